Source: an optimization exercise on an open RTL-to-GDS flow (aim: small area). Production flows keep margins and buffers that such runs may drop.
At most, simulation tests tie the RTL to the original design; equivalence was not proved.
The runs stand in the order in which they began. Some may have run side by side, so a run need not build on the results above it, and the first need not be the original design.
Not every run is shown, and edits may drop behaviour that the tests do not exercise.
For runs 3 to 5, 11 and 12, only the layout was checked, not whether the RTL still works.
In runs 12 to 21 the design's own scripts or RTL, not TritonCTS, make the clock network.
No driver is modelled on the clock port, so clock power and skew are understated where the tree is cut down; a real chip needs a root buffer or a tree.

==> design.v <==
`timescale 1ns / 1ps
module freqCounter(
	input clk100,
	input rst,
	input RPhotoT,
	input LPhotoT,
	input servoPhotoT,
	output reg [1:0] RFreq,
	output reg [1:0] LFreq,
	output reg [1:0] servoFreq
    );
	localparam MAX_COUNT = 10_000;  
	logic [26:0] counter;
	logic ROld;
	logic LOld;
	logic SOld;
	logic [15:0] RFreqCount;
	logic [15:0] LFreqCount;
	logic [15:0] servoFreqCount;
	logic [15:0] RFreqOut;
	logic [15:0] LFreqOut;
	logic [15:0] servoFreqOut;
	always @(posedge clk100) begin
		if (rst) begin
			counter <= 0;
			ROld <= 0;
			LOld <= 0;
			SOld <= 0;
			RFreqCount <= 0;
			LFreqCount <= 0;
			servoFreqCount <= 0;
			RFreqOut <= 0;
			LFreqOut <= 0;
			servoFreqOut <= 0;
		end
		else begin
		counter <= counter + 1;
		if (RPhotoT != ROld) begin
			RFreqCount <= RFreqCount + 1;
		end
		else if (LPhotoT != LOld) begin
			LFreqCount <= LFreqCount + 1;
		end
		else if (servoPhotoT != SOld) begin
			servoFreqCount <= servoFreqCount + 1;
		end
		if (counter == MAX_COUNT) begin
			counter <= 0;
			RFreqOut <= RFreqCount >> 1;
			LFreqOut <= LFreqCount >> 1;
			servoFreqOut <= servoFreqCount >> 1;
			RFreqCount <= 0;
			LFreqCount <= 0;
			servoFreqCount <= 0;
		end
		ROld <= RPhotoT;
		LOld <= LPhotoT;
		SOld <= servoPhotoT;
		end
	end
	always @(posedge clk100) begin
		if (rst) begin
			RFreq <= 2'b00;
			LFreq <= 2'b00;
			servoFreq <= 2'b00;
		end
		else begin
		if (RFreqOut > 10 && RFreqOut < 40)begin
			RFreq <= 2'b01;  
		end
		else if (RFreqOut > 40 && RFreqOut < 110) begin
			RFreq <= 2'b10;  
		end
		else begin
			RFreq <= 2'b00;  
		end
		if (LFreqOut > 10 && LFreqOut < 40)begin
			LFreq <= 2'b01;
		end
		else if (LFreqOut > 40 && LFreqOut < 110) begin
			LFreq <= 2'b10;
		end
		else begin
			LFreq <= 2'b00;
		end
		if (servoFreqOut > 10 && servoFreqOut < 40)begin
			servoFreq <= 2'b01;
		end
		else if (servoFreqOut > 40 && servoFreqOut < 110) begin
			servoFreq <= 2'b10;
		end
		else begin
			servoFreq <= 2'b00;
		end
		end
	end
endmodule
`timescale 1ns / 1ps
module servoController(
        input clk100,
        input rst,
        input [1:0] servoFreq,
        input [1:0] RFreq,
        input [1:0] LFreq,
        output reg fireSig,
        output servoOut
    );
    localparam MAX_PWM_SIGNAL = 250;  
    localparam MAX_POS = 240;  
    localparam NEUTRAL_POS = 150;  
    localparam MIN_POS = 60;  
    localparam STEP = 1;  
    localparam TIME_S = 500_000;  
    logic [19:0] pwmSize;
    logic [19:0] pulseCount;  
	logic [28:0] timer;  
    logic servoOutTemp;
	logic timerLStart;
	logic timerRStart;
	logic pauseMovement;
    always @(posedge clk100) begin
      if (rst) begin
        pwmSize <= NEUTRAL_POS;
        pulseCount <= 0;
        timer <= 0;
        servoOutTemp <= 0;
        timerLStart <= 0;
        timerRStart <= 0;
        pauseMovement <= 0;
        fireSig <= 0;
      end
      else begin
        pulseCount <= pulseCount + 1;
		if (timerLStart || timerRStart) begin
			timer <= timer + 1;
		end
        if ((pulseCount < pwmSize)) begin
            servoOutTemp <= 1'b1;
        end
        else begin
            servoOutTemp <= 1'b0;
        end
       if (pulseCount == MAX_PWM_SIGNAL) begin
        	pulseCount <= 20'd0;
			if (RFreq == 2 || timerRStart) begin
				timerRStart <= 1;
				if (servoFreq != 2 && !pauseMovement) begin
					pwmSize <= (pwmSize < MAX_POS) ? (pwmSize + STEP) : (pwmSize);
				end
			end
			else if (LFreq == 2 || timerLStart) begin
				timerLStart <= 1;
				if (servoFreq != 2 && !pauseMovement) begin
					pwmSize <= (pwmSize > MIN_POS) ? (pwmSize - STEP) : (pwmSize);
				end
				end
		end
		if (servoFreq == 2) begin
			pauseMovement <= 1;
			fireSig <= 1;
		end
		else if (pwmSize >= MAX_POS || pwmSize <= MIN_POS) begin
			pauseMovement <= 1;
			fireSig <= 1;
		end
		if (timer == TIME_S) begin
		   timerRStart <= 0;
		   timerLStart <= 0;
		   timer <= 0;
		   pwmSize <= NEUTRAL_POS;
		   pauseMovement <= 0;
		   fireSig <= 0;
	   end
      end
    end
    assign servoOut = servoOutTemp;
endmodule
`timescale 1ns/1ps
module driverController (
	input clk100,
	input rst,
	input [2:0] infraSensor,
	input motor,
	output [3:0] IN
);
localparam COAST_SPEED = 81_750;  
localparam SPIN_RIGHT = 4'b1010;
localparam SPIN_LEFT = 4'b0101;
localparam FORWARD = 4'b1001;
localparam REVERSE = 4'b0110;
localparam PAUSE = 4'b0000;
logic [16:0] widthCounter;
logic [16:0] pwmSize;
logic [3:0] inTemp;
always @(posedge clk100) begin
	if (rst) begin
		widthCounter <= 0;
		pwmSize <= COAST_SPEED;
		inTemp <= 0;
	end
	else begin
	widthCounter <= widthCounter + 1;
	if ((widthCounter < pwmSize) && !motor) begin
		case (infraSensor)
			3'b000: inTemp <= FORWARD;
			3'b001: inTemp <= SPIN_RIGHT;
			3'b010: inTemp <= FORWARD;
			3'b011: inTemp <= SPIN_RIGHT;
			3'b100: inTemp <= SPIN_LEFT;
			3'b101: inTemp <= FORWARD;
			3'b110: inTemp <= SPIN_LEFT;
			3'b111: inTemp <= FORWARD;
		endcase
	end
	else begin
		inTemp <= PAUSE;
	end
	end
end
assign IN = inTemp;
endmodule
`timescale 1ns / 1ps
module fireController(
	input clk100,
	input rst,
	input fireSig,
	output actuatorPush,
	output actuatorPull
	);
	localparam TIME_A = 400_000;  
	localparam SETUP = 0;
	localparam WAIT = 1;
	localparam PUSH_TRIG = 2;
	localparam PULL_TRIG = 3;
	logic [31:0] timer;
	logic [7:0] state;
	logic actuatorPullTemp;
	logic actuatorPushTemp;
	assign actuatorPull = actuatorPullTemp;
	assign actuatorPush = actuatorPushTemp;
	always @(posedge clk100) begin
	  if (rst) begin
		timer <= 0;
		state <= SETUP;
		actuatorPullTemp <= 0;
		actuatorPushTemp <= 0;
	  end
	  else
		case (state)
			SETUP: begin  
				if (timer < TIME_A) begin
					timer <= timer + 1;
					state <= SETUP;
				end
				actuatorPullTemp <= 1;
				if (timer == TIME_A) begin
					state <= WAIT;
					actuatorPullTemp <= 0;
					timer <= 0;
				end
			end
			WAIT: begin  
				if (fireSig) begin
					state <= PUSH_TRIG;
				end
				else begin
					timer <= 0;
					actuatorPushTemp <= 0;
					actuatorPullTemp <= 0;
					state <= WAIT;
				end
			end
			PUSH_TRIG: begin  
				if (timer < TIME_A) begin
					timer <= timer + 1;
					state <= PUSH_TRIG;
				end
				actuatorPushTemp <= 1;  
				if (timer == TIME_A) begin
					timer <= 0;
					actuatorPushTemp <= 0;
					state <= PULL_TRIG;
				end
			end
			PULL_TRIG: begin  
				if (timer < TIME_A) begin
					timer <= timer + 1;
					state <= PULL_TRIG;
				end
				actuatorPullTemp <= 1;  
				if (timer == TIME_A) begin
					timer <= 0;
					actuatorPullTemp <= 0;
					state <= WAIT;
				end
			end
		endcase
	end
endmodule
`timescale 1ns/1ps
module sevsegController(
    input clk100,
    input rst,
	input [1:0] RFreq,
    input [1:0] LFreq,
    output [6:0] seg,
    output [3:0] an
);
    typedef enum logic [1:0] {FOUR = 0, THREE = 1, TWO = 2, ONE = 3} ANODE_POS;
    ANODE_POS position;
    logic [19:0] counter;
    logic [6:0] seg_temp;
    logic [3:0] an_temp;
    always @(posedge clk100) begin
        if (rst)
            counter <= 0;
        else
            counter <= counter + 1;
    end
    assign position = ANODE_POS'(counter[19:18]);
    always @(posedge clk100) begin
        if (rst)
            an_temp <= 4'b0111;
        else
        case (position)
            FOUR:    an_temp <= 4'b0111;
            THREE:   an_temp <= 4'b1011;
            TWO:     an_temp <= 4'b1101;
            ONE:     an_temp <= 4'b1110;
            default: an_temp <= 4'b0111;
        endcase
    end
    assign an = an_temp;
    always @(posedge clk100) begin
        if (rst)
            seg_temp <= 7'b0111111;
        else
        if (RFreq == 2 || LFreq == 2) begin
            seg_temp <= 7'b1000110;  
        end
        else if (RFreq == 1 || LFreq == 1) begin
            seg_temp <= 7'b0001110;  
        end
        else begin
            seg_temp <= 7'b0111111;  
        end
    end
    assign seg = seg_temp;
endmodule
`timescale 1ns / 1ps
module final_top(
	input clk100,			 
	input rst,				 
	output servoOut,		 
	output actuatorPull,	 
	output actuatorPush,	 
	input [2:0] infraSensor,  
	input servoPhotoT,	 
	input RPhotoT,		 
	input LPhotoT,		 
	input motor,	  
	output [3:0] IN,  
	output [6:0] seg,	 
	output [3:0] an		 
	);
	wire fireSig;
	wire [1:0] RFreq;
	wire [1:0] LFreq;
	wire [1:0] servoFreq;
	sevsegController u0 (
		.*
	);
	servoController u1 (
		.*
	);
	driverController u2 (
		.*
	);
	freqCounter u3 (
		.*
	);
	fireController u4 (
		.*
	);
endmodule
==> run.sh <==
#!/bin/bash
# synth_recipe.tcl (not shown) runs the flow's synth.tcl, then flattens the netlist and writes it again
# the make line also repeats each setting of config.mk as NAME=value (left out here)
make -C /OpenROAD-flow-scripts/flow DESIGN_CONFIG=/design/flow/config.mk WORK_HOME=/design/flow/orfs CLKGATE_MAP_FILE= SYNTH_SCRIPT=/design/flow/synth_recipe.tcl finish
==> config.mk <==
export PLATFORM = sky130hd
export DESIGN_NAME = final_top
export DESIGN_NICKNAME = final_top
export VERILOG_FILES = /design/flow/design.v
export SDC_FILE = /design/flow/constraint.sdc
export NUM_CORES = 4
export LEC_CHECK = 0
export CAP_MARGIN = 20
export CORE_MARGIN = 2
export CORE_UTILIZATION = 40
export SLEW_MARGIN = 20
==> constraint.sdc <==
create_clock -name core_clock -period 10.0 [get_ports {clk100}]
set_input_delay 2.0000 -clock core_clock [delete_from_list [all_inputs] [get_ports {clk100}]]
set_output_delay 2.0000 -clock core_clock [all_outputs]
set_load 0.01 [all_outputs]
==> results.yml, run 1 <==
synth:
  synth_cells: 1597
  syn_area_per_cell_um2: 8.35
  ys_ff_latch: 286
  netlist_area_um2: 13300
  synthArstFlopShare: 0
  synth_warnings: 5
  yosysUniqueCellTypes: 66
  synth-edff-count: 0
  synth_seq_area_share: 0.429
  postSynth.topFlopCell: "dfxtp_1"
critical_path:
  critPathLaunchType: "register"
  timing.critical_path.mode_cell: "nand2_1"
  r2r-end: "u1.pwmSize[13]"
  regToRegSetupSlack_ns: 5.44
  critical_path_class: "register to register"
  r2r_cells: 11
  end_kind: "register"
  cp_max_fo: 27
  worstReg2RegStart: "u1.timerRStart"
  cp_cell_sequence: "inv_1 -> nand2_1 -> inv_1 -> ha_1 -> nand2_1 -> a2111oi_0 -> a31oi_1 -> a211oi_1 -> o211ai_1 -> a211o_1 -> nand2_1"
  crit_required_ns: 10.51
  critPathSlowestCell: "nand2_1"
  cpPeakStageDelay_ns: 0.73
  arrival_ns: 5.07
finish:
  seq_area_um2: 5730
  final_cell_area_um2: 14900
  drive_above_1_share: 0.0472
  fillers: 3271
  layout_common_cells: "dfxtp_1, nor2_1, nand2_1, xor2_1, a21oi_1"
  final_common_cell: "dfxtp_1"
  diodes: 0
  final_nets: 1638
  syn2layout_area_growth_pct: 11.4
  multi_input_area_um2: 7130
timing:
  slew_violations: 0
  min_period_ns: 4.56
  layout_setup_ws_ns: 5.44
  rsz0062_at_grt: "no"
  hold_viol: 0
  fmax_mhz: 219
  setup-tns-final_ns: 0
  finClkSkew_ns: 0.00928
  relSlewSlack: 0.375
  worstMarginPinSlew_ns: 0.936
  finalCritPeriodShare: 0.456
  setup_viol_count_final: 0
clock_tree:
  clk_path_buf_depth: 3
  clk_pin_slew_worst_paths_ns: 0.06
  post_cts_buffers: 0
  cts_buffers: 31
  cts_sinks: 286
  cts_resized: 0
  clk_latency_ns: 0.57
  cts_hold_buf: 0
  tritoncts: "built"
  cts_max_level: 1
  cts_root_buf: "clkbuf_16"
global_routing:
  antenna_found_initial: 0
  grt_pass1_vias: 10200
  grt_start_max_net_pins: 76
  grt_pass1_wl_um: 47300
  grt-ovfl-total: 0
  track_usage: 0.154
drt:
  initialDrtViolationCount: 561
  wl_per_cell_um: 13.1
  ant_nets: 0
  num_vias: 10600
  drc: 0
  viasPerCell: 5.17
  drt_pre_antenna_iters: 5
  wirelength_um: 26900
worst_hold_path:
  hold_start: "u0.counter[0]"
  hold_path_class: "register to register"
  min_to: "u0.counter[0]"
  hold_depth: 1
place:
  placed_area_um2: 13900
  dpl_worst_slack_ns: 5.49
  io_buffers: 23
  dpl.hpwl_um: 17700
  gp_congestion: 0.838
die:
  core-area_um2: 32700
  die_area_um2: 34800
  floorplan.die.height_um: 187
  ios: 27
  rows: 66
  die_x_um: 187
  start_util: 0.408
job:
  maxCapViolCount: 0
run_status:
  run_status: "complete, no violations"
[sequential cells by signal (all words and copies together), names as in the netlist, 2 cells and up]
name	count
u1.pwmSize	20
u3.RFreqCount	16
u3.counter	27
u0.seg_temp	3
u1.pulseCount	20
u1.timer	29
u3.LFreqCount	16
u0.counter	20
u3.LFreqOut	15
u2.widthCounter	17
u4.state	2
u3.RFreqOut	15
u3.servoFreq	2
u2.inTemp	4
u3.servoFreqOut	15
u3.servoFreqCount	16
u4.timer	32
u3.RFreq	2
u3.LFreq	2
u0.an_temp	4
[cells in the mapped netlist, types with 4 or more instances]
cell type,number,area share
buf_1,9,0.0025
nor2_1,225,0.063
xnor2_1,49,0.032
o211ai_1,10,0.0056
inv_1,53,0.015
and3_1,32,0.015
nor2b_1,15,0.0070
o21ai_0,48,0.018
o2111ai_1,10,0.0066
buf_4,6,0.0034
a31o_2,4,0.0026
or3_1,26,0.012
and2_1,18,0.0084
o31ai_1,6,0.0034
dfxtp_1,286,0.43
nand2b_1,10,0.0047
or2_2,4,0.0019
a211oi_1,4,0.0023
ha_1,41,0.038
a21boi_0,4,0.0023
nor4_1,30,0.014
a41oi_1,5,0.0033
a2111oi_0,5,0.0033
a31oi_1,12,0.0056
a211o_1,6,0.0039
nor4b_1,6,0.0039
mux2i_1,7,0.0053
and4_1,16,0.011
nor3_1,29,0.011
a22oi_1,6,0.0034
clkbuf_1,56,0.016
nand3_1,70,0.026
a21o_1,11,0.0062
xor2_1,113,0.074
nand4_1,40,0.019
o21a_1,4,0.0023
a21oi_1,96,0.036
nand2_1,183,0.051
[routing by layer]
metal,vias to the layer above,wire [um],share of wire,track usage
li1,5502,-,-,-
met1,4935,13600,0.50,0.213
met2,140,11900,0.44,0.252
met3,37,839,0.031,0.0201
met4,0,573,0.021,0.0433
met5,-,0,0,0
[how the worst max path moves through the flow]
stage	from	end	cells after the start
floorplan	RPhotoT	u3.servoFreqCount[13]	7
global placement	u1.timerRStart	u1.pwmSize[16]	11
detailed placement	u1.timerRStart	u1.pwmSize[16]	11
CTS	u1.timerRStart	u1.pwmSize[16]	11
global route	u1.timerRStart	u1.pwmSize[15]	11
finish	u1.timerRStart	u1.pwmSize[13]	11
[layout make-up]
type | instances | share of cell area
multi-input combinational | 1186 | 0.480
clock buffer | 44 | 0.0595
inverter | 54 | 0.0136
tap | 442 | 0.0372
sequential | 286 | 0.385
clock inverter | 11 | 0.00640
timing repair buffer | 29 | 0.0183
[worst max-delay path: cells and delay by family (launching register included)]
kind / cells / cell delay, ns
adders and majority gates: 1 / 0.69
buffers and inverters: 2 / 0.84
AOI/OAI and AO/OA: 5 / 1.44
DFF: 1 / 0.65
and+or+nand+nor: 3 / 0.86
[metrics by stage]
stage	hold WS, ns	cells	utilization
5_1_grt	0.466	2052	0.455
4_1_cts	0.451	2052	0.454
6_report	0.443	2052	0.455
2_1_floorplan	0.418	1598	-
3_3_place_gp	0.432	1997	0.424
3_5_place_dp	0.437	1997	0.424
[logic make-up after synthesis]
kind of cell | Yosys count | synth area share
AO/OA/AOI/OAI | 256 | 0.125
XOR/XNOR | 162 | 0.106
adder cells (fa/ha/maj) | 41 | 0.0385
buffers and inverters | 126 | 0.0372
flip-flops | 286 | 0.429
multiplexers | 7 | 0.00525
other | 1 | 0.000281
AND/OR/NAND/NOR | 718 | 0.258
Power of run 1 is not shown: the default activity estimate is doubtful for this run.
==> run 2: changes to the inputs <==
==> design.v (replaced) <==
`timescale 1ns / 1ps
module final_top(
	input clk100,
	input rst,
	output servoOut,
	output actuatorPull,
	output actuatorPush,
	input [2:0] infraSensor,
	input servoPhotoT,
	input RPhotoT,
	input LPhotoT,
	input motor,
	output [3:0] IN,
	output [6:0] seg,
	output [3:0] an
	);
	logic [19:0] c;
	logic [3:0] an_r;
	logic [3:0] in_r;
	always @(posedge clk100) begin
		if (rst) begin
			c <= 0;
			an_r <= 4'b0111;
			in_r <= 4'b0000;
		end else begin
			c <= c + 1;
			case (c[19:18])
				2'd0: an_r <= 4'b0111;
				2'd1: an_r <= 4'b1011;
				2'd2: an_r <= 4'b1101;
				default: an_r <= 4'b1110;
			endcase
			if (c[16:0] < 17'd81750 && !motor)
				case (infraSensor)
					3'b001, 3'b011: in_r <= 4'b1010;
					3'b100, 3'b110: in_r <= 4'b0101;
					default:        in_r <= 4'b1001;
				endcase
			else
				in_r <= 4'b0000;
		end
	end
	assign an = an_r;
	assign IN = in_r;
	logic [13:0] w;
	logic ro, lo, so;
	logic [7:0] cr, cl, cs;
	logic r2, l2, af, s2;
	wire er = RPhotoT ^ ro;
	wire el = LPhotoT ^ lo;
	wire es = servoPhotoT ^ so;
	wire ir = er;
	wire il = !er && el;
	wire is_ = !er && !el && es;
	wire wend = (w == 14'd10000);
	wire wz = (w == 14'd0);
	function automatic [7:0] sinc(input [7:0] x, input i);
		sinc = (i && x != 8'hff) ? x + 8'd1 : x;
	endfunction
	function automatic fr(input [7:0] x);
		fr = (x >= 8'd22) && (x <= 8'd79);
	endfunction
	function automatic en(input [7:0] x);
		en = (x >= 8'd82) && (x <= 8'd219);
	endfunction
	always @(posedge clk100) begin
		if (rst) begin
			w <= 0;
			ro <= 0; lo <= 0; so <= 0;
			cr <= 0; cl <= 0; cs <= 0;
			r2 <= 0; l2 <= 0; af <= 0; s2 <= 0;
		end else begin
			ro <= RPhotoT; lo <= LPhotoT; so <= servoPhotoT;
			w <= wend ? 14'd0 : w + 14'd1;
			if (wend) begin
			end else if (wz) begin
				cr <= {7'd0, ir}; cl <= {7'd0, il}; cs <= {7'd0, is_};
				r2 <= en(cr); l2 <= en(cl); s2 <= en(cs);
				af <= fr(cr) || fr(cl);
			end else begin
				cr <= sinc(cr, ir); cl <= sinc(cl, il); cs <= sinc(cs, is_);
			end
		end
	end
	logic isc, isd;
	always @(posedge clk100) begin
		if (rst) begin
			isc <= 0; isd <= 1;
		end else begin
			isc <= r2 || l2;
			isd <= !(r2 || l2 || af);
		end
	end
	assign seg = {isc, isd, isd, !isc, 1'b1, 1'b1, isd};
	logic [7:0] p, pos;
	logic sv, act, dirR, fire;
	logic [10:0] k;
	wire pend = (p == 8'd250);
	wire send = act && (k == 11'd1992) && (p == 8'd8);
	always @(posedge clk100) begin
		if (rst) begin
			p <= 0; pos <= 8'd150; sv <= 0; act <= 0; dirR <= 0; fire <= 0; k <= 0;
		end else begin
			p <= pend ? 8'd0 : p + 8'd1;
			sv <= p < pos;
			if (send) begin
				act <= 0; dirR <= 0; fire <= 0; k <= 0; pos <= 8'd150;
			end else begin
				if (s2 || pos == 8'd240 || pos == 8'd60) fire <= 1;
				if (pend) begin
					if (act) k <= k + 11'd1;
					if (r2 || dirR) begin
						dirR <= 1; act <= 1;
						if (!s2 && !fire) pos <= pos + 8'd1;
					end else if (l2 || act) begin
						act <= 1;
						if (!s2 && !fire) pos <= pos - 8'd1;
					end
				end
			end
		end
	end
	assign servoOut = sv;
	localparam WAIT = 2'd0, PUSH = 2'd1, PULL = 2'd2;
	logic [18:0] f;
	logic [1:0] st;
	logic push, pull;
	wire term = (f == 19'd400000);
	always @(posedge clk100) begin
		if (rst) begin
			f <= 0; st <= PULL; push <= 0; pull <= 0;
		end else begin
			case (st)
				PUSH: if (term) begin f <= 0; push <= 0; st <= PULL; end
				      else begin f <= f + 19'd1; push <= 1; end
				PULL: if (term) begin f <= 0; pull <= 0; st <= WAIT; end
				      else begin f <= f + 19'd1; pull <= 1; end
				default: begin
					f <= 0; push <= 0; pull <= 0;
					if (fire) st <= PUSH;
				end
			endcase
		end
	end
	assign actuatorPush = push;
	assign actuatorPull = pull;
endmodule
==> run 2 against run 1 <==
  * Critical endpoint is now cs[6]
  * Sequential share of layout area decreased by 2.2 points
  * Final area down 52%
  * Sequential cell count fell by 157
  * Still clean
  * Global-route usage increased by 0.57 points
  * Worst setup slack improved by 0.80 ns
==> results.yml, run 2 <==
synth:
  postSynth.topFlopCell: "dfxtp_1"
  syn_area_per_cell_um2: 8.49
  ys_ff_latch: 129
  synth_most_common_cell: "dfxtp_1"
  synth_seq_area_share: 0.416
  synth_cells: 732
  synth_area_leaders: "dfxtp_1, xnor2_1, nor2_1"
  synth_warnings: 1
  netlist_area_um2: 6210
  synthTopCellsByCount: "dfxtp_1, nor2_1, xnor2_1"
  netlist.area_leader.share: 0.416
  synth_area_leader_cell: "dfxtp_1"
  yosysUniqueCellTypes: 56
  synthArstFlopShare: 0
  synth-edff-count: 0
timing:
  finalCritPeriodShare: 0.376
  min_period_ns: 3.76
  relSlewSlack: 0.409
  setup-tns-final_ns: 0
  fmax_mhz: 266
  hold_viol: 0
  slew_violations: 0
  finClkSkew_ns: 0.00937
  rsz0062_at_grt: "no"
  setup_viol_count_final: 0
  worstMarginPinSlew_ns: 0.873
clock_tree:
  clk_pin_slew_worst_paths_ns: 0.06
  cts_resized: 0
  post_cts_buffers: 0
  cts_root_buf: "clkbuf_16"
  clk_path_buf_depth: 2
  tritoncts: "built"
  cts_sinks: 129
  cts_max_level: 4
  cts_buffers: 17
  cts_hold_buf: 0
  clk_latency_ns: 0.42
critical_path:
  critical_path_class: "primary input to register"
  end_kind: "register"
  crit_required_ns: 10.26
  critPathLaunchType: "primary input"
  arrival_ns: 4.02
  cp_max_fo: 6
die:
  die_x_um: 129
  die_area_um2: 16500
  rows: 45
  core-area_um2: 15200
  start_util: 0.409
  floorplan.die.height_um: 129
  ios: 27
drt:
  ant_nets: 0
  drc: 0
  wl_per_cell_um: 12.8
  wirelength_um: 12100
  initialDrtViolationCount: 196
  drt_pre_antenna_iters: 5
  viasPerCell: 5.20
  num_vias: 4913
place:
  io_buffers: 23
  gp_congestion: 0.838
  dpl.hpwl_um: 8340
finish:
  regMostFlops: "c"
  final_common_cell: "dfxtp_1"
  top_regs: "c x20, f x19, w x14"
  drive_above_1_share: 0.0648
  diodes: 0
  largest_reg_flops: 20
  syn2layout_area_growth_pct: 14.6
  final_nets: 780
  layout_common_cells: "dfxtp_1, nor2_1, xnor2_1, nand2_1, nand3_1"
global_routing:
  antenna_found_initial: 0
  grt_pass1_vias: 4845
  grt_start_max_net_pins: 45
  track_usage: 0.160
  grt-ovfl-total: 0
  grt_pass1_wl_um: 21400
worst_hold_path:
  hold_path_class: "register to register"
job:
  maxCapViolCount: 0
run_status:
  run_status: "complete, no violations"
run 2: worst paths after layout:
path	from	endpoint	slack, ns	depth (start not counted)
max	RPhotoT	cs[6]	6.24	6
min	c[0]	c[0]	0.44	1
max reg2reg	w[0]	cl[2]	7.23	6
min reg2reg	c[0]	c[0]	0.44	1
run 2: kinds of logic (layout without fill, tap and decap cells):
family,count (synthesis),after routing,synth area share
mux,4,4,0.00665
buf+inv,73,96,0.0504
other cells,1,2,0.000604
fa+ha+maj,27,27,0.0544
compound gates,87,87,0.0912
simple gates,325,325,0.260
flops,129,129,0.416
xor+xnor,86,86,0.121
run 2: through the flow:
step	utilization	instance area [um2]	hold slack, ns	cells	setup slack [ns]
global route	0.468	7120	0.468	944	6.08
global placement	0.431	6550	0.426	913	5.83
floorplan	-	6220	0.413	733	6.48
CTS	0.468	7120	0.443	944	6.25
finish	0.468	7120	0.439	944	6.24
detailed placement	0.431	6550	0.432	913	5.81
run 2: area by class of cell:
| cell class | instances | area [um2] |
|---|---|---|
| fillers | 1408 | 8090 |
| repair buffers | 27 | 260 |
| flip-flops and latches | 129 | 2580 |
| multi-input cells | 531 | 3330 |
| inverters | 38 | 143 |
| clock inverters | 11 | 108 |
| well taps | 188 | 235 |
| clock buffers | 20 | 457 |
run 2: critical path: stages:
cell	delay [ns]
clkdlybuf4s50_1	0.46
xor2_1	0.19
or3_1	0.50
nor4b_1	0.59
a31o_2	0.23
a21oi_1	0.05
run 2: layer usage:
metal  global-route usage  routed length [um]  up-vias
met3               0.0520                 324       13
met5                    0                   0        -
met1                0.185                5610     2313
met2                0.271                5970       55
li1                     -                   -     2532
met4               0.0691                 159        0
Power of run 2 is not shown: the default activity estimate is doubtful for this run.
==> run 3: changes to the inputs <==
==> design.v (replaced) <==
`timescale 1ns / 1ps
module final_top(
	input clk100,
	input rst,
	output servoOut,
	output actuatorPull,
	output actuatorPush,
	input [2:0] infraSensor,
	input servoPhotoT,
	input RPhotoT,
	input LPhotoT,
	input motor,
	output [3:0] IN,
	output [6:0] seg,
	output [3:0] an
	);
	localparam SETUP = 2'd0, WAIT = 2'd1, PUSH = 2'd2, PULL = 2'd3;
	logic [1:0] st;
	logic push, pull;
	wire first = (st == SETUP) && !pull;
	logic [19:0] cl;
	wire [19:0] cinc = cl + {19'd0, !first};    
	logic [3:0] in_r;
	always @(posedge clk100) begin
		if (rst) begin
			cl <= 0;
			in_r <= 4'b0000;
		end else begin
			cl <= cinc;
			if (cinc[16:0] < 17'd81750 && !motor)
				case (infraSensor)
					3'b001, 3'b011: in_r <= 4'b1010;
					3'b100, 3'b110: in_r <= 4'b0101;
					default:        in_r <= 4'b1001;
				endcase
			else
				in_r <= 4'b0000;
		end
	end
	assign an = {cl[19:18] == 2'd0 ? 1'b0 : 1'b1, cl[19:18] == 2'd1 ? 1'b0 : 1'b1,
	             cl[19:18] == 2'd2 ? 1'b0 : 1'b1, cl[19:18] == 2'd3 ? 1'b0 : 1'b1};
	assign IN = in_r;
	logic [13:0] w;
	logic ro, lo, so;
	logic [7:0] cr, cL, cs;
	logic r2, l2, af, s2;
	wire er = RPhotoT ^ ro;
	wire el = LPhotoT ^ lo;
	wire es = servoPhotoT ^ so;
	wire ir = er;
	wire il = !er && el;
	wire is_ = !er && !el && es;
	wire wend = ((w & 14'h3bdf) == (14'h2a9f & 14'h3bdf));
	wire wz = ((w & 14'h0fff) == 14'h0000);
	function automatic [7:0] sinc(input [7:0] x, input i);
		sinc = (i && x != 8'hff) ? x + 8'd1 : x;
	endfunction
	function automatic fr(input [7:0] x);
		fr = (x >= 8'd22) && (x <= 8'd79);
	endfunction
	function automatic en(input [7:0] x);
		en = (x >= 8'd82) && (x <= 8'd219);
	endfunction
	always @(posedge clk100) begin
		if (rst) begin
			w <= 0;
			ro <= 0; lo <= 0; so <= 0;
			cr <= 0; cL <= 0; cs <= 0;
			r2 <= 0; l2 <= 0; af <= 0; s2 <= 0;
		end else begin
			ro <= RPhotoT; lo <= LPhotoT; so <= servoPhotoT;
			w <= wend ? 14'd0 : {w[12:0], ~(w[0] ^ w[13])};
			if (wend) begin
			end else if (wz) begin
				cr <= {7'd0, ir}; cL <= {7'd0, il}; cs <= {7'd0, is_};
				r2 <= en(cr); l2 <= en(cL); s2 <= en(cs);
				af <= fr(cr) || fr(cL);
			end else begin
				cr <= sinc(cr, ir); cL <= sinc(cL, il); cs <= sinc(cs, is_);
			end
		end
	end
	logic isc, isd;
	always @(posedge clk100) begin
		if (rst) begin
			isc <= 0; isd <= 1;
		end else begin
			isc <= r2 || l2;
			isd <= !(r2 || l2 || af);
		end
	end
	assign seg = {isc, isd, isd, !isc, 1'b1, 1'b1, isd};
	logic [7:0] q, pos;
	logic act, dirR, fire;
	logic [10:0] k;
	wire pend = (&q[7:3]) && !q[2] && q[0];           
	wire qwrap = (&q[7:3]) && q[1] && !q[0];          
	wire send = act && (&k[10:6]) && k[3] && (q == 8'd7);   
	always @(posedge clk100) begin
		if (rst) begin
			q <= 8'd250; pos <= 8'd150; act <= 0; dirR <= 0; fire <= 0; k <= 0;
		end else begin
			q <= qwrap ? 8'd0 : q + 8'd1;
			if (send) begin
				act <= 0; dirR <= 0; fire <= 0; k <= 0; pos <= 8'd150;
			end else begin
				if (s2 || (&pos[7:4]) || (pos[7:6] == 2'b00 && pos[1:0] == 2'b00)) fire <= 1;
				if (pend) begin
					if (act) k <= k + 11'd1;
					if (r2 || dirR) begin
						dirR <= 1; act <= 1;
						if (!s2 && !fire) pos <= pos + 8'd1;
					end else if (l2 || act) begin
						act <= 1;
						if (!s2 && !fire) pos <= pos - 8'd1;
					end
				end
			end
		end
	end
	assign servoOut = q < pos;
	logic [18:0] f;
	wire term = (f == 19'h4adb0);
	always @(posedge clk100) begin
		if (rst) begin
			f <= 0; st <= SETUP; push <= 0; pull <= 0;
		end else begin
			f <= (term || st == WAIT) ? 19'd0 : {f[17:0], ~(f[0] ^ f[18])};
			push <= (st == PUSH) && !term;
			pull <= (st == PULL || st == SETUP) && !term;
			case (st)
				PUSH: if (term) st <= PULL;
				WAIT: if (fire) st <= PUSH;
				default: if (term) st <= WAIT;
			endcase
		end
	end
	assign actuatorPush = push;
	assign actuatorPull = pull;
endmodule
==> run 3 against run 2 <==
  * Worst hold slack better by 0.0068 ns
  * Critical path type is now register to primary output
  * Core utilization is 0.21 points higher
  * Fmax decreased by 19%
  * Final area is 5.1% lower
  * Highest routed layer unchanged
  * Clock-buffer cell count is 1 higher
  * Sequential cell count decreased by 5
  * Synthesized cell count decreased by 10%
==> results.yml, run 3 <==
synth:
  netlist_area_um2: 5840
  synthArstFlopShare: 0
  synth_warnings: 1
  synth_top_family_by_area: "simple AND/OR/NAND/NOR gates"
  yosys.area_share.simple: 0.245
  ys_ff_latch: 124
  postSynth.topFlopCell: "dfxtp_1"
  synth.mux.area_fraction: 0.00515
  synth_xor_xnor_area_share: 0.0931
  synth_cells: 656
  synth_area_leader_cell: "dfxtp_1"
  synth_seq_area_share: 0.425
  synth_compound_area_frac: 0.127
  synthAdderAreaFrac: 0.0613
  syn_area_per_cell_um2: 8.90
  yosysUniqueCellTypes: 65
  netlist.area_leader.share: 0.425
  synth_area_leaders: "dfxtp_1, nor2_1, ha_1"
  synthTopCellsByCount: "dfxtp_1, nor2_1, xor2_1"
  synth-edff-count: 0
  synth_most_common_cell: "dfxtp_1"
clock_tree:
  clk_pin_slew_worst_paths_ns: 0.05
  cts_sinks: 124
  clk_path_buf_depth: 2
  cts_buffers: 17
  cts_resized: 0
  clk_latency_ns: 0.42
  cts_max_level: 4
  cts_hold_buf: 0
  tritoncts: "built"
  cts_root_buf: "clkbuf_16"
  post_cts_buffers: 0
global_routing:
  antenna_found_initial: 0
  grt_start_max_net_pins: 46
  grt-ovfl-total: 0
  track_usage: 0.158
  grt_pass1_vias: 4448
  grt_pass1_wl_um: 20300
timing:
  layout_setup_ws_ns: 5.38
  worstMarginPinSlew_ns: 0.897
  finClkSkew_ns: 0.00807
  slew_violations: 0
  relSlewSlack: 0.402
  rsz0062_at_grt: "no"
  fmax_mhz: 217
  setup_viol_count_final: 0
  setup-tns-final_ns: 0
  hold_viol: 0
  finalCritPeriodShare: 0.462
  min_period_ns: 4.62
drt:
  ant_nets: 0
  wirelength_um: 11300
  initialDrtViolationCount: 199
  num_vias: 4454
  drt_pre_antenna_iters: 4
  wl_per_cell_um: 13.1
  viasPerCell: 5.14
  drc: 0
finish:
  final_common_cell: "dfxtp_1"
  layout_common_cells: "dfxtp_1, nor2_1, xor2_1, nand2_1, and2_1"
  final_nets: 708
  drive_above_1_share: 0.0645
  syn2layout_area_growth_pct: 15.8
  regMostFlops: "cl"
  diodes: 0
  top_regs: "cl x20, f x19, w x14"
  largest_reg_flops: 20
place:
  gp_congestion: 0.821
  dpl.hpwl_um: 7680
  io_buffers: 23
  dpl_worst_slack_ns: 5.68
critical_path:
  critPathLaunchType: "register"
  timing.critical_path.mode_cell: "a21o_1"
  cp_max_fo: 3
  critPathSlowestCell: "clkdlybuf4s50_1"
  arrival_ns: 2.62
  critical_path_class: "register to primary output"
  crit_required_ns: 8.00
  cp_cell_sequence: "inv_1 -> ha_1 -> a21o_1 -> a21o_1 -> a211oi_1 -> o21bai_1 -> a31oi_1 -> clkdlybuf4s50_1"
  end_kind: "primary output"
  regToRegSetupSlack_ns: 7.11
  cpPeakStageDelay_ns: 0.58
die:
  rows: 44
  die_x_um: 125
  ios: 27
  floorplan.die.height_um: 125
  start_util: 0.406
  die_area_um2: 15600
  core-area_um2: 14400
run_status:
  run_status: "complete, no violations"
job:
  maxCapViolCount: 0
worst_hold_path:
  hold_path_class: "register to register"
run 3: worst max-delay path, delay by kind of cell (launching register included):
family	cells	cell delay [ns]
flip-flops	1	0.35
buffers and inverters	2	0.68
AO/OA/AOI/OAI	5	0.90
adder cells (fa/ha/maj)	1	0.28
run 3: cell families after synthesis:
logic type               Yosys count
AO/OA/AOI/OAI                    107
XOR/XNOR                          62
adder cells (fa/ha/maj)           28
buffers and inverters             57
flip-flops                       124
multiplexers                       3
other                              1
AND/OR/NAND/NOR                  274
run 3: final timing paths:
path              startpoint  cells past startpoint       end
hold / removal            af                      1       isd
setup / recovery      pos[1]                      8  servoOut
setup reg to reg       st[0]                     11   in_r[0]
hold reg to reg           af                      1       isd
run 3: area by class of cell:
cell class                      instances  area [um2]
Fill cell                            1341        7610
Tap cell                              184         230
Sequential cell                       124        2480
Clock buffer                           21         450
Inverter                               27         101
Timing Repair Buffer                   25         240
Multi-Input combinational cell        476        3110
Clock inverter                          9         145
run 3: routing by layer:
metal | GRT usage | share of wire | routed length, um
met3 | 0.0442 | 0.029 | 331
met2 | 0.262 | 0.48 | 5480
met5 | 0 | 0 | 0
met4 | 0.0707 | 0.011 | 120
met1 | 0.189 | 0.48 | 5410
run 3: per-stage QoR:
step           area [um2]  std cells   util  hold slack [ns]
4_1_cts              6760        866  0.470            0.448
3_5_place_dp         6160        836  0.429            0.439
6_report             6760        866  0.470            0.446
3_3_place_gp         6160        836  0.429            0.426
2_1_floorplan        5840        657      -            0.409
5_1_grt              6760        866  0.470            0.475
Power of run 3 is not shown: the default activity estimate is doubtful for this run.
==> run 4: changes to the inputs <==
--- a/config.mk
+++ b/config.mk
@@ -10,2 +10,4 @@
 export CORE_UTILIZATION = 40
+export CTS_BUF_LIST = sky130_fd_sc_hd__clkbuf_4
+export CTS_CLUSTER_SIZE = 20
 export SLEW_MARGIN = 20
==> run 4 against run 3 <==
  * Still clean on timing, DRC and antenna
  * Critical path depth is the same
  * Sequential cell count unchanged
  * Die area stayed put
  * Wire length down 1.9%
  * Via count up 0.43%
  * Highest routed layer unchanged
==> results.yml, run 4 <==
timing:
  setup_viol_count_final: 0
  worstMarginPinSlew_ns: 0.899
  min_period_ns: 4.73
  finalCritPeriodShare: 0.473
  hold_viol: 0
  finClkSkew_ns: 0.0123
  fmax_mhz: 211
  relSlewSlack: 0.401
  setup-tns-final_ns: 0
  slew_violations: 0
  rsz0062_at_grt: "no"
finish:
  top_regs: "cl x20, f x19, w x14"
  syn2layout_area_growth_pct: 10.7
  fillers: 1383
  final_nets: 708
  layout_common_cells: "dfxtp_1, nor2_1, xor2_1, nand2_1, and2_1"
  multi_input_area_um2: 3110
  final_common_cell: "dfxtp_1"
  largest_reg_flops: 20
  seq_area_um2: 2480
  drive_above_1_share: 0.0674
  regMostFlops: "cl"
die:
  start_util: 0.406
  ios: 27
  die_x_um: 125
  floorplan.die.height_um: 125
  rows: 44
  core-area_um2: 14400
  die_area_um2: 15600
synth:
  synth_most_common_cell: "dfxtp_1"
  ys_ff_latch: 124
  synth-edff-count: 0
  synth_warnings: 1
  synth_seq_area_share: 0.425
  synth_area_leaders: "dfxtp_1, nor2_1, ha_1"
  netlist_area_um2: 5840
  yosysUniqueCellTypes: 65
  netlist.area_leader.share: 0.425
  postSynth.topFlopCell: "dfxtp_1"
  syn_area_per_cell_um2: 8.90
  synth_area_leader_cell: "dfxtp_1"
  synthArstFlopShare: 0
  synth_cells: 656
  synthTopCellsByCount: "dfxtp_1, nor2_1, xor2_1"
clock_tree:
  cts_max_level: 4
  tritoncts: "built"
  clk_path_buf_depth: 2
  cts_buffers: 17
  cts_root_buf: "clkbuf_4"
  post_cts_buffers: 0
  clk_pin_slew_worst_paths_ns: 0.10
  clk_latency_ns: 0.52
  cts_sinks: 124
  cts_hold_buf: 0
  cts_resized: 0
drt:
  wirelength_um: 11100
  viasPerCell: 5.16
  initialDrtViolationCount: 242
  drc: 0
  drt_pre_antenna_iters: 4
  num_vias: 4473
  ant_nets: 0
  wl_per_cell_um: 12.8
global_routing:
  grt_util_met1: 0.187
  antenna_found_initial: 1
  grt_start_max_net_pins: 46
  grt_pass1_wl_um: 20000
  grt_pass1_vias: 4411
  track_usage: 0.154
  grt-busiest-layer: "met2"
  use_met3: 0.0417
  met2_usage: 0.259
  grt-ovfl-total: 0
place:
  dpl.hpwl_um: 7680
  io_buffers: 23
  gp_congestion: 0.821
critical_path:
  cpPeakStageDelay_ns: 0.57
  arrival_ns: 2.73
  timing.critical_path.mode_cell: "a21o_1"
  critPathSlowestCell: "clkdlybuf4s50_1"
  cp_max_fo: 3
  end_kind: "primary output"
  critPathLaunchType: "register"
  crit_required_ns: 8.00
  critical_path_class: "register to primary output"
  cp_cell_sequence: "inv_1 -> ha_1 -> a21o_1 -> a21o_1 -> a211oi_1 -> o21bai_1 -> a31oi_1 -> clkdlybuf4s50_1"
worst_hold_path:
  hold_path_class: "register to register"
job:
  maxCapViolCount: 0
run_status:
  run_status: "complete, no violations"
run 4: changes by cell type in the layout (fill, tap and decap cells not counted), sizes merged:
cell and change:
clkinv +1, clkbuf -1, diode +1
run 4: path summary, 6_finish.rpt:
check | from | endpoint | slack (ns) | cells past startpoint
max | pos[1] | servoOut | 5.27 | 8
min | af | isd | 0.45 | 1
min reg2reg | af | isd | 0.45 | 1
max reg2reg | st[0] | in_r[1] | 7.11 | 11
run 4: cell families after synthesis:
group           count (synthesis)  share of synthesized area
buf+inv                        57                     0.0429
simple gates                  274                      0.245
other cells                     1                   0.000643
flops                         124                      0.425
mux                             3                    0.00515
fa+ha+maj                      28                     0.0613
xor+xnor                       62                     0.0931
compound gates                107                      0.127
run 4: routing by layer:
layer / vias to the layer above / part of all wire
li1: 2311 / -
met1: 2091 / 0.48
met2: 52 / 0.47
met3: 19 / 0.029
met4: 0 / 0.019
met5: - / 0
run 4: area by class of cell:
class                           count  area share
Sequential cell                   124       0.384
Timing Repair Buffer               25      0.0372
Multi-Input combinational cell    476       0.481
Antenna cell                        1    0.000387
Clock inverter                     10      0.0230
Clock buffer                       20      0.0232
Inverter                           27      0.0157
Tap cell                          184      0.0356
run 4: critical path: cells and delay by family (launching register included):
family / cells / cell delay, ns
compound gates: 5 / 0.90
buf+inv: 2 / 0.67
flops: 1 / 0.37
fa+ha+maj: 1 / 0.28
run 4: per-stage QoR:
step / utilization / hold slack (ns) / setup WS (ns) / instances / cell area (um2)
floorplan: - / 0.409 / 6.44 / 657 / 5840
global placement: 0.429 / 0.426 / 5.72 / 836 / 6160
detailed placement: 0.429 / 0.439 / 5.68 / 836 / 6160
CTS: 0.450 / 0.455 / 5.18 / 866 / 6460
global route: 0.450 / 0.489 / 4.99 / 867 / 6460
finish: 0.450 / 0.455 / 5.27 / 867 / 6460
Power of run 4 is not shown: the default activity estimate is doubtful for this run.
==> run 5: changes to the inputs <==
--- a/design.v
+++ b/design.v
@@ -29,3 +29,3 @@
 			cl <= cinc;
-			if (cinc[16:0] < 17'd81750 && !motor)
+			if ((cl[16:0] < 17'd81749 || (&cl[16:0])) && !motor)
 				case (infraSensor)
@@ -107,4 +107,5 @@
 				if (s2 || (&pos[7:4]) || (pos[7:6] == 2'b00 && pos[1:0] == 2'b00)) fire <= 1;
+				if (!act) k <= 0;
+				else if (pend) k <= k + 11'd1;
 				if (pend) begin
-					if (act) k <= k + 11'd1;
 					if (r2 || dirR) begin
--- a/config.mk
+++ b/config.mk
@@ -11,3 +11,4 @@
 export CTS_BUF_LIST = sky130_fd_sc_hd__clkbuf_4
-export CTS_CLUSTER_SIZE = 20
+export CTS_CLUSTER_DIAMETER = 200
+export CTS_CLUSTER_SIZE = 40
 export SLEW_MARGIN = 20
==> run 5 against run 4 <==
  * Still clean
  * Non-clock buffer count down 1
  * Final cell count down 3.8%
  * Worst setup slack better by 0.034 ns
  * Register-to-register slack better by 0.34 ns
  * Sequential share of layout area up 1.0 points
  * Area after synthesis down 4.2%
  * Synthesized cell count down 5.5%
  * Via count down 4.3%
  * Largest cell class unchanged
==> results.yml, run 5 <==
synth:
  synth_warnings: 1
  synthArstFlopShare: 0
  synth_area_leader_cell: "dfxtp_1"
  netlist_area_um2: 5590
  synth_area_leaders: "dfxtp_1, xor2_1, nor2_1"
  synthTopCellsByCount: "dfxtp_1, nor2_1, xor2_1"
  yosysUniqueCellTypes: 57
  syn_area_per_cell_um2: 9.01
  ys_ff_latch: 124
  synth-edff-count: 0
  synth_cells: 620
  netlist.area_leader.share: 0.444
  synth_seq_area_share: 0.444
  postSynth.topFlopCell: "dfxtp_1"
  synth_most_common_cell: "dfxtp_1"
timing:
  relSlewSlack: 0.472
  rsz0062_at_grt: "no"
  slew_violations: 0
  layout_setup_ws_ns: 5.30
  setup-tns-final_ns: 0
  finClkSkew_ns: 0.0153
  min_period_ns: 4.70
  setup_viol_count_final: 0
  worstMarginPinSlew_ns: 0.787
  fmax_mhz: 213
  finalCritPeriodShare: 0.470
  hold_viol: 0
worst_hold_path:
  hold_path_class: "register to register"
  hold_depth: 1
  hold_start: "af"
  min_to: "isd"
critical_path:
  end_kind: "primary output"
  arrival_ns: 2.70
  critical_path_class: "register to primary output"
  critPathLaunchType: "register"
  r2r_cells: 9
  cp_max_fo: 8
  crit_required_ns: 8.00
  worstReg2RegStart: "r2"
  r2r-end: "pos[7]"
  regToRegSetupSlack_ns: 7.45
  crit_path_start: "q[2]"
finish:
  largest_reg_flops: 20
  diodes: 0
  syn2layout_area_growth_pct: 12.6
  top_regs: "cl x20, f x19, w x14"
  seq_area_um2: 2480
  layout_common_cells: "dfxtp_1, nor2_1, xor2_1, nand2_1, and2_1"
  drive_above_1_share: 0.0627
  final_cells: 834
  multi_input_area_um2: 2900
  regMostFlops: "cl"
  final_nets: 677
  fillers: 1386
  final_common_cell: "dfxtp_1"
drt:
  wirelength_um: 10300
  viasPerCell: 5.13
  drt_pre_antenna_iters: 4
  drc: 0
  route.met3.wl_um: 377
  dr_wl_met2_um: 4820
  routed.top_layer: "met4"
  wl_per_cell_um: 12.3
  num_vias: 4280
  drt-met1-wl_um: 4910
  ant_nets: 0
  initialDrtViolationCount: 205
global_routing:
  grt_pass1_vias: 4063
  grt_start_max_net_pins: 43
  grt_pass1_wl_um: 18000
  track_usage: 0.150
  grt-ovfl-total: 0
  antenna_found_initial: 0
clock_tree:
  cts_max_level: 4
  cts_sinks: 124
  post_cts_buffers: 0
  tritoncts: "built"
  clk_pin_slew_worst_paths_ns: 0.10
  cts_root_buf: "clkbuf_4"
  clk_path_buf_depth: 2
  cts_resized: 0
  cts_buffers: 17
  cts_hold_buf: 0
  clk_latency_ns: 0.52
place:
  gp_congestion: 0.814
  io_buffers: 23
  place_inst: 802
  dpl.hpwl_um: 7190
  dpl_worst_slack_ns: 5.81
die:
  core-area_um2: 13800
  floorplan.die.height_um: 122
  start_util: 0.406
  die_x_um: 122
  die_area_um2: 14900
  rows: 43
  ios: 27
job:
  maxCapViolCount: 0
run_status:
  run_status: "complete, no violations"
[run 5: changes by cell type in the layout (fill, tap and decap cells not counted), sizes merged, moves of 3 or more]
| cell | delta |
|---|---|
| xnor2 | -9 |
| nor2 | -6 |
| nor3 | +6 |
| a211oi | -5 |
| xor2 | +5 |
| a21o | -3 |
| a31oi | -3 |
| clkbuf | -3 |
| inv | -3 |
[run 5: how the worst max path moves through the flow]
stage	to	slack, ns	depth (start not counted)
2_1_floorplan	servoOut	6.55	7
3_3_place_gp	servoOut	5.86	6
3_5_place_dp	servoOut	5.81	6
4_1_cts	servoOut	5.21	6
5_1_grt	servoOut	5.10	6
6_report	servoOut	5.30	6
[run 5: worst max-delay path, cell delays in order, from the launching register on]
cell             delay [ns]
dfxtp_1                0.52
ha_1                   0.28
a21boi_0               0.12
o21ai_0                0.16
a21oi_1                0.09
o41ai_1                0.39
clkdlybuf4s50_1        0.63
[run 5: layout make-up]
cell class                 count  area share
clock inverter                15      0.0360
timing repair buffer          24      0.0378
inverter                      24      0.0143
clock buffer                  17      0.0203
sequential                   124       0.395
multi-input combinational    450       0.461
tap                          180      0.0358
[run 5: cells by family after synthesis]
kind of cell | Yosys count | synth area share
and+or+nand+nor | 268 | 0.248
DFF | 124 | 0.444
AOI/OAI and AO/OA | 92 | 0.111
xor gates and xnor gates | 58 | 0.0922
buffers and inverters | 47 | 0.0372
adders and majority gates | 27 | 0.0618
muxes | 3 | 0.00560
other | 1 | 0.000671
[run 5: routing by layer]
layer  track usage  up-vias
met2         0.250       54
met5             0        -
li1              -     2206
met3        0.0440       12
met1         0.184     2008
met4        0.0560        0
[run 5: metrics by stage]
step           cell area (um2)   util  hold WS (ns)
2_1_floorplan             5590      -         0.409
3_3_place_gp              5940  0.431         0.432
3_5_place_dp              5940  0.431         0.432
4_1_cts                   6290  0.457         0.453
5_1_grt                   6290  0.457         0.467
6_report                  6290  0.457         0.447
Power of run 5 is not shown: the default activity estimate is doubtful for this run.
==> run 6: changes to the inputs <==
--- a/design.v
+++ b/design.v
@@ -20,12 +20,22 @@
 	wire first = (st == SETUP) && !pull;
-	logic [19:0] cl;
-	wire [19:0] cinc = cl + {19'd0, !first};    
+	logic [16:0] dd;
+	logic [2:0] hi;
+	logic en_r;
 	logic [3:0] in_r;
+	wire dz16 = (dd[15:0] == 16'd0);
+	wire dd_zero = dz16 && !dd[16];
+	wire dd_last = dz16 && dd[16];                       
+	wire dd_clr = ((dd & 17'h1ff6f) == 17'h11346);       
 	always @(posedge clk100) begin
 		if (rst) begin
-			cl <= 0;
+			dd <= 0;
+			hi <= 0;
+			en_r <= 1;
 			in_r <= 4'b0000;
 		end else begin
-			cl <= cinc;
-			if ((cl[16:0] < 17'd81749 || (&cl[16:0])) && !motor)
+			dd <= {dd[15:0], dd[16] ^ dd[13] ^ dz16};
+			if (dd_zero && !first) hi <= hi + 3'd1;
+			if (dd_clr) en_r <= 0;
+			else if (dd_last) en_r <= 1;
+			if (en_r && !motor)
 				case (infraSensor)
@@ -39,4 +49,3 @@
 	end
-	assign an = {cl[19:18] == 2'd0 ? 1'b0 : 1'b1, cl[19:18] == 2'd1 ? 1'b0 : 1'b1,
-	             cl[19:18] == 2'd2 ? 1'b0 : 1'b1, cl[19:18] == 2'd3 ? 1'b0 : 1'b1};
+	assign an = {hi[2:1] != 2'd0, hi[2:1] != 2'd1, hi[2:1] != 2'd2, hi[2:1] != 2'd3};
 	assign IN = in_r;
@@ -54,4 +63,11 @@
 	wire wz = ((w & 14'h0fff) == 14'h0000);
-	function automatic [7:0] sinc(input [7:0] x, input i);
-		sinc = (i && x != 8'hff) ? x + 8'd1 : x;
+	function automatic [7:0] cnext(input [7:0] c, input i);
+		logic e;
+		integer b;
+		begin
+			e = i && !wend && !(&c);
+			cnext[0] = wz ? i : (c[0] ^ e);
+			for (b = 1; b < 8; b = b + 1)
+				cnext[b] = !wz && (c[b] ^ (e && (&(c | ~((8'd1 << b) - 8'd1)))));
+		end
 	endfunction
@@ -72,9 +88,6 @@
 			w <= wend ? 14'd0 : {w[12:0], ~(w[0] ^ w[13])};
-			if (wend) begin
-			end else if (wz) begin
-				cr <= {7'd0, ir}; cL <= {7'd0, il}; cs <= {7'd0, is_};
+			cr <= cnext(cr, ir); cL <= cnext(cL, il); cs <= cnext(cs, is_);
+			if (wz) begin
 				r2 <= en(cr); l2 <= en(cL); s2 <= en(cs);
 				af <= fr(cr) || fr(cL);
-			end else begin
-				cr <= sinc(cr, ir); cL <= sinc(cL, il); cs <= sinc(cs, is_);
 			end
@@ -92,19 +105,26 @@
 	assign seg = {isc, isd, isd, !isc, 1'b1, 1'b1, isd};
-	logic [7:0] q, pos;
-	logic act, dirR, fire;
+	logic [7:0] q, P;
+	logic sv, act, dirR, fire;
 	logic [10:0] k;
-	wire pend = (&q[7:3]) && !q[2] && q[0];           
-	wire qwrap = (&q[7:3]) && q[1] && !q[0];          
-	wire send = act && (&k[10:6]) && k[3] && (q == 8'd7);   
+	wire pend  = ((q & 8'hf7) == 8'hf0);    
+	wire q8    = ((q & 8'hfe) == 8'hfe);    
+	wire q0    = ((q & 8'h7f) == 8'h00);    
+	wire pos240 = ((P & 8'h3f) == 8'h00);   
+	wire pos60  = ((P & 8'hde) == 8'h00);   
+	wire send = act && (k == 11'h5f9) && q8;  
+	wire [7:0] Pfwd = {P[6:0], P[7] ^ ~(P[2] & P[6])};
+	wire [7:0] Pbwd = {P[0] ^ ~(P[3] & P[7]), P[7:1]};
 	always @(posedge clk100) begin
 		if (rst) begin
-			q <= 8'd250; pos <= 8'd150; act <= 0; dirR <= 0; fire <= 0; k <= 0;
+			q <= 8'h00; P <= 8'h33; sv <= 0; act <= 0; dirR <= 0; fire <= 0; k <= 0;
 		end else begin
-			q <= qwrap ? 8'd0 : q + 8'd1;
+			q <= pend ? 8'h00 : {q[6:0], q[7] ^ ~(q[2] & q[6])};
+			if (q0) sv <= 1;
+			else if (q == P) sv <= 0;
 			if (send) begin
-				act <= 0; dirR <= 0; fire <= 0; k <= 0; pos <= 8'd150;
+				act <= 0; dirR <= 0; fire <= 0; k <= 0; P <= 8'h33;
 			end else begin
-				if (s2 || (&pos[7:4]) || (pos[7:6] == 2'b00 && pos[1:0] == 2'b00)) fire <= 1;
+				if (s2 || pos240 || pos60) fire <= 1;
 				if (!act) k <= 0;
-				else if (pend) k <= k + 11'd1;
+				else if (pend) k <= {k[9:0], ~(k[1] ^ k[10])};
 				if (pend) begin
@@ -112,6 +132,6 @@
 						dirR <= 1; act <= 1;
-						if (!s2 && !fire) pos <= pos + 8'd1;
+						if (!s2 && !fire) P <= Pfwd;
 					end else if (l2 || act) begin
 						act <= 1;
-						if (!s2 && !fire) pos <= pos - 8'd1;
+						if (!s2 && !fire) P <= Pbwd;
 					end
@@ -121,5 +141,5 @@
 	end
-	assign servoOut = q < pos;
+	assign servoOut = sv;
 	logic [18:0] f;
-	wire term = (f == 19'h4adb0);
+	wire term = ((f & 19'h5ffff) == 19'h4adb0);
 	always @(posedge clk100) begin
--- a/config.mk
+++ b/config.mk
@@ -10,5 +10,2 @@
 export CORE_UTILIZATION = 40
-export CTS_BUF_LIST = sky130_fd_sc_hd__clkbuf_4
-export CTS_CLUSTER_DIAMETER = 200
-export CTS_CLUSTER_SIZE = 40
 export SLEW_MARGIN = 20
==> run 6 against run 5 <==
  * Final cell count decreased by 11%
  * Fmax rose by 32%
  * Global-route usage grew 0.54 points
  * Clock skew shrank 0.0078 ns
  * Critical path depth is the same
  * Area after synthesis fell by 11%
  * Sequential cell count up 2
  * Register-to-register slack worse by 0.10 ns
  * Worst setup slack improved by 1.1 ns
  * Final area is 6.0% lower
  * Critical path type is now primary input to register
  * Largest cell class is now registers
  * Highest routed layer unchanged
==> results.yml, run 6 <==
synth:
  synth_area_leaders: "dfxtp_1, xnor2_1, nor2_1"
  ys_ff_latch: 126
  synth_area_leader_cell: "dfxtp_1"
  netlist.area_leader.share: 0.505
  postSynth.topFlopCell: "dfxtp_1"
  synthArstFlopShare: 0
  synth_seq_area_share: 0.505
  netlist_area_um2: 4990
  synth_warnings: 1
  syn_area_per_cell_um2: 9.21
  yosysUniqueCellTypes: 52
  synth_most_common_cell: "dfxtp_1"
  synthTopCellsByCount: "dfxtp_1, nor2_1, nand2_1"
  synth_cells: 542
  synth-edff-count: 0
global_routing:
  grt_pass1_wl_um: 16300
  grt-ovfl-total: 0
  antenna_found_initial: 0
  track_usage: 0.156
  grt_pass1_vias: 3517
  grt_start_max_net_pins: 51
place:
  gp_congestion: 0.847
  io_buffers: 23
  dpl.hpwl_um: 6340
drt:
  initialDrtViolationCount: 215
  ant_nets: 0
  wl_per_cell_um: 13.0
  wirelength_um: 9590
  drt_pre_antenna_iters: 4
  drc: 0
  viasPerCell: 4.95
  num_vias: 3660
critical_path:
  worstReg2RegStart: "w[4]"
  r2r_cells: 5
  arrival_ns: 3.85
  regToRegSetupSlack_ns: 7.35
  crit_end: "cr[3]"
  critPathLaunchType: "primary input"
  end_kind: "register"
  critical_path_class: "primary input to register"
  crit_required_ns: 10.30
  r2r-end: "cr[3]"
  cp_max_fo: 50
  crit_path_start: "rst"
timing:
  relSlewSlack: 0.482
  min_period_ns: 3.55
  rsz0062_at_grt: "no"
  worstMarginPinSlew_ns: 0.776
  setup-tns-final_ns: 0
  fmax_mhz: 282
  finalCritPeriodShare: 0.355
  finClkSkew_ns: 0.00744
  slew_violations: 0
  setup_viol_count_final: 0
  hold_viol: 0
  holdWs_ns: 0.421
finish:
  regMostFlops: "f"
  top_regs: "f x19, dd x17, w x14"
  drive_above_1_share: 0.0771
  layout_common_cells: "dfxtp_1, nor2_1, nand2_1, a21oi_1, and2_1"
  final_common_cell: "dfxtp_1"
  diodes: 0
  final_nets: 575
  syn2layout_area_growth_pct: 18.4
  largest_reg_flops: 19
  fin_util: 0.488
die:
  ios: 27
  floorplan.die.height_um: 116
  die_area_um2: 13400
  die_x_um: 116
  start_util: 0.412
  core-area_um2: 12100
  rows: 40
clock_tree:
  cts_sinks: 126
  clk_latency_ns: 0.41
  post_cts_buffers: 0
  tritoncts: "built"
  cts_max_level: 4
  cts_root_buf: "clkbuf_16"
  cts_buffers: 17
  cts_hold_buf: 0
  clk_path_buf_depth: 2
  clk_pin_slew_worst_paths_ns: 0.05
  cts_resized: 0
run_status:
  run_status: "complete, no violations"
job:
  maxCapViolCount: 0
worst_hold_path:
  hold_path_class: "register to register"
[run 6: changes by cell type in the layout (fill, tap and decap cells not counted), sizes merged, moves of 13 or more]
cell | before | now
ha | 26 | 7
inv | 24 | 10
nand2 | 31 | 56
nand3 | 25 | 12
nand4 | 19 | 6
nor2 | 87 | 58
nor2b | 12 | 25
nor4 | 5 | 20
o21ai | 29 | 12
xor2 | 41 | 7
[run 6: final cells by class]
| type | instances | area (um2) |
|---|---|---|
| clock buffer | 25 | 505 |
| tap | 168 | 210 |
| multi-input combinational | 380 | 2300 |
| timing repair buffer | 24 | 233 |
| inverter | 10 | 37.5 |
| sequential | 126 | 2520 |
| fill | 1154 | 6200 |
| clock inverter | 6 | 105 |
[run 6: cell families (layout without fill, tap and decap cells)]
family          after synthesis  after routing  synth area share
simple gates                255            255             0.274
flops                       126            126             0.505
compound gates               78             78            0.0972
buf+inv                      37             65            0.0366
xor+xnor                     34             34            0.0611
fa+ha+maj                     7              7            0.0175
mux                           4              4           0.00802
other cells                   1              2          0.000751
[run 6: worst min-delay path by stage]
stage | from | slack [ns] | end | depth (start not counted)
floorplan | f[17] | 0.41 | f[18] | 1
global placement | f[17] | 0.41 | f[18] | 1
detailed placement | f[17] | 0.41 | f[18] | 1
CTS | f[17] | 0.42 | f[18] | 1
global route | f[17] | 0.45 | f[18] | 1
finish | f[17] | 0.42 | f[18] | 1
[run 6: metrics by stage]
step	setup WS [ns]	cell area, um2	cells
after global routing	6.24	5910	739
after CTS	6.45	5910	739
final	6.45	5910	739
after detailed placement	6.01	5300	708
after floorplan	6.74	5000	543
after global placement	6.03	5300	708
[run 6: per-layer routing]
metal | GRT usage | part of all wire
met1 | 0.194 | 0.49
met2 | 0.249 | 0.46
met3 | 0.0523 | 0.037
met4 | 0.0651 | 0.0096
met5 | 0 | 0
[run 6: worst max-delay path: stages]
cell and delay (ns):
buf_2 0.08, buf_4 0.44, inv_1 0.30, nand2_1 0.65
nor2_1 0.08, a31o_2 0.27
Power of run 6 is not shown: the default activity estimate is doubtful for this run.
==> run 7: changes to the inputs <==
==> flow/run.sh (new file) <==
#!/bin/bash
# Layout flow: the standard synthesis, then an area-oriented re-mapping of the
# combinational logic between the registers (registers, their names and cells are
# untouched; the result is proven equivalent to the standard netlist before use),
# then the standard floorplan..finish with single-drive port buffers and a clock
# tree without dummy loads. Each tool's output goes to its own log here.
set -euo pipefail
W=$(pwd)
RES=$W/orfs/results/$FLOW_PLATFORM/final_top/base
LIB=$FLOW_HOME/platforms/$FLOW_PLATFORM/lib/sky130_fd_sc_hd__tt_025C_1v80.lib
YOSYS=${YOSYS_EXE:-/OpenROAD-flow-scripts/tools/install/yosys/bin/yosys}
[[ -x $YOSYS ]] || YOSYS=$(command -v yosys)

# 1. standard synthesis
bash standard.sh synth > $W/log_1_standard_synth.log 2>&1

# 2. re-map the combinational logic for area
mkdir -p $W/remap
cp $RES/1_2_yosys.v $W/remap/in.v
DU=""
for c in $(sed -n '/^export DONT_USE_CELLS/,/^#/p' $FLOW_HOME/platforms/$FLOW_PLATFORM/config.mk | grep -o 'sky130_fd_sc_hd__[a-z0-9_]*'); do
  DU="$DU -dont_use $c"
done
cat > $W/remap/flat.ys <<EOS
read_liberty -overwrite -ignore_miss_func $LIB
read_verilog $W/remap/in.v
hierarchy -top $FLOW_TOP
blackbox sky130_fd_sc_hd__dfxtp_1
flatten
rename -hide w:*.*
opt_clean -purge
select -module $FLOW_TOP
write_verilog -noattr -selected $W/remap/flat.v
EOS
cat > $W/remap/map.ys <<EOS
read_liberty -lib $LIB
read_verilog $W/remap/flat.v
hierarchy -top $FLOW_TOP
techmap
opt -fast
abc -liberty $LIB $DU -script +strash;&get,-n;&deepsyn,-T,${DEEPSYN_T:-20};&dch;&nf,-a,-R,1000;&put
opt_clean -purge
splitnets
hilomap -singleton -hicell sky130_fd_sc_hd__conb_1 HI -locell sky130_fd_sc_hd__conb_1 LO
insbuf -buf sky130_fd_sc_hd__buf_1 A X
opt_clean -purge
stat -liberty $LIB
write_verilog -noattr -noexpr -nohex -nodec $W/remap/out.v
EOS
cat > $W/remap/equiv.ys <<EOS
read_liberty -overwrite -ignore_miss_func $LIB
blackbox sky130_fd_sc_hd__dfxtp_1
read_verilog $W/remap/in.v
rename $FLOW_TOP gold
read_verilog $W/remap/out.v
rename $FLOW_TOP gate
flatten gold gate
opt_clean
equiv_make gold gate eq
hierarchy -top eq
equiv_simple
equiv_status -assert
EOS
remapped=0
if $YOSYS -l $W/log_2_remap_flat.log -q $W/remap/flat.ys > /dev/null 2>&1 &&
   $YOSYS -l $W/log_2_remap_map.log -q $W/remap/map.ys > /dev/null 2>&1 &&
   $YOSYS -l $W/log_2_remap_equiv.log -q $W/remap/equiv.ys > /dev/null 2>&1 &&
   [[ $(grep -c 'sky130_fd_sc_hd__dfxtp' $W/remap/in.v) == $(grep -c 'sky130_fd_sc_hd__dfxtp' $W/remap/out.v) ]]; then
  cp $W/remap/out.v $RES/1_2_yosys.v
  rm -f $RES/1_synth.odb $RES/1_synth.sdc
  bash standard.sh synth > $W/log_2_remap_odb.log 2>&1
  remapped=1
fi
echo "remapped=$remapped"

# 3. floorplan .. finish
export BUFFER_PORTS_ARGS="-buffer_cell sky130_fd_sc_hd__buf_1"
export CTS_ARGS="-sink_clustering_enable -repair_clock_nets -dont_use_dummy_load -buf_list ${CTS_BUFS:-sky130_fd_sc_hd__clkbuf_4}"
bash standard.sh finish > $W/log_3_standard_finish.log 2>&1
==> standard.sh (new file) <==
#!/bin/bash
# synth_recipe.tcl (not shown) runs the flow's synth.tcl, then flattens the netlist and writes it again
# the make line also repeats each setting of config.mk as NAME=value (left out here)
make -C /OpenROAD-flow-scripts/flow DESIGN_CONFIG=/design/flow/config.mk WORK_HOME=/design/flow/orfs CLKGATE_MAP_FILE= SYNTH_SCRIPT=/design/flow/synth_recipe.tcl "${@:-finish}"
removed: run.sh
==> run 7 against run 6 <==
  * Non-clock buffer count is 1 higher
  * Register-to-register slack better by 0.17 ns
  * Sequential share of layout area rose by 9.3 points
  * Worst setup slack worse by 0.24 ns
==> results.yml, run 7 <==
synth:
  synth_cells: 467
  syn_area_per_cell_um2: 9.56
  synth_warnings: 1
  netlist_area_um2: 4460
job:
  maxCapViolCount: 0
die:
  floorplan.die.height_um: 110
  rows: 38
  start_util: 0.412
  ios: 27
  die_x_um: 110
  die_area_um2: 12000
  core-area_um2: 10800
critical_path:
  worstReg2RegStart: "q[6]"
  path_buf_inv: 2
  cp_cell_sequence: "clkbuf_2 -> buf_4 -> a21oi_1 -> nand3_1 -> or3_1 -> nor3_1 -> a222oi_1"
  crit_path_start: "rst"
  cp_top_family: "simple AND/OR/NAND/NOR gates"
  critical_path_class: "primary input to register"
  cp_max_fo: 40
  crit_required_ns: 10.35
  critPathSlowestCell: "nor3_1"
  end_kind: "register"
  arrival_ns: 4.15
  cpPeakStageDelay_ns: 0.67
  critPathLaunchType: "primary input"
place:
  dpl.hpwl_um: 5570
  place_inst: 627
  placed_area_um2: 4720
  io_buffers: 23
  gp_congestion: 0.779
timing:
  slew_violations: 0
  worstMarginPinSlew_ns: 0.875
  hold_viol: 0
  relSlewSlack: 0.415
  finClkSkew_ns: 0.0316
  finalCritPeriodShare: 0.380
  min_period_ns: 3.80
  setup-tns-final_ns: 0
  setup_viol_count_final: 0
  fmax_mhz: 263
  rsz0062_at_grt: "no"
drt:
  initialDrtViolationCount: 170
  viasPerCell: 5.24
  wirelength_um: 8340
  ant_nets: 0
  num_vias: 3373
  wl_per_cell_um: 13.0
  drc: 0
  drt_pre_antenna_iters: 5
finish:
  multi_input_area_um2: 1850
  largest_reg_flops: 19
  drive_above_1_share: 0.0417
  top_regs: "f x19, dd x17, w x14"
  final_cell_area_um2: 4860
  final_common_cell: "dfxtp_1"
  layout_common_cells: "dfxtp_1, nor2_1, nor2b_1, and2_0, a21oi_1"
  syn2layout_area_growth_pct: 8.80
  regMostFlops: "f"
  diodes: 0
  final_nets: 515
  fillers: 1093
  fin_util: 0.448
  final_cells: 644
  seq_area_um2: 2520
worst_hold_path:
  hold_path_class: "register to register"
  hold_start: "f[17]"
clock_tree:
  clk_pin_slew_worst_paths_ns: 0.11
  tritoncts: "built"
  cts_root_buf: "clkbuf_4"
  post_cts_buffers: 0
  clk_path_buf_depth: 2
  cts_hold_buf: 0
  cts_sinks: 126
  cts_resized: 0
  cts_buffers: 17
  cts_max_level: 4
  clk_latency_ns: 0.50
global_routing:
  track_usage: 0.152
  antenna_found_initial: 0
  grt_pass1_vias: 3153
  grt_start_max_net_pins: 41
  grt_pass1_wl_um: 14200
  grt-ovfl-total: 0
run_status:
  run_status: "complete, no violations"
-- run 7: path summary, 6_finish.rpt --
path                              end  slack (ns)  cells after the start
worst min-delay path            f[18]        0.45                      1
worst min register to register  f[18]        0.45                      1
worst max-delay path             P[0]        6.20                      7
worst max register to register   P[0]        7.52                      6
-- run 7: through the flow --
stage	hold slack, ns	worst slack (ns)
floorplan	0.407	6.47
global placement	0.413	5.73
detailed placement	0.428	5.71
CTS	0.454	6.27
global route	0.476	6.12
finish	0.446	6.20
-- run 7: worst reg2reg max path, stage by stage, from the launching register on --
cell and delay [ns]:
dfxtp_1 0.42, nand4_1 0.15, nor4_1 0.33, nand3_1 0.16
or3_1 0.36, nor3_1 0.67, a222oi_1 0.26
-- run 7: area by class of cell --
type                    instances  area share
clock buffers                  17      0.0263
inverters                      22      0.0170
multi-input cells             314       0.380
flip-flops and latches        126       0.519
well taps                     140      0.0361
repair buffers                 25      0.0211
-- run 7: layer usage --
metal	GRT usage	part of all wire	vias to the layer above	routed length (um)
li1	-	-	1747	-
met1	0.197	0.50	1566	4130
met2	0.224	0.46	54	3800
met3	0.0587	0.038	6	314
met4	0.0678	0.011	0	94
met5	0	0	-	0
Power of run 7 is not shown: the default activity estimate is doubtful for this run.
==> run 8: changes to the inputs <==
--- a/design.v
+++ b/design.v
@@ -23,3 +23,3 @@
 	logic en_r;
-	logic [3:0] in_r;
+	logic ina, inb;       
 	wire dz16 = (dd[15:0] == 16'd0);
@@ -33,3 +33,3 @@
 			en_r <= 1;
-			in_r <= 4'b0000;
+			ina <= 0; inb <= 0;
 		end else begin
@@ -39,10 +39,4 @@
 			else if (dd_last) en_r <= 1;
-			if (en_r && !motor)
-				case (infraSensor)
-					3'b001, 3'b011: in_r <= 4'b1010;
-					3'b100, 3'b110: in_r <= 4'b0101;
-					default:        in_r <= 4'b1001;
-				endcase
-			else
-				in_r <= 4'b0000;
+			ina <= en_r && !motor && !(infraSensor == 3'b001 || infraSensor == 3'b011);
+			inb <= en_r && !motor && !(infraSensor == 3'b100 || infraSensor == 3'b110);
 		end
@@ -50,3 +44,3 @@
 	assign an = {hi[2:1] != 2'd0, hi[2:1] != 2'd1, hi[2:1] != 2'd2, hi[2:1] != 2'd3};
-	assign IN = in_r;
+	assign IN = {inb, ina && !inb, !ina && inb, ina};
 	logic [13:0] w;
@@ -105,26 +99,29 @@
 	assign seg = {isc, isd, isd, !isc, 1'b1, 1'b1, isd};
-	logic [7:0] q, P;
+	logic [7:0] q, u;
 	logic sv, act, dirR, fire;
 	logic [10:0] k;
-	wire pend  = ((q & 8'hf7) == 8'hf0);    
-	wire q8    = ((q & 8'hfe) == 8'hfe);    
-	wire q0    = ((q & 8'h7f) == 8'h00);    
-	wire pos240 = ((P & 8'h3f) == 8'h00);   
-	wire pos60  = ((P & 8'hde) == 8'h00);   
-	wire send = act && (k == 11'h5f9) && q8;  
-	wire [7:0] Pfwd = {P[6:0], P[7] ^ ~(P[2] & P[6])};
-	wire [7:0] Pbwd = {P[0] ^ ~(P[3] & P[7]), P[7:1]};
+	function automatic [7:0] st1(input [7:0] x);
+		st1 = {x[6:0], x[7] ^ (x[0] & ~(x[1] & x[2]))};
+	endfunction
+	wire pend  = (q == 8'h81);                 
+	wire q8    = (q == 8'h03);                 
+	wire q0    = ((q & 8'hfd) == 8'h00);       
+	wire u0    = ((u & 8'hfd) == 8'h00);       
+	wire u11   = ((u & 8'he3) == 8'h00);       
+	wire u191  = ((u & 8'hdc) == 8'h00);       
+	wire send = act && (k == 11'h5f9) && q8;   
 	always @(posedge clk100) begin
 		if (rst) begin
-			q <= 8'h00; P <= 8'h33; sv <= 0; act <= 0; dirR <= 0; fire <= 0; k <= 0;
+			q <= 8'h02; u <= 8'hd7; sv <= 0; act <= 0; dirR <= 0; fire <= 0; k <= 0;
 		end else begin
-			q <= pend ? 8'h00 : {q[6:0], q[7] ^ ~(q[2] & q[6])};
+			q <= st1(q);
 			if (q0) sv <= 1;
-			else if (q == P) sv <= 0;
+			else if (u0) sv <= 0;
 			if (send) begin
-				act <= 0; dirR <= 0; fire <= 0; k <= 0; P <= 8'h33;
+				act <= 0; dirR <= 0; fire <= 0; k <= 0; u <= 8'hb5;
 			end else begin
-				if (s2 || pos240 || pos60) fire <= 1;
+				if (s2 || (q0 && (u11 || u191))) fire <= 1;
 				if (!act) k <= 0;
 				else if (pend) k <= {k[9:0], ~(k[1] ^ k[10])};
+				u <= st1(u);
 				if (pend) begin
@@ -132,6 +129,6 @@
 						dirR <= 1; act <= 1;
-						if (!s2 && !fire) P <= Pfwd;
+						if (!s2 && !fire) u <= u;
 					end else if (l2 || act) begin
 						act <= 1;
-						if (!s2 && !fire) P <= Pbwd;
+						if (!s2 && !fire) u <= st1(st1(u));
 					end
==> run 8 against run 7 <==
  * Critical path depth increased by 3
  * First-iteration DRC count decreased by 33%
  * Final cell count decreased by 1.6%
  * Non-clock buffer count decreased by 1
  * Die area decreased by 1.5%
  * Worst setup slack improved by 0.19 ns
  * Fmax increased by 5.4%
  * Core utilization decreased by 0.57 points
  * Worst hold slack got worse by 0.0070 ns
  * Clock skew increased by 0.0064 ns
  * Wire length decreased by 5.7%
  * Sequential cell count decreased by 2
==> results.yml, run 8 <==
critical_path:
  cp_max_fo: 6
  r2r_cells: 11
  end_kind: "register"
  crit_required_ns: 10.39
  worstReg2RegStart: "w[6]"
  critPathLaunchType: "primary input"
  arrival_ns: 4.00
  regToRegSetupSlack_ns: 7.67
  critical_path_class: "primary input to register"
  r2r-end: "cL[7]"
  crit_path_start: "LPhotoT"
  crit_end: "cL[7]"
finish:
  largest_reg_flops: 19
  drive_above_1_share: 0.0405
  top_regs: "f x19, dd x17, w x14"
  final_nets: 505
  layout_common_cells: "dfxtp_1, nor2_1, nor2b_1, and2_0, a21oi_1"
  syn2layout_area_growth_pct: 8.60
  regMostFlops: "f"
  fin_util: 0.442
  final_common_cell: "dfxtp_1"
  diodes: 0
die:
  die_area_um2: 11800
  floorplan.die.height_um: 109
  ios: 27
  die_x_um: 109
  core-area_um2: 10800
  start_util: 0.407
  rows: 38
drt:
  wirelength_um: 7870
  drc: 0
  num_vias: 3240
  viasPerCell: 5.11
  drt_pre_antenna_iters: 4
  initialDrtViolationCount: 114
  ant_nets: 0
  wl_per_cell_um: 12.4
timing:
  setup_viol_count_final: 0
  setup-tns-final_ns: 0
  finClkSkew_ns: 0.0380
  slew_violations: 0
  holdWs_ns: 0.439
  worstMarginPinSlew_ns: 0.854
  hold_viol: 0
  rsz0062_at_grt: "no"
  fmax_mhz: 278
  min_period_ns: 3.60
  relSlewSlack: 0.429
  finalCritPeriodShare: 0.360
global_routing:
  grt_start_max_net_pins: 47
  grt_pass1_vias: 3023
  antenna_found_initial: 0
  grt_pass1_wl_um: 13600
  grt-ovfl-total: 0
  track_usage: 0.145
run_status:
  run_status: "complete, no violations"
clock_tree:
  cts_sinks: 124
  cts_max_level: 4
  clk_latency_ns: 0.49
  cts_buffers: 17
  cts_hold_buf: 0
  clk_path_buf_depth: 2
  clk_pin_slew_worst_paths_ns: 0.10
  tritoncts: "built"
  post_cts_buffers: 0
  cts_root_buf: "clkbuf_4"
  cts_resized: 0
place:
  dpl.hpwl_um: 5320
  gp_congestion: 0.789
  io_buffers: 23
worst_hold_path:
  hold_start: "f[16]"
  hold_path_class: "register to register"
synth:
  synth_warnings: 1
  netlist_area_um2: 4400
  syn_area_per_cell_um2: 9.56
  synth_cells: 460
job:
  maxCapViolCount: 0
run 8: changes by cell type in the layout (fill, tap and decap cells not counted), sizes merged, moves of 5 or more:
cell | previous run | this run
a222oi | 9 | 0
and3 | 17 | 8
clkinv | 22 | 11
nor2 | 34 | 39
nor2b | 32 | 37
o21a | 4 | 9
run 8: final cells by class:
class	instances	area, um2
fill	1067	6020
sequential	124	2480
timing repair buffer	24	95.1
inverter	11	41.3
multi-input combinational	318	1850
tap	140	175
clock buffer	17	128
run 8: worst min-delay path by stage:
| stage | to | slack, ns | cells past startpoint |
|---|---|---|---|
| after floorplan | f[18] | 0.41 | 1 |
| after global placement | f[18] | 0.42 | 1 |
| after detailed placement | f[18] | 0.43 | 1 |
| after CTS | f[17] | 0.44 | 1 |
| after global routing | f[15] | 0.44 | 1 |
| final | f[17] | 0.44 | 1 |
run 8: critical path, cell delays in order:
cell and delay [ns]:
buf_1 0.11, xor2_1 0.20, nor3b_1 0.41, nand2_1 0.10
a31oi_1 0.18, and2_0 0.32, nor2b_1 0.33, and3_1 0.22
nor2_1 0.04, nor2_1 0.08
run 8: metal layers:
metal	part of all wire	GRT usage	vias to the layer above
met5	0	0	-
met4	0.011	0.0522	0
met3	0.033	0.0484	9
met2	0.45	0.229	40
met1	0.51	0.186	1501
li1	-	-	1690
run 8: per-stage QoR:
| step | std cells | instance area (um2) | setup WS (ns) |
|---|---|---|---|
| after global placement | 617 | 4640 | 5.98 |
| after floorplan | 461 | 4400 | 6.42 |
| after CTS | 634 | 4770 | 6.43 |
| final | 634 | 4770 | 6.40 |
| after detailed placement | 617 | 4640 | 5.93 |
| after global routing | 634 | 4770 | 6.19 |
Power of run 8 is not shown: the default activity estimate is doubtful for this run.
==> run 9: changes to the inputs <==
--- a/config.mk
+++ b/config.mk
@@ -9,3 +9,4 @@
 export CORE_MARGIN = 2
-export CORE_UTILIZATION = 40
+export CORE_UTILIZATION = 70
+export PLACE_DENSITY = 0.85
 export SLEW_MARGIN = 20
==> run 9 against run 8 <==
  * Fmax down 4.2%
  * Die area down 41%
  * Critical endpoint is now cL[5]
  * Worst setup slack worse by 0.16 ns
  * Area after synthesis unchanged
==> results.yml, run 9 <==
clock_tree:
  tritoncts: "built"
  cts_hold_buf: 0
  cts_buffers: 17
  post_cts_buffers: 0
  clk_pin_slew_worst_paths_ns: 0.07
  cts_max_level: 4
  cts_resized: 0
  clk_latency_ns: 0.51
  clk_path_buf_depth: 2
  cts_root_buf: "clkbuf_4"
  cts_sinks: 124
timing:
  finalCritPeriodShare: 0.376
  relSlewSlack: 0.281
  holdWs_ns: 0.439
  hold_viol: 0
  min_period_ns: 3.76
  setup-tns-final_ns: 0
  worstMarginPinSlew_ns: 1.07
  slew_violations: 0
  rsz0062_at_grt: "no"
  finClkSkew_ns: 0.0383
  fmax_mhz: 266
  setup_viol_count_final: 0
finish:
  final_cells: 568
  final_nets: 504
  regMostFlops: "f"
  top_regs: "f x19, dd x17, w x14"
  final_cell_area_um2: 4680
  layout_common_cells: "dfxtp_1, nor2_1, nor2b_1, and2_0, a21oi_1"
  drive_above_1_share: 0.0365
  diodes: 0
  final_common_cell: "dfxtp_1"
  largest_reg_flops: 19
  syn2layout_area_growth_pct: 6.43
worst_hold_path:
  hold_path_class: "register to register"
  hold_depth: 1
  min_to: "isd"
  hold_start: "af"
job:
  maxCapViolCount: 0
run_status:
  run_status: "complete, no violations"
place:
  gp_congestion: 0.895
  placed_area_um2: 4550
  place_inst: 551
  io_buffers: 23
  dpl.hpwl_um: 5450
global_routing:
  grt-ovfl-total: 0
  track_usage: 0.244
  grt_start_max_net_pins: 47
  grt_pass1_wl_um: 13800
  antenna_found_initial: 0
  grt_pass1_vias: 3172
die:
  ios: 27
  floorplan.die.height_um: 83.2
  rows: 28
  core-area_um2: 5990
  die_x_um: 83.2
  start_util: 0.734
  die_area_um2: 6930
critical_path:
  critical_path_class: "primary input to register"
  r2r_cells: 8
  crit_required_ns: 10.39
  cp_max_fo: 46
  r2r-end: "u[4]"
  regToRegSetupSlack_ns: 7.61
  worstReg2RegStart: "q[3]"
  end_kind: "register"
  critPathLaunchType: "primary input"
  arrival_ns: 4.15
drt:
  wl_per_cell_um: 14.1
  drc: 0
  ant_nets: 0
  drt_pre_antenna_iters: 5
  wirelength_um: 8000
  viasPerCell: 5.85
  initialDrtViolationCount: 168
  num_vias: 3325
synth:
  synth_cells: 460
  netlist_area_um2: 4400
  syn_area_per_cell_um2: 9.56
  synth_warnings: 1
## run 9: final cells by class
cell class	count	area, um2
Tap cell	75	93.8
Multi-Input combinational cell	318	1850
Sequential cell	124	2480
Fill cell	444	1310
Inverter	11	41.3
Clock buffer	17	128
Timing Repair Buffer	23	87.6
## run 9: per-layer routing
metal	wire, um	global-route usage	part of all wire	up-vias
met5	0	0	0	-
met4	93	0.0820	0.012	0
met3	398	0.0835	0.050	13
met2	3840	0.410	0.48	82
met1	3660	0.293	0.46	1549
li1	-	-	-	1681
## run 9: worst max-delay path: stages
cell	delay [ns]
clkbuf_2	0.69
clkinv_1	0.58
nand2_1	0.63
a21oi_1	0.09
o21a_1	0.13
## run 9: worst max-delay path by stage
| stage | end | startpoint | slack [ns] | cells past startpoint |
|---|---|---|---|---|
| final | cL[5] | rst | 6.24 | 5 |
| after global routing | cL[5] | rst | 6.04 | 5 |
| after CTS | cL[5] | rst | 6.26 | 5 |
| after detailed placement | cL[5] | rst | 5.76 | 5 |
| after global placement | cs[3] | rst | 5.79 | 5 |
| after floorplan | cs[6] | RPhotoT | 6.42 | 8 |
## run 9: through the flow
step                utilization  setup slack [ns]
global placement          0.760              5.79
finish                    0.781              6.24
global route              0.781              6.04
detailed placement        0.760              5.76
CTS                       0.781              6.26
floorplan                     -              6.42
Power of run 9 is not shown: the default activity estimate is doubtful for this run.
==> run 10: changes to the inputs <==
--- a/design.v
+++ b/design.v
@@ -20,3 +20,4 @@
 	wire first = (st == SETUP) && !pull;
-	logic [16:0] dd;
+	logic [16:0] ddp;
+	wire [16:0] dd = ddp ^ 17'h15555;
 	logic [2:0] hi;
@@ -30,3 +31,3 @@
 		if (rst) begin
-			dd <= 0;
+			ddp <= 17'h15555;
 			hi <= 0;
@@ -35,3 +36,3 @@
 		end else begin
-			dd <= {dd[15:0], dd[16] ^ dd[13] ^ dz16};
+			ddp <= {dd[15:0], dd[16] ^ dd[13] ^ dz16} ^ 17'h15555;
 			if (dd_zero && !first) hi <= hi + 3'd1;
@@ -45,4 +46,6 @@
 	assign IN = {inb, ina && !inb, !ina && inb, ina};
-	logic [13:0] w;
-	logic ro, lo, so;
+	logic [13:0] wp;
+	wire [13:0] w = wp ^ 14'h1555;
+	logic ron, lon, son;    
+	wire ro = !ron, lo = !lon, so = !son;
 	logic [7:0] cr, cL, cs;
@@ -75,4 +78,4 @@
 		if (rst) begin
-			w <= 0;
-			ro <= 0; lo <= 0; so <= 0;
+			wp <= 14'h1555;
+			ron <= 1; lon <= 1; son <= 1;
 			cr <= 0; cL <= 0; cs <= 0;
@@ -80,4 +83,4 @@
 		end else begin
-			ro <= RPhotoT; lo <= LPhotoT; so <= servoPhotoT;
-			w <= wend ? 14'd0 : {w[12:0], ~(w[0] ^ w[13])};
+			ron <= !RPhotoT; lon <= !LPhotoT; son <= !servoPhotoT;
+			wp <= (wend ? 14'd0 : {w[12:0], ~(w[0] ^ w[13])}) ^ 14'h1555;
 			cr <= cnext(cr, ir); cL <= cnext(cL, il); cs <= cnext(cs, is_);
@@ -99,5 +102,8 @@
 	assign seg = {isc, isd, isd, !isc, 1'b1, 1'b1, isd};
-	logic [7:0] q, u;
+	logic [7:0] qp, up;
+	wire [7:0] u = up ^ 8'h55;
+	wire [7:0] q = qp ^ 8'h55;
 	logic sv, act, dirR, fire;
-	logic [10:0] k;
+	logic [10:0] kp;
+	wire [10:0] k = kp ^ 11'h555;
 	function automatic [7:0] st1(input [7:0] x);
@@ -114,5 +120,5 @@
 		if (rst) begin
-			q <= 8'h02; u <= 8'hd7; sv <= 0; act <= 0; dirR <= 0; fire <= 0; k <= 0;
+			qp <= 8'h02 ^ 8'h55; up <= 8'hd7 ^ 8'h55; sv <= 0; act <= 0; dirR <= 0; fire <= 0; kp <= 11'h555;
 		end else begin
-			q <= st1(q);
+			qp <= st1(q) ^ 8'h55;
 			if (q0) sv <= 1;
@@ -120,8 +126,8 @@
 			if (send) begin
-				act <= 0; dirR <= 0; fire <= 0; k <= 0; u <= 8'hb5;
+				act <= 0; dirR <= 0; fire <= 0; kp <= 11'h555; up <= 8'hb5 ^ 8'h55;
 			end else begin
 				if (s2 || (q0 && (u11 || u191))) fire <= 1;
-				if (!act) k <= 0;
-				else if (pend) k <= {k[9:0], ~(k[1] ^ k[10])};
-				u <= st1(u);
+				if (!act) kp <= 11'h555;
+				else if (pend) kp <= {k[9:0], ~(k[1] ^ k[10])} ^ 11'h555;
+				up <= st1(u) ^ 8'h55;
 				if (pend) begin
@@ -129,6 +135,6 @@
 						dirR <= 1; act <= 1;
-						if (!s2 && !fire) u <= u;
+						if (!s2 && !fire) up <= up;
 					end else if (l2 || act) begin
 						act <= 1;
-						if (!s2 && !fire) u <= st1(st1(u));
+						if (!s2 && !fire) up <= st1(st1(u)) ^ 8'h55;
 					end
@@ -139,3 +145,4 @@
 	assign servoOut = sv;
-	logic [18:0] f;
+	logic [18:0] fp;
+	wire [18:0] f = fp ^ 19'h55555;
 	wire term = ((f & 19'h5ffff) == 19'h4adb0);
@@ -143,5 +150,5 @@
 		if (rst) begin
-			f <= 0; st <= SETUP; push <= 0; pull <= 0;
+			fp <= 19'h55555; st <= SETUP; push <= 0; pull <= 0;
 		end else begin
-			f <= (term || st == WAIT) ? 19'd0 : {f[17:0], ~(f[0] ^ f[18])};
+			fp <= ((term || st == WAIT) ? 19'd0 : {f[17:0], ~(f[0] ^ f[18])}) ^ 19'h55555;
 			push <= (st == PUSH) && !term;
--- a/config.mk
+++ b/config.mk
@@ -9,4 +9,3 @@
 export CORE_MARGIN = 2
-export CORE_UTILIZATION = 70
-export PLACE_DENSITY = 0.85
+export CORE_UTILIZATION = 40
 export SLEW_MARGIN = 20
==> run 10 against run 9 <==
  * Die area increased by 68%
  * Synthesized cell count grew 5.2%
  * Via count rose by 1.2%
  * Wire length rose by 0.31%
  * Still clean
  * Sequential cell count stayed put
  * Non-clock buffer count up 1
  * Clock-buffer cell count stayed put
  * Worst hold slack got worse by 0.082 ns
==> results.yml, run 10 <==
die:
  die_area_um2: 11600
  die_x_um: 108
  ios: 27
  rows: 37
  core-area_um2: 10400
  start_util: 0.415
  floorplan.die.height_um: 108
clock_tree:
  cts_resized: 0
  clk_latency_ns: 0.50
  clk_path_buf_depth: 2
  cts_buffers: 17
  cts_hold_buf: 0
  cts_root_buf: "clkbuf_4"
  clk_pin_slew_worst_paths_ns: 0.10
  tritoncts: "built"
  cts_max_level: 4
  cts_sinks: 124
  post_cts_buffers: 0
drt:
  drt_pre_antenna_iters: 4
  drc: 0
  viasPerCell: 5.15
  ant_nets: 0
  wirelength_um: 8020
  num_vias: 3366
  wl_per_cell_um: 12.3
  initialDrtViolationCount: 119
finish:
  drive_above_1_share: 0.0367
  final_common_cell: "dfxtp_1"
  fillers: 1040
  syn2layout_area_growth_pct: 8.51
  final_nets: 529
  seq_area_um2: 2480
  regMostFlops: "fp"
  layout_common_cells: "dfxtp_1, nor2_1, nand2_1, a21oi_1, o21ai_0"
  top_regs: "fp x19, ddp x17, wp x14"
  multi_input_area_um2: 1760
  diodes: 0
  largest_reg_flops: 19
global_routing:
  grt_pass1_vias: 3172
  track_usage: 0.151
  grt_start_max_net_pins: 40
  grt-ovfl-total: 0
  grt_pass1_wl_um: 14000
  antenna_found_initial: 0
critical_path:
  end_kind: "register"
  cp_cell_sequence: "clkbuf_2 -> buf_4 -> clkinv_1 -> nand2_1 -> nor2_1 -> a21oi_1 -> nor2_1"
  critPathSlowestCell: "nand2_1"
  critical_path_class: "primary input to register"
  cp_max_fo: 39
  critPathLaunchType: "primary input"
  crit_required_ns: 10.38
  regToRegSetupSlack_ns: 7.48
  r2r_cells: 8
  r2r-end: "up[3]"
  worstReg2RegStart: "qp[4]"
  timing.critical_path.mode_cell: "nor2_1"
  cpPeakStageDelay_ns: 0.71
  arrival_ns: 4.13
worst_hold_path:
  hold_path_class: "register to register"
  hold_start: "fp[17]"
  min_to: "fp[18]"
  hold_depth: 1
timing:
  rsz0062_at_grt: "no"
  slew_violations: 0
  setup_viol_count_final: 0
  fmax_mhz: 267
  hold_viol: 0
  relSlewSlack: 0.355
  finalCritPeriodShare: 0.375
  finClkSkew_ns: 0.0302
  min_period_ns: 3.75
  worstMarginPinSlew_ns: 0.959
  setup-tns-final_ns: 0
place:
  dpl.hpwl_um: 5480
  gp_congestion: 0.802
  io_buffers: 23
run_status:
  run_status: "complete, no violations"
synth:
  synth_warnings: 1
  synth_cells: 484
  netlist_area_um2: 4310
  syn_area_per_cell_um2: 8.90
job:
  maxCapViolCount: 0
-- run 10: cell types whose count changed in the layout (fill, tap and decap cells not counted), sizes merged, moves of 9 or more --
cell   delta
nand2    +39
a22o     -11
a21oi    +11
o21ai     +9
nor2     +44
and2     -25
nor2b    -29
-- run 10: layout make-up --
type	instances	area share
clock buffer	17	0.0273
multi-input combinational	342	0.376
tap	136	0.0364
inverter	11	0.00884
sequential	124	0.531
timing repair buffer	24	0.0203
-- run 10: routing by layer --
layer | global-route usage | vias up | routed length, um
met2 | 0.241 | 42 | 3650
met5 | 0 | - | 0
met1 | 0.188 | 1571 | 3990
met4 | 0.0467 | 0 | 83
li1 | - | 1745 | -
met3 | 0.0587 | 8 | 296
-- run 10: worst max-delay path: cells and delay by family --
kind / cells / cell delay (ns)
AOI/OAI and AO/OA: 1 / 0.14
and+or+nand+nor: 3 / 0.87
buffers and inverters: 3 / 1.10
-- run 10: worst max path at each step --
stage / startpoint / to / slack [ns] / depth (start not counted)
floorplan: LPhotoT / cs[6] / 6.45 / 9
global placement: rst / cr[0] / 5.74 / 7
detailed placement: rst / cL[0] / 5.70 / 7
CTS: rst / cL[0] / 6.22 / 7
global route: rst / cr[0] / 6.03 / 7
finish: rst / cL[0] / 6.25 / 7
-- run 10: through the flow --
stage	cell area (um2)	setup slack, ns	util	std cells	hold slack [ns]
floorplan	4310	6.45	-	485	0.343
global placement	4550	5.74	0.438	637	0.354
detailed placement	4550	5.70	0.438	637	0.353
CTS	4670	6.22	0.451	654	0.362
global route	4670	6.03	0.451	654	0.363
finish	4670	6.25	0.451	654	0.357
Power of run 10 is not shown: the default activity estimate is doubtful for this run.
==> run 11: changes to the inputs <==
--- a/design.v
+++ b/design.v
@@ -64,3 +64,3 @@
 		begin
-			e = i && !wend && !(&c);
+			e = i && !wend && !(c[7] && c[6] && c[5]);    
 			cnext[0] = wz ? i : (c[0] ^ e);
==> flow/run.sh (replaced) <==
#!/bin/bash
# Layout flow: the standard synthesis, then an area-oriented re-mapping of the
# combinational logic between the registers (registers, their names and cells are
# untouched; several ABC scripts are tried and the smallest result that is proven
# equivalent to the standard netlist is used), then the standard
# floorplan..finish with single-drive port buffers and a clock tree without dummy
# loads. Each tool's output goes to its own log here.
set -euo pipefail
W=$(pwd)
RES=$W/orfs/results/$FLOW_PLATFORM/final_top/base
LIB=$FLOW_HOME/platforms/$FLOW_PLATFORM/lib/sky130_fd_sc_hd__tt_025C_1v80.lib
YOSYS=${YOSYS_EXE:-/OpenROAD-flow-scripts/tools/install/yosys/bin/yosys}
[[ -x $YOSYS ]] || YOSYS=$(command -v yosys)

# 1. standard synthesis
bash standard.sh synth > $W/log_1_standard_synth.log 2>&1

# 2. re-map the combinational logic for area
R=$W/remap
mkdir -p $R
cp $RES/1_2_yosys.v $R/in.v
DU=""
for c in $(sed -n '/^export DONT_USE_CELLS/,/^#/p' $FLOW_HOME/platforms/$FLOW_PLATFORM/config.mk | grep -o 'sky130_fd_sc_hd__[a-z0-9_]*'); do
  DU="$DU -dont_use $c"
done
cat > $R/flat.ys <<EOS
read_liberty -overwrite -ignore_miss_func $LIB
read_verilog $R/in.v
hierarchy -top $FLOW_TOP
blackbox sky130_fd_sc_hd__dfxtp_1
flatten
rename -hide w:*.*
opt_clean -purge
select -module $FLOW_TOP
write_verilog -noattr -selected $R/flat.v
EOS
$YOSYS -l $W/log_2_remap_flat.log -q $R/flat.ys > /dev/null 2>&1 || true

SCRIPTS=(
  "+strash;&get,-n;&deepsyn,-T,25;&dch;&nf,-a,-R,1000;&put"
  "+strash;&get,-n;&st;&syn2;&dch;&nf,-a,-R,1000;&st;&syn2;&dch;&nf,-a,-R,1000;&put"
  "+strash;dch;amap;&get,-n;&st;&syn3;&dch,-f;&nf,-a,-R,1000;&put"
  "+strash;&get,-n;&st;&syn2;&deepsyn,-T,25;&st;&dch;&nf,-a,-R,1000;&put"
)
if [[ -s $R/flat.v ]]; then
  for i in "${!SCRIPTS[@]}"; do
    cat > $R/map$i.ys <<EOS
read_liberty -lib $LIB
read_verilog $R/flat.v
hierarchy -top $FLOW_TOP
techmap
opt -fast
abc -liberty $LIB $DU -script ${SCRIPTS[$i]}
opt_clean -purge
splitnets
hilomap -singleton -hicell sky130_fd_sc_hd__conb_1 HI -locell sky130_fd_sc_hd__conb_1 LO
insbuf -buf sky130_fd_sc_hd__buf_1 A X
opt_clean -purge
tee -o $R/area$i.txt stat -liberty $LIB
write_verilog -noattr -noexpr -nohex -nodec $R/out$i.v
EOS
    ( $YOSYS -l $W/log_2_remap_map$i.log -q $R/map$i.ys > /dev/null 2>&1 || true ) &
  done
  wait
fi
# candidates, smallest first
CANDS=$(for i in "${!SCRIPTS[@]}"; do
  a=$(grep -h 'Chip area' $R/area$i.txt 2>/dev/null | awk '{print $NF}')
  [[ -n "$a" && -s $R/out$i.v ]] && echo "$a $i"
done | sort -g | awk '{print $2}')
echo "remap candidates (smallest first): $CANDS"
remapped=none
for i in $CANDS; do
  cat > $R/equiv$i.ys <<EOS
read_liberty -overwrite -ignore_miss_func $LIB
blackbox sky130_fd_sc_hd__dfxtp_1
read_verilog $R/in.v
rename $FLOW_TOP gold
read_verilog $R/out$i.v
rename $FLOW_TOP gate
flatten gold gate
opt_clean
equiv_make gold gate eq
hierarchy -top eq
equiv_simple
equiv_status -assert
EOS
  if $YOSYS -l $W/log_2_remap_equiv$i.log -q $R/equiv$i.ys > /dev/null 2>&1 &&
     [[ $(grep -c 'sky130_fd_sc_hd__dfxtp' $R/in.v) == $(grep -c 'sky130_fd_sc_hd__dfxtp' $R/out$i.v) ]]; then
    cp $R/out$i.v $RES/1_2_yosys.v
    rm -f $RES/1_synth.odb $RES/1_synth.sdc
    bash standard.sh synth > $W/log_2_remap_odb.log 2>&1
    remapped=$i
    break
  fi
done
echo "remapped with script: $remapped"

# 3. floorplan .. finish
export BUFFER_PORTS_ARGS="-buffer_cell sky130_fd_sc_hd__buf_1"
export CTS_ARGS="-sink_clustering_enable -repair_clock_nets -dont_use_dummy_load -buf_list ${CTS_BUFS:-sky130_fd_sc_hd__clkbuf_4}"
bash standard.sh finish > $W/log_3_standard_finish.log 2>&1
==> run 11 against run 10 <==
  * Worst setup slack better by 0.25 ns
  * Worst hold slack better by 0.018 ns
  * Largest cell class unchanged
  * Via count down 1.8%
  * Register-to-register slack lost 0.50 ns
==> results.yml, run 11 <==
timing:
  setup-tns-final_ns: 0
  relSlewSlack: 0.330
  setup_viol_count_final: 0
  layout_setup_ws_ns: 6.50
  worstMarginPinSlew_ns: 0.991
  min_period_ns: 3.50
  fmax_mhz: 286
  rsz0062_at_grt: "no"
  finClkSkew_ns: 0.0344
  hold_viol: 0
  slew_violations: 0
  finalCritPeriodShare: 0.350
finish:
  syn2layout_area_growth_pct: 8.55
  final_common_cell: "dfxtp_1"
  layout_common_cells: "dfxtp_1, nor2_1, nand2_1, a21oi_1, o21ai_0"
  diodes: 0
  final_nets: 520
  drive_above_1_share: 0.0354
  top_regs: "fp x19, ddp x17, wp x14"
  fin_util: 0.448
  largest_reg_flops: 19
  regMostFlops: "fp"
die:
  rows: 37
  core-area_um2: 10400
  die_x_um: 107
  floorplan.die.height_um: 107
  start_util: 0.412
  ios: 27
  die_area_um2: 11500
critical_path:
  arrival_ns: 3.84
  worstReg2RegStart: "qp[3]"
  end_kind: "register"
  regToRegSetupSlack_ns: 6.98
  critPathLaunchType: "primary input"
  crit_path_start: "RPhotoT"
  r2r-end: "up[7]"
  crit_required_ns: 10.35
  crit_end: "cL[6]"
  cp_max_fo: 5
  critical_path_class: "primary input to register"
  r2r_cells: 9
drt:
  wl_per_cell_um: 11.9
  drt_pre_antenna_iters: 4
  num_vias: 3304
  wirelength_um: 7650
  initialDrtViolationCount: 94
  drc: 0
  ant_nets: 0
  viasPerCell: 5.12
clock_tree:
  cts_max_level: 4
  clk_path_buf_depth: 2
  clk_pin_slew_worst_paths_ns: 0.10
  cts_sinks: 124
  cts_root_buf: "clkbuf_4"
  cts_buffers: 17
  cts_resized: 0
  cts_hold_buf: 0
  post_cts_buffers: 0
  tritoncts: "built"
  clk_latency_ns: 0.51
synth:
  synth_warnings: 1
  synth_cells: 475
  syn_area_per_cell_um2: 9.00
  netlist_area_um2: 4280
global_routing:
  use_met3: 0.0436
  grt_pass1_vias: 3085
  grt_pass1_wl_um: 13300
  grt_start_max_net_pins: 35
  track_usage: 0.145
  grt-ovfl-total: 0
  grt_util_met1: 0.178
  met2_usage: 0.230
  grt-busiest-layer: "met2"
  antenna_found_initial: 0
place:
  io_buffers: 23
  dpl.hpwl_um: 5290
  gp_congestion: 0.821
  dpl_worst_slack_ns: 6.00
worst_hold_path:
  hold_start: "fp[17]"
  hold_path_class: "register to register"
run_status:
  run_status: "complete, no violations"
job:
  maxCapViolCount: 0
==> run 11: cell count changes in the layout (fill, tap and decap cells not counted), sizes merged, moves of 3 or more <==
cell    before  now
nor2        83   78
a21oi       42   39
xnor2        6    2
or2          3    7
a221oi       3    0
a22oi        1    4
a311oi       0    3
nor2b        8    2
nand4        8    3
nor3        21   15
o21ai       24   36
nand2       64   61
xor2         3    6
==> run 11: worst min-delay path by stage <==
stage	endpoint	slack [ns]	cells after the start
finish	fp[18]	0.37	1
CTS	fp[8]	0.37	1
floorplan	fp[18]	0.34	1
global placement	fp[18]	0.35	1
detailed placement	fp[18]	0.36	1
global route	fp[8]	0.39	1
==> run 11: cell type report <==
| cell class | count | area [um2] |
|---|---|---|
| Fill cell | 1046 | 5730 |
| Tap cell | 136 | 170 |
| Timing Repair Buffer | 24 | 93.8 |
| Sequential cell | 124 | 2480 |
| Clock buffer | 17 | 128 |
| Multi-Input combinational cell | 334 | 1730 |
| Inverter | 10 | 37.5 |
==> run 11: routing by layer <==
metal | routed length [um] | part of all wire
met3 | 229 | 0.030
met4 | 148 | 0.019
met1 | 3850 | 0.50
met5 | 0 | 0
met2 | 3430 | 0.45
==> run 11: per-stage QoR <==
stage          hold slack (ns)  instance area [um2]  instances
2_1_floorplan            0.343                 4280        476
3_5_place_dp             0.358                 4510        628
6_report                 0.375                 4640        645
5_1_grt                  0.386                 4640        645
3_3_place_gp             0.345                 4510        628
4_1_cts                  0.374                 4640        645
==> run 11: critical path, cell delays in order <==
cell	delay [ns]
buf_1	0.11
xor2_1	0.29
nand2b_1	0.13
a311oi_1	0.34
and3_1	0.27
and3_1	0.20
and2_0	0.23
and3_1	0.21
nor3_1	0.05
Power of run 11 is not shown: the default activity estimate is doubtful for this run.
==> run 12: changes to the inputs <==
--- a/flow/run.sh
+++ b/flow/run.sh
@@ -5,4 +5,4 @@
 # equivalent to the standard netlist is used), then the standard
-# floorplan..finish with single-drive port buffers and a clock tree without dummy
-# loads. Each tool's output goes to its own log here.
+# floorplan and placement with single-drive port buffers, a two-level clock tree
+# built here (flow/cts.tcl), and the standard routing and finish. Each tool's output goes to its own log here.
 set -euo pipefail
@@ -39,6 +39,6 @@
 SCRIPTS=(
-  "+strash;&get,-n;&deepsyn,-T,25;&dch;&nf,-a,-R,1000;&put"
-  "+strash;&get,-n;&st;&syn2;&dch;&nf,-a,-R,1000;&st;&syn2;&dch;&nf,-a,-R,1000;&put"
-  "+strash;dch;amap;&get,-n;&st;&syn3;&dch,-f;&nf,-a,-R,1000;&put"
-  "+strash;&get,-n;&st;&syn2;&deepsyn,-T,25;&st;&dch;&nf,-a,-R,1000;&put"
+  "+strash;&get,-n;&deepsyn,-T,30,-S,1;&dch;&nf,-a,-R,1000;&put"
+  "+strash;&get,-n;&deepsyn,-T,30,-S,2;&dch;&nf,-a,-R,1000;&put"
+  "+strash;&get,-n;&st;&syn2;&deepsyn,-T,30,-S,3;&st;&dch;&nf,-a,-R,1000;&put"
+  "+strash;&get,-n;&st;&syn2;&deepsyn,-T,30,-S,4;&st;&dch;&nf,-a,-R,1000;&put"
 )
@@ -98,5 +98,13 @@
 
-# 3. floorplan .. finish
+# 3. floorplan .. placement
 export BUFFER_PORTS_ARGS="-buffer_cell sky130_fd_sc_hd__buf_1"
-export CTS_ARGS="-sink_clustering_enable -repair_clock_nets -dont_use_dummy_load -buf_list ${CTS_BUFS:-sky130_fd_sc_hd__clkbuf_4}"
-bash standard.sh finish > $W/log_3_standard_finish.log 2>&1
+bash standard.sh place > $W/log_3_standard_place.log 2>&1
+
+# 4. clock tree (flow/cts.tcl): root buffer and NLEAF leaf buffers over equal groups
+export RES
+export FLOW_CLOCK=$(grep -o 'get_ports {[^}]*}' constraint.sdc | head -1 | sed 's/get_ports {\(.*\)}/\1/')
+export NLEAF=${NLEAF:-7} LEAFBUF=${LEAFBUF:-sky130_fd_sc_hd__clkbuf_8} ROOTBUF=${ROOTBUF:-sky130_fd_sc_hd__clkbuf_4}
+openroad -exit -no_init $W/flow/cts.tcl > $W/log_4_cts.log 2>&1
+
+# 5. routing .. finish (the standard steps from the clock-tree database on)
+bash standard.sh finish > $W/log_5_standard_finish.log 2>&1
==> flow/cts.tcl (new file) <==
# Clock tree built by hand after placement: the clock port drives one root buffer,
# which drives NLEAF leaf buffers; the flip-flops are split into NLEAF compact groups
# of equal size by recursive bisection, each driven by one leaf buffer placed at the
# group's centre. All flip-flops see the same two buffer levels.
set P $::env(FLOW_HOME)/platforms/$::env(FLOW_PLATFORM)
set RES $::env(RES)
read_liberty $P/lib/sky130_fd_sc_hd__tt_025C_1v80.lib
read_db $RES/3_place.odb
read_sdc $RES/3_place.sdc
source $P/setRC.tcl
set NLEAF $::env(NLEAF)
set LEAFBUF $::env(LEAFBUF)
set ROOTBUF $::env(ROOTBUF)
set block [ord::get_db_block]
set db [ord::get_db]
set clkport [lindex [all_clocks] 0]
set clknet [$block findNet $::env(FLOW_CLOCK)]
set sinks [$clknet getITerms]
puts "clock sinks: [llength $sinks]"
set pts {}
foreach it $sinks {
  set b [[$it getInst] getBBox]
  lappend pts [list [expr ([$b xMin]+[$b xMax])/2.0] [expr ([$b yMin]+[$b yMax])/2.0]]
}
proc cmpdim {pts dim a b} {
  set va [lindex $pts $a $dim]; set vb [lindex $pts $b $dim]
  if {$va < $vb} {return -1} elseif {$va > $vb} {return 1} else {return 0}
}
proc bisect {idxs pts k} {
  if {$k <= 1} { return [list $idxs] }
  set xs {}; set ys {}
  foreach i $idxs { lappend xs [lindex $pts $i 0]; lappend ys [lindex $pts $i 1] }
  set xs [lsort -real $xs]; set ys [lsort -real $ys]
  set dim [expr {([lindex $xs end]-[lindex $xs 0]) >= ([lindex $ys end]-[lindex $ys 0]) ? 0 : 1}]
  set srt [lsort -command [list cmpdim $pts $dim] $idxs]
  set k1 [expr $k/2]; set k2 [expr $k-$k1]
  set h [expr int(round(double([llength $srt])*$k1/$k))]
  return [concat [bisect [lrange $srt 0 [expr $h-1]] $pts $k1] [bisect [lrange $srt $h end] $pts $k2]]
}
set n [llength $pts]
set all {}
for {set i 0} {$i < $n} {incr i} { lappend all $i }
set groups [bisect $all $pts $NLEAF]
set rootm [$db findMaster $ROOTBUF]
set leafm [$db findMaster $LEAFBUF]
set root [odb::dbInst_create $block $rootm clkbuf_root]
set rootnet [odb::dbNet_create $block clknet_root]
$rootnet setSigType CLOCK
foreach it $sinks { $it disconnect }
[$root findITerm A] connect $clknet
[$root findITerm X] connect $rootnet
set rx 0; set ry 0
set k 0
foreach g $groups {
  set sx 0; set sy 0
  foreach i $g { set sx [expr $sx+[lindex $pts $i 0]]; set sy [expr $sy+[lindex $pts $i 1]] }
  set cx [expr $sx/[llength $g]]; set cy [expr $sy/[llength $g]]
  set rx [expr $rx+$cx]; set ry [expr $ry+$cy]
  set b [odb::dbInst_create $block $leafm clkbuf_leaf_$k]
  set net [odb::dbNet_create $block clknet_leaf_$k]
  $net setSigType CLOCK
  [$b findITerm A] connect $rootnet
  [$b findITerm X] connect $net
  $b setLocation [expr int($cx)] [expr int($cy)]
  $b setPlacementStatus PLACED
  foreach i $g { [lindex $sinks $i] connect $net }
  puts "leaf $k: [llength $g] flip-flops"
  incr k
}
$root setLocation [expr int($rx/$NLEAF)] [expr int($ry/$NLEAF)]
$root setPlacementStatus PLACED
detailed_placement
check_placement -verbose
set_propagated_clock [all_clocks]
estimate_parasitics -placement
set worst 0
foreach pin [get_pins -hierarchical */CLK] {
  foreach p {slew_max_rise slew_max_fall} {
    set s [get_property $pin $p]
    if {$s > $worst} {set worst $s}
  }
}
puts "worst flip-flop clock slew (placement estimate): $worst"
report_clock_skew
report_worst_slack -max
report_worst_slack -min
repair_timing -hold
report_worst_slack -min
write_db $RES/4_1_cts.odb
write_sdc -no_timestamp $RES/4_cts.sdc
==> run 12 against run 11 <==
  * Critical endpoint is now cs[6]
  * Sequential cell count did not move
  * Still clean
  * Worst setup slack got worse by 0.0091 ns
  * Clock skew fell by 0.022 ns
  * Fmax fell by 0.26%
  * Final area fell by 0.32%
  * Worst hold slack barely moved
  * Sequential share of layout area rose by 0.17 points
  * Via count fell by 0.58%
  * Critical path depth did not move
  * First-iteration DRC count rose by 41%
==> results.yml, run 12 <==
clock_tree:
  clk_pin_slew_worst_paths_ns: 0.11
  clk_latency_ns: 0.46
critical_path:
  r2r-end: "up[0]"
  crit_required_ns: 10.40
  critical_path_class: "primary input to register"
  cpPeakStageDelay_ns: 0.35
  critPathLaunchType: "primary input"
  arrival_ns: 3.90
  critPathSlowestCell: "a311oi_1"
  cp_max_fo: 4
  r2r_cells: 10
  worstReg2RegStart: "qp[4]"
  end_kind: "register"
  regToRegSetupSlack_ns: 7.11
  cp_cell_sequence: "buf_1 -> xor2_1 -> nand3b_1 -> a311oi_1 -> and3_1 -> and4_1 -> and2_0 -> o21ai_0 -> a21oi_1"
  path_buf_inv: 1
  cp_top_family: "simple AND/OR/NAND/NOR gates"
finish:
  final_cell_area_um2: 4630
  regMostFlops: "fp"
  final_common_cell: "dfxtp_1"
  largest_reg_flops: 19
  drive_above_1_share: 0.0178
  layout_common_cells: "dfxtp_1, nor2_1, nand2_1, a21oi_1, o21ai_0"
  final_nets: 516
  top_regs: "fp x19, ddp x17, wp x14"
  fin_util: 0.446
  final_cells: 641
  fillers: 1073
  syn2layout_area_growth_pct: 7.97
  diodes: 0
place:
  placed_area_um2: 4520
  dpl.hpwl_um: 5360
  place_inst: 633
  io_buffers: 23
  gp_congestion: 0.790
timing:
  rsz0062_at_grt: "no"
  worstMarginPinSlew_ns: 1.02
  min_period_ns: 3.51
  slew_violations: 0
  hold_viol: 0
  relSlewSlack: 0.316
  setup-tns-final_ns: 0
  finalCritPeriodShare: 0.351
  fmax_mhz: 285
  setup_viol_count_final: 0
  finClkSkew_ns: 0.0123
die:
  die_area_um2: 11600
  floorplan.die.height_um: 107
  rows: 37
  core-area_um2: 10400
  ios: 27
  start_util: 0.413
  die_x_um: 107
worst_hold_path:
  hold_start: "fp[17]"
  hold_path_class: "register to register"
  hold_depth: 1
  min_to: "fp[18]"
run_status:
  run_status: "complete, no violations"
drt:
  wl_per_cell_um: 12.2
  num_vias: 3285
  initialDrtViolationCount: 133
  viasPerCell: 5.12
  wirelength_um: 7790
  ant_nets: 0
  drc: 0
  drt_pre_antenna_iters: 4
synth:
  synth_cells: 480
  syn_area_per_cell_um2: 8.93
  netlist_area_um2: 4280
  synth_warnings: 1
global_routing:
  use_met3: 0.0133
  grt-busiest-layer: "met2"
  grt_util_met1: 0.183
  grt_pass1_wl_um: 13300
  met2_usage: 0.233
  track_usage: 0.134
  grt_start_max_net_pins: 37
  antenna_found_initial: 0
  grt-ovfl-total: 0
  grt_pass1_vias: 3068
job:
  maxCapViolCount: 0
run 12: cell type report:
| type | count | area, um2 | share of cell area |
|---|---|---|---|
| sequential | 124 | 2480 | 0.537 |
| inverter | 8 | 30.0 | 0.00649 |
| tap | 136 | 170 | 0.0368 |
| multi-input combinational | 341 | 1750 | 0.377 |
| buffer | 8 | 104 | 0.0225 |
| timing repair buffer | 24 | 93.8 | 0.0203 |
run 12: routing by layer:
metal	wire (um)	part of all wire
met5	0	0
met4	123	0.016
met3	245	0.031
met2	3530	0.45
met1	3900	0.50
run 12: worst max-delay path by stage:
stage	cells past startpoint	to	startpoint
final	9	cs[6]	RPhotoT
after global routing	10	cL[7]	RPhotoT
after detailed placement	9	cL[6]	RPhotoT
after global placement	9	cL[6]	RPhotoT
after floorplan	8	cL[6]	RPhotoT
run 12: worst reg2reg max path: cells and delay by family, from the launching register on:
family / cells / cell delay [ns]
DFF: 1 / 0.34
AOI/OAI and AO/OA: 3 / 0.53
and+or+nand+nor: 7 / 1.90
run 12: through the flow:
step           setup slack [ns]  hold slack [ns]
2_1_floorplan              6.46            0.343
3_3_place_gp               6.07            0.346
5_1_grt                    6.29            0.398
6_report                   6.49            0.374
3_5_place_dp               6.03            0.355
Power of run 12 is not shown: the default activity estimate is doubtful for this run.
==> run 13: changes to the inputs <==
--- a/design.v
+++ b/design.v
@@ -80,3 +80,2 @@
 			ron <= 1; lon <= 1; son <= 1;
-			cr <= 0; cL <= 0; cs <= 0;
 			r2 <= 0; l2 <= 0; af <= 0; s2 <= 0;
@@ -85,8 +84,10 @@
 			wp <= (wend ? 14'd0 : {w[12:0], ~(w[0] ^ w[13])}) ^ 14'h1555;
-			cr <= cnext(cr, ir); cL <= cnext(cL, il); cs <= cnext(cs, is_);
 			if (wz) begin
-				r2 <= en(cr); l2 <= en(cL); s2 <= en(cs);
-				af <= fr(cr) || fr(cL);
+				r2 <= en(cr) && !first; l2 <= en(cL) && !first; s2 <= en(cs) && !first;
+				af <= (fr(cr) || fr(cL)) && !first;
 			end
 		end
+	end
+	always @(posedge clk100) begin
+		cr <= cnext(cr, ir); cL <= cnext(cL, il); cs <= cnext(cs, is_);
 	end
==> run 13 against run 12 <==
  * Area after synthesis fell by 0.23%
  * Wire length fell by 0.78%
  * Critical path type unchanged
  * Register-to-register slack improved by 0.10 ns
  * First-iteration DRC count rose by 50%
==> results.yml, run 13 <==
finish:
  fillers: 1046
  multi_input_area_um2: 1710
  syn2layout_area_growth_pct: 7.99
  diodes: 0
  drive_above_1_share: 0.0179
  regMostFlops: "fp"
  layout_common_cells: "dfxtp_1, nor2_1, nand2_1, a21oi_1, nor3_1"
  final_common_cell: "dfxtp_1"
  top_regs: "fp x19, ddp x17, wp x14"
  largest_reg_flops: 19
  seq_area_um2: 2480
  final_nets: 514
timing:
  holdWs_ns: 0.374
  finalCritPeriodShare: 0.363
  hold_viol: 0
  worstMarginPinSlew_ns: 0.956
  fmax_mhz: 276
  setup_viol_count_final: 0
  finClkSkew_ns: 0.0118
  slew_violations: 0
  setup-tns-final_ns: 0
  rsz0062_at_grt: "no"
  min_period_ns: 3.63
  relSlewSlack: 0.358
critical_path:
  end_kind: "register"
  critical_path_class: "primary input to register"
  crit_path_start: "RPhotoT"
  regToRegSetupSlack_ns: 7.21
  worstReg2RegStart: "wp[11]"
  r2r-end: "r2"
  r2r_cells: 7
  crit_required_ns: 10.39
  arrival_ns: 4.01
  cp_max_fo: 4
  critPathLaunchType: "primary input"
  crit_end: "cs[6]"
job:
  maxCapViolCount: 0
place:
  io_buffers: 23
  dpl.hpwl_um: 5460
  gp_congestion: 0.798
synth:
  syn_area_per_cell_um2: 8.94
  synth_cells: 478
  synth_warnings: 1
  netlist_area_um2: 4270
die:
  rows: 37
  floorplan.die.height_um: 107
  die_x_um: 107
  start_util: 0.412
  core-area_um2: 10400
  ios: 27
  die_area_um2: 11500
global_routing:
  grt_start_max_net_pins: 35
  track_usage: 0.138
  grt_pass1_vias: 3086
  grt-ovfl-total: 0
  antenna_found_initial: 0
  grt_pass1_wl_um: 13800
drt:
  wl_per_cell_um: 12.1
  num_vias: 3227
  wirelength_um: 7730
  viasPerCell: 5.05
  drt_pre_antenna_iters: 4
  ant_nets: 0
  initialDrtViolationCount: 200
  drc: 0
worst_hold_path:
  hold_start: "fp[17]"
  hold_path_class: "register to register"
clock_tree:
  clk_pin_slew_worst_paths_ns: 0.10
  clk_latency_ns: 0.48
run_status:
  run_status: "complete, no violations"
## run 13: layout make-up
cell class	instances	area share
plain buffers	8	0.0225
inverters	15	0.0122
multi-input cells	332	0.370
flip-flops and latches	124	0.538
well taps	136	0.0369
repair buffers	24	0.0203
## run 13: worst max-delay path, cell delays in order
cell and delay (ns):
buf_1 0.11, xor2_1 0.27, nand3_1 0.17, nor3_1 0.27, and2_0 0.22, and3_1 0.22
and2_0 0.22, and3_1 0.26, nor2_1 0.06, a211oi_1 0.21
## run 13: through the flow
stage          cell area (um2)  worst slack, ns  cells   util
6_report                  4620             6.37    639  0.445
5_1_grt                   4620             6.12    639  0.445
3_5_place_dp              4510             5.85    631  0.435
3_3_place_gp              4510             6.01    631  0.435
2_1_floorplan             4280             6.35    479      -
## run 13: how the worst min path moves through the flow
stage / to / slack [ns] / cells past startpoint
after detailed placement: fp[18] / 0.35 / 1
after global placement: fp[18] / 0.35 / 1
final: fp[18] / 0.37 / 1
after floorplan: fp[18] / 0.34 / 1
after global routing: fp[18] / 0.41 / 1
## run 13: metal layers
layer	vias up	wire (um)	GRT usage
li1	1697	-	-
met4	0	175	0.0293
met5	-	0	0
met2	45	3520	0.234
met3	12	267	0.0121
met1	1473	3770	0.194
Power of run 13 is not shown: the default activity estimate is doubtful for this run.
==> run 14: changes to the inputs <==
--- a/design.v
+++ b/design.v
@@ -16,6 +16,5 @@
 	);
-	localparam SETUP = 2'd0, WAIT = 2'd1, PUSH = 2'd2, PULL = 2'd3;
-	logic [1:0] st;
-	logic push, pull;
-	wire first = (st == SETUP) && !pull;
+	logic fsx, fsy, fsz;
+	wire fs_wait = !fsx && !fsy && !fsz;
+	wire first = !fsx && fsy && !fsz;
 	logic [16:0] ddp;
@@ -151,16 +150,12 @@
 		if (rst) begin
-			fp <= 19'h55555; st <= SETUP; push <= 0; pull <= 0;
+			fp <= 19'h55555; fsx <= 0; fsy <= 1; fsz <= 0;
 		end else begin
-			fp <= ((term || st == WAIT) ? 19'd0 : {f[17:0], ~(f[0] ^ f[18])}) ^ 19'h55555;
-			push <= (st == PUSH) && !term;
-			pull <= (st == PULL || st == SETUP) && !term;
-			case (st)
-				PUSH: if (term) st <= PULL;
-				WAIT: if (fire) st <= PUSH;
-				default: if (term) st <= WAIT;
-			endcase
+			fp <= ((term || fs_wait) ? 19'd0 : {f[17:0], ~(f[0] ^ f[18])}) ^ 19'h55555;
+			fsx <= (fsy && fsz && term) || (fsx && !fsy) || (fsx && fsy && !term) || first;
+			fsy <= (!fsx && !fsy && fsz) || (fsy && fsz && !term) || (fsx && !fsy) || (fsx && fsy && !term) || first;
+			fsz <= (fs_wait && fire) || (!fsx && !fsy && fsz) || (fsy && fsz && !term);
 		end
 	end
-	assign actuatorPush = push;
-	assign actuatorPull = pull;
+	assign actuatorPush = fsy && fsz;
+	assign actuatorPull = fsx && fsy;
 endmodule
==> run 14 against run 13 <==
  * Die area up 0.20%
  * Core utilization up 0.30 points
  * Critical path depth down 1
  * Sequential share of layout area down 0.79 points
  * Clock skew down 0.0040 ns
  * Synthesized cell count up 1.0%
  * Final area up 0.68%
  * Critical endpoint unchanged
  * Largest cell class unchanged
==> results.yml, run 14 <==
timing:
  min_period_ns: 3.43
  worstMarginPinSlew_ns: 0.745
  relSlewSlack: 0.501
  rsz0062_at_grt: "no"
  hold_viol: 0
  setup-tns-final_ns: 0
  setup_viol_count_final: 0
  fmax_mhz: 292
  finClkSkew_ns: 0.00771
  finalCritPeriodShare: 0.343
  slew_violations: 0
clock_tree:
  clk_latency_ns: 0.46
  clk_pin_slew_worst_paths_ns: 0.10
critical_path:
  critPathLaunchType: "primary input"
  cp_max_fo: 4
  critical_path_class: "primary input to register"
  crit_required_ns: 10.36
  arrival_ns: 3.79
  end_kind: "register"
job:
  maxCapViolCount: 0
global_routing:
  grt-ovfl-total: 0
  grt_start_max_net_pins: 30
  grt_pass1_wl_um: 13500
  grt_pass1_vias: 3027
  track_usage: 0.135
  antenna_found_initial: 0
finish:
  largest_reg_flops: 19
  regMostFlops: "fp"
  top_regs: "fp x19, ddp x17, wp x14"
  syn2layout_area_growth_pct: 8.50
  final_nets: 521
  final_common_cell: "dfxtp_1"
  layout_common_cells: "dfxtp_1, nor2_1, nand2_1, a21oi_1, o21ai_0"
  drive_above_1_share: 0.0235
drt:
  wl_per_cell_um: 11.9
  drc: 0
  wirelength_um: 7680
  initialDrtViolationCount: 158
  drt_pre_antenna_iters: 5
  viasPerCell: 5.02
  ant_nets: 0
  num_vias: 3250
synth:
  syn_area_per_cell_um2: 8.87
  synth_cells: 483
  netlist_area_um2: 4280
  synth_warnings: 1
die:
  core-area_um2: 10400
  floorplan.die.height_um: 107
  ios: 27
  die_x_um: 107
  rows: 37
  die_area_um2: 11600
  start_util: 0.413
worst_hold_path:
  hold_path_class: "register to register"
place:
  io_buffers: 23
  gp_congestion: 0.820
  dpl.hpwl_um: 5300
run_status:
  run_status: "complete, no violations"
## run 14: worst max-delay path, cell delays in order
cell     delay [ns]
buf_1          0.11
xor2_1         0.31
and3_1         0.25
and4_1         0.26
and2_0         0.19
nor2b_1        0.21
and2_0         0.25
a21oi_1        0.09
o21a_1         0.11
## run 14: cell type report
cell class | instances | area [um2]
fillers | 1043 | 5720
inverters | 13 | 48.8
plain buffers | 8 | 104
multi-input cells | 340 | 1750
flip-flops and latches | 123 | 2460
repair buffers | 26 | 109
diodes | 1 | 2.50
well taps | 136 | 170
## run 14: final timing paths
kind                            depth (start not counted)     end  slack (ns)    start
worst min register to register                          1  fp[18]        0.37   fp[17]
worst min-delay path                                    1  fp[18]        0.37   fp[17]
worst max-delay path                                    9   cs[6]        6.57  RPhotoT
worst max register to register                          8   cr[6]        7.48    wp[0]
## run 14: layer usage
layer  track usage  part of all wire  up-vias
li1              -                 -     1717
met1         0.191              0.51     1479
met2         0.228              0.44       44
met3        0.0127             0.034       10
met4        0.0229             0.020        0
met5             0                 0        -
## run 14: through the flow
step	std cells	util	setup WS [ns]	hold WS [ns]	instance area [um2]
after floorplan	484	-	6.41	0.343	4290
after global placement	638	0.438	6.14	0.348	4540
after detailed placement	638	0.438	6.10	0.356	4540
after global routing	646	0.448	6.34	0.389	4640
final	647	0.448	6.57	0.370	4650
Power of run 14 is not shown: the default activity estimate is doubtful for this run.
==> run 15: changes to the inputs <==
--- a/flow/run.sh
+++ b/flow/run.sh
@@ -43,2 +43,6 @@
   "+strash;&get,-n;&st;&syn2;&deepsyn,-T,30,-S,4;&st;&dch;&nf,-a,-R,1000;&put"
+  "+strash;&get,-n;&deepsyn,-T,30,-S,5;&dch;&nf,-a,-R,1000;&put"
+  "+strash;&get,-n;&deepsyn,-T,30,-S,6;&dch;&nf,-a,-R,1000;&put"
+  "+strash;&get,-n;&st;&syn2;&deepsyn,-T,30,-S,7;&st;&dch;&nf,-a,-R,1000;&put"
+  "+strash;&get,-n;&st;&syn2;&deepsyn,-T,30,-S,8;&st;&dch;&nf,-a,-R,1000;&put"
 )
@@ -62,2 +66,3 @@
     ( $YOSYS -l $W/log_2_remap_map$i.log -q $R/map$i.ys > /dev/null 2>&1 || true ) &
+    (( (i + 1) % 4 == 0 )) && wait
   done
@@ -102,7 +107,21 @@
 
-# 4. clock tree (flow/cts.tcl): root buffer and NLEAF leaf buffers over equal groups
+# 4. clock tree (flow/cts.tcl): a root buffer and NLEAF leaf buffers over equal
+# groups of flip-flops. Configurations are tried smallest area first; the first
+# whose flip-flop clock slew (placement estimate) is at most 118 ps is built.
 export RES
 export FLOW_CLOCK=$(grep -o 'get_ports {[^}]*}' constraint.sdc | head -1 | sed 's/get_ports {\(.*\)}/\1/')
-export NLEAF=${NLEAF:-7} LEAFBUF=${LEAFBUF:-sky130_fd_sc_hd__clkbuf_8} ROOTBUF=${ROOTBUF:-sky130_fd_sc_hd__clkbuf_4}
-openroad -exit -no_init $W/flow/cts.tcl > $W/log_4_cts.log 2>&1
+export ROOTBUF=sky130_fd_sc_hd__clkbuf_4
+CHOSEN="7 sky130_fd_sc_hd__clkbuf_8"
+for cfg in "5 clkbuf_8" "10 clkbuf_4" "3 clkbuf_16" "11 clkbuf_4" "6 clkbuf_8" "12 clkbuf_4" "7 clkbuf_8" "13 clkbuf_4" "4 clkbuf_16" "14 clkbuf_4" "8 clkbuf_8"; do
+  set -- $cfg
+  s=$(CTS_TRIAL=1 NLEAF=$1 LEAFBUF=sky130_fd_sc_hd__$2 openroad -exit -no_init $W/flow/cts.tcl 2>&1 | tee -a $W/log_4_cts_trials.log | grep TRIAL_SLEW | awk '{print $2}')
+  echo "clock tree trial $cfg: slew $s"
+  if [[ -n "$s" ]] && awk -v s="$s" 'BEGIN{exit !(s <= 0.118)}'; then
+    CHOSEN="$1 sky130_fd_sc_hd__$2"
+    break
+  fi
+done
+set -- $CHOSEN
+echo "clock tree: $CHOSEN"
+NLEAF=$1 LEAFBUF=$2 openroad -exit -no_init $W/flow/cts.tcl > $W/log_4_cts.log 2>&1
 
--- a/flow/cts.tcl
+++ b/flow/cts.tcl
@@ -86,2 +86,6 @@
 report_worst_slack -min
+if {[info exists ::env(CTS_TRIAL)]} {
+  puts "TRIAL_SLEW $worst"
+  exit
+}
 repair_timing -hold
--- a/config.mk
+++ b/config.mk
@@ -9,3 +9,3 @@
 export CORE_MARGIN = 2
-export CORE_UTILIZATION = 40
+export CORE_UTILIZATION = 60
 export SLEW_MARGIN = 20
==> run 15 against run 14 <==
  * Still clean on timing, DRC and antenna
  * Sequential cell count unchanged
  * First-iteration DRC count down 5.7%
  * Fmax down 4.9%
  * Core utilization up 22 points
  * Clock skew up 0.0065 ns
  * Worst setup slack worse by 0.18 ns
  * Register-to-register slack worse by 0.14 ns
  * Worst hold slack better by 0.0017 ns
  * Critical path depth up 1
  * Final cell count down 6.5%
  * Critical path type unchanged
  * Largest cell class unchanged
==> results.yml, run 15 <==
finish:
  fin_util: 0.669
  regMostFlops: "fp"
  top_regs: "fp x19, ddp x17, wp x14"
  largest_reg_flops: 19
  fillers: 599
  layout_common_cells: "dfxtp_1, nor2_1, nand2_1, a21oi_1, nor3_1"
  diodes: 0
  final_nets: 520
  final_common_cell: "dfxtp_1"
  syn2layout_area_growth_pct: 6.97
  drive_above_1_share: 0.0314
job:
  maxCapViolCount: 0
synth:
  syn_area_per_cell_um2: 8.94
  synth_warnings: 1
  netlist_area_um2: 4280
  synth_cells: 478
drt:
  ant_nets: 0
  num_vias: 3325
  wl_per_cell_um: 12.6
  viasPerCell: 5.50
  wirelength_um: 7640
  drc: 0
  initialDrtViolationCount: 149
  drt_pre_antenna_iters: 4
global_routing:
  grt-ovfl-total: 0
  grt_pass1_vias: 3104
  antenna_found_initial: 0
  track_usage: 0.200
  grt_pass1_wl_um: 13200
  grt_start_max_net_pins: 33
critical_path:
  crit_required_ns: 10.39
  cp_max_fo: 5
  arrival_ns: 3.99
  critical_path_class: "primary input to register"
  critPathLaunchType: "primary input"
  end_kind: "register"
timing:
  worstMarginPinSlew_ns: 0.624
  min_period_ns: 3.61
  setup-tns-final_ns: 0
  finalCritPeriodShare: 0.361
  setup_viol_count_final: 0
  finClkSkew_ns: 0.0142
  rsz0062_at_grt: "no"
  hold_viol: 0
  relSlewSlack: 0.581
  slew_violations: 0
  fmax_mhz: 277
die:
  die_area_um2: 7820
  floorplan.die.height_um: 88.4
  start_util: 0.626
  core-area_um2: 6830
  ios: 27
  die_x_um: 88.4
  rows: 30
clock_tree:
  clk_latency_ns: 0.48
  clk_pin_slew_worst_paths_ns: 0.10
place:
  io_buffers: 23
  gp_congestion: 0.818
  dpl.hpwl_um: 5400
run_status:
  run_status: "complete, no violations"
worst_hold_path:
  hold_path_class: "register to register"
[run 15: stage by stage]
stage          setup WS, ns  area, um2  instances  hold slack (ns)
5_1_grt                6.18       4570        605            0.384
2_1_floorplan          6.21       4280        479            0.343
6_report               6.39       4570        605            0.372
3_5_place_dp           5.87       4480        592            0.354
3_3_place_gp           5.93       4480        592            0.348
[run 15: final timing paths]
| check | endpoint | slack (ns) | cells after the start | from |
|---|---|---|---|---|
| hold reg to reg | fp[18] | 0.37 | 1 | fp[17] |
| setup reg to reg | cs[6] | 7.34 | 9 | wp[0] |
| setup / recovery | cs[6] | 6.39 | 10 | RPhotoT |
| hold / removal | fp[18] | 0.37 | 1 | fp[17] |
[run 15: layout make-up]
cell class | instances | area, um2 | area share
buffer | 13 | 97.6 | 0.0213
inverter | 11 | 41.3 | 0.00903
multi-input combinational | 337 | 1750 | 0.383
sequential | 123 | 2460 | 0.538
tap | 96 | 120 | 0.0263
timing repair buffer | 25 | 101 | 0.0222
[run 15: critical path: stages]
cell      delay (ns)
buf_1           0.11
xor2_1          0.26
nand3_1         0.15
a311oi_1        0.33
and2_0          0.23
and3_1          0.27
and3_1          0.23
and2_0          0.22
a21oi_1         0.09
o21a_1          0.11
[run 15: routing by layer]
layer / wire length [um] / global-route usage / share of wire
met1: 3630 / 0.265 / 0.48
met2: 3670 / 0.356 / 0.48
met3: 226 / 0.0205 / 0.030
met4: 109 / 0.0399 / 0.014
met5: 0 / 0 / 0
Power of run 15 is not shown: the default activity estimate is doubtful for this run.
==> run 16: changes to the inputs <==
--- a/flow/run.sh
+++ b/flow/run.sh
@@ -39,10 +39,10 @@
 SCRIPTS=(
-  "+strash;&get,-n;&deepsyn,-T,30,-S,1;&dch;&nf,-a,-R,1000;&put"
-  "+strash;&get,-n;&deepsyn,-T,30,-S,2;&dch;&nf,-a,-R,1000;&put"
-  "+strash;&get,-n;&st;&syn2;&deepsyn,-T,30,-S,3;&st;&dch;&nf,-a,-R,1000;&put"
-  "+strash;&get,-n;&st;&syn2;&deepsyn,-T,30,-S,4;&st;&dch;&nf,-a,-R,1000;&put"
-  "+strash;&get,-n;&deepsyn,-T,30,-S,5;&dch;&nf,-a,-R,1000;&put"
-  "+strash;&get,-n;&deepsyn,-T,30,-S,6;&dch;&nf,-a,-R,1000;&put"
-  "+strash;&get,-n;&st;&syn2;&deepsyn,-T,30,-S,7;&st;&dch;&nf,-a,-R,1000;&put"
-  "+strash;&get,-n;&st;&syn2;&deepsyn,-T,30,-S,8;&st;&dch;&nf,-a,-R,1000;&put"
+  "+strash;&get,-n;&deepsyn,-T,30,-S,1;&st;&if,-K,4;&mfs;&st;&deepsyn,-T,10;&dch;&nf,-a,-R,1000;&put"
+  "+strash;&get,-n;&deepsyn,-T,30,-S,2;&st;&if,-K,4;&mfs;&st;&deepsyn,-T,10;&dch;&nf,-a,-R,1000;&put"
+  "+strash;&get,-n;&deepsyn,-T,30,-S,3;&st;&if,-K,4;&mfs;&st;&deepsyn,-T,10;&dch;&nf,-a,-R,1000;&put"
+  "+strash;&get,-n;&deepsyn,-T,30,-S,4;&st;&if,-K,3;&mfs;&st;&deepsyn,-T,10;&dch;&nf,-a,-R,1000;&put"
+  "+strash;&get,-n;&deepsyn,-T,30,-S,5;&st;&if,-K,4;&mfs;&st;&deepsyn,-T,10;&dch;&nf,-a,-R,1000;&put"
+  "+strash;&get,-n;&deepsyn,-T,30,-S,6;&st;&if,-K,3;&mfs;&st;&deepsyn,-T,10;&dch;&nf,-a,-R,1000;&put"
+  "+strash;&get,-n;&deepsyn,-T,30,-S,7;&dch;&nf,-a,-R,1000;&put"
+  "+strash;&get,-n;&deepsyn,-T,30,-S,8;&dch,-f;&nf,-a,-R,1000;&st;&dch;&nf,-a,-R,1000;&put"
 )
@@ -116,3 +116,3 @@
   set -- $cfg
-  s=$(CTS_TRIAL=1 NLEAF=$1 LEAFBUF=sky130_fd_sc_hd__$2 openroad -exit -no_init $W/flow/cts.tcl 2>&1 | tee -a $W/log_4_cts_trials.log | grep TRIAL_SLEW | awk '{print $2}')
+  s=$(CTS_TRIAL=1 NLEAF=$1 LEAFBUF=sky130_fd_sc_hd__$2 openroad -exit -no_init $W/flow/cts.tcl 2>&1 | tee -a $W/log_4_cts_trials.log | grep TRIAL_SLEW | awk '{print $2}' || true)
   echo "clock tree trial $cfg: slew $s"
==> run 16 against run 15 <==
  * Still clean on timing, DRC and antenna
  * Area after synthesis decreased by 0.20%
  * Clock skew is 0.0017 ns lower
  * Sequential share of layout area barely moved
  * Wire length up 0.39%
  * Die area down 0.20%
  * First-iteration DRC count down 2.7%
  * Synthesized cell count is 0.21% lower
  * Sequential cell count is the same
  * Final area about the same
==> results.yml, run 16 <==
run_status:
  run_status: "complete, no violations"
die:
  start_util: 0.625
  die_x_um: 88.3
  floorplan.die.height_um: 88.3
  core-area_um2: 6830
  rows: 30
  ios: 27
  die_area_um2: 7800
finish:
  drive_above_1_share: 0.0334
  fin_util: 0.669
  regMostFlops: "fp"
  final_common_cell: "dfxtp_1"
  syn2layout_area_growth_pct: 7.16
  largest_reg_flops: 19
  seq_area_um2: 2460
  layout_common_cells: "dfxtp_1, nor2_1, nand2_1, a21oi_1, o21ai_0"
  diodes: 0
  final_nets: 520
  multi_input_area_um2: 1730
  top_regs: "fp x19, ddp x17, wp x14"
  fillers: 596
drt:
  ant_nets: 0
  num_vias: 3296
  wl_per_cell_um: 12.7
  drc: 0
  wirelength_um: 7670
  initialDrtViolationCount: 145
  viasPerCell: 5.45
  drt_pre_antenna_iters: 4
timing:
  setup_viol_count_final: 0
  fmax_mhz: 270
  rsz0062_at_grt: "no"
  holdWs_ns: 0.372
  min_period_ns: 3.70
  worstMarginPinSlew_ns: 0.738
  relSlewSlack: 0.505
  hold_viol: 0
  layout_setup_ws_ns: 6.30
  slew_violations: 0
  setup-tns-final_ns: 0
  finClkSkew_ns: 0.0125
  finalCritPeriodShare: 0.370
place:
  io_buffers: 23
  dpl.hpwl_um: 5410
  gp_congestion: 0.838
  dpl_worst_slack_ns: 5.80
clock_tree:
  clk_pin_slew_worst_paths_ns: 0.09
  clk_latency_ns: 0.48
synth:
  netlist_area_um2: 4270
  synth_cells: 477
  synth_warnings: 1
  syn_area_per_cell_um2: 8.94
critical_path:
  arrival_ns: 4.05
  worstReg2RegStart: "wp[0]"
  end_kind: "register"
  cp_max_fo: 29
  crit_required_ns: 10.35
  crit_path_start: "rst"
  critPathLaunchType: "primary input"
  critical_path_class: "primary input to register"
worst_hold_path:
  hold_path_class: "register to register"
  hold_start: "fp[17]"
global_routing:
  grt_pass1_wl_um: 13000
  grt-ovfl-total: 0
  antenna_found_initial: 0
  track_usage: 0.197
  grt_pass1_vias: 3074
  grt_start_max_net_pins: 30
job:
  maxCapViolCount: 0
-- run 16: cell types whose count changed in the layout (fill, tap and decap cells not counted), moves of 3 or more --
cell,previous run,this run
a22oi_1,1,5
nand3b_1,4,0
a22o_1,0,4
nand2_1,60,55
nor3_1,26,23
o21ai_0,21,24
clkinv_1,11,15
or3_1,1,4
nor2_1,79,76
nand4_1,4,7
a31oi_1,2,5
and3_1,14,11
-- run 16: final timing paths --
check | to | slack (ns) | cells after the start
max reg2reg | cL[7] | 7.33 | 9
min | fp[18] | 0.37 | 1
min reg2reg | fp[18] | 0.37 | 1
max | fp[9] | 6.30 | 6
-- run 16: area by class of cell --
class | count | share of cell area
inverter | 15 | 0.0123
sequential | 123 | 0.539
tap | 96 | 0.0263
multi-input combinational | 332 | 0.378
timing repair buffer | 26 | 0.0238
buffer | 13 | 0.0213
-- run 16: per-layer routing --
metal	wire, um	vias to the layer above	GRT usage	part of all wire
li1	-	1725	-	-
met1	3700	1514	0.268	0.48
met2	3560	39	0.338	0.46
met3	243	18	0.0233	0.032
met4	162	0	0.0496	0.021
met5	0	-	0	0
-- run 16: per-stage QoR --
| stage | cells | area [um2] |
|---|---|---|
| final | 605 | 4570 |
| after global routing | 605 | 4570 |
| after detailed placement | 592 | 4470 |
| after global placement | 592 | 4470 |
| after floorplan | 478 | 4270 |
-- run 16: critical path, stage by stage --
cell	delay (ns)
buf_1	0.07
buf_4	0.31
clkinv_1	0.68
o21ai_0	0.46
or2_0	0.43
nor2_1	0.08
Power of run 16 is not shown: the default activity estimate is doubtful for this run.
==> run 17: changes to the inputs <==
--- a/config.mk
+++ b/config.mk
@@ -10,2 +10,3 @@
 export CORE_UTILIZATION = 60
+export PLACE_DENSITY = 0.9
 export SLEW_MARGIN = 20
==> run 17 against run 16 <==
  * Die area stayed put
  * Critical path depth unchanged
  * Fmax up 1.6%
  * Final area is 0.19% lower
  * Register-to-register slack worse by 0.39 ns
  * Critical path type unchanged
==> results.yml, run 17 <==
timing:
  finClkSkew_ns: 0.0171
  setup-tns-final_ns: 0
  finalCritPeriodShare: 0.364
  min_period_ns: 3.64
  relSlewSlack: 0.511
  hold_viol: 0
  worstMarginPinSlew_ns: 0.731
  setup_viol_count_final: 0
  fmax_mhz: 275
  rsz0062_at_grt: "no"
  slew_violations: 0
finish:
  diodes: 0
  final_nets: 518
  syn2layout_area_growth_pct: 6.95
  largest_reg_flops: 19
  layout_common_cells: "dfxtp_1, nor2_1, nand2_1, a21oi_1, o21ai_0"
  regMostFlops: "fp"
  final_common_cell: "dfxtp_1"
  top_regs: "fp x19, ddp x17, wp x14"
  drive_above_1_share: 0.0316
worst_hold_path:
  hold_start: "wp[5]"
  hold_path_class: "register to register"
job:
  maxCapViolCount: 0
place:
  dpl.hpwl_um: 5600
  io_buffers: 23
  gp_congestion: 0.908
synth:
  netlist_area_um2: 4270
  synth_warnings: 1
  syn_area_per_cell_um2: 8.94
  synth_cells: 477
critical_path:
  cp_top_family: "buffers and inverters"
  critical_path_class: "primary input to register"
  cp_max_fo: 29
  crit_end: "fp[17]"
  r2r_cells: 9
  cp_cell_sequence: "buf_1 -> buf_4 -> clkinv_1 -> o21ai_0 -> or2_0 -> nor2_1"
  critPathSlowestCell: "clkinv_1"
  cpPeakStageDelay_ns: 0.64
  critPathLaunchType: "primary input"
  arrival_ns: 4.00
  path_buf_inv: 3
  cp_num_cells: 6
  crit_path_start: "rst"
  regToRegSetupSlack_ns: 6.94
  worstReg2RegStart: "qp[2]"
  end_kind: "register"
  crit_required_ns: 10.36
  r2r-end: "up[0]"
drt:
  ant_nets: 0
  initialDrtViolationCount: 242
  num_vias: 3368
  wirelength_um: 7900
  wl_per_cell_um: 13.1
  viasPerCell: 5.59
  drt_pre_antenna_iters: 5
  drc: 0
die:
  die_x_um: 88.3
  die_area_um2: 7800
  start_util: 0.625
  rows: 30
  ios: 27
  floorplan.die.height_um: 88.3
  core-area_um2: 6830
global_routing:
  grt_pass1_vias: 3103
  track_usage: 0.199
  grt_start_max_net_pins: 30
  antenna_found_initial: 0
  grt-ovfl-total: 0
  grt_pass1_wl_um: 13000
run_status:
  run_status: "complete, no violations"
clock_tree:
  clk_latency_ns: 0.49
  clk_pin_slew_worst_paths_ns: 0.12
[run 17: worst min-delay path by stage]
stage                   to  slack, ns  cells past startpoint
global placement    fp[18]       0.35                      1
finish               wp[6]       0.37                      1
floorplan           fp[18]       0.34                      1
detailed placement  fp[18]       0.36                      1
global route         wp[6]       0.39                      1
[run 17: final cells by class]
cell class | instances | area (um2)
flip-flops and latches | 123 | 2460
fillers | 555 | 2270
multi-input cells | 332 | 1730
well taps | 96 | 120
repair buffers | 25 | 101
plain buffers | 12 | 90.1
inverters | 15 | 56.3
[run 17: through the flow]
step	utilization	setup WS [ns]	area, um2	std cells	hold slack (ns)
2_1_floorplan	-	6.27	4270	478	0.343
3_3_place_gp	0.654	5.90	4470	591	0.346
3_5_place_dp	0.654	5.86	4470	591	0.357
5_1_grt	0.668	6.15	4560	603	0.386
6_report	0.668	6.36	4560	603	0.371
[run 17: layer usage]
layer  track usage  up-vias  wire length, um
met5             0        -                0
met4        0.0441        0              114
met3        0.0252       12              363
met2         0.373       72             3880
met1         0.243     1567             3530
li1              -     1717                -
Power of run 17 is not shown: the default activity estimate is doubtful for this run.
==> run 18: changes to the inputs <==
--- a/flow/run.sh
+++ b/flow/run.sh
@@ -39,10 +39,10 @@
 SCRIPTS=(
-  "+strash;&get,-n;&deepsyn,-T,30,-S,1;&st;&if,-K,4;&mfs;&st;&deepsyn,-T,10;&dch;&nf,-a,-R,1000;&put"
-  "+strash;&get,-n;&deepsyn,-T,30,-S,2;&st;&if,-K,4;&mfs;&st;&deepsyn,-T,10;&dch;&nf,-a,-R,1000;&put"
-  "+strash;&get,-n;&deepsyn,-T,30,-S,3;&st;&if,-K,4;&mfs;&st;&deepsyn,-T,10;&dch;&nf,-a,-R,1000;&put"
-  "+strash;&get,-n;&deepsyn,-T,30,-S,4;&st;&if,-K,3;&mfs;&st;&deepsyn,-T,10;&dch;&nf,-a,-R,1000;&put"
-  "+strash;&get,-n;&deepsyn,-T,30,-S,5;&st;&if,-K,4;&mfs;&st;&deepsyn,-T,10;&dch;&nf,-a,-R,1000;&put"
-  "+strash;&get,-n;&deepsyn,-T,30,-S,6;&st;&if,-K,3;&mfs;&st;&deepsyn,-T,10;&dch;&nf,-a,-R,1000;&put"
-  "+strash;&get,-n;&deepsyn,-T,30,-S,7;&dch;&nf,-a,-R,1000;&put"
-  "+strash;&get,-n;&deepsyn,-T,30,-S,8;&dch,-f;&nf,-a,-R,1000;&st;&dch;&nf,-a,-R,1000;&put"
+  "+strash;&get,-n;&deepsyn,-I,4,-J,50,-S,1;&st;&if,-K,4;&mfs;&st;&deepsyn,-I,2,-J,30;&dch;&nf,-a,-R,1000;&put"
+  "+strash;&get,-n;&deepsyn,-I,4,-J,50,-S,2;&st;&if,-K,4;&mfs;&st;&deepsyn,-I,2,-J,30;&dch;&nf,-a,-R,1000;&put"
+  "+strash;&get,-n;&deepsyn,-I,4,-J,50,-S,3;&st;&if,-K,4;&mfs;&st;&deepsyn,-I,2,-J,30;&dch;&nf,-a,-R,1000;&put"
+  "+strash;&get,-n;&deepsyn,-I,4,-J,50,-S,4;&st;&if,-K,3;&mfs;&st;&deepsyn,-I,2,-J,30;&dch;&nf,-a,-R,1000;&put"
+  "+strash;&get,-n;&deepsyn,-I,4,-J,50,-S,5;&st;&if,-K,4;&mfs;&st;&deepsyn,-I,2,-J,30;&dch;&nf,-a,-R,1000;&put"
+  "+strash;&get,-n;&deepsyn,-I,4,-J,50,-S,6;&st;&if,-K,3;&mfs;&st;&deepsyn,-I,2,-J,30;&dch;&nf,-a,-R,1000;&put"
+  "+strash;&get,-n;&deepsyn,-I,4,-J,50,-S,7;&dch;&nf,-a,-R,1000;&put"
+  "+strash;&get,-n;&deepsyn,-I,4,-J,50,-S,8;&st;&if,-K,4;&mfs;&st;&if,-K,4;&mfs;&st;&deepsyn,-I,2,-J,30;&dch;&nf,-a,-R,1000;&put"
 )
@@ -109,3 +109,3 @@
 # groups of flip-flops. Configurations are tried smallest area first; the first
-# whose flip-flop clock slew (placement estimate) is at most 118 ps is built.
+# whose flip-flop clock slew (placement estimate) is at most 112 ps is built.
 export RES
@@ -118,3 +118,3 @@
   echo "clock tree trial $cfg: slew $s"
-  if [[ -n "$s" ]] && awk -v s="$s" 'BEGIN{exit !(s <= 0.118)}'; then
+  if [[ -n "$s" ]] && awk -v s="$s" 'BEGIN{exit !(s <= 0.112)}'; then
     CHOSEN="$1 sky130_fd_sc_hd__$2"
==> run 18 against run 17 <==
  * Still clean on timing, DRC and antenna
  * Synthesized cell count is the same
  * Global-route usage shrank 0.16 points
  * Area after synthesis is the same
  * Final area grew 0.16%
  * Via count grew 0.39%
  * Worst setup slack lost 0.0074 ns
  * Clock skew shrank 0.0076 ns
  * Critical endpoint unchanged
  * Largest cell class unchanged
  * Highest routed layer unchanged
==> results.yml, run 18 <==
worst_hold_path:
  hold_path_class: "register to register"
timing:
  rsz0062_at_grt: "no"
  finClkSkew_ns: 0.00945
  hold_viol: 0
  holdWs_ns: 0.382
  finalCritPeriodShare: 0.365
  fmax_mhz: 274
  min_period_ns: 3.65
  worstMarginPinSlew_ns: 0.739
  slew_violations: 0
  relSlewSlack: 0.506
  setup-tns-final_ns: 0
  setup_viol_count_final: 0
drt:
  wl_per_cell_um: 13.0
  ant_nets: 0
  viasPerCell: 5.60
  wirelength_um: 7850
  drt_pre_antenna_iters: 4
  initialDrtViolationCount: 263
  num_vias: 3381
  drc: 0
critical_path:
  regToRegSetupSlack_ns: 6.92
  cpPeakStageDelay_ns: 0.64
  cp_max_fo: 29
  arrival_ns: 4.00
  path_buf_inv: 3
  cp_cell_sequence: "buf_1 -> buf_4 -> clkinv_1 -> o21ai_0 -> or2_0 -> nor2_1"
  end_kind: "register"
  cp_top_family: "buffers and inverters"
  critPathSlowestCell: "clkinv_1"
  critical_path_class: "primary input to register"
  crit_required_ns: 10.35
  critPathLaunchType: "primary input"
finish:
  final_common_cell: "dfxtp_1"
  drive_above_1_share: 0.0335
  final_cell_area_um2: 4570
  diodes: 0
  largest_reg_flops: 19
  regMostFlops: "fp"
  top_regs: "fp x19, ddp x17, wp x14"
  syn2layout_area_growth_pct: 7.13
  fin_util: 0.669
  final_nets: 519
  layout_common_cells: "dfxtp_1, nor2_1, nand2_1, a21oi_1, o21ai_0"
die:
  ios: 27
  floorplan.die.height_um: 88.3
  start_util: 0.625
  die_area_um2: 7800
  rows: 30
  die_x_um: 88.3
  core-area_um2: 6830
clock_tree:
  clk_pin_slew_worst_paths_ns: 0.10
  clk_latency_ns: 0.48
global_routing:
  grt_pass1_wl_um: 12900
  antenna_found_initial: 0
  grt_pass1_vias: 3113
  track_usage: 0.197
  grt-ovfl-total: 0
  grt_start_max_net_pins: 30
synth:
  netlist_area_um2: 4270
  syn_area_per_cell_um2: 8.94
  synth_warnings: 1
  synth_cells: 477
place:
  io_buffers: 23
  gp_congestion: 0.908
  placed_area_um2: 4470
  dpl.hpwl_um: 5600
job:
  maxCapViolCount: 0
run_status:
  run_status: "complete, no violations"
[run 18: cell types whose count changed in the layout (fill, tap and decap cells not counted), sizes merged]
cell    before  now
clkbuf      12   13
[run 18: stage by stage]
| stage | worst slack (ns) | instances |
|---|---|---|
| after floorplan | 6.27 | 478 |
| after global placement | 5.90 | 591 |
| after detailed placement | 5.86 | 591 |
| after global routing | 6.13 | 604 |
| final | 6.35 | 604 |
[run 18: routing by layer]
layer  wire length, um  track usage  share of wire  vias to the layer above
li1                  -            -              -                     1718
met1              3550        0.243           0.45                     1579
met2              3810        0.368           0.49                       77
met3               409       0.0271          0.052                        7
met4                80       0.0399          0.010                        0
met5                 0            0              0                        -
[run 18: cell type report]
class	instances	area, um2
well taps	96	120
fillers	555	2260
inverters	15	56.3
repair buffers	25	101
plain buffers	13	97.6
multi-input cells	332	1730
flip-flops and latches	123	2460
[run 18: worst paths after layout]
| kind | startpoint | end | cells after the start |
|---|---|---|---|
| max | rst | fp[17] | 6 |
| min reg2reg | wp[5] | wp[6] | 1 |
| min | wp[5] | wp[6] | 1 |
| max reg2reg | qp[2] | up[0] | 9 |
Power of run 18 is not shown: the default activity estimate is doubtful for this run.
==> run 19: changes to the inputs <==
--- a/design.v
+++ b/design.v
@@ -106,4 +106,3 @@
 	logic sv, act, dirR, fire;
-	logic [10:0] kp;
-	wire [10:0] k = kp ^ 11'h555;
+	logic [10:0] k;
 	function automatic [7:0] st1(input [7:0] x);
@@ -120,3 +119,3 @@
 		if (rst) begin
-			qp <= 8'h02 ^ 8'h55; up <= 8'hd7 ^ 8'h55; sv <= 0; act <= 0; dirR <= 0; fire <= 0; kp <= 11'h555;
+			qp <= 8'h02 ^ 8'h55; up <= 8'hd7 ^ 8'h55; sv <= 0; act <= 0; dirR <= 0; fire <= 0; k <= 0;
 		end else begin
@@ -126,7 +125,7 @@
 			if (send) begin
-				act <= 0; dirR <= 0; fire <= 0; kp <= 11'h555; up <= 8'hb5 ^ 8'h55;
+				act <= 0; dirR <= 0; fire <= 0; k <= 0; up <= 8'hb5 ^ 8'h55;
 			end else begin
 				if (s2 || (q0 && (u11 || u191))) fire <= 1;
-				if (!act) kp <= 11'h555;
-				else if (pend) kp <= {k[9:0], ~(k[1] ^ k[10])} ^ 11'h555;
+				if (!act) k <= 0;
+				else if (pend) k <= {k[9:0], ~(k[1] ^ k[10])};
 				up <= st1(u) ^ 8'h55;
==> run 19 against run 18 <==
  * Still clean
  * Die area fell by 0.11%
  * Final cell count down 2.0%
  * Via count decreased by 2.8%
  * Synthesized cell count fell by 1.5%
  * Worst hold slack improved by 0.0043 ns
  * Largest cell class unchanged
==> results.yml, run 19 <==
drt:
  wirelength_um: 7580
  drt_pre_antenna_iters: 4
  initialDrtViolationCount: 139
  drc: 0
  num_vias: 3286
  ant_nets: 0
  wl_per_cell_um: 12.8
  viasPerCell: 5.55
global_routing:
  antenna_found_initial: 0
  met2_usage: 0.366
  grt_start_max_net_pins: 30
  grt-ovfl-total: 0
  grt_pass1_vias: 3018
  grt_util_met1: 0.246
  grt-busiest-layer: "met2"
  track_usage: 0.195
  use_met3: 0.0187
  grt_pass1_wl_um: 12700
critical_path:
  r2r_cells: 9
  critical_path_class: "primary input to register"
  end_kind: "register"
  critPathLaunchType: "primary input"
  regToRegSetupSlack_ns: 6.96
  crit_required_ns: 10.30
  crit_end: "fp[14]"
  r2r-end: "up[0]"
  crit_path_start: "rst"
  worstReg2RegStart: "qp[2]"
  arrival_ns: 4.20
  cp_max_fo: 28
die:
  rows: 30
  start_util: 0.624
  core-area_um2: 6830
  floorplan.die.height_um: 88.3
  die_x_um: 88.3
  ios: 27
  die_area_um2: 7790
finish:
  multi_input_area_um2: 1730
  regMostFlops: "fp"
  syn2layout_area_growth_pct: 7.25
  final_common_cell: "dfxtp_1"
  final_nets: 507
  largest_reg_flops: 19
  top_regs: "fp x19, ddp x17, wp x14"
  fillers: 574
  diodes: 0
  final_cells: 592
  seq_area_um2: 2460
  layout_common_cells: "dfxtp_1, nor2_1, nand2_1, a21oi_1, buf_1"
  drive_above_1_share: 0.0242
run_status:
  run_status: "complete, no violations"
timing:
  relSlewSlack: 0.463
  slew_violations: 0
  setup_viol_count_final: 0
  rsz0062_at_grt: "no"
  finClkSkew_ns: 0.00869
  hold_viol: 0
  holdWs_ns: 0.386
  worstMarginPinSlew_ns: 0.794
  min_period_ns: 3.89
  finalCritPeriodShare: 0.389
  setup-tns-final_ns: 0
  fmax_mhz: 257
place:
  io_buffers: 23
  dpl.hpwl_um: 5330
  place_inst: 584
  gp_congestion: 0.869
worst_hold_path:
  hold_path_class: "register to register"
clock_tree:
  clk_pin_slew_worst_paths_ns: 0.10
  clk_latency_ns: 0.44
synth:
  netlist_area_um2: 4260
  syn_area_per_cell_um2: 9.07
  synth_warnings: 1
  synth_cells: 470
job:
  maxCapViolCount: 0
-- run 19: final cells by class --
| type | instances | area share |
|---|---|---|
| multi-input cells | 326 | 0.379 |
| flip-flops and latches | 123 | 0.539 |
| inverters | 14 | 0.0115 |
| plain buffers | 8 | 0.0227 |
| well taps | 96 | 0.0263 |
| repair buffers | 25 | 0.0222 |
-- run 19: how the worst min path moves through the flow --
| stage | endpoint | cells past startpoint | startpoint |
|---|---|---|---|
| 5_1_grt | fp[18] | 1 | fp[17] |
| 2_1_floorplan | fp[18] | 1 | fp[17] |
| 3_5_place_dp | fp[18] | 1 | fp[17] |
| 3_3_place_gp | fp[18] | 1 | fp[17] |
| 6_report | fp[18] | 1 | fp[17] |
-- run 19: worst max-delay path, cell delays in order --
cell      delay [ns]
buf_1           0.06
buf_4           0.29
clkinv_1        0.69
nand2_1         0.29
a21oi_1         0.09
clkinv_1        0.06
nand2_1         0.06
nor2_1          0.51
nand2_1         0.13
-- run 19: per-stage QoR --
stage	instance area, um2	utilization	setup slack (ns)
global route	4570	0.669	5.89
global placement	4460	0.653	5.68
finish	4570	0.669	6.11
detailed placement	4460	0.653	5.59
floorplan	4270	-	6.47
-- run 19: per-layer routing --
layer,vias to the layer above,part of all wire
li1,1678,-
met5,-,0
met3,4,0.024
met4,0,0.0084
met2,54,0.50
met1,1550,0.46
Power of run 19 is not shown: the default activity estimate is doubtful for this run.
==> run 20: changes to the inputs <==
--- a/flow/run.sh
+++ b/flow/run.sh
@@ -39,10 +39,10 @@
 SCRIPTS=(
+  "+strash;&get,-n;&syn3;&st;&deepsyn,-I,4,-J,50,-S,1;&st;&if,-K,4;&mfs;&st;&deepsyn,-I,2,-J,30;&dch;&nf,-a,-R,1000;&put"
+  "+strash;&get,-n;&if,-K,6;&st;&deepsyn,-I,4,-J,50,-S,1;&st;&if,-K,4;&mfs;&st;&deepsyn,-I,2,-J,30;&dch;&nf,-a,-R,1000;&put"
+  "+strash;&get,-n;&deepsyn,-I,4,-J,50,-S,1;&st;&if,-K,4;&mfs;&st;&deepsyn,-I,2,-J,30;&dch;&nf,-a,-R,1000;&st;&if,-K,4;&mfs;&st;&deepsyn,-I,2,-J,30;&dch;&nf,-a,-R,1000;&put"
   "+strash;&get,-n;&deepsyn,-I,4,-J,50,-S,1;&st;&if,-K,4;&mfs;&st;&deepsyn,-I,2,-J,30;&dch;&nf,-a,-R,1000;&put"
-  "+strash;&get,-n;&deepsyn,-I,4,-J,50,-S,2;&st;&if,-K,4;&mfs;&st;&deepsyn,-I,2,-J,30;&dch;&nf,-a,-R,1000;&put"
-  "+strash;&get,-n;&deepsyn,-I,4,-J,50,-S,3;&st;&if,-K,4;&mfs;&st;&deepsyn,-I,2,-J,30;&dch;&nf,-a,-R,1000;&put"
-  "+strash;&get,-n;&deepsyn,-I,4,-J,50,-S,4;&st;&if,-K,3;&mfs;&st;&deepsyn,-I,2,-J,30;&dch;&nf,-a,-R,1000;&put"
-  "+strash;&get,-n;&deepsyn,-I,4,-J,50,-S,5;&st;&if,-K,4;&mfs;&st;&deepsyn,-I,2,-J,30;&dch;&nf,-a,-R,1000;&put"
-  "+strash;&get,-n;&deepsyn,-I,4,-J,50,-S,6;&st;&if,-K,3;&mfs;&st;&deepsyn,-I,2,-J,30;&dch;&nf,-a,-R,1000;&put"
-  "+strash;&get,-n;&deepsyn,-I,4,-J,50,-S,7;&dch;&nf,-a,-R,1000;&put"
-  "+strash;&get,-n;&deepsyn,-I,4,-J,50,-S,8;&st;&if,-K,4;&mfs;&st;&if,-K,4;&mfs;&st;&deepsyn,-I,2,-J,30;&dch;&nf,-a,-R,1000;&put"
+  "+strash;&get,-n;&syn3;&st;&deepsyn,-I,4,-J,50,-S,2;&st;&if,-K,4;&mfs;&st;&deepsyn,-I,2,-J,30;&dch;&nf,-a,-R,1000;&put"
+  "+strash;&get,-n;&syn2;&st;&deepsyn,-I,4,-J,50,-S,3;&st;&if,-K,4;&mfs;&st;&deepsyn,-I,2,-J,30;&dch;&nf,-a,-R,1000;&put"
+  "+strash;&get,-n;&dc2;&st;&deepsyn,-I,4,-J,50,-S,4;&st;&if,-K,4;&mfs;&st;&deepsyn,-I,2,-J,30;&dch;&nf,-a,-R,1000;&put"
+  "+strash;&get,-n;&if,-K,5;&st;&syn3;&st;&deepsyn,-I,4,-J,50,-S,5;&st;&if,-K,4;&mfs;&st;&deepsyn,-I,2,-J,30;&dch;&nf,-a,-R,1000;&put"
 )
==> run 20 against run 19 <==
  * Die area decreased by 0.11%
  * Final area decreased by 0.22%
  * Critical path depth decreased by 2
  * Final cell count increased by 0.17%
  * Global-route usage increased by 0.92 points
  * Fmax increased by 8.5%
  * Area after synthesis decreased by 0.12%
==> results.yml, run 20 <==
run_status:
  run_status: "complete, no violations"
die:
  die_area_um2: 7780
  start_util: 0.623
  core-area_um2: 6830
  ios: 27
  die_x_um: 88.2
  rows: 30
  floorplan.die.height_um: 88.2
critical_path:
  crit_required_ns: 10.34
  end_kind: "register"
  cp_cell_sequence: "buf_1 -> buf_4 -> clkinv_1 -> nand2_1 -> nor2_1 -> a22oi_1 -> o21ai_0"
  r2r_cells: 8
  regToRegSetupSlack_ns: 7.05
  cpPeakStageDelay_ns: 0.65
  critPathSlowestCell: "clkinv_1"
  cp_top_family: "buffers and inverters"
  worstReg2RegStart: "qp[2]"
  path_buf_inv: 3
  r2r-end: "up[0]"
  critical_path_class: "primary input to register"
  arrival_ns: 3.92
  critPathLaunchType: "primary input"
  cp_max_fo: 31
finish:
  fillers: 561
  diodes: 0
  final_cells: 593
  final_common_cell: "dfxtp_1"
  syn2layout_area_growth_pct: 7.14
  final_nets: 508
  top_regs: "fp x19, ddp x17, wp x14"
  regMostFlops: "fp"
  fin_util: 0.668
  largest_reg_flops: 19
  final_cell_area_um2: 4560
  layout_common_cells: "dfxtp_1, nor2_1, nand2_1, a21oi_1, buf_1"
  drive_above_1_share: 0.0221
drt:
  viasPerCell: 5.58
  drc: 0
  initialDrtViolationCount: 140
  wirelength_um: 7800
  num_vias: 3308
  ant_nets: 0
  drt_pre_antenna_iters: 4
  wl_per_cell_um: 13.2
timing:
  min_period_ns: 3.59
  finalCritPeriodShare: 0.359
  fmax_mhz: 279
  finClkSkew_ns: 0.00705
  relSlewSlack: 0.481
  hold_viol: 0
  setup_viol_count_final: 0
  rsz0062_at_grt: "no"
  worstMarginPinSlew_ns: 0.767
  slew_violations: 0
  setup-tns-final_ns: 0
worst_hold_path:
  hold_path_class: "register to register"
  min_to: "ddp[16]"
  hold_start: "ddp[15]"
  hold_depth: 1
place:
  dpl.hpwl_um: 5520
  gp_congestion: 0.862
  io_buffers: 23
  place_inst: 585
  placed_area_um2: 4460
global_routing:
  grt-ovfl-total: 0
  antenna_found_initial: 0
  grt_pass1_wl_um: 13400
  grt_pass1_vias: 3131
  track_usage: 0.204
  grt_start_max_net_pins: 32
synth:
  synth_cells: 471
  synth_warnings: 1
  syn_area_per_cell_um2: 9.04
  netlist_area_um2: 4260
job:
  maxCapViolCount: 0
clock_tree:
  clk_latency_ns: 0.45
  clk_pin_slew_worst_paths_ns: 0.10
[run 20: worst reg2reg max path, delay by kind of cell (launching register included)]
kind,cells,cell delay [ns]
AOI/OAI and AO/OA,2,0.48
DFF,1,0.35
and+or+nand+nor,5,1.93
buffers and inverters,1,0.08
[run 20: final cells by class]
type,count,area (um2),area share
Tap cell,96,120,0.0263
Multi-Input combinational cell,329,1730,0.379
Inverter,12,45.0,0.00988
Timing Repair Buffer,25,101,0.0222
Sequential cell,123,2460,0.540
Buffer,8,104,0.0228
[run 20: per-layer routing]
layer | part of all wire | global-route usage
met5 | 0 | 0
met3 | 0.041 | 0.0159
met4 | 0.018 | 0.0386
met2 | 0.48 | 0.370
met1 | 0.46 | 0.270
[run 20: per-stage QoR]
stage,hold WS (ns),setup slack [ns]
finish,0.389,6.41
global route,0.400,6.27
detailed placement,0.365,5.98
global placement,0.344,6.02
floorplan,0.343,6.39
[run 20: worst max-delay path by stage]
| stage | endpoint | start | cells after the start |
|---|---|---|---|
| 5_1_grt | cL[7] | RPhotoT | 10 |
| 3_5_place_dp | up[3] | rst | 7 |
| 6_report | up[3] | rst | 7 |
| 3_3_place_gp | up[3] | rst | 7 |
| 2_1_floorplan | cL[6] | RPhotoT | 8 |
Power of run 20 is not shown: the default activity estimate is doubtful for this run.
==> run 21: changes to the inputs <==
--- a/design.v
+++ b/design.v
@@ -79,2 +79,3 @@
 			ron <= 1; lon <= 1; son <= 1;
+			cr <= 0; cL <= 0; cs <= 0;
 			r2 <= 0; l2 <= 0; af <= 0; s2 <= 0;
@@ -83,10 +84,8 @@
 			wp <= (wend ? 14'd0 : {w[12:0], ~(w[0] ^ w[13])}) ^ 14'h1555;
+			cr <= cnext(cr, ir); cL <= cnext(cL, il); cs <= cnext(cs, is_);
 			if (wz) begin
-				r2 <= en(cr) && !first; l2 <= en(cL) && !first; s2 <= en(cs) && !first;
-				af <= (fr(cr) || fr(cL)) && !first;
+				r2 <= en(cr); l2 <= en(cL); s2 <= en(cs);
+				af <= fr(cr) || fr(cL);
 			end
 		end
-	end
-	always @(posedge clk100) begin
-		cr <= cnext(cr, ir); cL <= cnext(cL, il); cs <= cnext(cs, is_);
 	end
--- a/flow/run.sh
+++ b/flow/run.sh
@@ -47,2 +47,6 @@
   "+strash;&get,-n;&if,-K,5;&st;&syn3;&st;&deepsyn,-I,4,-J,50,-S,5;&st;&if,-K,4;&mfs;&st;&deepsyn,-I,2,-J,30;&dch;&nf,-a,-R,1000;&put"
+  "+strash;&get,-n;&if,-K,6;&st;&deepsyn,-I,4,-J,50,-S,6;&st;&if,-K,4;&mfs;&st;&deepsyn,-I,2,-J,30;&dch;&nf,-a,-R,1000;&put"
+  "+strash;&get,-n;&syn3;&st;&if,-K,6;&st;&deepsyn,-I,4,-J,50,-S,7;&st;&if,-K,4;&mfs;&st;&deepsyn,-I,2,-J,30;&dch;&nf,-a,-R,1000;&put"
+  "+strash;&get,-n;&dc2;&st;&syn3;&st;&deepsyn,-I,4,-J,50,-S,8;&st;&if,-K,4;&mfs;&st;&deepsyn,-I,2,-J,30;&dch;&nf,-a,-R,1000;&put"
+  "+strash;&get,-n;&if,-K,4;&st;&deepsyn,-I,4,-J,50,-S,9;&st;&if,-K,4;&mfs;&st;&deepsyn,-I,2,-J,30;&dch;&nf,-a,-R,1000;&put"
 )
==> run 21 against run 20 <==
  * Worst setup slack lost 0.18 ns
  * Via count grew 1.4%
  * Wire length shrank 0.50%
  * Critical path depth grew 2
  * Final area shrank 0.58%
  * Sequential cell count is the same
  * Global-route usage shrank 0.55 points
  * Fmax shrank 4.7%
  * Critical path type unchanged
==> results.yml, run 21 <==
run_status:
  run_status: "complete, no violations"
die:
  start_util: 0.622
  die_x_um: 88.2
  rows: 30
  die_area_um2: 7770
  floorplan.die.height_um: 88.2
  core-area_um2: 6830
  ios: 27
timing:
  relSlewSlack: 0.324
  finalCritPeriodShare: 0.376
  setup-tns-final_ns: 0
  fmax_mhz: 266
  rsz0062_at_grt: "no"
  slew_violations: 0
  worstMarginPinSlew_ns: 1.01
  hold_viol: 0
  finClkSkew_ns: 0.0120
  setup_viol_count_final: 0
  layout_setup_ws_ns: 6.24
  min_period_ns: 3.76
drt:
  ant_nets: 0
  viasPerCell: 5.70
  initialDrtViolationCount: 145
  num_vias: 3354
  drc: 0
  wirelength_um: 7760
  wl_per_cell_um: 13.2
  drt_pre_antenna_iters: 4
place:
  placed_area_um2: 4440
  dpl.hpwl_um: 5430
  io_buffers: 23
  dpl_worst_slack_ns: 5.78
  gp_congestion: 0.843
synth:
  syn_area_per_cell_um2: 9.20
  netlist_area_um2: 4250
  synth_cells: 462
  synth_warnings: 1
critical_path:
  cpPeakStageDelay_ns: 0.42
  critical_path_class: "primary input to register"
  cp_cell_sequence: "buf_1 -> xor2_1 -> or3b_1 -> a311oi_1 -> and3_1 -> and4_1 -> and2_0 -> o21ai_0 -> a21oi_1"
  arrival_ns: 4.18
  critPathSlowestCell: "or3b_1"
  end_kind: "register"
  crit_required_ns: 10.41
  critPathLaunchType: "primary input"
  cp_max_fo: 5
finish:
  fillers: 569
  syn2layout_area_growth_pct: 6.71
  final_common_cell: "dfxtp_1"
  fin_util: 0.664
  final_nets: 503
  final_cell_area_um2: 4530
  regMostFlops: "fp"
  diodes: 0
  layout_common_cells: "dfxtp_1, nor2_1, nand2_1, o21ai_0, a21oi_1"
  drive_above_1_share: 0.0285
  largest_reg_flops: 19
  top_regs: "fp x19, ddp x17, wp x14"
global_routing:
  grt-ovfl-total: 0
  antenna_found_initial: 0
  track_usage: 0.199
  grt_pass1_vias: 3057
  grt_start_max_net_pins: 30
  grt_pass1_wl_um: 13000
worst_hold_path:
  hold_path_class: "register to register"
clock_tree:
  clk_pin_slew_worst_paths_ns: 0.09
  clk_latency_ns: 0.48
job:
  maxCapViolCount: 0
-- run 21: routing by layer --
layer / vias to the layer above / GRT usage / part of all wire
met1: 1567 / 0.246 / 0.44
li1: 1685 / - / -
met4: 0 / 0.0455 / 0.014
met5: - / 0 / 0
met3: 16 / 0.0302 / 0.052
met2: 86 / 0.364 / 0.49
-- run 21: path summary, 6_finish.rpt --
kind,start,to,slack [ns],depth (start not counted)
hold reg to reg,fp[17],fp[18],0.38,1
setup reg to reg,fp[4],fp[17],7.24,7
hold / removal,fp[17],fp[18],0.38,1
setup / recovery,RPhotoT,cs[6],6.24,9
-- run 21: worst max-delay path: cells and delay by family --
kind / cells / cell delay, ns
AOI/OAI and AO/OA: 3 / 0.58
buffers and inverters: 1 / 0.10
and+or+nand+nor: 4 / 1.20
xor gates and xnor gates: 1 / 0.29
-- run 21: stage by stage --
stage                     hold slack (ns)  instances
after global placement              0.345        575
after detailed placement            0.358        575
after floorplan                     0.343        463
after global routing                0.404        588
final                               0.375        588
-- run 21: layout make-up --
| type | count | area [um2] | share of cell area |
|---|---|---|---|
| Tap cell | 96 | 120 | 0.0265 |
| Timing Repair Buffer | 24 | 93.8 | 0.0207 |
| Buffer | 13 | 97.6 | 0.0215 |
| Inverter | 14 | 52.6 | 0.0116 |
| Multi-Input combinational cell | 318 | 1710 | 0.377 |
| Sequential cell | 123 | 2460 | 0.543 |
Power of run 21 is not shown: the default activity estimate is doubtful for this run.

-- what the ideal ports hide --
Ports are ideal in the flow. The routed layouts listed here were re-timed in OpenROAD. Step 1 sets driving cells, clkbuf_16 on the clock port and buf_2 on the other inputs (assumed; they add their load-dependent delay and slew). Step 2 also shifts input and output timing later by t, the mid clock arrival at the registers, as if the neighbouring blocks saw the same clock. a / b / c = ideal / step 1 / step 2; a / b = the first two.
run	shift t [ns]	setup slack, ns	worst setup path at the end	latest minus earliest clock arrival (ns)	pins driven straight from the clock port
run 1	0.608	5.438 / 5.438 / 5.438	register to register	0.009 / 0.010	1
run 2	0.449	6.238 / 6.256 / 5.807	input to register	0.009 / 0.010	1
run 3	0.456	5.382 / 5.338 / 5.672	input to register	0.011 / 0.011	1
run 4	0.551	5.268 / 5.234 / 5.659	input to register	0.016 / 0.016	1
run 5	0.540	5.302 / 5.272 / 5.812	register to output	0.015 / 0.016	1
run 6	0.446	6.448 / 6.438 / 6.022	input to register	0.007 / 0.008	1
run 7	0.516	6.204 / 6.214 / 5.699	input to register	0.032 / 0.031	1
run 8	0.493	6.397 / 6.404 / 5.911	input to register	0.048 / 0.047	1
run 9	0.523	6.241 / 6.250 / 5.727	input to register	0.039 / 0.040	1
run 10	0.512	6.254 / 6.259 / 5.748	input to register	0.034 / 0.033	1
run 11	0.522	6.503 / 6.511 / 5.989	input to register	0.036 / 0.036	1
run 12	0.476	6.494 / 6.500 / 6.023	input to register	0.013 / 0.013	1
run 13	0.499	6.374 / 6.382 / 5.883	input to register	0.014 / 0.014	1
run 14	0.482	6.571 / 6.579 / 6.096	input to register	0.011 / 0.011	1
run 15	0.505	6.393 / 6.398 / 5.893	input to register	0.015 / 0.014	1
run 16	0.499	6.300 / 6.305 / 5.806	input to register	0.015 / 0.016	1
run 17	0.508	6.358 / 6.362 / 5.854	input to register	0.018 / 0.017	1
run 18	0.498	6.350 / 6.354 / 5.856	input to register	0.010 / 0.010	1
run 19	0.463	6.106 / 6.111 / 5.648	input to register	0.011 / 0.010	1
run 20	0.472	6.413 / 6.417 / 5.946	input to register	0.008 / 0.007	1
run 21	0.502	6.235 / 6.241 / 5.739	input to register	0.015 / 0.014	1
After both steps every run listed still meets setup and hold.
